Context: an optimization exercise on an open-source flow, tuned for small area. The choices shown serve that exercise and are no tape-out recipe. The RTL was checked by simulation tests, not by an equivalence proof against the original design. Runs are listed by start time; runs that overlapped did not see each other's results, and the first one shown may already differ from the original design. The series may have gaps, and a smaller design here may also do less where the tests do not look. Power is estimated from default activity; no workload was simulated.

**design/flow/walls_colors.hex**
```
fd
fd
fd
fd
fd
fd
fd
fd
fd
fd
fd
fd
fd
fd
fd
fd
fd
fd
fd
fd
fd
fd
fd
fd
fd
fd
fd
fd
b4
b4
00
00
fd
fd
fd
fd
fd
fd
fd
fd
fd
fd
fd
fd
fd
fd
fd
fd
fd
fd
fd
fd
fd
fd
fd
fd
fd
fd
fd
fd
b4
b4
00
00
fd
fd
fc
fc
fc
fc
fc
fc
fc
fc
fc
fc
fc
fc
fc
fc
fc
fc
fc
fc
fc
fc
fc
fc
fc
fc
fc
fc
b4
b4
00
00
fd
fd
fc
fc
fc
fc
fc
fc
fc
fc
fc
fc
fc
fc
fc
fc
fc
fc
fc
fc
fc
fc
fc
fc
fc
fc
fc
fc
b4
b4
00
00
fd
fd
fc
fc
fc
fc
fc
fc
fc
fc
fc
fc
fc
fc
fc
fc
fc
fc
fc
fc
fc
fc
fc
fc
fc
fc
fc
fc
b4
b4
00
00
fd
fd
fc
fc
fc
fc
fc
fc
fc
fc
fc
fc
fc
fc
fc
fc
fc
fc
fc
fc
fc
fc
fc
fc
fc
fc
fc
fc
b4
b4
00
00
fd
fd
fc
fc
fc
fc
fc
fc
fc
fc
fc
fc
fc
fc
fc
fc
fc
fc
fc
fc
fc
fc
fc
fc
fc
fc
fc
fc
b4
b4
00
00
fd
fd
fc
fc
fc
fc
fc
fc
fc
fc
fc
fc
fc
fc
fc
fc
fc
fc
fc
fc
fc
fc
fc
fc
fc
fc
fc
fc
b4
b4
00
00
fd
fd
fc
fc
fc
fc
fc
fc
fc
fc
fc
fc
fc
fc
fc
fc
fc
fc
fc
fc
fc
fc
fc
fc
fc
fc
fc
fc
b4
b4
00
00
fd
fd
fc
fc
fc
fc
fc
fc
fc
fc
fc
fc
fc
fc
fc
fc
fc
fc
fc
fc
fc
fc
fc
fc
fc
fc
fc
fc
b4
b4
00
00
fd
fd
fc
fc
fc
fc
fc
fc
fc
fc
fc
fc
fc
fc
fc
fc
fc
fc
fc
fc
fc
fc
fc
fc
fc
fc
fc
fc
b4
b4
00
00
fd
fd
fc
fc
fc
fc
fc
fc
fc
fc
fc
fc
fc
fc
fc
fc
fc
fc
fc
fc
fc
fc
fc
fc
fc
fc
fc
fc
b4
b4
00
00
fd
fd
fc
fc
fc
fc
fc
fc
fc
fc
fc
fc
fc
fc
fc
fc
fc
fc
fc
fc
fc
fc
fc
fc
fc
fc
fc
fc
b4
b4
00
00
fd
fd
fc
fc
fc
fc
fc
fc
fc
fc
fc
fc
fc
fc
fc
fc
fc
fc
fc
fc
fc
fc
fc
fc
fc
fc
fc
fc
b4
b4
00
00
fd
fd
fc
fc
fc
fc
fc
fc
fc
fc
fc
fc
fc
fc
fc
fc
fc
fc
fc
fc
fc
fc
fc
fc
fc
fc
fc
fc
b4
b4
00
00
fd
fd
fc
fc
fc
fc
fc
fc
fc
fc
fc
fc
fc
fc
fc
fc
fc
fc
fc
fc
fc
fc
fc
fc
fc
fc
fc
fc
b4
b4
00
00
fd
fd
fc
fc
fc
fc
fc
fc
fc
fc
fc
fc
fc
fc
fc
fc
fc
fc
fc
fc
fc
fc
fc
fc
fc
fc
fc
fc
b4
b4
00
00
fd
fd
fc
fc
fc
fc
fc
fc
fc
fc
fc
fc
fc
fc
fc
fc
fc
fc
fc
fc
fc
fc
fc
fc
fc
fc
fc
fc
b4
b4
00
00
fd
fd
fc
fc
fc
fc
fc
fc
fc
fc
fc
fc
fc
fc
fc
fc
fc
fc
fc
fc
fc
fc
fc
fc
fc
fc
fc
fc
b4
b4
00
00
fd
fd
fc
fc
fc
fc
fc
fc
fc
fc
fc
fc
fc
fc
fc
fc
fc
fc
fc
fc
fc
fc
fc
fc
fc
fc
fc
fc
b4
b4
00
00
fd
fd
fc
fc
fc
fc
fc
fc
fc
fc
fc
fc
fc
fc
fc
fc
fc
fc
fc
fc
fc
fc
fc
fc
fc
fc
fc
fc
b4
b4
00
00
fd
fd
fc
fc
fc
fc
fc
fc
fc
fc
fc
fc
fc
fc
fc
fc
fc
fc
fc
fc
fc
fc
fc
fc
fc
fc
fc
fc
b4
b4
00
00
fd
fd
fc
fc
fc
fc
fc
fc
fc
fc
fc
fc
fc
fc
fc
fc
fc
fc
fc
fc
fc
fc
fc
fc
fc
fc
fc
fc
b4
b4
00
00
fd
fd
fc
fc
fc
fc
fc
fc
fc
fc
fc
fc
fc
fc
fc
fc
fc
fc
fc
fc
fc
fc
fc
fc
fc
fc
fc
fc
b4
b4
00
00
fd
fd
fc
fc
fc
fc
fc
fc
fc
fc
fc
fc
fc
fc
fc
fc
fc
fc
fc
fc
fc
fc
fc
fc
fc
fc
fc
fc
b4
b4
00
00
fd
fd
fc
fc
fc
fc
fc
fc
fc
fc
fc
fc
fc
fc
fc
fc
fc
fc
fc
fc
fc
fc
fc
fc
fc
fc
fc
fc
b4
b4
00
00
fd
fd
fc
fc
fc
fc
fc
fc
fc
fc
fc
fc
fc
fc
fc
fc
fc
fc
fc
fc
fc
fc
fc
fc
fc
fc
fc
fc
b4
b4
00
00
fd
fd
fc
fc
fc
fc
fc
fc
fc
fc
fc
fc
fc
fc
fc
fc
fc
fc
fc
fc
fc
fc
fc
fc
fc
fc
fc
fc
b4
b4
00
00
fd
fd
fc
fc
fc
fc
fc
fc
fc
fc
fc
fc
fc
fc
fc
fc
fc
fc
fc
fc
fc
fc
fc
fc
fc
fc
fc
fc
b4
b4
00
00
fd
fd
24
24
24
24
24
24
24
24
24
24
24
24
24
24
24
24
24
24
24
24
24
24
24
24
24
24
24
24
00
00
fd
24
24
24
24
24
24
24
24
24
24
24
24
24
24
24
24
24
24
24
24
24
24
24
24
24
24
24
24
24
24
24
24
24
24
24
24
24
24
24
24
24
24
24
24
24
24
24
24
24
24
24
24
24
24
24
24
24
24
24
24
24
24
24
00
00
00
00
00
00
00
00
00
00
00
00
00
00
00
00
00
00
00
00
00
00
00
00
00
00
00
00
00
00
00
00
00
b5
fc
fc
fc
fc
fc
fc
fc
fc
fc
fc
fc
fc
00
00
d8
d8
d8
d8
d8
d8
d8
d8
d8
d8
d8
d8
d8
d8
00
00
00
fc
fc
fc
fc
fc
fc
fc
fc
fc
fc
fc
fc
fc
00
d8
d8
d8
d8
d8
d8
d8
d8
d8
d8
d8
d8
d8
d8
d8
00
00
00
fc
fc
fc
fc
fc
fc
fc
fc
fc
fc
fc
fc
fc
00
d8
d8
d8
d8
d8
d8
d8
d8
d8
d8
d8
d8
d8
d8
d8
00
00
00
fc
fc
fc
fc
fc
fc
fc
fc
fc
fc
fc
fc
fc
00
d8
d8
d8
d8
d8
d8
d8
d8
d8
d8
d8
d8
d8
d8
d8
00
00
00
00
00
00
00
00
00
00
00
00
00
00
00
00
00
00
00
00
00
00
00
00
00
00
00
00
00
00
00
00
00
00
00
00
00
00
00
00
00
00
00
00
00
00
00
00
00
00
00
00
00
00
00
00
00
00
00
00
00
00
00
00
00
00
00
00
fc
fc
fc
00
00
fd
fd
fd
fd
fd
fd
fd
fd
fd
fd
fd
fd
fd
fd
fd
fd
fd
00
00
fc
fc
fc
fc
00
00
00
00
fc
fc
fc
00
00
fd
fd
fd
fd
fd
fd
fd
fd
fd
fd
fd
fd
fd
fd
fd
fd
fd
00
00
fc
fc
fc
fc
00
00
00
00
fc
fc
fc
00
00
fd
fd
fd
fd
fd
fd
fd
fd
fd
fd
fd
fd
fd
fd
fd
fd
fd
00
00
fc
fc
fc
fc
00
00
00
00
fc
fc
fc
00
00
fd
fd
fd
fd
fd
fd
fd
fd
fd
fd
fd
fd
fd
fd
fd
fd
fd
00
00
fc
fc
fc
fc
00
00
00
00
fc
fc
fc
00
00
fd
fd
fd
fd
fd
fd
fd
fd
fd
fd
fd
fd
fd
fd
fd
fd
fd
00
00
fc
fc
fc
fc
00
00
00
00
fc
fc
fc
00
00
fd
fd
fd
fd
fd
fd
fd
fd
fd
fd
fd
fd
fd
fd
fd
fd
fd
00
00
fc
fc
fc
fc
00
00
00
00
00
00
00
00
00
00
00
00
00
00
00
00
00
00
00
00
00
00
00
00
00
00
00
00
00
00
00
00
00
00
00
00
00
00
00
00
00
00
00
00
00
00
00
00
00
00
00
00
00
00
00
00
00
00
00
00
00
00
00
00
00
00
00
00
d8
d8
d8
d8
d8
d8
d8
d8
d8
d8
d8
d8
d8
00
00
fc
fc
fc
fc
fc
fc
fc
fc
fc
fc
fc
fc
fc
00
00
00
00
d8
d8
d8
d8
d8
d8
d8
d8
d8
d8
d8
d8
d8
00
00
fc
fc
fc
fc
fc
fc
fc
fc
fc
fc
fc
fc
fc
00
00
00
00
d8
d8
d8
d8
d8
d8
d8
d8
d8
d8
d8
d8
d8
00
00
fc
fc
fc
fc
fc
fc
fc
fc
fc
fc
fc
fc
fc
00
00
00
00
d8
d8
d8
d8
d8
d8
d8
d8
d8
d8
d8
d8
d8
00
00
fc
fc
fc
fc
fc
fc
fc
fc
fc
fc
fc
fc
fc
00
00
00
00
d8
d8
d8
d8
d8
d8
d8
d8
d8
d8
d8
d8
d8
00
00
fc
fc
fc
fc
fc
fc
fc
fc
fc
fc
fc
fc
fc
00
00
00
00
d8
d8
d8
d8
d8
d8
d8
d8
d8
d8
d8
d8
d8
00
00
fc
fc
fc
fc
fc
fc
fc
fc
fc
fc
fc
fc
fc
00
00
00
00
00
00
00
00
00
00
00
00
00
00
00
00
00
00
00
00
00
00
00
00
00
00
00
00
00
00
00
00
00
00
00
00
00
00
00
00
00
00
00
00
00
00
00
00
00
00
00
00
00
00
00
00
00
00
00
00
00
00
00
00
00
00
00
00
d8
d8
d8
d8
d8
00
fc
fc
fc
fc
fc
fc
fc
fc
fc
fc
fc
fc
fc
fc
fc
fc
fc
fc
00
fd
fd
fd
00
00
00
00
d8
d8
d8
d8
d8
00
fc
fc
fc
fc
fc
fc
fc
fc
fc
fc
fc
fc
fc
fc
fc
fc
fc
fc
00
fd
fd
fd
00
00
00
00
d8
d8
d8
d8
d8
00
fc
fc
fc
fc
fc
fc
fc
fc
fc
fc
fc
fc
fc
fc
fc
fc
fc
fc
00
fd
fd
fd
00
00
00
00
d8
d8
d8
d8
d8
00
fc
fc
fc
fc
fc
fc
fc
fc
fc
fc
fc
fc
fc
fc
fc
fc
fc
fc
00
fd
fd
fd
00
00
00
00
d8
d8
d8
d8
d8
00
fc
fc
fc
fc
fc
fc
fc
fc
fc
fc
fc
fc
fc
fc
fc
fc
fc
fc
00
fd
fd
fd
00
00
00
00
d8
d8
d8
d8
d8
00
fc
fc
fc
fc
fc
fc
fc
fc
fc
fc
fc
fc
fc
fc
fc
fc
fc
fc
00
fd
fd
fd
00
00
00
00
d8
d8
d8
d8
d8
00
fc
fc
fc
fc
fc
fc
fc
fc
fc
fc
fc
fc
fc
fc
fc
fc
fc
fc
00
90
fd
fd
00
00
00
00
00
00
00
00
00
00
00
00
00
00
00
00
00
00
00
00
00
00
00
00
00
00
00
00
00
00
00
00
00
00
00
00
00
00
00
00
00
00
00
00
00
00
00
00
00
00
00
00
00
00
00
00
00
00
00
00
00
00
00
00
00
00
00
00
00
00
00
00
00
00
00
00
00
00
00
00
00
00
00
00
00
00
00
00
00
00
00
00
00
00
00
00
00
00
00
d8
fc
fc
00
00
00
fc
fc
fc
fc
fc
fc
00
00
00
00
00
00
00
00
00
00
00
00
00
00
00
00
00
00
00
00
fc
fc
fc
fc
00
00
00
fc
fc
fc
fc
fc
fc
00
00
00
d8
d8
d8
d8
d8
d8
d8
00
00
00
00
d8
d8
d8
00
00
fc
fc
fc
fc
fc
fc
00
00
00
fc
fc
fc
fc
00
d8
d8
00
d8
d8
d8
d8
d8
00
00
00
00
d8
d8
d8
d8
00
00
fc
fc
fc
fc
fc
fc
fc
00
00
00
fc
fc
fc
00
d8
d8
d8
d8
d8
d8
d8
00
00
00
00
d8
d8
d8
d8
d8
00
00
00
00
00
00
00
00
00
00
00
00
00
00
00
00
00
00
00
00
00
00
00
00
00
00
00
00
00
00
00
00
00
00
00
00
00
00
00
00
00
00
00
00
00
00
00
00
00
00
00
00
00
00
00
00
00
00
00
00
00
00
00
00
00
00
c4
fc
fc
fc
00
d5
fd
fd
fd
fd
00
00
fd
fd
fd
fd
fd
fd
fd
00
00
fd
fd
00
00
fc
fc
fc
fc
00
00
00
c4
fc
fc
fc
00
fe
fd
fd
fd
fd
00
00
fe
fd
fd
fd
fd
fd
fd
00
00
fd
fd
fe
00
fc
fc
fc
fc
fc
00
00
c4
fd
fc
fc
00
fe
fd
fd
00
00
00
00
fd
fd
fd
00
fd
fd
fd
00
00
fd
fd
fe
00
fc
fc
fc
fc
fc
00
00
c4
fc
00
fc
00
fe
fd
fd
00
00
00
00
fd
fd
fd
fd
fd
fd
00
00
00
fd
fd
fe
00
fc
fc
00
fc
fc
00
00
c4
fc
fc
00
00
fe
fd
fd
fd
fd
00
00
00
fd
00
fd
00
00
00
00
fd
fd
fd
fe
00
fc
00
fc
fc
fc
00
00
ec
fc
fc
fc
00
fd
fd
fd
fd
fd
fd
00
00
00
00
00
00
00
00
fd
fd
fd
fd
6c
00
00
fc
fc
fc
fd
00
00
00
00
00
00
00
00
00
00
00
00
00
00
00
00
00
00
00
00
00
00
00
00
00
00
00
00
00
00
00
00
00
00
00
00
00
00
00
00
00
00
00
00
00
00
00
00
00
00
00
00
00
00
00
00
00
00
00
00
00
00
00
00
00
00
f8
d8
00
d8
d8
d8
d8
d8
d8
d8
d8
00
00
00
00
00
00
00
00
00
00
fc
fc
fc
fc
fc
fc
fc
fc
fc
00
00
d8
00
00
00
d8
d8
d8
d8
d8
d8
00
00
00
d8
00
00
fc
00
00
00
00
00
00
fc
fc
fc
fc
fc
fc
fc
00
00
00
00
00
00
00
00
d8
d8
d8
d8
d9
00
d8
d8
00
00
fc
fc
fc
00
00
00
00
fc
fc
fd
00
00
fd
fc
00
00
00
00
d8
d8
d8
00
d8
d8
d8
d8
d8
00
d8
d8
00
00
fc
fc
fc
00
00
00
fc
fc
00
00
fc
fc
00
00
00
00
00
d8
d8
d8
d8
d8
d8
d8
d8
d8
00
00
00
d8
00
00
fc
fc
00
00
00
fc
fc
fc
fc
fc
fc
fc
fc
fc
00
00
f8
d8
d8
d8
d8
d8
d8
d8
d8
00
00
24
d8
d8
00
00
fc
fc
fc
00
00
00
fc
fc
fc
fc
fc
fc
fc
fd
00
00
00
00
00
00
00
00
00
00
00
00
00
00
00
00
00
00
00
00
00
00
00
00
00
00
00
00
00
00
00
00
00
00
00
00
00
00
00
00
00
00
00
00
00
00
00
00
00
00
00
00
00
00
00
00
00
00
00
00
00
00
00
00
00
00
d8
d8
d8
d8
00
00
00
fc
fc
00
00
fc
fc
fc
fc
fc
fc
fc
fc
fc
fc
fc
fc
00
00
00
d9
fd
fd
fe
00
00
d8
d8
00
00
00
24
00
fc
fc
00
00
fc
fc
fc
fc
fc
fc
fc
fc
fc
fc
00
00
00
00
00
d9
fd
fd
fe
00
00
d8
d8
00
90
d8
24
00
fc
fc
fc
00
00
fc
fc
fc
00
fc
fc
fc
fc
00
00
00
00
fc
00
d9
fd
fd
fe
00
00
d8
d8
00
00
d8
24
00
fc
fc
fc
00
00
fc
fc
fc
00
fc
fc
fc
fc
00
00
fc
fc
fc
00
d9
fd
fd
fe
00
00
d8
d8
d8
00
00
24
00
fc
fc
fc
00
00
fc
fc
fc
fc
24
fc
fc
fc
00
00
fd
fc
fc
00
d9
fd
fd
fe
00
00
d8
d8
d8
00
00
24
00
fc
fc
00
00
fc
fc
fc
fc
00
fc
fc
fc
fc
fc
00
00
fc
fc
00
d9
fd
fd
fe
00
00
d8
00
00
00
d8
24
00
fc
fc
00
fd
fc
fc
fc
fc
00
fc
fc
fc
fc
fc
00
00
fc
fc
00
00
fd
fd
00
00
00
00
00
00
d8
d8
00
00
00
00
00
00
00
00
00
00
00
00
00
00
00
00
00
00
00
00
00
00
00
00
00
00
00
00
00
00
00
00
00
00
00
00
00
00
00
00
00
00
00
00
00
00
00
00
00
00
00
00
00
00
00
00
00
00
00
00
00
00
00
00
00
00
00
00
00
00
00
00
00
00
00
00
00
00
00
00
00
00
00
00
00
00
00
00
00
00
00
00
00
fc
fc
00
00
fd
fc
fc
fc
fc
fc
fd
00
00
00
00
00
00
00
00
00
00
00
00
00
00
00
00
00
00
00
00
fc
fc
fc
fc
00
00
00
fc
fc
fc
fc
fc
00
d8
00
d8
d8
d8
d8
d8
d8
d8
00
00
00
00
00
00
d8
00
00
00
00
00
00
fc
fc
00
00
00
fc
fc
fc
fc
00
d8
d8
00
6c
d8
d8
d8
d8
00
00
00
00
d8
90
00
d8
00
00
fc
fc
fc
00
fc
fc
fc
00
e2
00
fc
fc
fc
00
d8
d8
00
00
d8
d8
d8
00
00
00
00
d8
d8
d8
00
d8
00
00
00
00
00
00
00
00
00
00
00
e1
00
00
00
00
00
00
e1
00
00
00
00
00
e2
00
00
00
00
00
00
00
00
00
00
00
00
00
00
00
00
00
00
e1
00
00
00
00
00
e2
e2
00
00
00
00
e1
c1
00
00
00
00
00
00
00
00
00
00
fc
fc
fc
00
00
fd
fd
00
e2
e2
00
fd
fd
20
e2
e2
00
fd
00
00
e2
00
fd
00
fc
fc
fc
00
fc
00
00
00
fc
fc
fc
00
00
fd
fd
00
e2
e2
e2
00
00
e2
e2
e2
00
fd
00
e2
e2
00
fd
00
fc
fc
00
00
fc
00
00
00
fc
00
fc
00
00
fd
fd
00
e2
e2
e2
e2
e2
e2
e2
e2
e2
e2
e2
e2
00
fd
fd
00
fc
fc
00
00
fc
00
00
00
fc
00
fc
00
00
fd
fd
e1
e2
e2
e2
e2
e2
e2
e2
e2
e2
e2
e2
e2
00
fe
00
00
80
e2
00
00
00
00
00
00
fc
fc
00
00
00
00
00
e2
e2
e2
e2
e2
e2
e2
e2
e2
e2
e2
e2
e2
e2
e2
e2
e2
e2
00
00
fc
00
00
00
00
fc
fc
fc
00
00
e2
e2
e2
e2
e2
e2
e2
e2
e2
e2
e2
e2
e2
e2
e2
e2
e2
e2
e2
00
fc
fc
fc
fc
00
00
00
00
00
00
e1
e2
e2
e2
e2
e2
e2
e2
e2
e2
e2
e2
e2
e2
e2
e2
e2
e2
e2
00
00
00
00
00
00
00
00
00
00
00
00
00
00
00
e2
e2
e2
e2
e2
e2
e2
e2
e2
e2
e2
e2
e2
e2
e2
e2
00
00
00
00
00
00
00
00
00
00
00
d8
b4
d8
d8
00
e2
e2
e2
e2
e2
e2
e2
e2
e2
e2
e2
e2
e2
e2
e2
e2
00
fc
fc
fc
fc
fc
fc
fc
00
00
00
00
00
00
00
e2
e2
e2
e2
e2
e2
e2
e2
e2
e2
e2
e2
e2
e2
e2
e2
e2
e2
00
fc
fc
fc
fc
fc
fc
00
00
00
00
00
00
e2
e2
e2
e2
e2
e2
e2
e2
e2
e2
e2
e2
e2
e2
e2
e2
e2
e2
e2
00
24
00
00
00
24
fc
00
00
00
00
d8
d8
00
00
e2
e2
e2
e2
e2
e2
e2
e2
e2
e2
e2
e2
e2
e2
e2
e2
e2
e2
e2
e2
e2
00
00
00
00
00
00
d8
d8
d8
d8
d8
e2
e2
e2
e2
e2
e2
e2
e2
e2
e2
e2
e2
e2
e2
e2
e2
e2
e2
e1
00
00
fc
fc
fc
00
00
00
d8
d8
d8
d8
00
e2
e2
e2
e2
e2
e2
e2
e2
e2
e2
e2
e2
e2
e2
e2
e2
00
00
00
fc
fc
fc
fc
fc
00
00
00
00
00
00
00
e2
e2
e2
e2
e2
e2
e2
e2
e2
e2
e1
e2
e2
e2
e2
e2
e2
e2
60
00
00
00
00
00
00
00
00
00
00
00
00
e1
e2
e2
e2
e2
e2
00
00
e2
e2
00
00
00
e2
e2
a1
00
00
e2
e2
e1
00
00
00
00
00
00
00
00
d8
d8
00
e2
e1
00
00
e2
00
00
fc
00
e2
00
fc
00
e2
e2
00
fc
00
e2
e2
e2
00
00
fd
fd
fd
00
00
00
d8
d8
00
00
d8
00
fd
00
00
00
fc
00
e2
00
fc
00
e2
e1
00
fc
00
e2
e2
00
00
00
fd
fd
fe
00
00
00
d8
00
00
d8
d8
00
fc
00
fc
00
00
00
e2
00
00
fc
00
e1
00
90
00
00
00
fc
fd
00
fd
fd
00
00
00
00
d8
00
00
d8
d8
00
fc
00
fc
00
00
fc
00
00
00
fc
fc
00
00
00
00
00
fc
fc
fd
00
fd
00
00
00
00
00
00
00
00
00
d8
00
fc
fc
fc
00
00
fc
fd
fc
fc
00
00
00
00
00
00
00
fc
fc
fd
00
00
00
fd
00
00
00
00
00
00
00
d8
00
fc
fc
fc
00
fc
fc
fc
fc
00
00
00
fc
00
00
00
00
fc
fc
fd
00
00
00
fd
00
00
00
00
00
00
00
d8
00
fc
fc
00
00
fc
fc
fc
fc
00
00
00
fc
fc
fc
00
00
fc
fc
fd
00
00
00
00
00
00
00
00
00
d8
d8
24
00
20
00
00
20
20
20
20
00
00
00
20
20
20
20
20
00
00
20
00
00
20
20
00
00
00
00
00
00
00
00
00
00
00
00
00
00
00
00
00
00
00
00
00
00
00
00
00
00
00
00
00
00
00
00
00
00
ff
ff
ff
ff
ff
ff
ff
ff
ff
ff
ff
ff
ff
ff
ff
ff
ff
ff
ff
ff
ff
ff
ff
ff
ff
ff
ff
ff
ff
ff
ff
ff
ff
ff
ff
ff
ff
ff
ff
ff
ff
ff
ff
ff
ff
ff
ff
ff
ff
ff
ff
ff
ff
ff
ff
ff
ff
ff
ff
ff
ff
ff
ff
ff
ff
ff
ff
ff
ff
ff
ff
ff
ff
ff
ff
ff
ff
ff
ff
ff
ff
ff
ff
ff
ff
ff
ff
ff
ff
ff
ff
ff
ff
ff
ff
ff
ff
ff
ff
ff
ff
ff
ff
ff
ff
ff
ff
ff
ff
ff
ff
ff
ff
ff
ff
ff
ff
ff
ff
ff
ff
ff
ff
ff
ff
ff
ff
ff
ff
ff
ff
ff
ff
ff
ff
ff
ff
ff
ff
ff
ff
ff
ff
ff
ff
ff
ff
ff
ff
ff
ff
ff
ff
ff
ff
ff
ff
ff
ff
ff
ff
ff
ff
ff
ff
ff
ff
ff
ff
ff
ff
ff
ff
ff
ff
ff
ff
ff
ff
ff
ff
ff
ff
ff
ff
ff
ff
ff
ff
ff
ff
ff
ff
ff
ff
ff
ff
ff
ff
ff
ff
ff
ff
ff
ff
ff
ff
ff
ff
ff
ff
ff
ff
ff
ff
ff
ff
ff
ff
ff
ff
ff
ff
ff
ff
ff
ff
ff
ff
ff
ff
ff
ff
ff
ff
ff
ff
ff
ff
ff
ff
ff
ff
ff
ff
ff
ff
ff
ff
ff
ff
ff
ff
ff
ff
ff
ff
ff
ff
ff
ff
ff
ff
ff
ff
ff
ff
ff
ff
ff
ff
ff
ff
ff
ff
ff
ff
ff
ff
ff
ff
ff
ff
ff
ff
ff
ff
ff
ff
ff
ff
ff
ff
ff
ff
ff
ff
ff
ff
ff
ff
ff
ff
ff
ff
ff
ff
ff
ff
ff
ff
ff
ff
ff
ff
ff
ff
ff
ff
ff
ff
ff
ff
ff
ff
ff
ff
ff
ff
ff
ff
ff
ff
ff
ff
ff
ff
ff
ff
ff
ff
ff
ff
ff
ff
ff
ff
ff
ff
ff
ff
ff
ff
ff
ff
ff
ff
ff
ff
ff
ff
ff
ff
ff
ff
ff
ff
ff
ff
ff
ff
ff
ff
ff
ff
ff
ff
ff
ff
ff
ff
ff
ff
ff
ff
ff
ff
ff
ff
ff
ff
ff
ff
ff
ff
ff
ff
ff
ff
ff
ff
ff
ff
ff
ff
ff
ff
ff
ff
ff
ff
ff
ff
ff
ff
ff
ff
ff
ff
ff
ff
ff
ff
ff
ff
ff
ff
ff
ff
ff
ff
ff
ff
ff
ff
ff
ff
ff
ff
ff
ff
ff
ff
ff
ff
ff
ff
ff
ff
ff
ff
ff
ff
ff
ff
ff
ff
ff
ff
ff
ff
ff
ff
ff
ff
ff
ff
ff
ff
ff
ff
ff
ff
ff
ff
ff
ff
ff
ff
ff
ff
ff
ff
ff
ff
ff
ff
ff
ff
ff
ff
ff
ff
ff
ff
ff
ff
ff
ff
ff
ff
ff
ff
ff
ff
ff
ff
ff
ff
ff
ff
ff
ff
ff
ff
ff
ff
ff
ff
ff
ff
ff
ff
ff
ff
ff
ff
ff
ff
ff
ff
ff
ff
ff
ff
ff
ff
ff
ff
ff
ff
ff
ff
ff
ff
ff
ff
ff
ff
ff
ff
ff
ff
ff
ff
ff
ff
ff
ff
ff
ff
ff
ff
ff
ff
ff
ff
ff
ff
ff
ff
ff
ff
ff
ff
ff
ff
ff
ff
ff
ff
ff
ff
ff
ff
ff
ff
ff
ff
ff
ff
ff
ff
ff
ff
ff
ff
ff
ff
ff
ff
ff
ff
ff
ff
ff
ff
ff
ff
ff
ff
ff
ff
ff
ff
ff
ff
ff
ff
ff
ff
ff
ff
ff
ff
ff
ff
ff
ff
ff
ff
ff
ff
ff
ff
ff
ff
ff
ff
ff
ff
ff
ff
ff
ff
ff
ff
ff
ff
ff
ff
ff
ff
ff
ff
ff
ff
ff
ff
ff
ff
ff
ff
ff
ff
ff
ff
ff
ff
ff
ff
ff
ff
ff
ff
ff
ff
ff
ff
ff
ff
ff
ff
ff
ff
ff
ff
ff
ff
ff
ff
ff
ff
ff
ff
ff
ff
ff
ff
ff
ff
ff
ff
ff
ff
ff
ff
ff
ff
ff
ff
ff
ff
ff
ff
ff
ff
ff
ff
ff
ff
ff
ff
ff
ff
ff
ff
ff
ff
ff
ff
ff
ff
ff
ff
ff
ff
ff
ff
ff
ff
ff
ff
ff
ff
ff
ff
ff
ff
ff
ff
ff
ff
ff
ff
ff
ff
ff
ff
ff
ff
ff
ff
ff
ff
ff
ff
ff
ff
ff
ff
ff
ff
ff
ff
ff
ff
ff
ff
ff
ff
ff
ff
ff
ff
ff
ff
ff
ff
ff
ff
ff
ff
ff
ff
ff
ff
ff
ff
ff
ff
ff
ff
ff
ff
ff
ff
ff
ff
ff
ff
ff
ff
ff
ff
ff
ff
ff
ff
ff
ff
ff
ff
ff
ff
ff
ff
ff
ff
ff
ff
ff
ff
ff
ff
ff
ff
ff
ff
ff
ff
ff
ff
ff
ff
ff
ff
ff
ff
ff
ff
ff
ff
ff
ff
ff
ff
ff
ff
ff
ff
ff
ff
ff
ff
ff
ff
ff
ff
ff
ff
ff
ff
ff
ff
ff
ff
ff
ff
ff
ff
ff
ff
ff
ff
ff
ff
ff
ff
ff
ff
ff
ff
ff
ff
ff
ff
ff
ff
ff
ff
ff
ff
ff
ff
ff
ff
ff
ff
ff
ff
ff
ff
ff
ff
ff
ff
ff
ff
ff
ff
ff
ff
ff
ff
ff
ff
ff
ff
ff
ff
ff
ff
ff
ff
ff
ff
ff
ff
ff
ff
ff
ff
ff
ff
ff
ff
ff
ff
ff
ff
ff
ff
ff
ff
ff
ff
ff
ff
ff
ff
ff
ff
ff
ff
ff
ff
ff
ff
ff
ff
ff
ff
ff
ff
ff
ff
ff
ff
ff
ff
ff
ff
ff
ff
ff
ff
ff
ff
ff
ff
ff
ff
ff
ff
ff
ff
ff
ff
ff
ff
ff
ff
ff
ff
ff
ff
ff
ff
ff
ff
ff
ff
ff
ff
ff
ff
ff
ff
ff
ff
ff
ff
ff
```
**design/flow/run.sh**
```bash
#!/bin/bash
# synth_recipe.tcl (not shown) runs the flow's synth.tcl, then flattens the netlist and writes it again
# the make line also repeats each setting of config.mk as NAME=value (left out here)
make -C /OpenROAD-flow-scripts/flow DESIGN_CONFIG=/design/flow/config.mk WORK_HOME=/design/flow/orfs CLKGATE_MAP_FILE= SYNTH_SCRIPT=/design/flow/synth_recipe.tcl finish
```
**design/flow/config.mk**
```make
export PLATFORM = sky130hd
export DESIGN_NAME = WALL_DISPLAY
export DESIGN_NICKNAME = WALL_DISPLAY
export VERILOG_FILES = /design/flow/design.v
export SDC_FILE = /design/flow/constraint.sdc
export NUM_CORES = 4
export LEC_CHECK = 0
export CAP_MARGIN = 20
export CORE_MARGIN = 2
export CORE_UTILIZATION = 40
export SLEW_MARGIN = 20
export SYNTH_MEMORY_MAX_BITS = 65536
```
**design/flow/constraint.sdc**
```tcl
create_clock -name core_clock -period 12.0 [get_ports {clk}]
set_input_delay 2.4000 -clock core_clock [delete_from_list [all_inputs] [get_ports {clk}]]
set_output_delay 2.4000 -clock core_clock [all_outputs]
set_load 0.01 [all_outputs]
```
**design/flow/design.v**
```verilog
module	square_object	(	
					input		logic	clk,
					input		logic	resetN,
					input 	logic signed	[10:0] pixelX, 
					input 	logic signed	[10:0] pixelY,
					input 	logic signed	[10:0] topLeftX,  
					input 	logic	signed [10:0] topLeftY,    
					output 	logic	[10:0] offsetX, 
					output 	logic	[10:0] offsetY,
					output	logic	drawingRequest,  
					output	logic	[7:0]	 RGBout  
);
parameter  int OBJECT_WIDTH_X = 100;
parameter  int OBJECT_HEIGHT_Y = 100;
parameter  logic [7:0] OBJECT_COLOR = 8'h5b ; 
localparam logic [7:0] TRANSPARENT_ENCODING = 8'hFF ; 
int rightX ;  
int bottomY ;
logic insideBracket ; 
assign rightX	= (topLeftX + OBJECT_WIDTH_X);
assign bottomY	= (topLeftY + OBJECT_HEIGHT_Y);
assign	insideBracket  = 	 ( (pixelX  >= topLeftX) &&  (pixelX < rightX)  
						   && (pixelY  >= topLeftY) &&  (pixelY < bottomY) )  ;  
always_ff@(posedge clk or negedge resetN)
begin
	if(!resetN) begin
		RGBout			<=	8'b0;
		drawingRequest	<=	1'b0;
		offsetX	<= 0;
		offsetY	<= 0;
	end
	else begin 
	      RGBout <= TRANSPARENT_ENCODING ;  
			drawingRequest <= 1'b0 ; 
			offsetX	<= 0;  
			offsetY	<= 0;  
		if (insideBracket)  
		begin 
			RGBout  <= OBJECT_COLOR ;	 
			drawingRequest <= 1'b1 ;
			offsetX	<= (pixelX - topLeftX);  
			offsetY	<= (pixelY - topLeftY);
		end 
	end
end 
endmodule 
module	WallsMatrixBitMap	(	
					input	logic	clk,
					input	logic	resetN,
					input logic startOfFrame,
					input logic	[10:0] offsetX, 
					input logic	[10:0] offsetY,
					input	logic	InsideRectangle,  
					input logic Wall_bomb_Collision,
					output	logic	wallsDrawingRequest, 
					output	logic	BreakablesDrawingRequest, 
					output	logic	[7:0] RGBout,  
					output	logic block_broke
 ) ;
localparam logic [7:0] TRANSPARENT_ENCODING = 8'hFF ; 
 logic BrokenFlag;
 logic collisionInFrame;
logic [0:12] [0:17] [3:0]  MazeBiMapMask;  
logic [7:0] object_colors [0:5119];
initial $readmemh("walls_colors.hex", object_colors);
logic [3:0] tileCode;
assign tileCode = MazeBiMapMask[offsetY[8:5]][offsetX[9:5]];
always_ff@(posedge clk or negedge resetN)
begin
	if(!resetN) begin
		RGBout <=	8'h00;
		BrokenFlag <= 1'b0;
		collisionInFrame <= 1'b0;
		MazeBiMapMask <= 
		{
		{4'h00, 4'h00, 4'h00, 4'h00, 4'h00, 4'h00, 4'h00, 4'h00, 4'h00, 4'h00, 4'h00, 4'h00, 4'h00, 4'h00, 4'h00, 4'h00, 4'h00, 4'h00},
		{4'h00, 4'h00, 4'h00, 4'h00, 4'h00, 4'h00, 4'h00, 4'h00, 4'h00, 4'h00, 4'h00, 4'h00, 4'h00, 4'h00, 4'h00, 4'h00, 4'h00, 4'h00},
		{4'h00, 4'h00, 4'h00, 4'h00, 4'h00, 4'h00, 4'h00, 4'h00, 4'h00, 4'h00, 4'h00, 4'h00, 4'h00, 4'h00, 4'h00, 4'h00, 4'h00, 4'h00},
		{4'h01, 4'h00, 4'h01, 4'h00, 4'h01, 4'h00, 4'h01, 4'h00, 4'h01, 4'h00, 4'h01, 4'h00, 4'h01, 4'h00, 4'h01, 4'h00, 4'h01, 4'h00},
		{4'h00, 4'h00, 4'h03, 4'h02, 4'h00, 4'h02, 4'h00, 4'h00, 4'h00, 4'h02, 4'h00, 4'h02, 4'h00, 4'h04, 4'h03, 4'h02, 4'h00, 4'h00},
		{4'h01, 4'h00, 4'h01, 4'h00, 4'h01, 4'h00, 4'h01, 4'h00, 4'h01, 4'h00, 4'h01, 4'h00, 4'h01, 4'h00, 4'h01, 4'h04, 4'h01, 4'h00},
		{4'h00, 4'h02, 4'h02, 4'h02, 4'h00, 4'h00, 4'h00, 4'h00, 4'h00, 4'h02, 4'h00, 4'h02, 4'h02, 4'h00, 4'h00, 4'h03, 4'h00, 4'h00},
		{4'h01, 4'h03, 4'h01, 4'h04, 4'h01, 4'h00, 4'h01, 4'h02, 4'h01, 4'h00, 4'h01, 4'h00, 4'h01, 4'h00, 4'h01, 4'h00, 4'h01, 4'h00},
		{4'h00, 4'h00, 4'h04, 4'h00, 4'h00, 4'h00, 4'h03, 4'h00, 4'h00, 4'h00, 4'h02, 4'h02, 4'h00, 4'h03, 4'h00, 4'h00, 4'h00, 4'h00},
		{4'h01, 4'h00, 4'h01, 4'h02, 4'h01, 4'h02, 4'h01, 4'h00, 4'h01, 4'h00, 4'h01, 4'h00, 4'h01, 4'h00, 4'h01, 4'h02, 4'h01, 4'h00},
		{4'h00, 4'h00, 4'h02, 4'h03, 4'h02, 4'h00, 4'h00, 4'h02, 4'h03, 4'h03, 4'h00, 4'h00, 4'h00, 4'h03, 4'h00, 4'h00, 4'h00, 4'h00},
		{4'h01, 4'h03, 4'h01, 4'h00, 4'h01, 4'h00, 4'h01, 4'h00, 4'h01, 4'h00, 4'h01, 4'h00, 4'h01, 4'h00, 4'h01, 4'h00, 4'h01, 4'h00},
		{4'h00, 4'h00, 4'h00, 4'h00, 4'h00, 4'h00, 4'h00, 4'h00, 4'h00, 4'h00, 4'h00, 4'h00, 4'h00, 4'h00, 4'h00, 4'h00, 4'h00, 4'h00}}; 
		end
	else begin
		RGBout <= TRANSPARENT_ENCODING ;  
		if ((InsideRectangle == 1'b1 )		& 	 
		   (tileCode == 4'h01 ))  
						RGBout <= object_colors[{3'd0, offsetY[4:0], offsetX[4:0]}] ;
		else if ((InsideRectangle == 1'b1 )		& 	 
		   (tileCode == 4'h02 ))
						RGBout <= object_colors[{3'd1, offsetY[4:0], offsetX[4:0]}] ;
		else if ((InsideRectangle == 1'b1 )		& 	 
		   (tileCode == 4'h03 ))
						RGBout <= object_colors[{3'd2, offsetY[4:0], offsetX[4:0]}] ;
		else if ((InsideRectangle == 1'b1 )		& 	 
		   (tileCode == 4'h04 ))
						RGBout <= object_colors[{3'd3, offsetY[4:0], offsetX[4:0]}] ;
		else if ((InsideRectangle == 1'b1 )		& 	 
		   (tileCode == 4'h05 ))
						RGBout <= object_colors[{3'd4, offsetY[4:0], offsetX[4:0]}] ;
			if ((InsideRectangle == 1'b1 )	& (tileCode >= 4'h02) & (tileCode <= 4'h05) &
				(Wall_bomb_Collision) & (!BrokenFlag))
					begin
					MazeBiMapMask[offsetY[8:5] ][offsetX[9:5]] <= (tileCode == 4'h05) ? 4'h00 : tileCode + 4'h01 ;
					BrokenFlag <= 1'b1;
					end
			if(Wall_bomb_Collision) begin  
				collisionInFrame <= 1'b1;
				BrokenFlag <= 1'b1;
			end
			if(startOfFrame && !collisionInFrame) 
				BrokenFlag <= 1'b0;
			if (startOfFrame)
				collisionInFrame <= 1'b0;
	end
end
assign block_broke = !BrokenFlag ;
assign wallsDrawingRequest = ((RGBout != TRANSPARENT_ENCODING) && (tileCode == 4'h01));  
assign BreakablesDrawingRequest =  ((tileCode == 4'h02) ||  
												(tileCode == 4'h03) || 
												(tileCode == 4'h04));  
endmodule
module WALL_DISPLAY (
	input  logic        clk,
	input  logic        resetN,
	input  logic [10:0] pixelX,
	input  logic [10:0] pixelY,
	input  logic [10:0] topLeftX,
	input  logic [10:0] topLeftY,
	input  logic        Wall_Bomb_collision,
	input  logic        startOfFrame,
	output logic        wallsDrawingRequest,
	output logic        BreakablesDrawingRequest,
	output logic [7:0]  WallsRGB,
	output logic        block_broke
);
logic [10:0] offsetX;
logic [10:0] offsetY;
logic        insideRectangle;
logic [7:0]  squareRGB;  
square_object #(
	.OBJECT_WIDTH_X(576),
	.OBJECT_HEIGHT_Y(416),
	.OBJECT_COLOR(8'b01011011)
) inst11 (
	.clk(clk),
	.resetN(resetN),
	.pixelX(pixelX),
	.pixelY(pixelY),
	.topLeftX(topLeftX),
	.topLeftY(topLeftY),
	.offsetX(offsetX),
	.offsetY(offsetY),
	.drawingRequest(insideRectangle),
	.RGBout(squareRGB)
);
WallsMatrixBitMap inst (
	.clk(clk),
	.resetN(resetN),
	.startOfFrame(startOfFrame),
	.offsetX(offsetX),
	.offsetY(offsetY),
	.InsideRectangle(insideRectangle),
	.Wall_bomb_Collision(Wall_Bomb_collision),
	.wallsDrawingRequest(wallsDrawingRequest),
	.BreakablesDrawingRequest(BreakablesDrawingRequest),
	.RGBout(WallsRGB),
	.block_broke(block_broke)
);
endmodule
```
==> results of run 1 <==
metal layers:
layer  part of all wire (%)  wire (µm)
met5                      0          0
met4                    4.9       8353
met2                     45      77580
met3                    6.8      11720
met1                     43      74510
sequential cells by signal (all words and copies together) (netlist names):
| name | flops |
|---|---|
| inst.MazeBiMapMask | 936 |
| inst11.offsetX | 10 |
| inst11.offsetY | 9 |
| inst.RGBout | 8 |
| inst.BrokenFlag | 1 |
| inst.collisionInFrame | 1 |
| inst11.drawingRequest | 1 |
per-stage QoR:
step	util [%]	instance area [µm²]	hold slack, ns	worst slack [ns]	total power (µW)
after floorplan	-	52880	0.4245	4.803	5058
after global routing	44.91	58970	0.3913	2.094	9987
after global placement	42.03	55180	0.3603	3.019	6158
final	44.91	58970	0.3779	2.440	9594
after detailed placement	42.03	55180	0.3678	3.189	6170
after CTS	44.91	58960	0.3821	2.462	9651
area by class of cell:
type / count / area [µm²] / share of cell area [%]
sequential: 966 / 24300 / 41.21
clock buffer: 147 / 3057 / 5.183
timing repair buffer: 164 / 1481 / 2.512
clock inverter: 52 / 723.2 / 1.226
tap: 1755 / 2196 / 3.724
multi-input combinational: 3073 / 26900 / 45.62
inverter: 83 / 311.5 / 0.5283
path summary, 6_finish.rpt:
check / startpoint / end / depth (start not counted)
max: inst11.offsetY[5]$_DFF_PN0_ / wallsDrawingRequest / 20
min: inst.MazeBiMapMask[935]$_DFFE_PN0P_ / inst.MazeBiMapMask[935]$_DFFE_PN0P_ / 0
max reg2reg: inst11.offsetY[5]$_DFF_PN0_ / inst.MazeBiMapMask[577]$_DFFE_PN0P_ / 27
min reg2reg: inst.MazeBiMapMask[935]$_DFFE_PN0P_ / inst.MazeBiMapMask[935]$_DFFE_PN0P_ / 0
max in group asynchronous: resetN / inst.RGBout[1]$_DFF_PN0_ / 3
min in group asynchronous: resetN / inst.MazeBiMapMask[79]$_DFFE_PN0P_ / 1
worst max-delay path: stages (launching register included):
cell             delay [ns]
dfrtp_1                0.43
inv_1                  0.07
ha_1                   0.20
nand2b_1               0.22
nor2_1                 0.24
ha_1                   0.18
ha_1                   0.16
inv_1                  0.06
fa_1                   0.49
inv_1                  0.05
ha_1                   0.44
nand2_1                0.11
o31ai_2                0.55
xnor2_1                0.40
nand2_1                0.24
nor3_1                 0.10
nor4_1                 0.54
nand3_4                0.52
or2_2                  0.57
nor3_1                 0.32
clkdlybuf4s50_1        0.62
layout by cell type, fill, tap and decap left out, types with 106 or more instances in the layout:
cell	Yosys	final
dfrtp_1	875	869
a21oi_1	197	197
o21ai_0	148	148
clkbuf_16	0	106
and2_1	255	255
nand4_1	203	203
mux4_2	221	221
mux2_2	680	680
nor2_1	171	161
nand2_1	205	205
power groups by stage:
stage	combinational [µW]	sequential (µW)	clock (µW)
finish	2820	3310	3470
global route	3010	3310	3670
CTS	2810	3300	3540
detailed placement	2810	3360	0
global placement	2800	3360	0
floorplan	1710	3350	0
logic make-up (layout without fill, tap and decap cells):
kind of cell,count (synthesis),in the layout,share of synthesized area (%)
flip-flops,966,966,45.93
multiplexers,1034,1034,26.51
XOR/XNOR,47,47,0.8210
adder cells (fa/ha/maj),91,91,2.210
AO/OA/AOI/OAI,718,718,8.804
AND/OR/NAND/NOR,1183,1183,12.06
buffers and inverters,460,446,3.665
==> summary.txt, run 1 <==
status=timing/DRC/antenna clean; Final Hold Fails=0; crit path time final=9.560 ns; power density over the cells=~160 nW/µm²; Worst R2R Setup Slack=3.91 ns; CTS sink count=966; ANT cells=0; DR vias/cell=slightly above 6; CTS Buf Count=105; Worst EP arrival=7.16 ns; global-route wire length before repair=261200 µm; aggregate global-route resource usage=25.30%; Fmax=0.1046 GHz; number of synthesized flops with an enable pin=0; Unique masters post-synth=88; clock share of power=around 36%; Tcrit/Tclk final=79.67%; CTS Buffer Depth=3; Setup violations, final=0; starting DRC count in detailed routing=4123; RSZ-0062 raised after global routing=false; Seq/Total Area, Yosys=45.93%; post-synthesis cell count=between 4000 and 5000; Final ANT Viol Nets=0; switching pwr=about 3700 µW; Site Rows=133; DRC errors left=0; Vias=38749; met1 usage=35.50%; Die Area=135100 µm²; die height=roughly 370 µm; Initial Util=between 40% and 50%; hold buffers post-CTS=0; fin nets=4532; wire length per cell=between 20 and 30 µm; Avg Synthesized Cell Area=11.75 µm²; Leak=0.02621 µW; H-tree depth=3; Async S/R FF share, synth=100.0%; largest net degree at the start of global routing=184; Slew @ Worst Pin=1.226 ns; top-count cell post-synth=dfrtp_1; layout cells sized above 1=30.30%; FILL cells=12061; Yosys warning count=2; met3 Use GR=4.123%; sequential power share=34.5%; TritonCTS clock tree=done; Yosys top cell area share=41.41%; sw frac=38.26%; Synth top cells by count=dfrtp_1 (875), mux2_2 (680), and2_1 (255), clkbuf_1 (235), mux4_2 (221); DP HPWL=114200 µm; number of port buffers=58; worst setup path category=register to primary output; Net Count, Synth=4638; Chip Width=about 370 µm; Inst Count DP=approximately 6000; clock transition at the registers of the reported paths=approximately 0.060 ns; skew final=0.07054 ns; M2 GR Usage=between 30% and 40%; io pins=a little under 60; Synth Register Bits=around 970; Area growth, synth to finish=11.52%; initial antenna violation count=1; grt peak-use layer=met2; routed wire length=172200 µm; Post-Layout Cell Count=6240; setup TNS=0 ns; startpoint types=register; CTS Root Cell=clkbuf_16; Post-CTS Resized=0; Worst Hold Class=register to register; ys flop type=dfrtp_1; CP max FO=41; Initial DRT Pass Iterations=6; Final GP Congestion=~1; synth top area cells=dfrtp_1 (41%), mux2_2 (14%), mux4_2 (9.4%), dfstp_2 (4.5%), and2_1 (3.0%); mapped cell area=52880 µm²; gr ovfl total=0; post-synth top area cell=dfrtp_1; Setup crit end kind=primary output; post-CTS setup buffer count=0; clock latency on the worst-skew pair=0.73 ns; combinational share of power=approximately 29%; Max VDD drop=464.2 µV; Max-Cap Viols=0; max_slew headroom=17.99%; Slew Limit Fails=0; internal power=5923 µW; number of global-route vias before repair=between 30000 and 40000; Critical Path RT=9.60 ns; Core ar.=131300 µm²
==> run 2: changes to the inputs <==
==> design/flow/design.v (replaced) <==
module square_object (
	input  logic        clk,
	input  logic        resetN,
	input  logic [10:0] pixelX,
	input  logic [10:0] pixelY,
	input  logic [10:0] topLeftX,
	input  logic [10:0] topLeftY,
	output logic [9:0]  offsetX,
	output logic [8:0]  offsetY
);
logic [11:0] dx, dy;
logic inBoard;
assign dx = {pixelX[10], pixelX} - {topLeftX[10], topLeftX};
assign dy = {pixelY[10], pixelY} - {topLeftY[10], topLeftY};
assign inBoard = (dx[11:10] == 2'b00) & (!dx[9] | (dx[8:6] == 3'b000)) &
                (dy[11:9] == 3'b000) & !(dy[8] & dy[7] & (dy[6] | dy[5]));
always_ff @(posedge clk or negedge resetN)
	if (!resetN) begin
		offsetX <= '0;
		offsetY <= '0;
	end else begin
		offsetX <= inBoard ? dx[9:0] : 10'd0;
		offsetY <= inBoard ? dy[8:0] : 9'd0;
	end
endmodule
module WallsMatrixBitMap (
	input  logic        clk,
	input  logic        resetN,
	input  logic        startOfFrame,
	input  logic [9:0]  offsetX,
	input  logic [8:0]  offsetY,
	input  logic        Wall_bomb_Collision,
	output logic        wallsDrawingRequest,
	output logic        BreakablesDrawingRequest,
	output logic [7:0]  RGBout,
	output logic        block_broke
);
logic [7:0] object_colors [0:5119];
initial $readmemh("walls_colors.hex", object_colors);
logic BrokenFlag, collisionInFrame;
logic [3:0] ty;
logic [4:0] tx;
assign ty = offsetY[8:5];
assign tx = offsetX[9:5];
logic isWall;
assign isWall = ty[0] & (ty >= 4'd3) & (ty <= 4'd11) & !tx[0] & (tx <= 5'd16);
logic [34:0] sel;
logic [104:0] st;
assign sel[0] = (ty == 4'd4) & (tx == 5'd2);
assign sel[1] = (ty == 4'd4) & (tx == 5'd3);
assign sel[2] = (ty == 4'd4) & (tx == 5'd5);
assign sel[3] = (ty == 4'd4) & (tx == 5'd9);
assign sel[4] = (ty == 4'd4) & (tx == 5'd11);
assign sel[5] = (ty == 4'd4) & (tx == 5'd13);
assign sel[6] = (ty == 4'd4) & (tx == 5'd14);
assign sel[7] = (ty == 4'd4) & (tx == 5'd15);
assign sel[8] = (ty == 4'd5) & (tx == 5'd15);
assign sel[9] = (ty == 4'd6) & (tx == 5'd1);
assign sel[10] = (ty == 4'd6) & (tx == 5'd2);
assign sel[11] = (ty == 4'd6) & (tx == 5'd3);
assign sel[12] = (ty == 4'd6) & (tx == 5'd9);
assign sel[13] = (ty == 4'd6) & (tx == 5'd11);
assign sel[14] = (ty == 4'd6) & (tx == 5'd12);
assign sel[15] = (ty == 4'd6) & (tx == 5'd15);
assign sel[16] = (ty == 4'd7) & (tx == 5'd1);
assign sel[17] = (ty == 4'd7) & (tx == 5'd3);
assign sel[18] = (ty == 4'd7) & (tx == 5'd7);
assign sel[19] = (ty == 4'd8) & (tx == 5'd2);
assign sel[20] = (ty == 4'd8) & (tx == 5'd6);
assign sel[21] = (ty == 4'd8) & (tx == 5'd10);
assign sel[22] = (ty == 4'd8) & (tx == 5'd11);
assign sel[23] = (ty == 4'd8) & (tx == 5'd13);
assign sel[24] = (ty == 4'd9) & (tx == 5'd3);
assign sel[25] = (ty == 4'd9) & (tx == 5'd5);
assign sel[26] = (ty == 4'd9) & (tx == 5'd15);
assign sel[27] = (ty == 4'd10) & (tx == 5'd2);
assign sel[28] = (ty == 4'd10) & (tx == 5'd3);
assign sel[29] = (ty == 4'd10) & (tx == 5'd4);
assign sel[30] = (ty == 4'd10) & (tx == 5'd7);
assign sel[31] = (ty == 4'd10) & (tx == 5'd8);
assign sel[32] = (ty == 4'd10) & (tx == 5'd9);
assign sel[33] = (ty == 4'd10) & (tx == 5'd13);
assign sel[34] = (ty == 4'd11) & (tx == 5'd1);
logic [2:0] cur;
always_comb begin
	cur = 3'd0;
	if (sel[0]) cur = st[2:0];
	if (sel[1]) cur = st[5:3];
	if (sel[2]) cur = st[8:6];
	if (sel[3]) cur = st[11:9];
	if (sel[4]) cur = st[14:12];
	if (sel[5]) cur = st[17:15];
	if (sel[6]) cur = st[20:18];
	if (sel[7]) cur = st[23:21];
	if (sel[8]) cur = st[26:24];
	if (sel[9]) cur = st[29:27];
	if (sel[10]) cur = st[32:30];
	if (sel[11]) cur = st[35:33];
	if (sel[12]) cur = st[38:36];
	if (sel[13]) cur = st[41:39];
	if (sel[14]) cur = st[44:42];
	if (sel[15]) cur = st[47:45];
	if (sel[16]) cur = st[50:48];
	if (sel[17]) cur = st[53:51];
	if (sel[18]) cur = st[56:54];
	if (sel[19]) cur = st[59:57];
	if (sel[20]) cur = st[62:60];
	if (sel[21]) cur = st[65:63];
	if (sel[22]) cur = st[68:66];
	if (sel[23]) cur = st[71:69];
	if (sel[24]) cur = st[74:72];
	if (sel[25]) cur = st[77:75];
	if (sel[26]) cur = st[80:78];
	if (sel[27]) cur = st[83:81];
	if (sel[28]) cur = st[86:84];
	if (sel[29]) cur = st[89:87];
	if (sel[30]) cur = st[92:90];
	if (sel[31]) cur = st[95:93];
	if (sel[32]) cur = st[98:96];
	if (sel[33]) cur = st[101:99];
	if (sel[34]) cur = st[104:102];
end
logic hit;
assign hit = (cur != 3'd0) & Wall_bomb_Collision & !BrokenFlag;
logic [2:0] nxt;
assign nxt = (cur == 3'd4) ? 3'd0 : cur + 3'd1;
always_ff @(posedge clk or negedge resetN)
	if (!resetN) st[2:0] <= 3'd2;
	else if (hit & sel[0]) st[2:0] <= nxt;
always_ff @(posedge clk or negedge resetN)
	if (!resetN) st[5:3] <= 3'd1;
	else if (hit & sel[1]) st[5:3] <= nxt;
always_ff @(posedge clk or negedge resetN)
	if (!resetN) st[8:6] <= 3'd1;
	else if (hit & sel[2]) st[8:6] <= nxt;
always_ff @(posedge clk or negedge resetN)
	if (!resetN) st[11:9] <= 3'd1;
	else if (hit & sel[3]) st[11:9] <= nxt;
always_ff @(posedge clk or negedge resetN)
	if (!resetN) st[14:12] <= 3'd1;
	else if (hit & sel[4]) st[14:12] <= nxt;
always_ff @(posedge clk or negedge resetN)
	if (!resetN) st[17:15] <= 3'd3;
	else if (hit & sel[5]) st[17:15] <= nxt;
always_ff @(posedge clk or negedge resetN)
	if (!resetN) st[20:18] <= 3'd2;
	else if (hit & sel[6]) st[20:18] <= nxt;
always_ff @(posedge clk or negedge resetN)
	if (!resetN) st[23:21] <= 3'd1;
	else if (hit & sel[7]) st[23:21] <= nxt;
always_ff @(posedge clk or negedge resetN)
	if (!resetN) st[26:24] <= 3'd3;
	else if (hit & sel[8]) st[26:24] <= nxt;
always_ff @(posedge clk or negedge resetN)
	if (!resetN) st[29:27] <= 3'd1;
	else if (hit & sel[9]) st[29:27] <= nxt;
always_ff @(posedge clk or negedge resetN)
	if (!resetN) st[32:30] <= 3'd1;
	else if (hit & sel[10]) st[32:30] <= nxt;
always_ff @(posedge clk or negedge resetN)
	if (!resetN) st[35:33] <= 3'd1;
	else if (hit & sel[11]) st[35:33] <= nxt;
always_ff @(posedge clk or negedge resetN)
	if (!resetN) st[38:36] <= 3'd1;
	else if (hit & sel[12]) st[38:36] <= nxt;
always_ff @(posedge clk or negedge resetN)
	if (!resetN) st[41:39] <= 3'd1;
	else if (hit & sel[13]) st[41:39] <= nxt;
always_ff @(posedge clk or negedge resetN)
	if (!resetN) st[44:42] <= 3'd1;
	else if (hit & sel[14]) st[44:42] <= nxt;
always_ff @(posedge clk or negedge resetN)
	if (!resetN) st[47:45] <= 3'd2;
	else if (hit & sel[15]) st[47:45] <= nxt;
always_ff @(posedge clk or negedge resetN)
	if (!resetN) st[50:48] <= 3'd2;
	else if (hit & sel[16]) st[50:48] <= nxt;
always_ff @(posedge clk or negedge resetN)
	if (!resetN) st[53:51] <= 3'd3;
	else if (hit & sel[17]) st[53:51] <= nxt;
always_ff @(posedge clk or negedge resetN)
	if (!resetN) st[56:54] <= 3'd1;
	else if (hit & sel[18]) st[56:54] <= nxt;
always_ff @(posedge clk or negedge resetN)
	if (!resetN) st[59:57] <= 3'd3;
	else if (hit & sel[19]) st[59:57] <= nxt;
always_ff @(posedge clk or negedge resetN)
	if (!resetN) st[62:60] <= 3'd2;
	else if (hit & sel[20]) st[62:60] <= nxt;
always_ff @(posedge clk or negedge resetN)
	if (!resetN) st[65:63] <= 3'd1;
	else if (hit & sel[21]) st[65:63] <= nxt;
always_ff @(posedge clk or negedge resetN)
	if (!resetN) st[68:66] <= 3'd1;
	else if (hit & sel[22]) st[68:66] <= nxt;
always_ff @(posedge clk or negedge resetN)
	if (!resetN) st[71:69] <= 3'd2;
	else if (hit & sel[23]) st[71:69] <= nxt;
always_ff @(posedge clk or negedge resetN)
	if (!resetN) st[74:72] <= 3'd1;
	else if (hit & sel[24]) st[74:72] <= nxt;
always_ff @(posedge clk or negedge resetN)
	if (!resetN) st[77:75] <= 3'd1;
	else if (hit & sel[25]) st[77:75] <= nxt;
always_ff @(posedge clk or negedge resetN)
	if (!resetN) st[80:78] <= 3'd1;
	else if (hit & sel[26]) st[80:78] <= nxt;
always_ff @(posedge clk or negedge resetN)
	if (!resetN) st[83:81] <= 3'd1;
	else if (hit & sel[27]) st[83:81] <= nxt;
always_ff @(posedge clk or negedge resetN)
	if (!resetN) st[86:84] <= 3'd2;
	else if (hit & sel[28]) st[86:84] <= nxt;
always_ff @(posedge clk or negedge resetN)
	if (!resetN) st[89:87] <= 3'd1;
	else if (hit & sel[29]) st[89:87] <= nxt;
always_ff @(posedge clk or negedge resetN)
	if (!resetN) st[92:90] <= 3'd1;
	else if (hit & sel[30]) st[92:90] <= nxt;
always_ff @(posedge clk or negedge resetN)
	if (!resetN) st[95:93] <= 3'd2;
	else if (hit & sel[31]) st[95:93] <= nxt;
always_ff @(posedge clk or negedge resetN)
	if (!resetN) st[98:96] <= 3'd2;
	else if (hit & sel[32]) st[98:96] <= nxt;
always_ff @(posedge clk or negedge resetN)
	if (!resetN) st[101:99] <= 3'd2;
	else if (hit & sel[33]) st[101:99] <= nxt;
always_ff @(posedge clk or negedge resetN)
	if (!resetN) st[104:102] <= 3'd2;
	else if (hit & sel[34]) st[104:102] <= nxt;
logic [2:0] bm;
logic vis;
assign vis = isWall | (cur != 3'd0 && cur != 3'd4);
assign bm = isWall ? 3'd0 : cur;
always_ff @(posedge clk or negedge resetN)
	if (!resetN) RGBout <= 8'h00;
	else RGBout <= vis ? object_colors[{bm[1:0], offsetY[4:0], offsetX[4:0]}] : 8'hFF;
always_ff @(posedge clk or negedge resetN)
	if (!resetN) begin
		BrokenFlag <= 1'b0;
		collisionInFrame <= 1'b0;
	end else begin
		if (Wall_bomb_Collision) begin
			collisionInFrame <= 1'b1;
			BrokenFlag <= 1'b1;
		end
		if (startOfFrame && !collisionInFrame) BrokenFlag <= 1'b0;
		if (startOfFrame) collisionInFrame <= 1'b0;
	end
assign block_broke = !BrokenFlag;
assign wallsDrawingRequest = (RGBout != 8'hFF) & isWall;
assign BreakablesDrawingRequest = (cur == 3'd1) | (cur == 3'd2) | (cur == 3'd3);
endmodule
module WALL_DISPLAY (
	input  logic        clk,
	input  logic        resetN,
	input  logic [10:0] pixelX,
	input  logic [10:0] pixelY,
	input  logic [10:0] topLeftX,
	input  logic [10:0] topLeftY,
	input  logic        Wall_Bomb_collision,
	input  logic        startOfFrame,
	output logic        wallsDrawingRequest,
	output logic        BreakablesDrawingRequest,
	output logic [7:0]  WallsRGB,
	output logic        block_broke
);
logic [9:0] offsetX;
logic [8:0] offsetY;
square_object inst11 (
	.clk(clk),
	.resetN(resetN),
	.pixelX(pixelX),
	.pixelY(pixelY),
	.topLeftX(topLeftX),
	.topLeftY(topLeftY),
	.offsetX(offsetX),
	.offsetY(offsetY)
);
WallsMatrixBitMap inst (
	.clk(clk),
	.resetN(resetN),
	.startOfFrame(startOfFrame),
	.offsetX(offsetX),
	.offsetY(offsetY),
	.Wall_bomb_Collision(Wall_Bomb_collision),
	.wallsDrawingRequest(wallsDrawingRequest),
	.BreakablesDrawingRequest(BreakablesDrawingRequest),
	.RGBout(WallsRGB),
	.block_broke(block_broke)
);
endmodule
==> run 2 against run 1 <==
Critical path depth decreased by 8. Global-route usage increased by 11 points. Die area decreased by 74%. Combinational power decreased by about 90%. Wire length decreased by 63%. Sequential power decreased by 86%. Critical path type unchanged. Largest power group unchanged. Highest routed layer unchanged.
==> summary.txt, run 2 <==
status=timing/DRC/antenna clean; largest register by flop count=inst.st; fin nets=1830 (-60%); hold path cells=2 (+2); gr ovfl total=0 (unchanged); Setup violations, final=0 (unchanged); global-route wire length before repair=95830 µm (-63%); DR vias/cell=7.094 (+14%); Yosys warning count=2 (unchanged); Slew Limit Fails=0 (unchanged); Worst R2R Setup Slack=6.61 ns (+2.70 ns); Final Hold Fails=0 (unchanged); Seq/Total Area, Yosys=25.24% (-21 points); Inst Count DP=2163 (-64%); starting DRC count in detailed routing=2736 (-34%); Core ar.=33360 µm² (-75%); die height=187.6 µm (-49%); Post-CTS Resized=0 (unchanged); pre-CTS setup slack=4.927 ns (+1.737 ns); largest stage delay on the critical path=0.91 ns (+0.29 ns); routed wire length=64210 µm (-63%); commonest non-fill, non-tap cell in the layout=nor2_1; Tcrit/Tclk final=64.18% (-15 points); worst setup path category=register to primary output; Worst Hold Class=register to register; Max-Cap Viols=0 (unchanged); Leak=0.005781 µW (-78%); Unique masters post-synth=100 (+14%); H-tree depth=4 (+1); io pins=59 (unchanged); power density over the cells=86.32 nW/µm² (-47%); Net Count, Synth=1871 (-60%); Synth top cells by count=nor2_1 (140), o21ai_0 (130), a21oi_1 (127), nand2_1 (127), inv_1 (98); RSZ-0062 raised after global routing=false; number of port buffers=58 (unchanged); CTS sink count=134 (-86%); Site Rows=67 (-50%); Chip Width=187.6 µm (-49%); Area growth, synth to finish=10.16%; number of global-route vias before repair=14472 (-63%); top-count cell post-synth=nor2_1; startpoint types=register; Reg2Reg Depth=14 (-48%); Yosys top cell area share=17.64% (-24 points); worst hold start=inst.st[1]$_DFFE_PN1P_; Avg Synthesized Cell Area=7.594 µm² (-35%); post-synthesis cell count=1775 (-61%); hold buffers post-CTS=0 (unchanged); Die Area=35180 µm² (-74%); initial antenna violation count=4 (+3); Async S/R FF share, synth=100.0% (unchanged); Setup crit end kind=primary output; Final ANT Viol Nets=0 (unchanged); Initial DRT Pass Iterations=8 (+2); Synth Register Bits=134 (-86%); layout cells sized above 1=9.502% (-21 points); CTS Buffer Depth=2 (-1); clock transition at the registers of the reported paths=0.07 ns (about the same); mapped cell area=13480 µm² (-75%); Worst EP arrival=5.30 ns (-1.86 ns); Max VDD drop=93.98 µV (-80%); largest net degree at the start of global routing=81 (-56%); crit-path cells=nand3b_1 > nor2_1 > nand3_1 > nor2_1 > a211o_1 > a21oi_1 > nor2_1 > inv_2 > ha_1 > or2_2 > a21o_1 > clkdlybuf4s50_1; FILL cells=3393 (-72%); TritonCTS clock tree=done; Vias=15585 (-60%); origin of the worst setup path=inst11.offsetX[6]$_DFF_PN0_; most frequent cells in the layout=nor2_1 (140), o21ai_0 (130), a21oi_1 (127), nand2_1 (127), inv_1 (98); wire length per cell=29.22 µm (+5.9%); Post-Layout Cell Count=2197 (-65%); skew final=0.01513 ns (-0.05542 ns); number of synthesized flops with an enable pin=0 (unchanged); Critical Path RT=9.60 ns (about the same); CTS Root Cell=clkbuf_16; Fmax=0.1298 GHz (+24%); Critical-path top delay cell=dfrtp_1; CTS Buf Count=17 (-84%); Slew @ Worst Pin=1.154 ns (-0.07125 ns); post-synth top area cell=dfrtp_1; DP HPWL=45720 µm (-60%); reg2reg start=inst11.offsetX[6]$_DFF_PN0_; CP max FO=28 (-32%); cell mode on critical path=nor2_1; Largest regs=inst.st (105), inst11.offsetX (10), inst11.offsetY (9); post-CTS setup buffer count=0 (unchanged); setup TNS=0 ns (unchanged); ys flop type=dfrtp_1; clock latency on the worst-skew pair=0.44 ns (-0.29 ns); Final GP Congestion=1.068 (+5.8%); max reg flops=105 (-89%); crit path capture=BreakablesDrawingRequest; reg2reg end=inst.st[17]$_DFFE_PN0P_; aggregate global-route resource usage=35.92% (+11 points); max_slew headroom=22.06% (+4.1 points); DRC errors left=0 (unchanged); Initial Util=40.40% (+0.12 points); worst setup margin=4.299 ns (+1.859 ns); synth top area cells=dfrtp_1 (18%), dfstp_2 (7.6%), o21ai_0 (4.8%), a21oi_1 (4.7%), ha_1 (4.3%); crit path time final=7.701 ns (-1.859 ns)
-- run 2: critical path, delay by kind of cell (launching register included) --
kind	cells	cell delay [ns]
and+or+nand+nor	6	2.58
DFF	1	0.91
buffers and inverters	2	0.66
AOI/OAI and AO/OA	3	0.44
adders and majority gates	1	0.26
-- run 2: worst min-delay path by stage --
| stage | to | slack (ns) |
|---|---|---|
| final | inst.st[1]$_DFFE_PN1P_ | 0.47 |
| after global routing | inst.st[25]$_DFFE_PN1P_ | 0.49 |
| after CTS | inst.st[1]$_DFFE_PN1P_ | 0.48 |
| after detailed placement | inst.st[1]$_DFFE_PN1P_ | 0.47 |
| after global placement | inst.st[25]$_DFFE_PN1P_ | 0.47 |
| after floorplan | inst.st[1]$_DFFE_PN1P_ | 0.45 |
-- run 2: logic make-up (layout without fill, tap and decap cells) --
kind of cell             after synthesis  count (layout)  share of synthesized area (%)
AO/OA/AOI/OAI                        667             667                          34.80
AND/OR/NAND/NOR                      602             602                          22.76
buffers and inverters                263             235                          8.159
flip-flops                           134             134                          25.24
multiplexers                          49              49                          3.694
adder cells (fa/ha/maj)               48              48                          4.567
XOR/XNOR                              12              12                         0.7797
other                                  0               2                              0
-- run 2: where the power goes --
part / switching (µW) / internal, µW / total (µW)
combinational: 192 / 96.0 / 288
sequential: 10.4 / 455 / 466
clock: 225 / 303 / 528
-- run 2: per-layer routing --
metal	up-vias	track usage, %	wire (µm)
met4	0	16.05	3386
met1	7424	51.20	26740
met2	1281	48.21	24830
li1	6618	-	-
met5	-	0	0
met3	262	12.60	9244
-- run 2: stage by stage --
step	hold WS, ns	util, %	power, µW	instance area, µm²
floorplan	0.4450	-	642.4	13480
global placement	0.4674	42.72	748.4	14250
detailed placement	0.4669	42.72	746.6	14250
CTS	0.4774	44.49	1274	14840
global route	0.4913	44.49	1323	14840
finish	0.4747	44.51	1282	14850
-- run 2: layout make-up --
cell class | instances | area, µm² | share of cell area (%)
Multi-Input combinational cell | 1378 | 8990 | 60.54
Sequential cell | 134 | 3412 | 22.98
Timing Repair Buffer | 102 | 912.1 | 6.143
Tap cell | 448 | 560.5 | 3.775
Clock buffer | 19 | 452.9 | 3.050
Inverter | 101 | 379.1 | 2.553
Clock inverter | 13 | 137.6 | 0.9269
Antenna cell | 2 | 5.005 | 0.03370
==> run 3: changes to the inputs <==
==> design/flow/design.v (replaced) <==
module square_object (
	input  logic [10:0] pixelX,
	input  logic [10:0] pixelY,
	input  logic [10:0] topLeftX,
	input  logic [10:0] topLeftY,
	output logic [9:0]  offsetX,
	output logic [8:0]  offsetY,
	output logic        inBoard
);
logic [11:0] dx, dy;
assign dx = {pixelX[10], pixelX} - {topLeftX[10], topLeftX};
assign dy = {pixelY[10], pixelY} - {topLeftY[10], topLeftY};
assign inBoard = (dx[11:10] == 2'b00) & (!dx[9] | (dx[8:6] == 3'b000)) &
                 (dy[11:9] == 3'b000) & !(dy[8] & dy[7] & (dy[6] | dy[5]));
assign offsetX = dx[9:0];
assign offsetY = dy[8:0];
endmodule
module WallsMatrixBitMap (
	input  logic        clk,
	input  logic        resetN,
	input  logic        startOfFrame,
	input  logic [9:0]  offsetX,
	input  logic [8:0]  offsetY,
	input  logic        inBoard,
	input  logic        Wall_bomb_Collision,
	output logic        wallsDrawingRequest,
	output logic        BreakablesDrawingRequest,
	output logic [7:0]  RGBout,
	output logic        block_broke
);
logic BrokenFlag, collisionInFrame;
logic [4:0] px, py;
always_ff @(posedge clk) begin
	px <= offsetX[4:0];
	py <= offsetY[4:0];
end
logic [89:0] st;
logic [34:0] sel;
logic isWall, twoBit;
logic [5:0] tileIdIn, tileId;
always_comb begin
	tileIdIn = 6'd0;
	if (inBoard)
		case ({offsetY[8:5], offsetX[9:5]})
			{4'd3, 5'd0}: tileIdIn = 6'd63;
			{4'd3, 5'd2}: tileIdIn = 6'd63;
			{4'd3, 5'd4}: tileIdIn = 6'd63;
			{4'd3, 5'd6}: tileIdIn = 6'd63;
			{4'd3, 5'd8}: tileIdIn = 6'd63;
			{4'd3, 5'd10}: tileIdIn = 6'd63;
			{4'd3, 5'd12}: tileIdIn = 6'd63;
			{4'd3, 5'd14}: tileIdIn = 6'd63;
			{4'd3, 5'd16}: tileIdIn = 6'd63;
			{4'd5, 5'd0}: tileIdIn = 6'd63;
			{4'd5, 5'd2}: tileIdIn = 6'd63;
			{4'd5, 5'd4}: tileIdIn = 6'd63;
			{4'd5, 5'd6}: tileIdIn = 6'd63;
			{4'd5, 5'd8}: tileIdIn = 6'd63;
			{4'd5, 5'd10}: tileIdIn = 6'd63;
			{4'd5, 5'd12}: tileIdIn = 6'd63;
			{4'd5, 5'd14}: tileIdIn = 6'd63;
			{4'd5, 5'd16}: tileIdIn = 6'd63;
			{4'd7, 5'd0}: tileIdIn = 6'd63;
			{4'd7, 5'd2}: tileIdIn = 6'd63;
			{4'd7, 5'd4}: tileIdIn = 6'd63;
			{4'd7, 5'd6}: tileIdIn = 6'd63;
			{4'd7, 5'd8}: tileIdIn = 6'd63;
			{4'd7, 5'd10}: tileIdIn = 6'd63;
			{4'd7, 5'd12}: tileIdIn = 6'd63;
			{4'd7, 5'd14}: tileIdIn = 6'd63;
			{4'd7, 5'd16}: tileIdIn = 6'd63;
			{4'd9, 5'd0}: tileIdIn = 6'd63;
			{4'd9, 5'd2}: tileIdIn = 6'd63;
			{4'd9, 5'd4}: tileIdIn = 6'd63;
			{4'd9, 5'd6}: tileIdIn = 6'd63;
			{4'd9, 5'd8}: tileIdIn = 6'd63;
			{4'd9, 5'd10}: tileIdIn = 6'd63;
			{4'd9, 5'd12}: tileIdIn = 6'd63;
			{4'd9, 5'd14}: tileIdIn = 6'd63;
			{4'd9, 5'd16}: tileIdIn = 6'd63;
			{4'd11, 5'd0}: tileIdIn = 6'd63;
			{4'd11, 5'd2}: tileIdIn = 6'd63;
			{4'd11, 5'd4}: tileIdIn = 6'd63;
			{4'd11, 5'd6}: tileIdIn = 6'd63;
			{4'd11, 5'd8}: tileIdIn = 6'd63;
			{4'd11, 5'd10}: tileIdIn = 6'd63;
			{4'd11, 5'd12}: tileIdIn = 6'd63;
			{4'd11, 5'd14}: tileIdIn = 6'd63;
			{4'd11, 5'd16}: tileIdIn = 6'd63;
			{4'd4, 5'd2}: tileIdIn = 6'd33;
			{4'd4, 5'd3}: tileIdIn = 6'd1;
			{4'd4, 5'd5}: tileIdIn = 6'd2;
			{4'd4, 5'd9}: tileIdIn = 6'd3;
			{4'd4, 5'd11}: tileIdIn = 6'd4;
			{4'd4, 5'd13}: tileIdIn = 6'd34;
			{4'd4, 5'd14}: tileIdIn = 6'd35;
			{4'd4, 5'd15}: tileIdIn = 6'd5;
			{4'd5, 5'd15}: tileIdIn = 6'd36;
			{4'd6, 5'd1}: tileIdIn = 6'd6;
			{4'd6, 5'd2}: tileIdIn = 6'd7;
			{4'd6, 5'd3}: tileIdIn = 6'd8;
			{4'd6, 5'd9}: tileIdIn = 6'd9;
			{4'd6, 5'd11}: tileIdIn = 6'd10;
			{4'd6, 5'd12}: tileIdIn = 6'd11;
			{4'd6, 5'd15}: tileIdIn = 6'd37;
			{4'd7, 5'd1}: tileIdIn = 6'd38;
			{4'd7, 5'd3}: tileIdIn = 6'd39;
			{4'd7, 5'd7}: tileIdIn = 6'd12;
			{4'd8, 5'd2}: tileIdIn = 6'd40;
			{4'd8, 5'd6}: tileIdIn = 6'd41;
			{4'd8, 5'd10}: tileIdIn = 6'd13;
			{4'd8, 5'd11}: tileIdIn = 6'd14;
			{4'd8, 5'd13}: tileIdIn = 6'd42;
			{4'd9, 5'd3}: tileIdIn = 6'd15;
			{4'd9, 5'd5}: tileIdIn = 6'd16;
			{4'd9, 5'd15}: tileIdIn = 6'd17;
			{4'd10, 5'd2}: tileIdIn = 6'd18;
			{4'd10, 5'd3}: tileIdIn = 6'd43;
			{4'd10, 5'd4}: tileIdIn = 6'd19;
			{4'd10, 5'd7}: tileIdIn = 6'd20;
			{4'd10, 5'd8}: tileIdIn = 6'd44;
			{4'd10, 5'd9}: tileIdIn = 6'd45;
			{4'd10, 5'd13}: tileIdIn = 6'd46;
			{4'd11, 5'd1}: tileIdIn = 6'd47;
			default: ;
		endcase
end
always_ff @(posedge clk or negedge resetN)
	if (!resetN) tileId <= 6'd0;
	else tileId <= tileIdIn;
assign isWall = (tileId == 6'd63);
assign twoBit = (tileId[5:4] == 2'b10);
assign sel[0] = (tileId == 6'd33);
assign sel[1] = (tileId == 6'd1);
assign sel[2] = (tileId == 6'd2);
assign sel[3] = (tileId == 6'd3);
assign sel[4] = (tileId == 6'd4);
assign sel[5] = (tileId == 6'd34);
assign sel[6] = (tileId == 6'd35);
assign sel[7] = (tileId == 6'd5);
assign sel[8] = (tileId == 6'd36);
assign sel[9] = (tileId == 6'd6);
assign sel[10] = (tileId == 6'd7);
assign sel[11] = (tileId == 6'd8);
assign sel[12] = (tileId == 6'd9);
assign sel[13] = (tileId == 6'd10);
assign sel[14] = (tileId == 6'd11);
assign sel[15] = (tileId == 6'd37);
assign sel[16] = (tileId == 6'd38);
assign sel[17] = (tileId == 6'd39);
assign sel[18] = (tileId == 6'd12);
assign sel[19] = (tileId == 6'd40);
assign sel[20] = (tileId == 6'd41);
assign sel[21] = (tileId == 6'd13);
assign sel[22] = (tileId == 6'd14);
assign sel[23] = (tileId == 6'd42);
assign sel[24] = (tileId == 6'd15);
assign sel[25] = (tileId == 6'd16);
assign sel[26] = (tileId == 6'd17);
assign sel[27] = (tileId == 6'd18);
assign sel[28] = (tileId == 6'd43);
assign sel[29] = (tileId == 6'd19);
assign sel[30] = (tileId == 6'd20);
assign sel[31] = (tileId == 6'd44);
assign sel[32] = (tileId == 6'd45);
assign sel[33] = (tileId == 6'd46);
assign sel[34] = (tileId == 6'd47);
logic [2:0] raw;
always_comb begin
	raw = 3'd0;
	if (sel[0]) raw = raw | 3'(st[1:0]);
	if (sel[1]) raw = raw | 3'(st[4:2]);
	if (sel[2]) raw = raw | 3'(st[7:5]);
	if (sel[3]) raw = raw | 3'(st[10:8]);
	if (sel[4]) raw = raw | 3'(st[13:11]);
	if (sel[5]) raw = raw | 3'(st[15:14]);
	if (sel[6]) raw = raw | 3'(st[17:16]);
	if (sel[7]) raw = raw | 3'(st[20:18]);
	if (sel[8]) raw = raw | 3'(st[22:21]);
	if (sel[9]) raw = raw | 3'(st[25:23]);
	if (sel[10]) raw = raw | 3'(st[28:26]);
	if (sel[11]) raw = raw | 3'(st[31:29]);
	if (sel[12]) raw = raw | 3'(st[34:32]);
	if (sel[13]) raw = raw | 3'(st[37:35]);
	if (sel[14]) raw = raw | 3'(st[40:38]);
	if (sel[15]) raw = raw | 3'(st[42:41]);
	if (sel[16]) raw = raw | 3'(st[44:43]);
	if (sel[17]) raw = raw | 3'(st[46:45]);
	if (sel[18]) raw = raw | 3'(st[49:47]);
	if (sel[19]) raw = raw | 3'(st[51:50]);
	if (sel[20]) raw = raw | 3'(st[53:52]);
	if (sel[21]) raw = raw | 3'(st[56:54]);
	if (sel[22]) raw = raw | 3'(st[59:57]);
	if (sel[23]) raw = raw | 3'(st[61:60]);
	if (sel[24]) raw = raw | 3'(st[64:62]);
	if (sel[25]) raw = raw | 3'(st[67:65]);
	if (sel[26]) raw = raw | 3'(st[70:68]);
	if (sel[27]) raw = raw | 3'(st[73:71]);
	if (sel[28]) raw = raw | 3'(st[75:74]);
	if (sel[29]) raw = raw | 3'(st[78:76]);
	if (sel[30]) raw = raw | 3'(st[81:79]);
	if (sel[31]) raw = raw | 3'(st[83:82]);
	if (sel[32]) raw = raw | 3'(st[85:84]);
	if (sel[33]) raw = raw | 3'(st[87:86]);
	if (sel[34]) raw = raw | 3'(st[89:88]);
end
logic [2:0] cur;
always_comb
	if (twoBit)
		case (raw[1:0])
			2'b10: cur = 3'd2;
			2'b11: cur = 3'd3;
			2'b01: cur = 3'd4;
			default: cur = 3'd0;
		endcase
	else
		cur = raw;
logic hit;
assign hit = (cur != 3'd0) & Wall_bomb_Collision & !BrokenFlag;
logic [2:0] nxt;
always_comb
	if (twoBit)
		case (raw[1:0])
			2'b10: nxt = 3'b011;
			2'b11: nxt = 3'b001;
			default: nxt = 3'b000;
		endcase
	else
		case (raw)
			3'b001: nxt = 3'b010;
			3'b010: nxt = 3'b011;
			3'b011: nxt = 3'b100;
			default: nxt = 3'b000;
		endcase
always_ff @(posedge clk or negedge resetN)
	if (!resetN) st[1:0] <= 2'd2;
	else if (hit & sel[0]) st[1:0] <= nxt[1:0];
always_ff @(posedge clk or negedge resetN)
	if (!resetN) st[4:2] <= 3'd1;
	else if (hit & sel[1]) st[4:2] <= nxt[2:0];
always_ff @(posedge clk or negedge resetN)
	if (!resetN) st[7:5] <= 3'd1;
	else if (hit & sel[2]) st[7:5] <= nxt[2:0];
always_ff @(posedge clk or negedge resetN)
	if (!resetN) st[10:8] <= 3'd1;
	else if (hit & sel[3]) st[10:8] <= nxt[2:0];
always_ff @(posedge clk or negedge resetN)
	if (!resetN) st[13:11] <= 3'd1;
	else if (hit & sel[4]) st[13:11] <= nxt[2:0];
always_ff @(posedge clk or negedge resetN)
	if (!resetN) st[15:14] <= 2'd3;
	else if (hit & sel[5]) st[15:14] <= nxt[1:0];
always_ff @(posedge clk or negedge resetN)
	if (!resetN) st[17:16] <= 2'd2;
	else if (hit & sel[6]) st[17:16] <= nxt[1:0];
always_ff @(posedge clk or negedge resetN)
	if (!resetN) st[20:18] <= 3'd1;
	else if (hit & sel[7]) st[20:18] <= nxt[2:0];
always_ff @(posedge clk or negedge resetN)
	if (!resetN) st[22:21] <= 2'd3;
	else if (hit & sel[8]) st[22:21] <= nxt[1:0];
always_ff @(posedge clk or negedge resetN)
	if (!resetN) st[25:23] <= 3'd1;
	else if (hit & sel[9]) st[25:23] <= nxt[2:0];
always_ff @(posedge clk or negedge resetN)
	if (!resetN) st[28:26] <= 3'd1;
	else if (hit & sel[10]) st[28:26] <= nxt[2:0];
always_ff @(posedge clk or negedge resetN)
	if (!resetN) st[31:29] <= 3'd1;
	else if (hit & sel[11]) st[31:29] <= nxt[2:0];
always_ff @(posedge clk or negedge resetN)
	if (!resetN) st[34:32] <= 3'd1;
	else if (hit & sel[12]) st[34:32] <= nxt[2:0];
always_ff @(posedge clk or negedge resetN)
	if (!resetN) st[37:35] <= 3'd1;
	else if (hit & sel[13]) st[37:35] <= nxt[2:0];
always_ff @(posedge clk or negedge resetN)
	if (!resetN) st[40:38] <= 3'd1;
	else if (hit & sel[14]) st[40:38] <= nxt[2:0];
always_ff @(posedge clk or negedge resetN)
	if (!resetN) st[42:41] <= 2'd2;
	else if (hit & sel[15]) st[42:41] <= nxt[1:0];
always_ff @(posedge clk or negedge resetN)
	if (!resetN) st[44:43] <= 2'd2;
	else if (hit & sel[16]) st[44:43] <= nxt[1:0];
always_ff @(posedge clk or negedge resetN)
	if (!resetN) st[46:45] <= 2'd3;
	else if (hit & sel[17]) st[46:45] <= nxt[1:0];
always_ff @(posedge clk or negedge resetN)
	if (!resetN) st[49:47] <= 3'd1;
	else if (hit & sel[18]) st[49:47] <= nxt[2:0];
always_ff @(posedge clk or negedge resetN)
	if (!resetN) st[51:50] <= 2'd3;
	else if (hit & sel[19]) st[51:50] <= nxt[1:0];
always_ff @(posedge clk or negedge resetN)
	if (!resetN) st[53:52] <= 2'd2;
	else if (hit & sel[20]) st[53:52] <= nxt[1:0];
always_ff @(posedge clk or negedge resetN)
	if (!resetN) st[56:54] <= 3'd1;
	else if (hit & sel[21]) st[56:54] <= nxt[2:0];
always_ff @(posedge clk or negedge resetN)
	if (!resetN) st[59:57] <= 3'd1;
	else if (hit & sel[22]) st[59:57] <= nxt[2:0];
always_ff @(posedge clk or negedge resetN)
	if (!resetN) st[61:60] <= 2'd2;
	else if (hit & sel[23]) st[61:60] <= nxt[1:0];
always_ff @(posedge clk or negedge resetN)
	if (!resetN) st[64:62] <= 3'd1;
	else if (hit & sel[24]) st[64:62] <= nxt[2:0];
always_ff @(posedge clk or negedge resetN)
	if (!resetN) st[67:65] <= 3'd1;
	else if (hit & sel[25]) st[67:65] <= nxt[2:0];
always_ff @(posedge clk or negedge resetN)
	if (!resetN) st[70:68] <= 3'd1;
	else if (hit & sel[26]) st[70:68] <= nxt[2:0];
always_ff @(posedge clk or negedge resetN)
	if (!resetN) st[73:71] <= 3'd1;
	else if (hit & sel[27]) st[73:71] <= nxt[2:0];
always_ff @(posedge clk or negedge resetN)
	if (!resetN) st[75:74] <= 2'd2;
	else if (hit & sel[28]) st[75:74] <= nxt[1:0];
always_ff @(posedge clk or negedge resetN)
	if (!resetN) st[78:76] <= 3'd1;
	else if (hit & sel[29]) st[78:76] <= nxt[2:0];
always_ff @(posedge clk or negedge resetN)
	if (!resetN) st[81:79] <= 3'd1;
	else if (hit & sel[30]) st[81:79] <= nxt[2:0];
always_ff @(posedge clk or negedge resetN)
	if (!resetN) st[83:82] <= 2'd2;
	else if (hit & sel[31]) st[83:82] <= nxt[1:0];
always_ff @(posedge clk or negedge resetN)
	if (!resetN) st[85:84] <= 2'd2;
	else if (hit & sel[32]) st[85:84] <= nxt[1:0];
always_ff @(posedge clk or negedge resetN)
	if (!resetN) st[87:86] <= 2'd2;
	else if (hit & sel[33]) st[87:86] <= nxt[1:0];
always_ff @(posedge clk or negedge resetN)
	if (!resetN) st[89:88] <= 2'd2;
	else if (hit & sel[34]) st[89:88] <= nxt[1:0];
logic [1:0] k;
assign k = (cur == 3'd4) ? 2'd0 : cur[1:0];
logic [7:0] color;
WallsColorTable table_i (isWall, k[1], k[0], py[4], py[3], py[2], py[1], py[0],
	px[4], px[3], px[2], px[1], px[0],
	color[7], color[6], color[5], color[4], color[3], color[2], color[1], color[0]);
always_ff @(posedge clk or negedge resetN)
	if (!resetN) RGBout <= 8'h00;
	else RGBout <= color;
always_ff @(posedge clk or negedge resetN)
	if (!resetN) begin
		BrokenFlag <= 1'b0;
		collisionInFrame <= 1'b0;
	end else begin
		if (Wall_bomb_Collision) begin
			collisionInFrame <= 1'b1;
			BrokenFlag <= 1'b1;
		end
		if (startOfFrame && !collisionInFrame) BrokenFlag <= 1'b0;
		if (startOfFrame) collisionInFrame <= 1'b0;
	end
assign block_broke = !BrokenFlag;
assign wallsDrawingRequest = (RGBout != 8'hFF) & isWall;
assign BreakablesDrawingRequest = (cur == 3'd1) | (cur == 3'd2) | (cur == 3'd3);
endmodule
module WallsColorTable ( 
    x00, x01, x02, x03, x04, x05, x06, x07, x08, x09, x10, x11, x12,
    z0, z1, z2, z3, z4, z5, z6, z7  );
  input  x00, x01, x02, x03, x04, x05, x06, x07, x08, x09, x10, x11, x12;
  output z0, z1, z2, z3, z4, z5, z6, z7;
  wire new_n22, new_n23, new_n24, new_n25, new_n26, new_n27, new_n28,
    new_n29, new_n30, new_n31, new_n32, new_n33, new_n34, new_n35, new_n36,
    new_n37, new_n38, new_n39, new_n40, new_n41, new_n42, new_n43, new_n44,
    new_n45, new_n46, new_n47, new_n48, new_n49, new_n50, new_n51, new_n52,
    new_n53, new_n54, new_n55, new_n56, new_n57, new_n58, new_n59, new_n60,
    new_n61, new_n62, new_n63, new_n64, new_n65, new_n66, new_n67, new_n68,
    new_n69, new_n70, new_n71, new_n72, new_n73, new_n74, new_n75, new_n76,
    new_n77, new_n78, new_n79, new_n80, new_n81, new_n82, new_n83, new_n84,
    new_n85, new_n86, new_n87, new_n88, new_n89, new_n90, new_n91, new_n92,
    new_n93, new_n94, new_n95, new_n96, new_n97, new_n98, new_n99,
    new_n100, new_n101, new_n102, new_n103, new_n104, new_n105, new_n106,
    new_n107, new_n108, new_n109, new_n110, new_n111, new_n112, new_n113,
    new_n114, new_n115, new_n116, new_n117, new_n118, new_n119, new_n120,
    new_n121, new_n122, new_n123, new_n124, new_n125, new_n126, new_n127,
    new_n128, new_n129, new_n130, new_n131, new_n132, new_n133, new_n134,
    new_n135, new_n136, new_n137, new_n138, new_n139, new_n140, new_n141,
    new_n142, new_n143, new_n144, new_n145, new_n146, new_n147, new_n148,
    new_n149, new_n150, new_n151, new_n152, new_n153, new_n154, new_n155,
    new_n156, new_n157, new_n158, new_n159, new_n160, new_n161, new_n162,
    new_n163, new_n164, new_n165, new_n166, new_n167, new_n168, new_n169,
    new_n170, new_n171, new_n172, new_n173, new_n174, new_n175, new_n176,
    new_n177, new_n178, new_n179, new_n180, new_n181, new_n182, new_n183,
    new_n184, new_n185, new_n186, new_n187, new_n188, new_n189, new_n190,
    new_n191, new_n192, new_n193, new_n194, new_n195, new_n196, new_n197,
    new_n198, new_n199, new_n200, new_n201, new_n202, new_n203, new_n204,
    new_n205, new_n206, new_n207, new_n208, new_n209, new_n210, new_n211,
    new_n212, new_n213, new_n214, new_n215, new_n216, new_n217, new_n218,
    new_n219, new_n220, new_n221, new_n222, new_n223, new_n224, new_n225,
    new_n226, new_n227, new_n228, new_n229, new_n230, new_n231, new_n232,
    new_n233, new_n234, new_n235, new_n236, new_n237, new_n238, new_n239,
    new_n240, new_n241, new_n242, new_n243, new_n244, new_n245, new_n246,
    new_n247, new_n248, new_n249, new_n250, new_n251, new_n252, new_n253,
    new_n254, new_n255, new_n256, new_n257, new_n258, new_n259, new_n260,
    new_n261, new_n262, new_n263, new_n264, new_n265, new_n266, new_n267,
    new_n268, new_n269, new_n270, new_n271, new_n272, new_n273, new_n274,
    new_n275, new_n276, new_n277, new_n278, new_n279, new_n280, new_n281,
    new_n282, new_n283, new_n284, new_n285, new_n286, new_n287, new_n288,
    new_n289, new_n290, new_n291, new_n292, new_n293, new_n294, new_n295,
    new_n296, new_n297, new_n298, new_n299, new_n300, new_n301, new_n302,
    new_n303, new_n304, new_n305, new_n306, new_n307, new_n308, new_n309,
    new_n310, new_n311, new_n312, new_n313, new_n314, new_n315, new_n316,
    new_n317, new_n318, new_n319, new_n320, new_n321, new_n322, new_n323,
    new_n324, new_n325, new_n326, new_n327, new_n328, new_n329, new_n330,
    new_n331, new_n332, new_n333, new_n334, new_n335, new_n336, new_n337,
    new_n338, new_n339, new_n340, new_n341, new_n342, new_n343, new_n344,
    new_n345, new_n346, new_n347, new_n348, new_n349, new_n350, new_n351,
    new_n352, new_n353, new_n354, new_n355, new_n356, new_n357, new_n358,
    new_n359, new_n360, new_n361, new_n362, new_n363, new_n364, new_n365,
    new_n366, new_n367, new_n368, new_n369, new_n370, new_n371, new_n372,
    new_n373, new_n374, new_n375, new_n376, new_n377, new_n378, new_n379,
    new_n380, new_n381, new_n382, new_n383, new_n384, new_n385, new_n386,
    new_n387, new_n388, new_n389, new_n390, new_n391, new_n392, new_n393,
    new_n394, new_n395, new_n396, new_n397, new_n398, new_n399, new_n400,
    new_n401, new_n402, new_n403, new_n404, new_n405, new_n406, new_n407,
    new_n408, new_n409, new_n410, new_n411, new_n412, new_n413, new_n414,
    new_n415, new_n416, new_n417, new_n418, new_n419, new_n420, new_n421,
    new_n422, new_n423, new_n424, new_n425, new_n426, new_n427, new_n428,
    new_n429, new_n430, new_n431, new_n432, new_n433, new_n434, new_n435,
    new_n436, new_n437, new_n438, new_n439, new_n440, new_n441, new_n442,
    new_n443, new_n444, new_n445, new_n446, new_n447, new_n448, new_n449,
    new_n450, new_n451, new_n452, new_n453, new_n454, new_n455, new_n456,
    new_n457, new_n458, new_n459, new_n460, new_n461, new_n462, new_n463,
    new_n464, new_n465, new_n466, new_n467, new_n468, new_n469, new_n470,
    new_n471, new_n472, new_n473, new_n474, new_n475, new_n476, new_n477,
    new_n478, new_n479, new_n480, new_n481, new_n482, new_n483, new_n484,
    new_n485, new_n486, new_n487, new_n488, new_n489, new_n490, new_n491,
    new_n492, new_n493, new_n494, new_n495, new_n496, new_n497, new_n498,
    new_n499, new_n500, new_n501, new_n502, new_n503, new_n504, new_n505,
    new_n506, new_n507, new_n508, new_n509, new_n510, new_n511, new_n512,
    new_n513, new_n514, new_n515, new_n516, new_n517, new_n518, new_n519,
    new_n520, new_n521, new_n522, new_n523, new_n524, new_n525, new_n526,
    new_n527, new_n528, new_n529, new_n530, new_n531, new_n532, new_n533,
    new_n534, new_n535, new_n536, new_n537, new_n538, new_n539, new_n540,
    new_n541, new_n542, new_n543, new_n544, new_n545, new_n546, new_n547,
    new_n548, new_n549, new_n550, new_n551, new_n552, new_n553, new_n554,
    new_n555, new_n556, new_n557, new_n558, new_n559, new_n560, new_n561,
    new_n562, new_n563, new_n564, new_n565, new_n566, new_n567, new_n568,
    new_n569, new_n570, new_n571, new_n572, new_n573, new_n574, new_n575,
    new_n576, new_n577, new_n578, new_n579, new_n580, new_n581, new_n582,
    new_n583, new_n584, new_n585, new_n586, new_n587, new_n588, new_n589,
    new_n590, new_n591, new_n592, new_n593, new_n594, new_n595, new_n596,
    new_n597, new_n598, new_n599, new_n600, new_n601, new_n602, new_n603,
    new_n604, new_n605, new_n606, new_n607, new_n609, new_n610, new_n611,
    new_n612, new_n613, new_n614, new_n615, new_n616, new_n617, new_n618,
    new_n619, new_n620, new_n621, new_n622, new_n623, new_n624, new_n625,
    new_n626, new_n627, new_n628, new_n629, new_n630, new_n631, new_n633,
    new_n634, new_n635, new_n636, new_n637, new_n638, new_n639, new_n640,
    new_n641, new_n642, new_n643, new_n644, new_n645, new_n646, new_n647,
    new_n648, new_n649, new_n650, new_n651, new_n652, new_n653, new_n654,
    new_n655, new_n656, new_n657, new_n658, new_n659, new_n660, new_n661,
    new_n662, new_n663, new_n664, new_n665, new_n666, new_n667, new_n668,
    new_n669, new_n670, new_n671, new_n672, new_n673, new_n674, new_n675,
    new_n676, new_n677, new_n678, new_n679, new_n680, new_n681, new_n682,
    new_n683, new_n684, new_n685, new_n686, new_n687, new_n688, new_n689,
    new_n690, new_n691, new_n692, new_n693, new_n694, new_n695, new_n696,
    new_n697, new_n698, new_n699, new_n700, new_n701, new_n702, new_n703,
    new_n704, new_n705, new_n706, new_n707, new_n708, new_n709, new_n710,
    new_n711, new_n712, new_n713, new_n714, new_n715, new_n716, new_n717,
    new_n718, new_n719, new_n720, new_n721, new_n722, new_n723, new_n724,
    new_n725, new_n726, new_n727, new_n728, new_n729, new_n730, new_n731,
    new_n732, new_n733, new_n734, new_n735, new_n736, new_n737, new_n738,
    new_n739, new_n740, new_n741, new_n742, new_n743, new_n744, new_n745,
    new_n746, new_n747, new_n748, new_n750, new_n751, new_n752, new_n753,
    new_n754, new_n755, new_n756, new_n757, new_n758, new_n759, new_n760,
    new_n761, new_n762, new_n763, new_n764, new_n765, new_n766, new_n767,
    new_n768, new_n769, new_n770, new_n771, new_n772, new_n773, new_n774,
    new_n775, new_n776, new_n777, new_n778, new_n779, new_n780, new_n781,
    new_n782, new_n783, new_n784, new_n785, new_n786, new_n787, new_n788,
    new_n789, new_n790, new_n791, new_n792, new_n793, new_n794, new_n795,
    new_n796, new_n797, new_n798, new_n799, new_n800, new_n801, new_n802,
    new_n803, new_n805, new_n806, new_n807, new_n808, new_n809, new_n810,
    new_n811, new_n812, new_n813, new_n814, new_n815, new_n816, new_n818,
    new_n819, new_n820, new_n821, new_n822, new_n823, new_n824, new_n825,
    new_n826, new_n827, new_n828, new_n829, new_n830, new_n831, new_n832,
    new_n833, new_n834, new_n835, new_n836, new_n837, new_n839, new_n840,
    new_n841, new_n842, new_n843, new_n844, new_n845, new_n846, new_n847,
    new_n848, new_n849, new_n850, new_n851, new_n852, new_n853, new_n854,
    new_n855, new_n856, new_n857, new_n858, new_n859, new_n860, new_n861,
    new_n862, new_n863, new_n864, new_n865, new_n866, new_n867, new_n868,
    new_n869, new_n870, new_n871, new_n872, new_n873, new_n874, new_n875,
    new_n876, new_n877, new_n878, new_n879, new_n880, new_n881, new_n882,
    new_n883, new_n884, new_n885, new_n886, new_n887, new_n888, new_n889,
    new_n890, new_n891, new_n892, new_n893, new_n894, new_n895, new_n897,
    new_n898, new_n899, new_n900, new_n901, new_n902, new_n903, new_n904,
    new_n905, new_n906, new_n907, new_n908, new_n909, new_n910, new_n911,
    new_n912, new_n913, new_n914, new_n915, new_n916, new_n917, new_n918,
    new_n919, new_n920, new_n921, new_n922, new_n923, new_n924, new_n925,
    new_n926, new_n927, new_n928, new_n929, new_n930, new_n931, new_n932,
    new_n933, new_n934, new_n935, new_n936, new_n937, new_n938, new_n939,
    new_n940, new_n941, new_n942, new_n943, new_n944, new_n945, new_n946,
    new_n947, new_n948, new_n949, new_n950, new_n951, new_n952, new_n953,
    new_n954, new_n955, new_n956, new_n957, new_n958, new_n959, new_n960,
    new_n961, new_n962, new_n963, new_n964, new_n965, new_n966, new_n967,
    new_n968, new_n969, new_n970, new_n971;
  assign new_n22 = ~x08 & ~x09;
  assign new_n23 = ~x10 & ~x11;
  assign new_n24 = new_n22 & new_n23;
  assign new_n25 = x03 & ~new_n24;
  assign new_n26 = ~x11 & ~x12;
  assign new_n27 = x11 & x12;
  assign new_n28 = ~new_n26 & ~new_n27;
  assign new_n29 = ~x12 & new_n23;
  assign new_n30 = ~x09 & new_n29;
  assign new_n31 = x09 & x11;
  assign new_n32 = x10 & new_n31;
  assign new_n33 = ~new_n30 & ~new_n32;
  assign new_n34 = ~new_n28 & ~new_n33;
  assign new_n35 = ~x06 & ~x07;
  assign new_n36 = x05 & ~new_n35;
  assign new_n37 = x08 & x10;
  assign new_n38 = new_n31 & new_n37;
  assign new_n39 = ~x04 & ~new_n38;
  assign new_n40 = ~new_n36 & new_n39;
  assign new_n41 = ~new_n34 & new_n40;
  assign new_n42 = x04 & ~x06;
  assign new_n43 = ~x04 & x05;
  assign new_n44 = x06 & x07;
  assign new_n45 = new_n43 & new_n44;
  assign new_n46 = x04 & ~new_n36;
  assign new_n47 = ~new_n45 & ~new_n46;
  assign new_n48 = ~new_n42 & new_n47;
  assign new_n49 = x08 & new_n31;
  assign new_n50 = x08 & ~x10;
  assign new_n51 = x12 & new_n50;
  assign new_n52 = new_n49 & ~new_n51;
  assign new_n53 = ~new_n48 & ~new_n52;
  assign new_n54 = ~x09 & x12;
  assign new_n55 = x10 & x11;
  assign new_n56 = ~x08 & new_n55;
  assign new_n57 = new_n54 & new_n56;
  assign new_n58 = new_n53 & ~new_n57;
  assign new_n59 = ~new_n41 & ~new_n58;
  assign new_n60 = new_n25 & ~new_n59;
  assign new_n61 = ~x01 & x02;
  assign new_n62 = ~new_n24 & ~new_n38;
  assign new_n63 = x04 & x05;
  assign new_n64 = new_n44 & new_n63;
  assign new_n65 = new_n62 & new_n64;
  assign new_n66 = ~new_n34 & new_n65;
  assign new_n67 = x08 & x09;
  assign new_n68 = ~new_n22 & ~new_n67;
  assign new_n69 = ~x09 & x11;
  assign new_n70 = x12 & new_n69;
  assign new_n71 = ~new_n23 & ~new_n55;
  assign new_n72 = x10 & new_n54;
  assign new_n73 = new_n71 & ~new_n72;
  assign new_n74 = ~new_n70 & ~new_n73;
  assign new_n75 = ~new_n68 & new_n74;
  assign new_n76 = ~new_n47 & ~new_n75;
  assign new_n77 = ~new_n24 & ~new_n32;
  assign new_n78 = ~x12 & ~new_n77;
  assign new_n79 = new_n40 & ~new_n78;
  assign new_n80 = ~new_n76 & ~new_n79;
  assign new_n81 = ~new_n66 & new_n80;
  assign new_n82 = ~x04 & ~x05;
  assign new_n83 = ~x06 & new_n82;
  assign new_n84 = x07 & new_n77;
  assign new_n85 = new_n83 & ~new_n84;
  assign new_n86 = ~x03 & ~new_n85;
  assign new_n87 = ~new_n81 & new_n86;
  assign new_n88 = new_n61 & ~new_n87;
  assign new_n89 = ~new_n60 & new_n88;
  assign new_n90 = ~x00 & ~new_n89;
  assign new_n91 = x07 & new_n63;
  assign new_n92 = new_n25 & new_n91;
  assign new_n93 = ~x07 & ~x08;
  assign new_n94 = new_n30 & new_n93;
  assign new_n95 = x03 & x06;
  assign new_n96 = new_n63 & new_n95;
  assign new_n97 = ~new_n94 & new_n96;
  assign new_n98 = x00 & ~new_n97;
  assign new_n99 = ~new_n92 & new_n98;
  assign new_n100 = ~new_n38 & new_n99;
  assign new_n101 = x02 & x03;
  assign new_n102 = new_n49 & new_n91;
  assign new_n103 = new_n53 & ~new_n102;
  assign new_n104 = new_n67 & new_n71;
  assign new_n105 = new_n103 & new_n104;
  assign new_n106 = new_n101 & ~new_n105;
  assign new_n107 = ~x11 & x12;
  assign new_n108 = x07 & new_n107;
  assign new_n109 = new_n85 & new_n108;
  assign new_n110 = x02 & ~x03;
  assign new_n111 = x12 & new_n55;
  assign new_n112 = ~x09 & new_n111;
  assign new_n113 = ~new_n68 & ~new_n112;
  assign new_n114 = ~new_n47 & ~new_n113;
  assign new_n115 = new_n110 & ~new_n114;
  assign new_n116 = ~new_n109 & new_n115;
  assign new_n117 = ~x00 & ~x01;
  assign new_n118 = ~new_n116 & new_n117;
  assign new_n119 = ~new_n106 & new_n118;
  assign new_n120 = ~new_n100 & ~new_n119;
  assign new_n121 = ~new_n90 & new_n120;
  assign new_n122 = x10 & new_n22;
  assign new_n123 = ~x10 & x11;
  assign new_n124 = ~x08 & new_n123;
  assign new_n125 = x09 & new_n124;
  assign new_n126 = ~new_n122 & ~new_n125;
  assign new_n127 = ~x07 & ~new_n126;
  assign new_n128 = ~x09 & new_n55;
  assign new_n129 = new_n27 & new_n37;
  assign new_n130 = ~x06 & ~new_n129;
  assign new_n131 = ~new_n128 & new_n130;
  assign new_n132 = ~new_n127 & new_n131;
  assign new_n133 = x11 & ~new_n68;
  assign new_n134 = x07 & new_n133;
  assign new_n135 = x07 & ~x12;
  assign new_n136 = new_n22 & new_n135;
  assign new_n137 = ~x10 & ~x12;
  assign new_n138 = new_n31 & new_n137;
  assign new_n139 = ~new_n136 & ~new_n138;
  assign new_n140 = ~new_n30 & new_n139;
  assign new_n141 = ~new_n134 & new_n140;
  assign new_n142 = new_n132 & new_n141;
  assign new_n143 = new_n63 & ~new_n142;
  assign new_n144 = x04 & ~x05;
  assign new_n145 = x10 & ~x11;
  assign new_n146 = x09 & ~x12;
  assign new_n147 = ~new_n54 & ~new_n146;
  assign new_n148 = new_n145 & ~new_n147;
  assign new_n149 = x07 & new_n68;
  assign new_n150 = new_n148 & new_n149;
  assign new_n151 = new_n132 & ~new_n150;
  assign new_n152 = new_n28 & ~new_n44;
  assign new_n153 = new_n136 & new_n152;
  assign new_n154 = x07 & ~x08;
  assign new_n155 = ~x06 & ~new_n154;
  assign new_n156 = ~x07 & new_n22;
  assign new_n157 = ~new_n26 & new_n156;
  assign new_n158 = ~new_n155 & ~new_n157;
  assign new_n159 = ~new_n153 & new_n158;
  assign new_n160 = ~new_n151 & new_n159;
  assign new_n161 = ~x10 & ~new_n155;
  assign new_n162 = ~new_n160 & ~new_n161;
  assign new_n163 = x07 & x12;
  assign new_n164 = ~x10 & new_n67;
  assign new_n165 = ~new_n163 & new_n164;
  assign new_n166 = ~x07 & ~x12;
  assign new_n167 = ~new_n163 & ~new_n166;
  assign new_n168 = x08 & new_n23;
  assign new_n169 = ~new_n167 & new_n168;
  assign new_n170 = ~new_n165 & ~new_n169;
  assign new_n171 = ~new_n162 & new_n170;
  assign new_n172 = x10 & ~new_n129;
  assign new_n173 = new_n171 & ~new_n172;
  assign new_n174 = ~x09 & ~new_n145;
  assign new_n175 = ~new_n173 & new_n174;
  assign new_n176 = ~new_n67 & new_n148;
  assign new_n177 = new_n171 & new_n176;
  assign new_n178 = x06 & ~new_n177;
  assign new_n179 = ~new_n175 & new_n178;
  assign new_n180 = ~x07 & new_n67;
  assign new_n181 = new_n23 & new_n180;
  assign new_n182 = x07 & x08;
  assign new_n183 = new_n29 & new_n182;
  assign new_n184 = ~x08 & x12;
  assign new_n185 = new_n123 & new_n184;
  assign new_n186 = ~new_n183 & ~new_n185;
  assign new_n187 = ~new_n181 & new_n186;
  assign new_n188 = new_n151 & new_n187;
  assign new_n189 = ~new_n179 & ~new_n188;
  assign new_n190 = x10 & ~x12;
  assign new_n191 = new_n52 & ~new_n190;
  assign new_n192 = new_n22 & new_n26;
  assign new_n193 = new_n69 & new_n154;
  assign new_n194 = new_n185 & ~new_n193;
  assign new_n195 = ~new_n192 & ~new_n194;
  assign new_n196 = ~new_n191 & new_n195;
  assign new_n197 = ~new_n189 & new_n196;
  assign new_n198 = new_n144 & ~new_n197;
  assign new_n199 = ~new_n143 & ~new_n198;
  assign new_n200 = x09 & ~x11;
  assign new_n201 = new_n163 & new_n200;
  assign new_n202 = x07 & ~x10;
  assign new_n203 = ~x08 & x09;
  assign new_n204 = new_n202 & new_n203;
  assign new_n205 = ~new_n180 & ~new_n204;
  assign new_n206 = ~new_n201 & new_n205;
  assign new_n207 = ~x12 & new_n31;
  assign new_n208 = new_n50 & new_n107;
  assign new_n209 = ~new_n207 & ~new_n208;
  assign new_n210 = x08 & ~x09;
  assign new_n211 = x07 & new_n210;
  assign new_n212 = new_n123 & new_n211;
  assign new_n213 = new_n209 & ~new_n212;
  assign new_n214 = new_n206 & new_n213;
  assign new_n215 = x09 & new_n23;
  assign new_n216 = ~new_n112 & ~new_n215;
  assign new_n217 = new_n93 & ~new_n137;
  assign new_n218 = new_n28 & new_n217;
  assign new_n219 = ~new_n200 & new_n218;
  assign new_n220 = new_n216 & ~new_n219;
  assign new_n221 = new_n214 & new_n220;
  assign new_n222 = new_n130 & ~new_n221;
  assign new_n223 = new_n145 & ~new_n184;
  assign new_n224 = new_n68 & new_n223;
  assign new_n225 = ~new_n34 & ~new_n224;
  assign new_n226 = new_n128 & new_n166;
  assign new_n227 = x06 & ~new_n226;
  assign new_n228 = new_n107 & new_n180;
  assign new_n229 = new_n227 & ~new_n228;
  assign new_n230 = x12 & ~new_n23;
  assign new_n231 = ~new_n37 & new_n230;
  assign new_n232 = new_n149 & new_n231;
  assign new_n233 = new_n133 & new_n166;
  assign new_n234 = ~new_n24 & ~new_n233;
  assign new_n235 = ~new_n232 & new_n234;
  assign new_n236 = new_n229 & new_n235;
  assign new_n237 = new_n225 & new_n236;
  assign new_n238 = ~new_n222 & ~new_n237;
  assign new_n239 = ~x05 & ~new_n238;
  assign new_n240 = new_n202 & ~new_n209;
  assign new_n241 = ~x06 & ~new_n240;
  assign new_n242 = ~x06 & new_n67;
  assign new_n243 = ~new_n241 & ~new_n242;
  assign new_n244 = ~x07 & ~new_n123;
  assign new_n245 = ~new_n37 & new_n244;
  assign new_n246 = ~x07 & ~new_n128;
  assign new_n247 = ~new_n245 & ~new_n246;
  assign new_n248 = new_n51 & new_n69;
  assign new_n249 = x09 & new_n29;
  assign new_n250 = new_n44 & ~new_n249;
  assign new_n251 = ~new_n248 & new_n250;
  assign new_n252 = new_n247 & ~new_n251;
  assign new_n253 = x07 & ~new_n55;
  assign new_n254 = ~new_n244 & ~new_n253;
  assign new_n255 = ~x12 & new_n203;
  assign new_n256 = new_n254 & new_n255;
  assign new_n257 = x10 & new_n163;
  assign new_n258 = ~x11 & new_n203;
  assign new_n259 = ~new_n166 & new_n258;
  assign new_n260 = ~new_n193 & ~new_n259;
  assign new_n261 = new_n257 & ~new_n260;
  assign new_n262 = ~new_n256 & ~new_n261;
  assign new_n263 = ~new_n252 & new_n262;
  assign new_n264 = x11 & new_n202;
  assign new_n265 = ~new_n145 & new_n210;
  assign new_n266 = ~new_n264 & ~new_n265;
  assign new_n267 = ~new_n74 & new_n265;
  assign new_n268 = ~new_n266 & ~new_n267;
  assign new_n269 = x09 & new_n37;
  assign new_n270 = new_n22 & new_n145;
  assign new_n271 = ~new_n269 & ~new_n270;
  assign new_n272 = new_n135 & ~new_n271;
  assign new_n273 = ~new_n268 & ~new_n272;
  assign new_n274 = new_n263 & new_n273;
  assign new_n275 = new_n243 & ~new_n274;
  assign new_n276 = new_n22 & new_n275;
  assign new_n277 = ~x08 & new_n71;
  assign new_n278 = ~new_n28 & new_n277;
  assign new_n279 = new_n145 & new_n210;
  assign new_n280 = x07 & ~new_n279;
  assign new_n281 = ~new_n68 & ~new_n104;
  assign new_n282 = new_n280 & ~new_n281;
  assign new_n283 = ~new_n278 & new_n282;
  assign new_n284 = x06 & ~new_n283;
  assign new_n285 = ~new_n276 & new_n284;
  assign new_n286 = ~new_n137 & new_n154;
  assign new_n287 = ~new_n71 & new_n286;
  assign new_n288 = new_n285 & ~new_n287;
  assign new_n289 = ~x10 & new_n288;
  assign new_n290 = new_n190 & new_n210;
  assign new_n291 = new_n35 & ~new_n290;
  assign new_n292 = new_n225 & new_n291;
  assign new_n293 = ~new_n26 & new_n122;
  assign new_n294 = new_n44 & ~new_n293;
  assign new_n295 = ~new_n191 & new_n294;
  assign new_n296 = ~new_n292 & ~new_n295;
  assign new_n297 = x05 & ~new_n125;
  assign new_n298 = ~new_n296 & new_n297;
  assign new_n299 = ~new_n289 & new_n298;
  assign new_n300 = ~new_n239 & ~new_n299;
  assign new_n301 = ~x04 & new_n300;
  assign new_n302 = new_n199 & ~new_n301;
  assign new_n303 = new_n145 & new_n156;
  assign new_n304 = new_n143 & new_n303;
  assign new_n305 = new_n300 & new_n304;
  assign new_n306 = x03 & ~new_n305;
  assign new_n307 = ~new_n302 & new_n306;
  assign new_n308 = new_n22 & ~new_n55;
  assign new_n309 = ~new_n257 & new_n308;
  assign new_n310 = ~new_n67 & ~new_n309;
  assign new_n311 = ~x06 & ~new_n310;
  assign new_n312 = x07 & new_n311;
  assign new_n313 = new_n144 & new_n145;
  assign new_n314 = new_n312 & new_n313;
  assign new_n315 = new_n307 & ~new_n314;
  assign new_n316 = ~x03 & x05;
  assign new_n317 = ~x08 & x10;
  assign new_n318 = ~new_n50 & ~new_n317;
  assign new_n319 = ~x11 & ~new_n318;
  assign new_n320 = ~new_n190 & new_n319;
  assign new_n321 = ~new_n68 & ~new_n137;
  assign new_n322 = ~new_n318 & ~new_n321;
  assign new_n323 = ~x07 & ~new_n322;
  assign new_n324 = ~new_n320 & new_n323;
  assign new_n325 = ~new_n34 & new_n324;
  assign new_n326 = new_n42 & ~new_n325;
  assign new_n327 = new_n316 & new_n326;
  assign new_n328 = ~x08 & new_n29;
  assign new_n329 = ~x08 & new_n207;
  assign new_n330 = ~new_n129 & ~new_n215;
  assign new_n331 = ~new_n329 & new_n330;
  assign new_n332 = ~new_n328 & new_n331;
  assign new_n333 = ~new_n247 & new_n332;
  assign new_n334 = ~x06 & ~new_n333;
  assign new_n335 = ~new_n288 & ~new_n334;
  assign new_n336 = ~x04 & ~new_n335;
  assign new_n337 = ~new_n202 & new_n203;
  assign new_n338 = new_n154 & ~new_n337;
  assign new_n339 = ~x09 & ~x10;
  assign new_n340 = ~new_n28 & new_n339;
  assign new_n341 = new_n338 & ~new_n340;
  assign new_n342 = new_n67 & new_n253;
  assign new_n343 = x04 & x06;
  assign new_n344 = new_n55 & new_n182;
  assign new_n345 = new_n31 & new_n163;
  assign new_n346 = new_n344 & ~new_n345;
  assign new_n347 = new_n343 & ~new_n346;
  assign new_n348 = ~new_n342 & new_n347;
  assign new_n349 = ~new_n341 & new_n348;
  assign new_n350 = x05 & ~new_n349;
  assign new_n351 = ~new_n336 & new_n350;
  assign new_n352 = ~new_n22 & ~new_n49;
  assign new_n353 = new_n34 & ~new_n352;
  assign new_n354 = new_n28 & new_n337;
  assign new_n355 = ~new_n28 & ~new_n203;
  assign new_n356 = ~new_n55 & ~new_n339;
  assign new_n357 = ~new_n355 & new_n356;
  assign new_n358 = ~new_n354 & new_n357;
  assign new_n359 = ~x06 & ~new_n29;
  assign new_n360 = ~new_n358 & new_n359;
  assign new_n361 = new_n44 & ~new_n51;
  assign new_n362 = x12 & new_n215;
  assign new_n363 = ~new_n211 & ~new_n362;
  assign new_n364 = new_n54 & new_n71;
  assign new_n365 = ~new_n125 & ~new_n364;
  assign new_n366 = new_n363 & new_n365;
  assign new_n367 = ~new_n361 & ~new_n366;
  assign new_n368 = ~x07 & new_n148;
  assign new_n369 = new_n145 & new_n154;
  assign new_n370 = ~new_n345 & ~new_n369;
  assign new_n371 = ~new_n212 & new_n370;
  assign new_n372 = ~new_n368 & new_n371;
  assign new_n373 = ~new_n367 & new_n372;
  assign new_n374 = ~new_n360 & ~new_n373;
  assign new_n375 = ~x11 & new_n290;
  assign new_n376 = new_n144 & ~new_n375;
  assign new_n377 = ~new_n374 & new_n376;
  assign new_n378 = new_n44 & ~new_n216;
  assign new_n379 = x07 & ~new_n146;
  assign new_n380 = new_n56 & ~new_n379;
  assign new_n381 = new_n82 & ~new_n380;
  assign new_n382 = ~new_n378 & new_n381;
  assign new_n383 = new_n171 & new_n382;
  assign new_n384 = ~new_n377 & ~new_n383;
  assign new_n385 = ~new_n353 & ~new_n384;
  assign new_n386 = ~x03 & ~new_n385;
  assign new_n387 = ~new_n351 & new_n386;
  assign new_n388 = ~x02 & ~new_n387;
  assign new_n389 = ~new_n327 & new_n388;
  assign new_n390 = ~new_n315 & new_n389;
  assign new_n391 = new_n101 & new_n144;
  assign new_n392 = new_n22 & ~new_n111;
  assign new_n393 = ~new_n129 & ~new_n180;
  assign new_n394 = ~new_n392 & new_n393;
  assign new_n395 = x06 & ~new_n394;
  assign new_n396 = ~new_n50 & ~new_n68;
  assign new_n397 = new_n395 & new_n396;
  assign new_n398 = ~new_n152 & new_n392;
  assign new_n399 = new_n397 & ~new_n398;
  assign new_n400 = ~x05 & new_n101;
  assign new_n401 = x09 & ~new_n29;
  assign new_n402 = ~new_n111 & ~new_n253;
  assign new_n403 = new_n401 & new_n402;
  assign new_n404 = new_n311 & ~new_n403;
  assign new_n405 = new_n400 & ~new_n404;
  assign new_n406 = new_n67 & new_n264;
  assign new_n407 = ~new_n24 & ~new_n406;
  assign new_n408 = new_n405 & new_n407;
  assign new_n409 = ~new_n399 & new_n408;
  assign new_n410 = ~new_n391 & ~new_n409;
  assign new_n411 = new_n22 & new_n55;
  assign new_n412 = ~x12 & new_n411;
  assign new_n413 = new_n26 & new_n180;
  assign new_n414 = new_n123 & new_n166;
  assign new_n415 = ~new_n413 & ~new_n414;
  assign new_n416 = x07 & new_n215;
  assign new_n417 = ~new_n183 & ~new_n416;
  assign new_n418 = new_n415 & new_n417;
  assign new_n419 = new_n203 & new_n257;
  assign new_n420 = x06 & ~new_n419;
  assign new_n421 = ~x07 & x12;
  assign new_n422 = new_n319 & new_n421;
  assign new_n423 = x11 & new_n135;
  assign new_n424 = ~new_n137 & ~new_n423;
  assign new_n425 = x09 & ~new_n424;
  assign new_n426 = ~new_n422 & ~new_n425;
  assign new_n427 = new_n420 & new_n426;
  assign new_n428 = new_n418 & new_n427;
  assign new_n429 = ~new_n412 & new_n428;
  assign new_n430 = ~new_n145 & new_n184;
  assign new_n431 = new_n145 & new_n203;
  assign new_n432 = ~new_n430 & ~new_n431;
  assign new_n433 = ~x06 & x07;
  assign new_n434 = ~new_n432 & new_n433;
  assign new_n435 = ~x06 & x12;
  assign new_n436 = new_n245 & new_n435;
  assign new_n437 = new_n31 & new_n35;
  assign new_n438 = ~new_n190 & new_n437;
  assign new_n439 = ~new_n192 & ~new_n290;
  assign new_n440 = ~new_n438 & new_n439;
  assign new_n441 = ~new_n436 & new_n440;
  assign new_n442 = ~new_n434 & new_n441;
  assign new_n443 = ~new_n31 & ~new_n137;
  assign new_n444 = ~new_n138 & ~new_n443;
  assign new_n445 = ~new_n72 & ~new_n444;
  assign new_n446 = ~x06 & ~new_n445;
  assign new_n447 = new_n182 & new_n446;
  assign new_n448 = new_n442 & ~new_n447;
  assign new_n449 = ~new_n429 & new_n448;
  assign new_n450 = x04 & ~new_n449;
  assign new_n451 = ~new_n410 & ~new_n450;
  assign new_n452 = x01 & ~new_n98;
  assign new_n453 = ~new_n451 & new_n452;
  assign new_n454 = ~new_n215 & ~new_n270;
  assign new_n455 = ~new_n322 & new_n454;
  assign new_n456 = x09 & ~new_n455;
  assign new_n457 = ~x07 & ~new_n207;
  assign new_n458 = ~new_n280 & ~new_n457;
  assign new_n459 = ~new_n248 & ~new_n458;
  assign new_n460 = ~new_n456 & new_n459;
  assign new_n461 = new_n42 & new_n460;
  assign new_n462 = ~new_n412 & new_n461;
  assign new_n463 = x05 & new_n101;
  assign new_n464 = ~new_n303 & new_n343;
  assign new_n465 = new_n463 & ~new_n464;
  assign new_n466 = ~new_n462 & new_n465;
  assign new_n467 = new_n453 & ~new_n466;
  assign new_n468 = new_n242 & new_n333;
  assign new_n469 = ~x04 & ~new_n468;
  assign new_n470 = x08 & new_n30;
  assign new_n471 = new_n67 & new_n190;
  assign new_n472 = new_n223 & new_n439;
  assign new_n473 = ~new_n471 & ~new_n472;
  assign new_n474 = ~new_n470 & new_n473;
  assign new_n475 = new_n44 & ~new_n474;
  assign new_n476 = new_n469 & ~new_n475;
  assign new_n477 = x06 & ~new_n93;
  assign new_n478 = ~new_n454 & ~new_n477;
  assign new_n479 = new_n22 & new_n123;
  assign new_n480 = ~new_n478 & ~new_n479;
  assign new_n481 = new_n335 & ~new_n480;
  assign new_n482 = new_n476 & ~new_n481;
  assign new_n483 = ~new_n167 & new_n215;
  assign new_n484 = ~new_n267 & ~new_n483;
  assign new_n485 = x07 & x10;
  assign new_n486 = ~new_n72 & ~new_n485;
  assign new_n487 = ~new_n379 & ~new_n486;
  assign new_n488 = new_n166 & new_n210;
  assign new_n489 = new_n71 & new_n488;
  assign new_n490 = ~x10 & ~new_n200;
  assign new_n491 = new_n28 & ~new_n490;
  assign new_n492 = ~new_n489 & ~new_n491;
  assign new_n493 = ~new_n487 & new_n492;
  assign new_n494 = new_n484 & new_n493;
  assign new_n495 = x06 & ~new_n494;
  assign new_n496 = ~x07 & new_n329;
  assign new_n497 = ~new_n183 & ~new_n496;
  assign new_n498 = ~new_n495 & new_n497;
  assign new_n499 = x07 & ~new_n69;
  assign new_n500 = new_n28 & new_n37;
  assign new_n501 = ~new_n499 & new_n500;
  assign new_n502 = ~new_n498 & ~new_n501;
  assign new_n503 = ~new_n290 & new_n420;
  assign new_n504 = new_n502 & new_n503;
  assign new_n505 = ~x06 & x08;
  assign new_n506 = new_n254 & new_n505;
  assign new_n507 = ~new_n130 & ~new_n506;
  assign new_n508 = ~new_n56 & ~new_n68;
  assign new_n509 = new_n56 & new_n166;
  assign new_n510 = ~x09 & new_n509;
  assign new_n511 = ~new_n508 & ~new_n510;
  assign new_n512 = ~new_n507 & new_n511;
  assign new_n513 = ~new_n504 & ~new_n512;
  assign new_n514 = new_n453 & new_n513;
  assign new_n515 = new_n482 & new_n514;
  assign new_n516 = x12 & new_n164;
  assign new_n517 = new_n54 & new_n317;
  assign new_n518 = ~x07 & ~new_n517;
  assign new_n519 = ~new_n375 & new_n518;
  assign new_n520 = ~new_n516 & new_n519;
  assign new_n521 = ~x06 & ~new_n470;
  assign new_n522 = new_n44 & ~new_n269;
  assign new_n523 = ~new_n411 & new_n522;
  assign new_n524 = ~x04 & ~new_n27;
  assign new_n525 = ~new_n523 & new_n524;
  assign new_n526 = ~new_n521 & new_n525;
  assign new_n527 = ~new_n520 & new_n526;
  assign new_n528 = new_n515 & ~new_n527;
  assign new_n529 = ~new_n467 & ~new_n528;
  assign new_n530 = ~x04 & new_n182;
  assign new_n531 = new_n28 & new_n202;
  assign new_n532 = new_n530 & new_n531;
  assign new_n533 = ~x09 & new_n28;
  assign new_n534 = new_n154 & ~new_n533;
  assign new_n535 = ~x06 & ~new_n534;
  assign new_n536 = ~new_n378 & ~new_n535;
  assign new_n537 = ~new_n276 & new_n536;
  assign new_n538 = new_n55 & ~new_n160;
  assign new_n539 = x12 & new_n269;
  assign new_n540 = new_n23 & new_n166;
  assign new_n541 = ~new_n24 & ~new_n540;
  assign new_n542 = ~new_n539 & new_n541;
  assign new_n543 = ~x11 & new_n180;
  assign new_n544 = new_n207 & new_n317;
  assign new_n545 = ~new_n543 & ~new_n544;
  assign new_n546 = ~new_n165 & new_n545;
  assign new_n547 = new_n542 & new_n546;
  assign new_n548 = ~new_n538 & new_n547;
  assign new_n549 = new_n537 & new_n548;
  assign new_n550 = ~x04 & ~new_n549;
  assign new_n551 = ~new_n532 & ~new_n550;
  assign new_n552 = new_n180 & new_n191;
  assign new_n553 = ~new_n312 & ~new_n552;
  assign new_n554 = new_n74 & new_n156;
  assign new_n555 = new_n553 & ~new_n554;
  assign new_n556 = x07 & new_n71;
  assign new_n557 = new_n395 & ~new_n556;
  assign new_n558 = new_n555 & ~new_n557;
  assign new_n559 = new_n63 & ~new_n558;
  assign new_n560 = ~new_n233 & ~new_n488;
  assign new_n561 = ~new_n69 & ~new_n560;
  assign new_n562 = new_n69 & new_n93;
  assign new_n563 = new_n54 & new_n344;
  assign new_n564 = ~new_n562 & ~new_n563;
  assign new_n565 = x08 & ~new_n123;
  assign new_n566 = new_n421 & ~new_n565;
  assign new_n567 = ~new_n368 & ~new_n566;
  assign new_n568 = new_n564 & new_n567;
  assign new_n569 = ~new_n561 & new_n568;
  assign new_n570 = ~x06 & ~new_n569;
  assign new_n571 = new_n43 & ~new_n570;
  assign new_n572 = ~new_n275 & new_n571;
  assign new_n573 = new_n110 & ~new_n572;
  assign new_n574 = ~new_n559 & new_n573;
  assign new_n575 = ~new_n218 & ~new_n539;
  assign new_n576 = new_n128 & new_n135;
  assign new_n577 = ~new_n489 & ~new_n576;
  assign new_n578 = ~new_n362 & new_n577;
  assign new_n579 = new_n575 & new_n578;
  assign new_n580 = ~new_n507 & new_n579;
  assign new_n581 = ~new_n23 & ~new_n163;
  assign new_n582 = new_n308 & ~new_n581;
  assign new_n583 = new_n67 & new_n145;
  assign new_n584 = ~new_n582 & ~new_n583;
  assign new_n585 = new_n580 & new_n584;
  assign new_n586 = x04 & ~new_n585;
  assign new_n587 = new_n49 & new_n163;
  assign new_n588 = new_n308 & new_n421;
  assign new_n589 = ~new_n543 & ~new_n588;
  assign new_n590 = ~new_n587 & new_n589;
  assign new_n591 = ~x10 & ~new_n26;
  assign new_n592 = new_n338 & ~new_n591;
  assign new_n593 = new_n62 & ~new_n471;
  assign new_n594 = ~new_n592 & new_n593;
  assign new_n595 = new_n227 & new_n594;
  assign new_n596 = new_n590 & new_n595;
  assign new_n597 = new_n586 & ~new_n596;
  assign new_n598 = new_n574 & ~new_n597;
  assign new_n599 = new_n551 & new_n598;
  assign new_n600 = ~x06 & new_n145;
  assign new_n601 = new_n442 & new_n600;
  assign new_n602 = ~new_n410 & new_n601;
  assign new_n603 = x05 & new_n574;
  assign new_n604 = ~new_n602 & ~new_n603;
  assign new_n605 = ~new_n599 & new_n604;
  assign new_n606 = ~new_n529 & new_n605;
  assign new_n607 = ~new_n390 & new_n606;
  assign z0 = ~new_n121 & ~new_n607;
  assign new_n609 = new_n88 & new_n102;
  assign new_n610 = new_n90 & ~new_n609;
  assign new_n611 = new_n99 & ~new_n269;
  assign new_n612 = ~new_n610 & ~new_n611;
  assign new_n613 = new_n326 & ~new_n413;
  assign new_n614 = new_n316 & new_n613;
  assign new_n615 = new_n388 & ~new_n614;
  assign new_n616 = ~new_n307 & new_n615;
  assign new_n617 = ~new_n183 & new_n515;
  assign new_n618 = ~new_n467 & ~new_n617;
  assign new_n619 = ~new_n200 & ~new_n208;
  assign new_n620 = new_n530 & ~new_n619;
  assign new_n621 = ~new_n550 & ~new_n620;
  assign new_n622 = new_n555 & new_n596;
  assign new_n623 = new_n586 & ~new_n622;
  assign new_n624 = new_n574 & ~new_n623;
  assign new_n625 = new_n621 & new_n624;
  assign new_n626 = ~new_n603 & ~new_n625;
  assign new_n627 = new_n184 & new_n339;
  assign new_n628 = new_n91 & new_n627;
  assign new_n629 = ~new_n626 & ~new_n628;
  assign new_n630 = ~new_n618 & ~new_n629;
  assign new_n631 = ~new_n616 & new_n630;
  assign z1 = ~new_n612 & ~new_n631;
  assign new_n633 = new_n38 & new_n98;
  assign new_n634 = ~new_n22 & new_n103;
  assign new_n635 = x08 & new_n41;
  assign new_n636 = x03 & ~new_n635;
  assign new_n637 = ~new_n634 & new_n636;
  assign new_n638 = ~new_n35 & new_n82;
  assign new_n639 = new_n35 & new_n43;
  assign new_n640 = ~x08 & ~new_n639;
  assign new_n641 = ~new_n638 & new_n640;
  assign new_n642 = x08 & ~new_n64;
  assign new_n643 = new_n33 & ~new_n642;
  assign new_n644 = ~new_n641 & new_n643;
  assign new_n645 = ~x03 & ~new_n76;
  assign new_n646 = ~new_n644 & new_n645;
  assign new_n647 = ~new_n637 & ~new_n646;
  assign new_n648 = ~x00 & new_n61;
  assign new_n649 = ~new_n647 & new_n648;
  assign new_n650 = ~new_n633 & ~new_n649;
  assign new_n651 = x05 & x07;
  assign new_n652 = new_n164 & new_n651;
  assign new_n653 = ~x04 & ~new_n22;
  assign new_n654 = ~x08 & ~new_n651;
  assign new_n655 = new_n653 & ~new_n654;
  assign new_n656 = ~new_n652 & new_n655;
  assign new_n657 = ~new_n300 & new_n656;
  assign new_n658 = ~new_n190 & ~new_n352;
  assign new_n659 = x04 & ~new_n658;
  assign new_n660 = new_n71 & new_n217;
  assign new_n661 = ~x04 & ~x06;
  assign new_n662 = ~new_n157 & new_n661;
  assign new_n663 = ~new_n660 & new_n662;
  assign new_n664 = new_n43 & ~new_n663;
  assign new_n665 = ~new_n285 & new_n664;
  assign new_n666 = new_n285 & new_n628;
  assign new_n667 = ~new_n665 & ~new_n666;
  assign new_n668 = new_n190 & new_n352;
  assign new_n669 = ~new_n667 & new_n668;
  assign new_n670 = ~new_n659 & ~new_n669;
  assign new_n671 = ~new_n657 & new_n670;
  assign new_n672 = ~new_n56 & ~new_n531;
  assign new_n673 = new_n198 & ~new_n672;
  assign new_n674 = ~x06 & new_n56;
  assign new_n675 = ~new_n199 & ~new_n674;
  assign new_n676 = ~new_n673 & new_n675;
  assign new_n677 = ~new_n671 & ~new_n676;
  assign new_n678 = x03 & ~new_n677;
  assign new_n679 = ~x02 & ~new_n678;
  assign new_n680 = new_n24 & new_n144;
  assign new_n681 = ~x08 & ~new_n55;
  assign new_n682 = new_n653 & ~new_n681;
  assign new_n683 = ~new_n85 & ~new_n682;
  assign new_n684 = new_n385 & new_n683;
  assign new_n685 = new_n63 & ~new_n348;
  assign new_n686 = ~new_n613 & new_n685;
  assign new_n687 = ~x03 & ~new_n686;
  assign new_n688 = ~new_n684 & new_n687;
  assign new_n689 = ~new_n680 & ~new_n688;
  assign new_n690 = new_n667 & ~new_n689;
  assign new_n691 = new_n679 & ~new_n690;
  assign new_n692 = new_n24 & ~new_n667;
  assign new_n693 = new_n616 & new_n692;
  assign new_n694 = new_n82 & ~new_n397;
  assign new_n695 = ~new_n108 & new_n404;
  assign new_n696 = new_n101 & new_n407;
  assign new_n697 = ~new_n695 & new_n696;
  assign new_n698 = new_n694 & new_n697;
  assign new_n699 = ~new_n461 & new_n463;
  assign new_n700 = ~new_n419 & new_n502;
  assign new_n701 = new_n469 & ~new_n512;
  assign new_n702 = ~new_n700 & new_n701;
  assign new_n703 = new_n699 & ~new_n702;
  assign new_n704 = ~new_n698 & ~new_n703;
  assign new_n705 = ~x07 & ~new_n22;
  assign new_n706 = ~x09 & new_n123;
  assign new_n707 = ~new_n185 & ~new_n706;
  assign new_n708 = new_n705 & ~new_n707;
  assign new_n709 = x04 & ~new_n509;
  assign new_n710 = new_n145 & new_n705;
  assign new_n711 = new_n203 & new_n540;
  assign new_n712 = ~new_n710 & ~new_n711;
  assign new_n713 = new_n709 & new_n712;
  assign new_n714 = ~new_n708 & new_n713;
  assign new_n715 = new_n229 & new_n714;
  assign new_n716 = ~new_n704 & ~new_n715;
  assign new_n717 = new_n135 & new_n706;
  assign new_n718 = ~new_n277 & ~new_n717;
  assign new_n719 = new_n260 & new_n718;
  assign new_n720 = new_n537 & ~new_n719;
  assign new_n721 = ~x04 & ~new_n720;
  assign new_n722 = ~x05 & new_n110;
  assign new_n723 = ~new_n623 & new_n722;
  assign new_n724 = ~new_n721 & new_n723;
  assign new_n725 = ~new_n129 & ~new_n274;
  assign new_n726 = new_n420 & ~new_n725;
  assign new_n727 = ~new_n421 & ~new_n710;
  assign new_n728 = new_n681 & ~new_n727;
  assign new_n729 = new_n564 & ~new_n728;
  assign new_n730 = ~new_n243 & new_n729;
  assign new_n731 = new_n43 & ~new_n730;
  assign new_n732 = ~new_n726 & new_n731;
  assign new_n733 = x07 & new_n185;
  assign new_n734 = new_n395 & ~new_n733;
  assign new_n735 = new_n63 & ~new_n734;
  assign new_n736 = new_n555 & new_n735;
  assign new_n737 = ~new_n732 & ~new_n736;
  assign new_n738 = new_n110 & ~new_n737;
  assign new_n739 = ~new_n22 & new_n391;
  assign new_n740 = ~new_n428 & new_n739;
  assign new_n741 = new_n448 & new_n740;
  assign new_n742 = ~x00 & x01;
  assign new_n743 = ~new_n741 & new_n742;
  assign new_n744 = ~new_n738 & new_n743;
  assign new_n745 = ~new_n724 & new_n744;
  assign new_n746 = ~new_n716 & new_n745;
  assign new_n747 = ~new_n693 & new_n746;
  assign new_n748 = ~new_n691 & new_n747;
  assign z2 = new_n650 & ~new_n748;
  assign new_n750 = ~x03 & new_n24;
  assign new_n751 = ~new_n47 & new_n750;
  assign new_n752 = new_n390 & ~new_n751;
  assign new_n753 = ~x07 & ~new_n474;
  assign new_n754 = new_n241 & ~new_n753;
  assign new_n755 = new_n26 & new_n203;
  assign new_n756 = ~new_n108 & ~new_n479;
  assign new_n757 = ~new_n755 & new_n756;
  assign new_n758 = ~new_n412 & new_n757;
  assign new_n759 = ~new_n472 & new_n758;
  assign new_n760 = new_n754 & new_n759;
  assign new_n761 = ~new_n429 & ~new_n434;
  assign new_n762 = ~new_n760 & new_n761;
  assign new_n763 = new_n144 & ~new_n762;
  assign new_n764 = new_n466 & ~new_n482;
  assign new_n765 = new_n269 & new_n393;
  assign new_n766 = ~new_n242 & ~new_n765;
  assign new_n767 = ~new_n23 & new_n398;
  assign new_n768 = new_n766 & ~new_n767;
  assign new_n769 = new_n405 & ~new_n768;
  assign new_n770 = ~new_n391 & ~new_n769;
  assign new_n771 = ~new_n764 & new_n770;
  assign new_n772 = ~new_n763 & ~new_n771;
  assign new_n773 = ~new_n56 & ~new_n254;
  assign new_n774 = ~x09 & ~new_n773;
  assign new_n775 = ~new_n49 & ~new_n774;
  assign new_n776 = new_n580 & ~new_n775;
  assign new_n777 = ~new_n367 & ~new_n480;
  assign new_n778 = x07 & ~new_n583;
  assign new_n779 = x06 & x12;
  assign new_n780 = ~new_n246 & new_n779;
  assign new_n781 = ~new_n778 & new_n780;
  assign new_n782 = x04 & ~new_n781;
  assign new_n783 = ~new_n777 & new_n782;
  assign new_n784 = ~new_n776 & new_n783;
  assign new_n785 = new_n722 & ~new_n784;
  assign new_n786 = new_n551 & new_n785;
  assign new_n787 = ~x06 & ~new_n145;
  assign new_n788 = ~x08 & ~new_n123;
  assign new_n789 = ~new_n787 & new_n788;
  assign new_n790 = ~new_n67 & ~new_n661;
  assign new_n791 = ~new_n706 & new_n790;
  assign new_n792 = ~new_n789 & new_n791;
  assign new_n793 = x05 & ~new_n326;
  assign new_n794 = ~new_n792 & new_n793;
  assign new_n795 = new_n573 & new_n794;
  assign new_n796 = new_n22 & new_n556;
  assign new_n797 = new_n348 & ~new_n796;
  assign new_n798 = ~new_n334 & ~new_n797;
  assign new_n799 = new_n795 & new_n798;
  assign new_n800 = new_n452 & ~new_n799;
  assign new_n801 = ~new_n786 & new_n800;
  assign new_n802 = ~new_n772 & new_n801;
  assign new_n803 = ~new_n752 & new_n802;
  assign z3 = ~new_n121 & ~new_n803;
  assign new_n805 = new_n43 & new_n285;
  assign new_n806 = ~new_n680 & ~new_n805;
  assign new_n807 = ~x03 & ~new_n806;
  assign new_n808 = new_n616 & ~new_n807;
  assign new_n809 = ~new_n467 & new_n772;
  assign new_n810 = new_n621 & new_n785;
  assign new_n811 = new_n27 & new_n348;
  assign new_n812 = new_n799 & ~new_n811;
  assign new_n813 = new_n742 & ~new_n812;
  assign new_n814 = ~new_n810 & new_n813;
  assign new_n815 = ~new_n809 & new_n814;
  assign new_n816 = ~new_n808 & new_n815;
  assign z4 = ~new_n612 & ~new_n816;
  assign new_n818 = ~new_n288 & new_n664;
  assign new_n819 = new_n688 & ~new_n818;
  assign new_n820 = new_n679 & ~new_n819;
  assign new_n821 = ~new_n721 & new_n785;
  assign new_n822 = ~new_n348 & ~new_n663;
  assign new_n823 = ~new_n733 & ~new_n822;
  assign new_n824 = new_n795 & ~new_n823;
  assign new_n825 = new_n343 & ~new_n510;
  assign new_n826 = new_n699 & ~new_n825;
  assign new_n827 = ~new_n328 & ~new_n583;
  assign new_n828 = new_n754 & new_n827;
  assign new_n829 = new_n740 & ~new_n828;
  assign new_n830 = ~new_n826 & ~new_n829;
  assign new_n831 = ~new_n476 & ~new_n830;
  assign new_n832 = new_n698 & ~new_n766;
  assign new_n833 = new_n742 & ~new_n832;
  assign new_n834 = ~new_n831 & new_n833;
  assign new_n835 = ~new_n824 & new_n834;
  assign new_n836 = ~new_n821 & new_n835;
  assign new_n837 = ~new_n820 & new_n836;
  assign z5 = new_n650 & ~new_n837;
  assign new_n839 = ~x07 & new_n23;
  assign new_n840 = new_n508 & ~new_n839;
  assign new_n841 = ~new_n124 & ~new_n565;
  assign new_n842 = new_n44 & ~new_n841;
  assign new_n843 = new_n68 & new_n839;
  assign new_n844 = ~x04 & ~new_n344;
  assign new_n845 = ~new_n843 & new_n844;
  assign new_n846 = ~new_n842 & new_n845;
  assign new_n847 = ~new_n840 & ~new_n846;
  assign new_n848 = ~new_n737 & new_n847;
  assign new_n849 = new_n144 & ~new_n396;
  assign new_n850 = ~new_n506 & new_n849;
  assign new_n851 = ~new_n478 & new_n850;
  assign new_n852 = ~new_n597 & new_n851;
  assign new_n853 = ~new_n848 & ~new_n852;
  assign new_n854 = new_n553 & ~new_n853;
  assign new_n855 = new_n110 & ~new_n854;
  assign new_n856 = ~new_n183 & new_n512;
  assign new_n857 = ~new_n112 & ~new_n329;
  assign new_n858 = ~x07 & ~new_n857;
  assign new_n859 = new_n203 & new_n491;
  assign new_n860 = new_n29 & new_n67;
  assign new_n861 = x12 & new_n369;
  assign new_n862 = ~new_n509 & ~new_n861;
  assign new_n863 = ~new_n860 & new_n862;
  assign new_n864 = ~new_n859 & new_n863;
  assign new_n865 = ~new_n858 & new_n864;
  assign new_n866 = new_n484 & new_n865;
  assign new_n867 = new_n420 & ~new_n866;
  assign new_n868 = ~new_n856 & ~new_n867;
  assign new_n869 = new_n43 & ~new_n868;
  assign new_n870 = x06 & ~new_n251;
  assign new_n871 = ~new_n310 & ~new_n870;
  assign new_n872 = new_n694 & ~new_n871;
  assign new_n873 = new_n69 & new_n705;
  assign new_n874 = new_n67 & new_n166;
  assign new_n875 = ~new_n329 & ~new_n874;
  assign new_n876 = ~new_n873 & new_n875;
  assign new_n877 = new_n144 & new_n446;
  assign new_n878 = ~new_n876 & new_n877;
  assign new_n879 = new_n101 & ~new_n878;
  assign new_n880 = ~new_n872 & new_n879;
  assign new_n881 = ~new_n869 & new_n880;
  assign new_n882 = x03 & new_n37;
  assign new_n883 = new_n207 & new_n882;
  assign new_n884 = ~new_n47 & new_n883;
  assign new_n885 = x01 & ~x02;
  assign new_n886 = ~new_n884 & new_n885;
  assign new_n887 = ~new_n881 & ~new_n886;
  assign new_n888 = new_n431 & new_n436;
  assign new_n889 = ~new_n412 & ~new_n888;
  assign new_n890 = ~new_n860 & new_n889;
  assign new_n891 = ~x03 & new_n144;
  assign new_n892 = ~new_n890 & new_n891;
  assign new_n893 = ~new_n887 & ~new_n892;
  assign new_n894 = ~x00 & ~new_n61;
  assign new_n895 = ~new_n893 & new_n894;
  assign z6 = ~new_n855 & new_n895;
  assign new_n897 = new_n38 & new_n43;
  assign new_n898 = new_n335 & new_n897;
  assign new_n899 = ~new_n63 & ~new_n82;
  assign new_n900 = new_n185 & ~new_n899;
  assign new_n901 = x08 & new_n82;
  assign new_n902 = new_n28 & new_n901;
  assign new_n903 = new_n71 & new_n902;
  assign new_n904 = ~new_n900 & ~new_n903;
  assign new_n905 = x09 & ~new_n904;
  assign new_n906 = new_n334 & new_n905;
  assign new_n907 = new_n37 & new_n144;
  assign new_n908 = new_n378 & new_n907;
  assign new_n909 = x03 & ~new_n908;
  assign new_n910 = ~new_n105 & new_n909;
  assign new_n911 = ~new_n906 & new_n910;
  assign new_n912 = ~new_n898 & new_n911;
  assign new_n913 = ~new_n55 & ~new_n68;
  assign new_n914 = ~new_n47 & ~new_n913;
  assign new_n915 = new_n793 & new_n914;
  assign new_n916 = ~new_n288 & new_n915;
  assign new_n917 = new_n113 & ~new_n153;
  assign new_n918 = new_n889 & ~new_n917;
  assign new_n919 = new_n377 & new_n918;
  assign new_n920 = ~x03 & ~new_n919;
  assign new_n921 = ~new_n916 & new_n920;
  assign new_n922 = ~new_n912 & ~new_n921;
  assign new_n923 = ~x02 & ~new_n922;
  assign new_n924 = new_n215 & ~new_n435;
  assign new_n925 = new_n70 & ~new_n202;
  assign new_n926 = ~new_n318 & new_n925;
  assign new_n927 = ~new_n924 & ~new_n926;
  assign new_n928 = new_n144 & ~new_n927;
  assign new_n929 = ~x05 & new_n69;
  assign new_n930 = ~new_n653 & new_n929;
  assign new_n931 = ~x11 & new_n22;
  assign new_n932 = new_n63 & new_n931;
  assign new_n933 = new_n82 & new_n258;
  assign new_n934 = ~new_n932 & ~new_n933;
  assign new_n935 = ~new_n930 & new_n934;
  assign new_n936 = new_n257 & ~new_n935;
  assign new_n937 = ~new_n928 & ~new_n936;
  assign new_n938 = ~new_n477 & ~new_n937;
  assign new_n939 = new_n43 & new_n243;
  assign new_n940 = ~new_n263 & new_n939;
  assign new_n941 = new_n110 & ~new_n940;
  assign new_n942 = ~new_n938 & new_n941;
  assign new_n943 = new_n42 & new_n49;
  assign new_n944 = ~new_n460 & new_n943;
  assign new_n945 = new_n463 & ~new_n527;
  assign new_n946 = ~new_n944 & new_n945;
  assign new_n947 = ~new_n248 & ~new_n583;
  assign new_n948 = ~new_n711 & new_n947;
  assign new_n949 = ~x06 & ~new_n948;
  assign new_n950 = ~x12 & new_n71;
  assign new_n951 = ~new_n423 & ~new_n950;
  assign new_n952 = ~x06 & ~new_n264;
  assign new_n953 = new_n67 & ~new_n485;
  assign new_n954 = ~new_n32 & ~new_n953;
  assign new_n955 = ~new_n952 & ~new_n954;
  assign new_n956 = ~new_n951 & new_n955;
  assign new_n957 = ~new_n949 & ~new_n956;
  assign new_n958 = x04 & ~new_n957;
  assign new_n959 = x06 & new_n530;
  assign new_n960 = new_n362 & new_n959;
  assign new_n961 = new_n400 & ~new_n960;
  assign new_n962 = ~new_n958 & new_n961;
  assign new_n963 = new_n742 & ~new_n962;
  assign new_n964 = ~new_n946 & new_n963;
  assign new_n965 = ~new_n942 & new_n964;
  assign new_n966 = ~new_n923 & new_n965;
  assign new_n967 = ~x03 & new_n83;
  assign new_n968 = ~new_n269 & new_n967;
  assign new_n969 = ~new_n24 & ~new_n968;
  assign new_n970 = new_n98 & ~new_n969;
  assign new_n971 = ~new_n119 & ~new_n970;
  assign z7 = new_n966 | ~new_n971;
endmodule
module WALL_DISPLAY (
	input  logic        clk,
	input  logic        resetN,
	input  logic [10:0] pixelX,
	input  logic [10:0] pixelY,
	input  logic [10:0] topLeftX,
	input  logic [10:0] topLeftY,
	input  logic        Wall_Bomb_collision,
	input  logic        startOfFrame,
	output logic        wallsDrawingRequest,
	output logic        BreakablesDrawingRequest,
	output logic [7:0]  WallsRGB,
	output logic        block_broke
);
logic [9:0] offsetX;
logic [8:0] offsetY;
logic       inBoard;
square_object inst11 (
	.pixelX(pixelX),
	.pixelY(pixelY),
	.topLeftX(topLeftX),
	.topLeftY(topLeftY),
	.offsetX(offsetX),
	.offsetY(offsetY),
	.inBoard(inBoard)
);
WallsMatrixBitMap inst (
	.clk(clk),
	.resetN(resetN),
	.startOfFrame(startOfFrame),
	.offsetX(offsetX),
	.offsetY(offsetY),
	.inBoard(inBoard),
	.Wall_bomb_Collision(Wall_Bomb_collision),
	.wallsDrawingRequest(wallsDrawingRequest),
	.BreakablesDrawingRequest(BreakablesDrawingRequest),
	.RGBout(WallsRGB),
	.block_broke(block_broke)
);
endmodule
--- a/design/flow/config.mk
+++ b/design/flow/config.mk
@@ -5,6 +5,7 @@
 export SDC_FILE = /design/flow/constraint.sdc
 export NUM_CORES = 4
 export LEC_CHECK = 0
+export ABC_AREA = 1
 export CAP_MARGIN = 20
 export CORE_MARGIN = 2
 export CORE_UTILIZATION = 40
removed: design/flow/walls_colors.hex
==> run 3 against run 2 <==
Clock-buffer cell count is 1 lower. Via count fell by 16%. Clock power fell by 4.0%. First-iteration DRC count decreased by 33%. Power increased by 30%. Fmax increased by 29%. Wire length down 23%. Non-clock buffer count shrank 26.
==> summary.txt, run 3 <==
number of global-route vias before repair=12431 (-14%); RSZ-0062 raised after global routing=false; Chip Width=170.4 µm (-9.1%); setup TNS=0 ns (unchanged); Setup crit end kind=primary output; Slew @ Worst Pin=1.019 ns (-0.1357 ns); layout cells sized above 1=7.774% (-1.7 points); DRC errors left=0 (unchanged); Setup violations, final=0 (unchanged); Critical Path RT=9.60 ns (about the same); CTS Buf Count=17 (unchanged); combinational share of power=45.1% (+23 points); die height=170.4 µm (-9.1%); Critical-path top delay cell=clkdlybuf4s50_1; Final Hold Fails=0 (unchanged); gr ovfl total=0 (unchanged); Worst EP arrival=3.58 ns (-1.72 ns); reg2reg end=inst.RGBout[4]$_DFF_PN0_; max_slew headroom=31.89% (+9.8 points); Largest regs=inst.st (90), inst.RGBout (8), inst.tileId (6); sequential power share=24.4% (-12 points); Synth Register Bits=116 (-13%); crit path capture=BreakablesDrawingRequest; pre-CTS setup slack=6.232 ns (+1.305 ns); H-tree depth=4 (unchanged); Max-Cap Viols=0 (unchanged); ys flop type=dfrtp_1; top-count cell post-synth=nand2_1; global-route wire length before repair=75230 µm (-21%); cell mode on critical path=nor2_1; TritonCTS clock tree=done; Worst R2R Setup Slack=7.38 ns (+0.77 ns); switching pwr=776.2 µW (+82%); most frequent cells in the layout=nand2_1 (620), inv_1 (220), nor2_1 (215); Avg Synthesized Cell Area=6.049 µm² (-20%); Final GP Congestion=1.050 (-1.7%); starting DRC count in detailed routing=1835 (-33%); cell count along the critical path=13 (+1); Post-CTS Resized=0 (unchanged); CTS Buffer Depth=2 (unchanged); initial antenna violation count=1 (-3); clock share of power=30.4% (-11 points); Synth top cells by count=nand2_1 (620), inv_1 (220), nor2_1 (216), nand3_1 (143), o21ai_0 (93); Post-Layout Cell Count=2263 (+3.0%); status=timing/DRC/antenna clean; DR vias/cell=5.787 (-18%); final core occ=46.50% (+2.0 points); power density over the cells=132.3 nW/µm² (+53%); Inst Count DP=2231 (+3.1%); CTS Root Cell=clkbuf_16; Die Area=29050 µm² (-17%); sw frac=46.56% (+13 points); Area growth, synth to finish=13.72%; Buf/Inv on CP=3 (+1); max reg flops=90 (-14%); worst setup margin=6.024 ns (+1.726 ns); ANT cells=0 (-2); Yosys warning count=1 (-1); Reg2Reg Depth=14 (unchanged); commonest non-fill, non-tap cell in the layout=nand2_1; crit path time final=5.976 ns (-1.726 ns); reg2reg start=inst.px[4]$_DFF_P_; Tcrit/Tclk final=49.80% (-14 points); Async S/R FF share, synth=91.38% (-8.6 points); skew final=0.01374 ns (-0.001385 ns); largest register by flop count=inst.st; clock latency on the worst-skew pair=0.42 ns (-0.02 ns); Initial DRT Pass Iterations=6 (-2); worst setup path category=register to primary output; largest net degree at the start of global routing=58 (-28%); hold buffers post-CTS=0 (unchanged); Worst Hold Class=register to register; hold_ws=0.4685 ns (-0.006179 ns); Vias=13095 (-16%); number of port buffers=58 (unchanged); Site Rows=60 (-10%); DP HPWL=38050 µm (-17%); post-synth top area cell=nand2_1; fin nets=1978 (+8.1%); hold path cells=2 (unchanged); delay-heaviest family, CP=simple AND/OR/NAND/NOR gates; mapped cell area=11080 µm² (-18%); post-synthesis cell count=1832 (+3.2%); clock transition at the registers of the reported paths=0.06 ns (about the same); Slew Limit Fails=0 (unchanged); CP max FO=19 (-32%); routed wire length=49370 µm (-23%); Initial Util=40.89% (+0.49 points); Net Count, Synth=1932 (+3.3%); Leak=0.006499 µW (+12%); largest stage delay on the critical path=0.55 ns (-0.36 ns); Core ar.=27100 µm² (-19%); Unique masters post-synth=63 (-37%); CTS sink count=116 (-13%); internal power=890.9 µW (+4.3%); Final ANT Viol Nets=0 (unchanged); Max VDD drop=97.50 µV (+3.7%); number of synthesized flops with an enable pin=0 (unchanged); Seq/Total Area, Yosys=26.18% (+0.94 points); crit-path cells=nor2_1 > buf_4 > inv_2 > nor2_1 > nand2_1 > nand2_1 > nor2_1 > nand2_1 > nor2_1 > nand3_1 > nor2_2 > nor2_1 > clkdlybuf4s50_1; aggregate global-route resource usage=34.52% (-1.4 points); origin of the worst setup path=inst.tileId[5]$_DFF_PN0_; io pins=59 (unchanged); synth top area cells=nand2_1 (21%), dfrtp_1 (15%), dfstp_2 (9.2%), inv_1 (7.5%), nor2_1 (7.3%); Fmax=0.1673 GHz (+29%); startpoint types=register; wire length per cell=21.82 µm (-25%); post-CTS setup buffer count=0 (unchanged); Yosys top cell area share=21.00% (+3.4 points)
## run 3: cell types whose count changed in the layout (fill, tap and decap cells not counted), moves of 37 or more
cell     previous run  this run
nand2_1           127       620
inv_1              98       220
nor2_1            140       215
a21oi_1           127        61
nand3_1            78       143
a22o_1             52         3
mux2i_1            43         0
nor2b_1            37         0
o21ai_0           130        93
## run 3: kinds of logic after synthesis
logic type,after synthesis,share of synthesized area (%)
AND/OR/NAND/NOR,1117,43.05
flip-flops,116,26.18
adder cells (fa/ha/maj),52,6.007
AO/OA/AOI/OAI,249,13.49
XOR/XNOR,12,1.016
buffers and inverters,286,10.25
## run 3: per-stage QoR
step	power [µW]	area (µm²)
6_report	1667	12600
5_1_grt	1740	12600
4_1_cts	1630	12600
3_5_place_dp	1120	12020
3_3_place_gp	1144	12020
2_1_floorplan	834.0	11080
## run 3: power by group through the flow
stage	combinational, µW	clock [µW]	sequential, µW
finish	752	507	408
global route	797	535	408
CTS	709	514	407
detailed placement	706	0	414
global placement	730	0	414
floorplan	421	0	413
## run 3: per-layer routing
metal	up-vias	share of wire (%)	global-route usage, %
li1	6059	-	-
met2	823	40	49.98
met5	-	0.016	0
met4	2	2.8	9.253
met1	6100	44	49.50
met3	111	13	10.42
## run 3: layout make-up
| class | instances | area, µm² |
|---|---|---|
| Clock inverter | 14 | 151.4 |
| Fill cell | 2851 | 14500 |
| Timing Repair Buffer | 76 | 713.2 |
| Sequential cell | 116 | 2902 |
| Tap cell | 372 | 465.4 |
| Inverter | 237 | 889.6 |
| Multi-Input combinational cell | 1430 | 7052 |
| Clock buffer | 18 | 429.2 |
## run 3: how the worst min path moves through the flow
stage	start	to
2_1_floorplan	inst.st[52]$_DFFE_PN0P_	inst.st[52]$_DFFE_PN0P_
3_3_place_gp	inst.st[87]$_DFFE_PN1P_	inst.st[87]$_DFFE_PN1P_
3_5_place_dp	inst.st[53]$_DFFE_PN1P_	inst.st[53]$_DFFE_PN1P_
4_1_cts	inst.st[53]$_DFFE_PN1P_	inst.st[53]$_DFFE_PN1P_
5_1_grt	inst.st[1]$_DFFE_PN1P_	inst.st[1]$_DFFE_PN1P_
6_report	inst.st[87]$_DFFE_PN1P_	inst.st[87]$_DFFE_PN1P_
## run 3: worst reg2reg max path: cells and delay by family (launching register included)
kind / cells / cell delay, ns
AOI/OAI and AO/OA: 4 / 1.45
buffers and inverters: 3 / 0.93
and+or+nand+nor: 6 / 1.10
DFF: 1 / 0.31
adders and majority gates: 1 / 0.73
==> run 4: changes to the inputs <==
--- a/design/flow/config.mk
+++ b/design/flow/config.mk
@@ -9,5 +9,7 @@
 export CAP_MARGIN = 20
 export CORE_MARGIN = 2
 export CORE_UTILIZATION = 40
+export CTS_BUF_LIST = sky130_fd_sc_hd__clkbuf_4 sky130_fd_sc_hd__clkbuf_8
+export CTS_CLUSTER_SIZE = 24
 export SLEW_MARGIN = 20
 export SYNTH_MEMORY_MAX_BITS = 65536
==> run 4 against run 3 <==
Largest power group unchanged. Register-to-register slack better by 0.07 ns. Still clean. Synthesized cell count stayed put. Combinational power hardly changed. Hold slack better by 0.0025 ns. Critical path depth is 1 lower. Clock-buffer cell count stayed put. Power is 8.4% lower. Fmax is 1.1% lower. Wire length is 0.52% lower. Clock skew is 0.0067 ns higher.
==> summary.txt, run 4 <==
ys flop type=dfrtp_1; layout cells sized above 1=7.827% (+0.053 points); Slew @ Worst Pin=1.010 ns (-0.008608 ns); Reg2Reg Depth=14 (unchanged); io pins=59 (unchanged); skew final=0.02048 ns (+0.006738 ns); CTS Buf Count=17 (unchanged); Chip Width=170.4 µm (unchanged); max reg flops=90 (unchanged); DRC errors left=0 (unchanged); Avg Synthesized Cell Area=6.049 µm² (unchanged); status=timing/DRC/antenna clean; Final GP Congestion=1.050 (unchanged); reg2reg start=inst.px[4]$_DFF_P_; pre-CTS setup slack=6.232 ns (unchanged); CTS Buffer Depth=2 (unchanged); combinational share of power=49.3% (+4.2 points); Max-Cap Viols=0 (unchanged); worst setup margin=5.955 ns (-0.06917 ns); Tcrit/Tclk final=50.37% (+0.58 points); delay-heaviest family, CP=simple AND/OR/NAND/NOR gates; internal power=771.6 µW (-13%); global-route wire length before repair=74890 µm (-0.46%); synth top area cells=nand2_1 (21%), dfrtp_1 (15%), dfstp_2 (9.2%), inv_1 (7.5%), nor2_1 (7.3%); Largest regs=inst.st (90), inst.RGBout (8), inst.tileId (6); TritonCTS clock tree=done; top-count cell post-synth=nand2_1; Worst R2R Setup Slack=7.45 ns (+0.07 ns); largest stage delay on the critical path=0.49 ns (-0.06 ns); crit path time final=6.045 ns (+0.06917 ns); Final ANT Viol Nets=0 (unchanged); fin nets=1978 (unchanged); Core ar.=27100 µm² (unchanged); Vias=13115 (+0.15%); crit-path cells=inv_2 > nand2_2 > inv_2 > nand4_1 > nand2_1 > nor2_1 > nand2_1 > nor2_1 > nand3_1 > nor2_2 > nor2_1 > clkdlybuf4s50_1; reg2reg end=inst.RGBout[4]$_DFF_PN0_; worst hold start=inst.st[42]$_DFFE_PN1P_; H-tree depth=4 (unchanged); Buf/Inv on CP=3 (unchanged); Yosys top cell area share=21.00% (unchanged); Post-CTS Resized=0 (unchanged); number of global-route vias before repair=12425 (-0.048%); Critical-path top delay cell=clkdlybuf4s50_1; DP HPWL=38050 µm (unchanged); DR vias/cell=5.795 (+0.15%); worst setup path category=register to primary output; die height=170.4 µm (unchanged); Fmax=0.1654 GHz (-1.1%); number of synthesized flops with an enable pin=0 (unchanged); Worst EP arrival=3.64 ns (+0.06 ns); routed wire length=49120 µm (-0.52%); most frequent cells in the layout=nand2_1 (620), inv_1 (220), nor2_1 (215); Net Count, Synth=1932 (unchanged); Leak=0.006415 µW (-1.3%); largest register by flop count=inst.st; clock share of power=24.1% (-6.3 points); post-synth top area cell=nand2_1; Max VDD drop=70.27 µV (-28%); Synth top cells by count=nand2_1 (620), inv_1 (220), nor2_1 (216), nand3_1 (143), o21ai_0 (93); Worst Hold Class=register to register; initial antenna violation count=1 (unchanged); mapped cell area=11080 µm² (unchanged); Slew Limit Fails=0 (unchanged); post-CTS setup buffer count=0 (unchanged); startpoint types=register; cell mode on critical path=nor2_1; aggregate global-route resource usage=34.33% (-0.19 points); starting DRC count in detailed routing=1712 (-6.7%); Setup violations, final=0 (unchanged); max_slew headroom=32.46% (+0.58 points); Seq/Total Area, Yosys=26.18% (unchanged); clock latency on the worst-skew pair=0.44 ns (+0.02 ns); Initial Util=40.89% (unchanged); final core occ=45.81% (-0.69 points); clock transition at the registers of the reported paths=0.08 ns (+0.02 ns); Initial DRT Pass Iterations=7 (+1); post-synthesis cell count=1832 (unchanged); Site Rows=60 (unchanged); number of port buffers=58 (unchanged); Final Hold Fails=0 (unchanged); Die Area=29050 µm² (unchanged); setup TNS=0 ns (unchanged); Async S/R FF share, synth=91.38% (unchanged); hold path cells=2 (unchanged); Yosys warning count=1 (unchanged); Setup crit end kind=primary output; CP max FO=29 (+10); ANT cells=0 (unchanged); gr ovfl total=0 (unchanged); commonest non-fill, non-tap cell in the layout=nand2_1; largest net degree at the start of global routing=58 (unchanged); Unique masters post-synth=63 (unchanged); power density over the cells=123.0 nW/µm² (-7.0%); hold buffers post-CTS=0 (unchanged); CTS sink count=116 (unchanged); switching pwr=755.4 µW (-2.7%); Synth Register Bits=116 (unchanged); Critical Path RT=9.60 ns (about the same); RSZ-0062 raised after global routing=false; Hold Path End=inst.st[42]$_DFFE_PN1P_; sequential power share=26.6% (+2.2 points); wire length per cell=21.70 µm (-0.52%); Area growth, synth to finish=12.02%; sw frac=49.47% (+2.9 points); CTS Root Cell=clkbuf_8
run 4: power groups by stage:
stage / Combinational (µW) / Clock (µW) / Sequential, µW
after CTS: 709 / 375 / 407
final: 753 / 367 / 407
after detailed placement: 706 / 0 / 414
after global routing: 797 / 396 / 407
after global placement: 730 / 0 / 414
after floorplan: 421 / 0 / 413
run 4: cells by family (layout without fill, tap and decap cells):
logic type | count (synthesis) | after routing | share of synthesized area, %
buf+inv | 286 | 345 | 10.25
simple gates | 1117 | 1117 | 43.05
xor+xnor | 12 | 12 | 1.016
compound gates | 249 | 249 | 13.49
flops | 116 | 116 | 26.18
fa+ha+maj | 52 | 52 | 6.007
run 4: stage by stage:
stage	hold WS, ns	power, µW	cells	cell area (µm²)
after CTS	0.4707	1490	2263	12410
after global placement	0.4536	1144	2231	12020
after detailed placement	0.4591	1120	2231	12020
after global routing	0.4792	1600	2263	12410
after floorplan	0.4427	834.0	1832	11080
final	0.4710	1527	2263	12410
run 4: worst min-delay path, stage by stage (launching register included):
cell and delay [ns]:
dfstp_2 0.37, nand2_1 0.06, nand2_1 0.05
run 4: worst max path at each step:
stage / startpoint / end / slack (ns) / depth (start not counted)
floorplan: pixelY[0] / inst.tileId[5]$_DFF_PN0_ / 7.33 / 17
global placement: pixelY[0] / inst.tileId[3]$_DFF_PN0_ / 6.21 / 16
detailed placement: pixelY[0] / inst.tileId[1]$_DFF_PN0_ / 6.23 / 16
CTS: inst.tileId[4]$_DFF_PN0_ / BreakablesDrawingRequest / 6.04 / 12
global route: inst.tileId[4]$_DFF_PN0_ / BreakablesDrawingRequest / 5.78 / 12
finish: inst.tileId[4]$_DFF_PN0_ / BreakablesDrawingRequest / 5.96 / 12
run 4: metal layers:
metal | track usage (%) | routed length [µm] | up-vias
met5 | 0 | 0 | -
met1 | 49.31 | 21870 | 6137
met2 | 49.63 | 19750 | 829
met3 | 10.28 | 6202 | 95
met4 | 9.253 | 1292 | 0
li1 | - | - | 6054
run 4: layout make-up:
cell class	instances	area [µm²]
Fill cell	2881	14690
Multi-Input combinational cell	1430	7052
Sequential cell	116	2902
Inverter	237	889.6
Timing Repair Buffer	76	713.2
Tap cell	372	465.4
Clock buffer	18	241.5
Clock inverter	14	151.4
==> run 5: changes to the inputs <==
--- a/design/flow/config.mk
+++ b/design/flow/config.mk
@@ -9,7 +9,6 @@
 export CAP_MARGIN = 20
 export CORE_MARGIN = 2
 export CORE_UTILIZATION = 40
-export CTS_BUF_LIST = sky130_fd_sc_hd__clkbuf_4 sky130_fd_sc_hd__clkbuf_8
-export CTS_CLUSTER_SIZE = 24
+export CTS_BUF_LIST = sky130_fd_sc_hd__clkbuf_8
 export SLEW_MARGIN = 20
 export SYNTH_MEMORY_MAX_BITS = 65536
==> run 5 against run 4 <==
Clock-buffer cell count is 1 lower. Setup slack worse by 0.0039 ns. Sequential power about the same. First-iteration DRC count unchanged. Highest routed layer unchanged.
==> summary.txt, run 5 <==
H-tree depth=4 (unchanged); Fmax=0.1653 GHz (about the same); main combinational cell family by area after synthesis=simple AND/OR/NAND/NOR gates; number of port buffers=58 (unchanged); Synth top cells by count=nand2_1 (620), inv_1 (220), nor2_1 (216), nand3_1 (143), o21ai_0 (93); Reg2Reg Depth=14 (unchanged); layout cells sized above 1=7.774% (-0.053 points); multiplexer share of the synthesized area=0% (unchanged); number of synthesized flops with an enable pin=0 (unchanged); Net Count, Synth=1932 (unchanged); Die Area=29050 µm² (unchanged); io pins=59 (unchanged); CTS Buf Count=17 (unchanged); most frequent cells in the layout=nand2_1 (620), inv_1 (221), nor2_1 (215); global-route wire length before repair=74890 µm (unchanged); synth top area cells=nand2_1 (21%), dfrtp_1 (15%), dfstp_2 (9.2%), inv_1 (7.5%), nor2_1 (7.3%); Max VDD drop=69.66 µV (-0.87%); worst setup path category=register to primary output; skew final=0.02107 ns (+0.0005874 ns); post-synth top area cell=nand2_1; worst setup margin=5.951 ns (-0.003920 ns); fin nets=1978 (unchanged); DR top layer=met4; CTS Buffer Depth=2 (unchanged); Yosys warning count=1 (unchanged); Largest regs=inst.st (90), inst.RGBout (8), inst.tileId (6); Post-Layout Cell Count=2263 (unchanged); Post-CTS Resized=0 (unchanged); commonest non-fill, non-tap cell in the layout=nand2_1; Leak=0.006415 µW (about the same); Register Area=2902 µm² (unchanged); Core ar.=27100 µm² (unchanged); Worst R2R Setup Slack=7.52 ns (+0.07 ns); Final GP Congestion=1.050 (unchanged); Site Rows=60 (unchanged); Seq/Total Area, Yosys=26.18% (unchanged); Async S/R FF share, synth=91.38% (unchanged); ANT cells=0 (unchanged); Hold Path End=inst.st[45]$_DFFE_PN1P_; hold buffers post-CTS=0 (unchanged); largest net degree at the start of global routing=58 (unchanged); Inst Count DP=2231 (unchanged); setup TNS=0 ns (unchanged); number of global-route vias before repair=12425 (unchanged); mapped cell area=11080 µm² (unchanged); startpoint types=register; aggregate global-route resource usage=34.33% (unchanged); Unique masters post-synth=63 (unchanged); wl on met1=21750 µm (-0.57%); die height=170.4 µm (unchanged); Initial Util=40.89% (unchanged); CP max FO=29 (unchanged); XOR/XNOR share of the synthesized area=1.016% (unchanged); clock transition at the registers of the reported paths=0.07 ns (about the same); wire length per cell=21.67 µm (-0.14%); CTS sink count=116 (unchanged); CTS Root Cell=clkbuf_8; gr ovfl total=0 (unchanged); status=timing/DRC/antenna clean; pre-CTS setup slack=6.232 ns (unchanged); FILL cells=2881 (unchanged); RSZ-0062 raised after global routing=false; Avg Synthesized Cell Area=6.049 µm² (unchanged); Synth Register Bits=116 (unchanged); Synth Area in Compound Gates=13.49% (unchanged); Final ANT Viol Nets=0 (unchanged); DRC errors left=0 (unchanged); Tcrit/Tclk final=50.41% (about the same); initial antenna violation count=1 (unchanged); max reg flops=90 (unchanged); Chip Width=170.4 µm (unchanged); Power, Total=1523 µW (-0.25%); metal2 WL=19710 µm (-0.22%); clock latency on the worst-skew pair=0.44 ns (about the same); starting DRC count in detailed routing=1712 (unchanged); routed wire length=49040 µm (-0.14%); Max-Cap Viols=0 (unchanged); reg2reg start=inst.px[4]$_DFF_P_; Worst Hold Class=register to register; Slew @ Worst Pin=1.000 ns (-0.009894 ns); hold path cells=2 (unchanged); Initial DRT Pass Iterations=6 (-1); post-CTS setup buffer count=0 (unchanged); reg2reg end=inst.RGBout[4]$_DFF_PN0_; final core occ=45.79% (about the same); Slew Limit Fails=0 (unchanged); Area growth, synth to finish=11.99% (about the same); Adder-Cell Fraction of Synth Area=6.007% (unchanged); DP HPWL=38050 µm (unchanged); Setup crit end kind=primary output; largest register by flop count=inst.st; TritonCTS clock tree=done; worst hold start=inst.st[45]$_DFFE_PN1P_; ys flop type=dfrtp_1; DR vias/cell=5.796 (about the same); Yosys top cell area share=21.00% (unchanged); Vias=13116 (+0.0076%); post-synthesis cell count=1832 (unchanged); Critical Path RT=9.60 ns (about the same); max_slew headroom=33.12% (+0.66 points); Multi-input gate area=7052 µm² (unchanged); power density over the cells=122.7 nW/µm² (-0.22%); met3 wire length=6217 µm (+0.24%); Final Hold Fails=0 (unchanged); top-count cell post-synth=nand2_1; crit path time final=6.049 ns (+0.003920 ns); Worst EP arrival=3.65 ns (about the same); Simple-Gate Fraction of Synth Area=43.05% (unchanged); Setup violations, final=0 (unchanged)
## run 5: cell counts after synthesis
Identical to the previous run, type by type.
## run 5: layout make-up
cell class | count | share of cell area [%]
clock buffers | 17 | 1.885
multi-input cells | 1430 | 56.82
clock inverters | 15 | 1.250
repair buffers | 76 | 5.747
flip-flops and latches | 116 | 23.38
inverters | 237 | 7.168
well taps | 372 | 3.750
## run 5: metal layers
layer	vias up	track usage, %
met2	821	49.63
met4	0	9.253
met1	6140	49.31
li1	6054	-
met3	101	10.28
met5	-	0
## run 5: kinds of logic after synthesis
kind of cell,after synthesis
compound gates,249
xor+xnor,12
fa+ha+maj,52
simple gates,1117
buf+inv,286
flops,116
## run 5: worst max path at each step
stage	end	cells after the start	start	slack (ns)
floorplan	inst.tileId[5]$_DFF_PN0_	17	pixelY[0]	7.33
global placement	inst.tileId[3]$_DFF_PN0_	16	pixelY[0]	6.21
detailed placement	inst.tileId[1]$_DFF_PN0_	16	pixelY[0]	6.23
CTS	BreakablesDrawingRequest	12	inst.tileId[4]$_DFF_PN0_	6.04
global route	BreakablesDrawingRequest	12	inst.tileId[4]$_DFF_PN0_	5.78
finish	BreakablesDrawingRequest	12	inst.tileId[4]$_DFF_PN0_	5.95
## run 5: per-stage QoR
stage | area, µm² | hold slack [ns]
finish | 12410 | 0.4708
global route | 12410 | 0.4792
CTS | 12410 | 0.4707
detailed placement | 12020 | 0.4591
global placement | 12020 | 0.4536
floorplan | 11080 | 0.4427
## run 5: power breakdown
part | switching (µW) | total (µW) | internal (µW)
registers | 8.72 | 407 | 398
clock network | 180 | 365 | 185
logic | 566 | 751 | 185
## run 5: critical path: stages, from the launching register on
cell and delay, ns:
dfrtp_1 0.43, inv_2 0.08, nand2_2 0.35, inv_2 0.36
nand4_1 0.15, nand2_1 0.06, nor2_1 0.22, nand2_1 0.08
nor2_1 0.13, nand3_1 0.43, nor2_2 0.34, nor2_1 0.08
clkdlybuf4s50_1 0.49

==> static timing again, ports no longer ideal <==
The flow's constraints put no driver on any port. The routed layouts listed below were extracted and timed again, unchanged, in two steps. Step 1 sets driving cells, clkbuf_16 on the clock port and buf_2 on the other inputs (assumed; they add their load-dependent delay and slew). Step 2 times the ports against the registers' clock, not the clock port: input delays grow and output delays shrink by t, the midpoint of the rising clock arrivals with the driver on. a / b / c = no drivers / after step 1 / after step 2; a / b = the first two.
run | t, ns | slack for setup (ns) | worst register clock-pin slew, ns | pins driven straight from the clock port
run 1 | 0.772 | 2.440 / 2.366 / 3.139 | 0.07 / 0.07 | 1
run 2 | 0.482 | 4.299 / 4.247 / 4.730 | 0.07 / 0.07 | 1
run 3 | 0.463 | 6.024 / 5.975 / 6.165 | 0.06 / 0.06 | 1
run 4 | 0.473 | 5.955 / 5.910 / 6.176 | 0.09 / 0.09 | 1
run 5 | 0.473 | 5.951 / 5.906 / 6.175 | 0.09 / 0.09 | 1
After both steps every run listed still meets setup and hold.
